Source: an optimization exercise on an open RTL-to-GDS flow (aim: small area and a short achievable clock period). Production flows keep margins and buffers that such runs may drop.
At most, simulation tests tie the RTL to the original design; equivalence was not proved.
The runs stand in the order in which they began. Some may have run side by side, so a run need not build on the results above it, and the first need not be the original design.
Some runs may be left out. An edit can pass the tests and still lose a function that they never use.
For runs 2 to 4, 11 to 13 and 17, only the layout was checked, not whether the RTL still works.
No activity file was given, so power comes from the tool's default toggle rates.

**flow/design.v**
```verilog
module fitness_eval #(
           parameter NUM_PARTICLE_TYPE        = 3  ,
           parameter DATA_WIDTH               = 4  ,
           parameter PARTICLE_LENGTH          = 2  ,
           parameter LATTICE_LENGTH           = 11 ,
           parameter SELF_FIT_LENGTH          = 10 ,
           parameter SELF_ENERGY_VEC_LENGTH   = NUM_PARTICLE_TYPE,
           parameter INTERACTION_MATRIX_LENGTH = (NUM_PARTICLE_TYPE**2),
           parameter INDIVIDUAL_LENGTH        = LATTICE_LENGTH * PARTICLE_LENGTH,
           parameter POP_SIZE                 = 50,
           parameter IDX_WIDTH                = 8,
           parameter PTR_LENGTH               = 2
       ) (
           input clk_i,
           input rst_n,
           input [DATA_WIDTH   -1 : 0 ]                 self_energy_i,
           input [DATA_WIDTH   -1 : 0]                  interact_energy_i,
           input [INDIVIDUAL_LENGTH   -1 :0]            individual_vec_i,
           input  wrSelfEnergyValid_i,
           input  wrInteractEnergyValid_i,
           input  in_valid_i,
           input [IDX_WIDTH -1 :0]  ind_idx_i,
           output reg out_valid_ff_o,
           output reg done_ff_o,
           output reg[SELF_FIT_LENGTH-1:0] total_energy_ff_o,
           output reg[INDIVIDUAL_LENGTH - 1 :0] individual_vec_ff_o,
           output reg[IDX_WIDTH-1:0] ind_wb_idx_ff_o
       );
localparam SE_DF_ADD1_PIPE_DEPTH = LATTICE_LENGTH;
localparam IE_DF_ADD1_PIPE_DEPTH = LATTICE_LENGTH - 1;
localparam LV1_SE_ADDER_NUM = 6;
localparam LV1_IE_ADDER_NUM = 5;
localparam LV2_SE_ADDER_NUM = 3;
localparam LV2_IE_ADDER_NUM = 3;
localparam LV3_ADDER_NUM = 3;
localparam LV1_ADD_RESULT_WIDTH  = DATA_WIDTH + 2;
localparam LV2_ADD_RESULT_WIDTH  = DATA_WIDTH + 3;
localparam LV3_ADD_RESULT_WIDTH  = DATA_WIDTH + 4;
localparam LV4_ADD_RESULT_WIDTH  = DATA_WIDTH + 5;
localparam LV5_ADD_RESULT_WIDTH  = SELF_FIT_LENGTH;
localparam DF_ADD1_PIPE_WIDTH    = DATA_WIDTH + 1;
localparam PARTIAL_ENERGY_PIPE_WIDTH   = LV3_ADD_RESULT_WIDTH;
localparam CNT_WIDTH = 8;
wire[PTR_LENGTH-1:0] interactMatrix_RowPtr;
wire[PTR_LENGTH-1:0] interactMatrix_ColPtr;
wire[PTR_LENGTH-1:0] selfEnergyPtr;
reg[PARTICLE_LENGTH - 1 :0] individual_buffer[0:LATTICE_LENGTH-1];
reg in_valid_buf;
reg[IDX_WIDTH-1:0] ind_idx_buf;
reg[DATA_WIDTH - 1 :0] self_energy_vec_rf[0:NUM_PARTICLE_TYPE-1];
reg[DATA_WIDTH - 1 :0] interact_matrix_rf[0:NUM_PARTICLE_TYPE-1][0:NUM_PARTICLE_TYPE-1];
reg[DF_ADD1_PIPE_WIDTH - 1: 0] self_energy_DF_ADD1_pipe[0:SE_DF_ADD1_PIPE_DEPTH-1];
reg[DF_ADD1_PIPE_WIDTH - 1: 0] interact_energy_DF_ADD1_pipe[0:IE_DF_ADD1_PIPE_DEPTH-1];
reg in_valid_DF_ADD1_pipe;
reg[IDX_WIDTH -1 :0] ind_idx_DF_ADD1_pipe;
reg[INDIVIDUAL_LENGTH  - 1 :0] individual_vec_DF_ADD1_pipe;
wire[LV1_ADD_RESULT_WIDTH-1:0]      self_energy_add_tree_lv1          [0:LV1_SE_ADDER_NUM -1];
wire[LV2_ADD_RESULT_WIDTH-1:0]      self_energy_add_tree_lv2          [0:LV2_SE_ADDER_NUM -1];
wire[LV1_ADD_RESULT_WIDTH-1:0]      interact_energy_add_tree_lv1      [0:LV1_IE_ADDER_NUM - 1];
wire[LV2_ADD_RESULT_WIDTH-1:0]      interact_energy_add_tree_lv2      [0:LV2_IE_ADDER_NUM - 1];
wire[LV3_ADD_RESULT_WIDTH-1:0]      partial_energy_add_tree_lv3       [0:LV3_ADDER_NUM-1];
reg[PARTIAL_ENERGY_PIPE_WIDTH-1 : 0]     partial_energy_ADD1_ADD2_pipe[0:LV3_ADDER_NUM-1];
reg[INDIVIDUAL_LENGTH        -1 : 0]     individual_vec_ADD1_ADD2_pipe;
reg[IDX_WIDTH-1:0]                       ind_idx_add1_add2_pipe;
reg in_valid_ADD1_ADD2_pipe;
reg[CNT_WIDTH -1:0] individual_cnt;
wire wrInteractMatrix_done_flag ;
wire wrSelfEnergy_done_flag;
wire[LV5_ADD_RESULT_WIDTH-1: 0] total_energy_wr;
wire done_flag;
wire wrInteractRight_bound_reach_flag = interactMatrix_ColPtr == NUM_PARTICLE_TYPE-1;
wire wrInteractLower_bound_reach_flag = interactMatrix_RowPtr == NUM_PARTICLE_TYPE-1;
genvar adder_idx;
integer pipe_idx;
integer i,j;
always @(posedge clk_i or negedge rst_n )
begin : IN_VALID_BUF
    if(~rst_n)
    begin
        in_valid_buf <= 1'b0;
        ind_idx_buf  <= 1'b0;
    end
    else
    begin
        in_valid_buf <= in_valid_i;
        ind_idx_buf  <= ind_idx_i;
    end
end
always @(posedge clk_i or negedge rst_n)
begin: IND_BUF
    if(~rst_n)
    begin
        for(i=0;i<LATTICE_LENGTH;i=i+1)
        begin
            individual_buffer[i] <= 'd0;
        end
    end
    else
    begin
        for(i=0;i<LATTICE_LENGTH;i=i+1)
        begin
            individual_buffer[i] <= in_valid_i ? individual_vec_i[INDIVIDUAL_LENGTH-1 - PARTICLE_LENGTH*i -: PARTICLE_LENGTH] : 'd0;
        end
    end
end
always @(posedge clk_i or negedge rst_n)
begin: SELF_ENERGY_VEC_RF
    if(~rst_n)
    begin
        for(i=0;i<NUM_PARTICLE_TYPE;i=i+1)
        begin
            self_energy_vec_rf[i] <= 'd0;
        end
    end
    else if(wrSelfEnergyValid_i)
    begin
        for(i=0;i<NUM_PARTICLE_TYPE;i=i+1)
        begin
            self_energy_vec_rf[selfEnergyPtr] <= self_energy_i;
        end
    end
    else
    begin
        for(i=0;i<NUM_PARTICLE_TYPE;i=i+1)
        begin
            self_energy_vec_rf[i] <= self_energy_vec_rf[i];
        end
    end
end
always @(posedge clk_i or negedge rst_n)
begin: INTERACT_MATRIX_RF
    if(~rst_n)
    begin
        for(i=0;i<NUM_PARTICLE_TYPE;i=i+1)
        begin
            for(j=0;j<NUM_PARTICLE_TYPE;j=j+1)
            begin
                interact_matrix_rf[i][j] <= 'd0;
            end
        end
    end
    else if(wrInteractEnergyValid_i)
    begin
        interact_matrix_rf[interactMatrix_RowPtr][interactMatrix_ColPtr] <= interact_energy_i;
    end
    else
    begin
        for(i=0;i<NUM_PARTICLE_TYPE;i=i+1)
        begin
            for(j=0;j<NUM_PARTICLE_TYPE;j=j+1)
            begin
                interact_matrix_rf[i][j] <= interact_matrix_rf[i][j];
            end
        end
    end
end
always @(posedge clk_i or negedge rst_n)
begin: SELF_ENERGY_DF_ADD1_PIPE
    if(~rst_n)
    begin
        for(i = 0; i < LATTICE_LENGTH ; i = i + 1)
        begin
            self_energy_DF_ADD1_pipe[i] <= 'd0;
        end
    end
    else
    begin
        for(i = 0; i < LATTICE_LENGTH ; i = i + 1)
        begin
            self_energy_DF_ADD1_pipe[i] <= self_energy_vec_rf[individual_buffer[i]];
        end
    end
end
always @(posedge clk_i or negedge rst_n)
begin: INTERACT_ENERGY_DF_ADD1_PIPE
    if(~rst_n)
    begin
        for(i=0;i<LATTICE_LENGTH-1;i=i+1)
        begin
            interact_energy_DF_ADD1_pipe[i] <= 'd0;
        end
    end
    else
    begin
        for(i=0;i<LATTICE_LENGTH-1;i=i+1)
        begin
            interact_energy_DF_ADD1_pipe[i] <= (interact_matrix_rf[individual_buffer[i]][individual_buffer[i+1]] << 1);
        end
    end
end
always @(posedge clk_i or negedge rst_n)
begin: INDIVIDUAL_VEC_DF_ADD1_PIPE
    if(~rst_n)
    begin
        individual_vec_DF_ADD1_pipe <= 'd0;
    end
    else
    begin
        for(i=0;i<LATTICE_LENGTH;i=i+1)
        begin
            individual_vec_DF_ADD1_pipe[INDIVIDUAL_LENGTH-1 - PARTICLE_LENGTH*i -: PARTICLE_LENGTH] <= individual_buffer[i];
        end
    end
end
always @(posedge clk_i or negedge rst_n )
begin: IN_VALID_DF_ADD1_PIPE
    if(~rst_n)
    begin
        in_valid_DF_ADD1_pipe<= 1'b0;
        ind_idx_DF_ADD1_pipe <= 1'b0;
    end
    else
    begin
        in_valid_DF_ADD1_pipe<= in_valid_buf;
        ind_idx_DF_ADD1_pipe <= ind_idx_buf;
    end
end
generate
    for(adder_idx =0; adder_idx < LV1_SE_ADDER_NUM-1; adder_idx = adder_idx +1)
    begin: LV1_SE_adder_Tree1
        assign self_energy_add_tree_lv1[adder_idx] = (self_energy_DF_ADD1_pipe[adder_idx*2] + self_energy_DF_ADD1_pipe[adder_idx*2+ 1]);
    end
    assign self_energy_add_tree_lv1[LV1_SE_ADDER_NUM-1] = {1'b0,self_energy_DF_ADD1_pipe[LATTICE_LENGTH-1]};
    for(adder_idx =0; adder_idx < LV1_IE_ADDER_NUM; adder_idx = adder_idx +1)
    begin: LV1_IE_adder_Tree1
        assign interact_energy_add_tree_lv1[adder_idx] = (interact_energy_DF_ADD1_pipe[adder_idx*2] + interact_energy_DF_ADD1_pipe[adder_idx*2 + 1]);
    end
endgenerate
generate
    for(adder_idx =0; adder_idx < LV2_SE_ADDER_NUM; adder_idx = adder_idx +1)
    begin: LV2_SE_adder_Tree2
        if(adder_idx == LV2_SE_ADDER_NUM-1)
        begin
            assign self_energy_add_tree_lv2[adder_idx] = (self_energy_add_tree_lv1[adder_idx*2] + {1'b0,self_energy_DF_ADD1_pipe[LATTICE_LENGTH-1]} );
        end
        else
        begin
            assign self_energy_add_tree_lv2[adder_idx] = (self_energy_add_tree_lv1[adder_idx*2] + self_energy_add_tree_lv1[adder_idx*2+1]);
        end
    end
    for(adder_idx =0; adder_idx < LV2_IE_ADDER_NUM; adder_idx = adder_idx +1)
    begin: LV2_IE_adder_Tree2
        if(adder_idx == 0)
        begin
            assign interact_energy_add_tree_lv2[0] = {1'b0,interact_energy_add_tree_lv1[0]} ;
        end
        else
        begin
            assign interact_energy_add_tree_lv2[adder_idx] = interact_energy_add_tree_lv1[adder_idx*2-1] + interact_energy_add_tree_lv1[adder_idx*2];
        end
    end
endgenerate
assign partial_energy_add_tree_lv3[0] = self_energy_add_tree_lv2[0]     + self_energy_add_tree_lv2[1];
assign partial_energy_add_tree_lv3[1] = self_energy_add_tree_lv2[2]     + interact_energy_add_tree_lv2[0];
assign partial_energy_add_tree_lv3[2] = interact_energy_add_tree_lv2[1] + interact_energy_add_tree_lv2[2];
always @(posedge clk_i or negedge rst_n)
begin: ADD1_ADD2_PIPE
    if(~rst_n)
    begin
        for(pipe_idx = 0 ; pipe_idx < LV3_ADDER_NUM ; pipe_idx = pipe_idx + 1)
        begin
            partial_energy_ADD1_ADD2_pipe[pipe_idx] <= 'd0;
        end
    end
    else
    begin
        for(pipe_idx = 0 ; pipe_idx < LV3_ADDER_NUM ; pipe_idx = pipe_idx + 1)
        begin
            partial_energy_ADD1_ADD2_pipe[pipe_idx] <= partial_energy_add_tree_lv3[pipe_idx];
        end
    end
end
always @(posedge clk_i or negedge rst_n)
begin: IN_VALID_ADD1_ADD2_PIPE
    if(~rst_n)
    begin
        in_valid_ADD1_ADD2_pipe<= 1'd0;
        ind_idx_add1_add2_pipe <= 1'd0;
    end
    else
    begin
        in_valid_ADD1_ADD2_pipe <= in_valid_DF_ADD1_pipe;
        ind_idx_add1_add2_pipe  <= ind_idx_DF_ADD1_pipe;
    end
end
always @(posedge clk_i or negedge rst_n)
begin: INDIVIDUAL_ADD1_ADD2_PIPE
    if(~rst_n)
    begin
        individual_vec_ADD1_ADD2_pipe <= 'd0;
    end
    else
    begin
        individual_vec_ADD1_ADD2_pipe <= individual_vec_DF_ADD1_pipe;
    end
end
assign total_energy_wr = (partial_energy_ADD1_ADD2_pipe[0] + partial_energy_ADD1_ADD2_pipe[1]) + {1'b0,partial_energy_ADD1_ADD2_pipe[2]};
always @(posedge clk_i or negedge rst_n)
begin: INDIVIDUAL_CNT
    if(~rst_n)
    begin
        individual_cnt <= 'd0;
    end
    else if(wrInteractEnergyValid_i || wrSelfEnergyValid_i)
    begin
        if(wrInteractMatrix_done_flag)
        begin
            individual_cnt <= 'd0;
        end
        else if(wrInteractRight_bound_reach_flag)
        begin
            individual_cnt[3:2] <= individual_cnt[3:2] + 'd1;
            individual_cnt[1:0] <= 'd0;
        end
        else
        begin
            individual_cnt <= individual_cnt + 'd1;
        end
    end
    else if(done_ff_o)
    begin
        individual_cnt <= 'd0;
    end
    else if(in_valid_ADD1_ADD2_pipe == 1'b1)
    begin
        individual_cnt <= individual_cnt + 'd1;
    end
    else
    begin
        individual_cnt <= individual_cnt;
    end
end
assign interactMatrix_RowPtr = individual_cnt[3:2];
assign interactMatrix_ColPtr = individual_cnt[1:0];
assign selfEnergyPtr         = individual_cnt[1:0];
assign wrInteractMatrix_done_flag       = (wrInteractRight_bound_reach_flag && wrInteractLower_bound_reach_flag);
assign wrSelfEnergy_done_flag           = (individual_cnt == SELF_ENERGY_VEC_LENGTH-1);
assign done_flag                        = (individual_cnt == POP_SIZE-1);
always @(posedge clk_i or negedge rst_n)
begin: TOTAL_ENERGY_O
    if(~rst_n)
    begin
        total_energy_ff_o <= 'd0;
    end
    else
    begin
        total_energy_ff_o <= total_energy_wr;
    end
end
always @(posedge clk_i or negedge rst_n)
begin: INDIVIDUAL_VEC_O
    if(~rst_n)
    begin
        individual_vec_ff_o <= 'd0;
    end
    else
    begin
        individual_vec_ff_o <= individual_vec_ADD1_ADD2_pipe ;
    end
end
always @(posedge clk_i or negedge rst_n)
begin: OUTPUT_INDICATOR_SIGNAL_O
    if(~rst_n)
    begin
        done_ff_o <= 1'b0;
        out_valid_ff_o <= 1'b0;
        ind_wb_idx_ff_o <= 1'b0;
    end
    else
    begin
        done_ff_o <= done_flag;
        out_valid_ff_o <=  in_valid_ADD1_ADD2_pipe;
        ind_wb_idx_ff_o <= ind_idx_add1_add2_pipe;
    end
end
endmodule
```
**flow/run.sh**
```bash
#!/bin/bash
# synth_recipe.tcl (not shown) runs the flow's synth.tcl, then flattens the netlist and writes it again
# the make line also repeats each setting of config.mk as NAME=value (left out here)
make -C /OpenROAD-flow-scripts/flow DESIGN_CONFIG=/design/flow/config.mk WORK_HOME=/design/flow/orfs CLKGATE_MAP_FILE= SYNTH_SCRIPT=/design/flow/synth_recipe.tcl finish
```
**flow/config.mk**
```make
export PLATFORM = sky130hd
export DESIGN_NAME = fitness_eval
export DESIGN_NICKNAME = fitness_eval
export VERILOG_FILES = /design/flow/design.v
export SDC_FILE = /design/flow/constraint.sdc
export NUM_CORES = 4
export LEC_CHECK = 0
export CAP_MARGIN = 20
export CORE_MARGIN = 2
export CORE_UTILIZATION = 40
export SLEW_MARGIN = 20
```
**flow/constraint.sdc**
```tcl
create_clock -name core_clock -period 5.0 [get_ports {clk_i}]
set_input_delay 1.0000 -clock core_clock [delete_from_list [all_inputs] [get_ports {clk_i}]]
set_output_delay 1.0000 -clock core_clock [all_outputs]
set_load 0.01 [all_outputs]
```
==> results of run 1 <==
[area by class of cell]
class | instances | area share
multi-input cells | 919 | 0.435
repair buffers | 87 | 0.0478
inverters | 149 | 0.0300
flip-flops and latches | 295 | 0.396
well taps | 532 | 0.0357
clock buffers | 47 | 0.0486
clock inverters | 9 | 0.00732
[layer usage]
layer,GRT usage,up-vias,wire length (um)
met4,0.0685,0,1680
met5,0,-,0
met3,0.0394,101,3320
met2,0.307,444,19000
li1,-,5100,-
met1,0.285,5547,18800
[cell families (layout without fill, tap and decap cells)]
family / after synthesis / count (layout) / synth area share
muxes: 129 / 129 / 0.100
DFF: 295 / 295 / 0.448
xor gates and xnor gates: 30 / 30 / 0.0159
adders and majority gates: 169 / 169 / 0.164
other: 1 / 1 / 0.000227
and+or+nand+nor: 274 / 274 / 0.0855
AOI/OAI and AO/OA: 316 / 316 / 0.125
buffers and inverters: 252 / 292 / 0.0610
[final timing paths]
path	slack, ns	cells after the start	to	start
setup / recovery	1.45	12	partial_energy_ADD1_ADD2_pipe[2][6]	interact_energy_DF_ADD1_pipe[2][4]
hold / removal	0.34	0	individual_vec_ADD1_ADD2_pipe[0]	individual_vec_DF_ADD1_pipe[0]
setup reg to reg	1.45	12	partial_energy_ADD1_ADD2_pipe[2][6]	interact_energy_DF_ADD1_pipe[2][4]
hold reg to reg	0.34	0	individual_vec_ADD1_ADD2_pipe[0]	individual_vec_DF_ADD1_pipe[0]
max in group asynchronous	3.52	2	individual_buffer[8][0]	rst_n
min in group asynchronous	0.42	1	ind_idx_add1_add2_pipe[1]	rst_n
[sequential cells by signal, summed over array words and instances, names as in the netlist, 9 cells and up]
signal,flops
total_energy_ff_o,9
self_energy_DF_ADD1_pipe,44
interact_energy_DF_ADD1_pipe,40
individual_vec_DF_ADD1_pipe,22
self_energy_vec_rf,12
individual_vec_ADD1_ADD2_pipe,22
interact_matrix_rf,36
individual_vec_ff_o,22
individual_buffer,22
partial_energy_ADD1_ADD2_pipe,21
[critical path, cell delays in order, from the launching register on]
cell,delay (ns)
dfrtp_1,0.32
inv_1,0.05
fa_1,0.53
inv_1,0.06
fa_1,0.50
fa_1,0.54
inv_1,0.05
fa_1,0.61
inv_1,0.06
ha_1,0.28
a21o_1,0.17
a21oi_1,0.16
xnor2_1,0.13
[metrics by stage]
stage / instances / util
floorplan: 1466 / -
global placement: 1982 / 0.432
detailed placement: 1982 / 0.432
CTS: 2038 / 0.458
global route: 2038 / 0.458
finish: 2038 / 0.458
[synth_stat cells, types with 12 or more instances]
cell type  count
and2_1        25
buf_2         21
a22oi_1       53
xnor2_1       20
nor3b_1       14
ha_1          90
o21ai_0       83
mux2i_1       44
nand3b_1      15
dfrtp_1      295
a211oi_1      22
o22ai_1       19
nand3_1       17
nor3_1        13
fa_1          79
nor2b_1       24
clkbuf_1      70
a221oi_1      12
inv_1        149
nand2_1      100
mux4_2        22
a21oi_1       54
mux2_2        62
nor2_1        40
==> impl_results.md, run 1 <==
* Status: complete, no violations
* Mapped Nets at roughly 1.7k
* DR vias at roughly 11k
* Ranking of synthesized cells by area: dfrtp_1, fa_1, ha_1
* I/O pins at between 80 and 90
* Clock Pin Slew Worst Setup and Hold Paths at roughly 0.070 ns
* DR DRC count at 0
* # H-tree levels at 1
* Clock latency at the later pin of the worst-skew pair at roughly 0.57 ns
* Post-synth EDFFs at 0
* Die width at about 210 um
* Initial Utilization at 0.405
* Antenna violations before repair at 0
* Crit Path Max Fanout at 2
* Placed instance area at 17600 um2
* Sequential area share after synthesis at 0.448
* WP data arrival at 4.03 ns
* CP Class: register to register
* Vias in the first global route at around 11k
* Post-synth top area share at 0.448
* Synth Flop Type: dfrtp_1
* Max Freq at about 280 MHz
* Layout area overhead at 13.1%
* Max-slew headroom at 0.369
* Fraction of registers with async set/reset at 1.00
* First-pass GRT wire length at 66900 um
* HPWL Detailed at between 20000 and 30000 um
* Port Buffers at 83
* Vias per std cell at 5.49
* Area occupied by registers at between 7000 and 8000 um2
* Slew Limit Fails at 0
* Setup TNS Final at 0 ns
* Share of cells above drive strength 1 at 0.0956
* Clk root buf: clkbuf_16
* TritonCTS clock tree: built
* Yosys cell types at 66
* Post-Synthesis Cell Area at around 16000 um2
* Antenna cells at 0
* Die Height at between 200 and 250 um
* Actual slew at the worst max-slew pin at between 0.9 and 1 ns
* Mapped Cells at 1466
* GRT overflow at 0
* Pre-CTS setup slack at ~1.4 ns
* Most frequent cells in the layout: dfrtp_1, inv_1, nand2_1
* Core region area at 40700 um2
* Synth Register Bits at 295
* Synth Area per Inst at 11.2 um2
* Antenna viol nets, final at 0
* Postcts setup bufs at 0
* CP startpoint kind: register
* Die area at approximately 43000 um2
* GPL Wtd Cong at around 0.88
* Multi-input gate area at 8100 um2
* Pin count of the biggest net entering global routing at between 90 and 100
* HP Class: register to register
* Routed WL per cell at 21.0 um
* Final worst slack at 1.45 ns
* Initial DRC Count at ~1.1k
* Synth warn at 7
* Final setup viols at 0
* Final hold violations at 0
* Clk sinks at 295
* Clk_skew at a little under 0.02 ns
* Commonest non-fill, non-tap cell in the layout: dfrtp_1
* CP required at around 5.5 ns
* Largest area contributor in the netlist: dfrtp_1
* Clock Path Buffers at 3
* Final hold slack at between 0.3 and 0.4 ns
* Design area at ~19000 um2
* Final net count at 1695
* Post-layout min period at about 3.6 ns
* Post-CTS sizing at 0
* Num rows at 74
* RSZ-0062 raised after global routing: no
* Drt total wl at 42800 um
* Crit path capture type: register
* Max Cap Violations at 0
* Total CTS buffers at 31
* Hold Buf Count CTS at 0
* 1st-pass router iterations at 5
* Filler instances at ~3.7k
* Total track usage at 0.200
* Tcrit/Tclk final at 0.710
Power of run 1 is not shown: the default activity estimate is doubtful for this run.
==> run 2: changes to the inputs <==
==> flow/design.v (replaced) <==
module fitness_eval #(
           parameter NUM_PARTICLE_TYPE        = 3  ,
           parameter DATA_WIDTH               = 4  ,
           parameter PARTICLE_LENGTH          = 2  ,
           parameter LATTICE_LENGTH           = 11 ,
           parameter SELF_FIT_LENGTH          = 10 ,
           parameter SELF_ENERGY_VEC_LENGTH   = NUM_PARTICLE_TYPE,
           parameter INTERACTION_MATRIX_LENGTH = (NUM_PARTICLE_TYPE**2),
           parameter INDIVIDUAL_LENGTH        = LATTICE_LENGTH * PARTICLE_LENGTH,
           parameter POP_SIZE                 = 50,
           parameter IDX_WIDTH                = 8,
           parameter PTR_LENGTH               = 2
       ) (
           input clk_i,
           input rst_n,
           input [DATA_WIDTH   -1 : 0 ]                 self_energy_i,
           input [DATA_WIDTH   -1 : 0]                  interact_energy_i,
           input [INDIVIDUAL_LENGTH   -1 :0]            individual_vec_i,
           input  wrSelfEnergyValid_i,
           input  wrInteractEnergyValid_i,
           input  in_valid_i,
           input [IDX_WIDTH -1 :0]  ind_idx_i,
           output reg out_valid_ff_o,
           output reg done_ff_o,
           output reg[SELF_FIT_LENGTH-1:0] total_energy_ff_o,
           output reg[INDIVIDUAL_LENGTH - 1 :0] individual_vec_ff_o,
           output reg[IDX_WIDTH-1:0] ind_wb_idx_ff_o
       );
integer i;
reg [3:0] s_rf [0:2];
reg [3:0] m_rf [0:8];
always @(posedge clk_i) begin
    if (wrSelfEnergyValid_i) begin
        s_rf[0] <= s_rf[1];
        s_rf[1] <= s_rf[2];
        s_rf[2] <= self_energy_i;
    end
end
always @(posedge clk_i) begin
    if (wrInteractEnergyValid_i) begin
        for (i = 0; i < 8; i = i + 1)
            m_rf[i] <= m_rf[i+1];
        m_rf[8] <= interact_energy_i;
    end
end
reg v1, v2, v3;
always @(posedge clk_i or negedge rst_n) begin
    if (~rst_n) begin
        v1 <= 1'b0; v2 <= 1'b0; v3 <= 1'b0; out_valid_ff_o <= 1'b0;
    end else begin
        v1 <= in_valid_i; v2 <= v1; v3 <= v2; out_valid_ff_o <= v3;
    end
end
reg [21:0] x1, x2, x3;
reg [7:0]  id1, id2, id3;
always @(posedge clk_i) begin
    x1 <= individual_vec_i; x2 <= x1; x3 <= x2; individual_vec_ff_o <= x3;
    id1 <= ind_idx_i; id2 <= id1; id3 <= id2; ind_wb_idx_ff_o <= id3;
end
reg [5:0] cnt;
always @(posedge clk_i or negedge rst_n) begin
    if (~rst_n) begin
        cnt <= 6'd0; done_ff_o <= 1'b0;
    end else begin
        done_ff_o <= (cnt == 6'd49);
        if (wrInteractEnergyValid_i | wrSelfEnergyValid_i | done_ff_o)
            cnt <= 6'd0;
        else if (v3)
            cnt <= cnt + 6'd1;
    end
end
function [3:0] slook;
    input [1:0] a;
    begin
        slook = ({4{~a[1] & ~a[0]}} & s_rf[0]) | ({4{a[0]}} & s_rf[1]) | ({4{a[1]}} & s_rf[2]);
    end
endfunction
function [3:0] mlook;
    input [1:0] a;
    input [1:0] b;
    reg [2:0] ha, hb;
    integer p, q;
    begin
        ha = {a[1], a[0], ~a[1] & ~a[0]};
        hb = {b[1], b[0], ~b[1] & ~b[0]};
        mlook = 4'd0;
        for (p = 0; p < 3; p = p + 1)
            for (q = 0; q < 3; q = q + 1)
                mlook = mlook | ({4{ha[p] & hb[q]}} & m_rf[3*p+q]);
    end
endfunction
function [1:0] site;
    input [21:0] x;
    input integer k;
    begin
        site = x[21-2*k -: 2];
    end
endfunction
reg [5:0] a0, a1, a2, b0, b1;
reg [4:0] b2;
always @(posedge clk_i) begin
    a0 <= slook(site(x1,0)) + slook(site(x1,1)) + slook(site(x1,2)) + slook(site(x1,3));
    a1 <= slook(site(x1,4)) + slook(site(x1,5)) + slook(site(x1,6)) + slook(site(x1,7));
    a2 <= slook(site(x1,8)) + slook(site(x1,9)) + slook(site(x1,10));
    b0 <= mlook(site(x1,0),site(x1,1)) + mlook(site(x1,1),site(x1,2)) + mlook(site(x1,2),site(x1,3)) + mlook(site(x1,3),site(x1,4));
    b1 <= mlook(site(x1,4),site(x1,5)) + mlook(site(x1,5),site(x1,6)) + mlook(site(x1,6),site(x1,7)) + mlook(site(x1,7),site(x1,8));
    b2 <= mlook(site(x1,8),site(x1,9)) + mlook(site(x1,9),site(x1,10));
end
reg [7:0] ss, sm;
always @(posedge clk_i) begin
    ss <= a0 + a1 + a2;
    sm <= b0 + b1 + b2;
end
always @(posedge clk_i) begin
    total_energy_ff_o <= {2'b00, ss} + {1'b0, sm, 1'b0};
end
endmodule
==> run 2 against run 1 <==
Effect of this change:
- first-iteration DRC count is 6.1% lower
- still clean
- register-to-register slack worse by 0.54 ns
- critical endpoint is now b0[5]
- clock skew is 0.010 ns lower
==> impl_results.md, run 2 <==
* Die area at 30300 um2 (was 42900 um2)
* P_leak at about 5.6 nW
* Antenna violations before repair at 0 (unchanged)
* Worst path max stage delay at 0.89 ns (was 0.61 ns)
* Core Util, Final at 0.469 (was 0.458)
* Most Crowded Layer GR: met2 (unchanged)
* Die Height at 174 um (was 207 um)
* Ranking of synthesized cells by area: dfxtp_1, edfxtp_1, a22o_1 (was dfrtp_1, fa_1, ha_1)
* Commonest non-fill, non-tap cell in the layout: dfxtp_1 (was dfrtp_1)
* DR DRC count at 0 (unchanged)
* Die width at 174 um (was 207 um)
* Max-slew headroom at 0.391 (was 0.369)
* DR vias at 8633 (was 11.2k)
* Routed WL per cell at 18.6 um (was 21.0 um)
* Clock Path Buffers at 3 (unchanged)
* Crit path capture type: register (unchanged)
* Core region area at 28500 um2 (was 40700 um2)
* Tcrit/Tclk final at 0.818 (was 0.710)
* TritonCTS clock tree: built (unchanged)
* CP required at 5.47 ns (about the same)
* Drt total wl at 28500 um (was 42800 um)
* Post-CTS sizing at 0 (unchanged)
* Post-synth top area share at 0.313 (was 0.448)
* Layout area overhead at 15.7% (was 13.1%)
* # H-tree levels at 1 (unchanged)
* Most common cell in the netlist: dfxtp_1 (was dfrtp_1)
* HP Class: register to register (unchanged)
* Clock Pin Slew Worst Setup and Hold Paths at 0.06 ns (was 0.07 ns)
* Sequential area share after synthesis at 0.462 (was 0.448)
* Mapped Cells at 1114 (was 1466)
* Clk sinks at 240 (was 295)
* Post-Synthesis Cell Area at 11600 um2 (was 16500 um2)
* Num rows at 62 (was 74)
* Port Buffers at 84 (was 83)
* Post-synth EDFFs at 48 (was 0)
* Synth Flop Type: dfxtp_1 (was dfrtp_1)
* Synth warn at 3 (was 7)
* Synth Register Bits at 240 (was 295)
* Pwr Total at 0.00703 W
* Postcts setup bufs at 0 (unchanged)
* Hold Buf Count CTS at 0 (unchanged)
* Initial Utilization at 0.405 (about the same)
* Yosys cell types at 56 (was 66)
* Worst Path Buf+Inv at 1 (was 4)
* WP data arrival at 4.56 ns (was 4.03 ns)
* Crit Path Max Fanout at 26 (was 2)
* Initial DRC Count at 1025 (was 1092)
* Antenna cells at 0 (unchanged)
* Share of cells above drive strength 1 at 0.0550 (was 0.0956)
* HPWL Detailed at 18800 um (was 29300 um)
* Antenna viol nets, final at 0 (unchanged)
* Slowest CP cell: dfxtp_1 (was fa_1)
* Fraction of registers with async set/reset at 0.0458 (was 1.00)
* GRT overflow at 0 (unchanged)
* Pin count of the biggest net entering global routing at 38 (was 95)
* CP startpoint kind: register (unchanged)
* I/O pins at 85 (unchanged)
* Vias per std cell at 5.64 (was 5.49)
* Slew Limit Fails at 0 (unchanged)
* Crit-path cells: nor2_1 > a221o_1 > a221o_1 > fa_1 > fa_1 > ha_1 > inv_1 > fa_1 > nor2b_1 > o21ai_0 > nand2b_1 (was inv_1 > fa_1 > inv_1 > fa_1 > fa_1 > inv_1 > fa_1 > inv_1 > ha_1 > a21o_1 > a21oi_1 > xnor2_1)
* Status: complete, no violations (unchanged)
* CP most frequent cell: fa_1
* Setup TNS Final at 0 ns (unchanged)
* Delay-heaviest family, CP: adder cells (unchanged)
* 1st-pass router iterations at 6 (was 5)
* Largest Register: m_rf (was self_energy_DF_ADD1_pipe)
* Synth Area per Inst at 10.4 um2 (was 11.2 um2)
* Post-layout min period at 4.09 ns (was 3.55 ns)
* Max reg flops at 36 (was 44)
* Clock latency at the later pin of the worst-skew pair at 0.53 ns (was 0.57 ns)
* GRT met2 Usage at 0.299 (was 0.307)
* Final setup viols at 0 (unchanged)
* First-pass GRT wire length at 45800 um (was 66900 um)
* Final net count at 1271 (was 1695)
* Most frequent cells after synthesis: dfxtp_1, a22o_1, nand2_1 (was dfrtp_1, inv_1, nand2_1)
* Final hold violations at 0 (unchanged)
* Mapped Nets at 1256 (was 1678)
* VDD IR max at 0.235 mV
* Vias in the first global route at 8254 (was 11.5k)
* Total track usage at 0.188 (was 0.200)
* Actual slew at the worst max-slew pin at 0.910 ns (was 0.946 ns)
* Most frequent cells in the layout: dfxtp_1, a22o_1, nand2_1 (was dfrtp_1, inv_1, nand2_1)
* RSZ-0062 raised after global routing: no (unchanged)
* Largest area contributor in the netlist: dfxtp_1 (was dfrtp_1)
* GRT met1 Usage at 0.257 (was 0.285)
* Max Freq at 244 MHz (was 282 MHz)
* Total CTS buffers at 25 (was 31)
* CP Class: register to register (unchanged)
* Clk root buf: clkbuf_16 (unchanged)
* Pwr per Cell Area at approximately 530 nW/um2
* Clk_skew at 0.00927 ns (was 0.0195 ns)
* Max Cap Violations at 0 (unchanged)
* GR Util met3 at 0.0337 (was 0.0394)
* GPL Wtd Cong at 0.879 (was 0.881)
-- run 2: cell count changes in the layout (fill, tap and decap cells not counted), sizes merged, moves of 48 or more --
| cell | delta |
|---|---|
| a22o | +115 |
| dfrtp | -284 |
| dfxtp | +181 |
| edfxtp | +48 |
| inv | -68 |
| mux2 | -63 |
| o21ai | -54 |
-- run 2: layout make-up --
class | count | area (um2)
fillers | 2725 | 15200
multi-input cells | 679 | 5450
flip-flops and latches | 240 | 5340
repair buffers | 102 | 971
clock buffers | 32 | 703
well taps | 384 | 480
inverters | 81 | 304
clock inverters | 12 | 129
-- run 2: worst paths after layout --
kind / from / to / slack [ns] / cells past startpoint
min: x3[5] / individual_vec_ff_o[5] / 0.32 / 0
max in group asynchronous: rst_n / cnt[5] / 3.88 / 1
min reg2reg: x3[5] / individual_vec_ff_o[5] / 0.32 / 0
max reg2reg: x1[17] / b0[5] / 0.91 / 11
max: x1[17] / b0[5] / 0.91 / 11
min in group asynchronous: rst_n / done_ff_o / 0.80 / 1
-- run 2: worst register-to-register path, delay by kind of cell, from the launching register on --
| kind | cells | cell delay (ns) |
|---|---|---|
| AND/OR/NAND/NOR | 3 | 0.65 |
| adder cells (fa/ha/maj) | 4 | 1.59 |
| flip-flops | 1 | 0.89 |
| AO/OA/AOI/OAI | 3 | 0.85 |
| buffers and inverters | 1 | 0.07 |
-- run 2: routing by layer --
layer,part of all wire,wire length [um]
met2,0.45,12900
met3,0.080,2270
met1,0.44,12400
met4,0.031,873
met5,0,0
-- run 2: cell families (layout without fill, tap and decap cells) --
family / after synthesis / in the layout / synth area share
compound gates: 381 / 381 / 0.242
flops: 240 / 240 / 0.462
buf+inv: 195 / 227 / 0.0671
simple gates: 172 / 172 / 0.0678
fa+ha+maj: 99 / 99 / 0.141
xor+xnor: 26 / 26 / 0.0197
mux: 1 / 1 / 0.000866
-- run 2: stage by stage --
step / worst slack (ns) / hold WS [ns] / area, um2 / instances
after floorplan: 1.74 / 0.310 / 11600 / 1114
after global placement: 1.05 / 0.310 / 12500 / 1486
after detailed placement: 0.967 / 0.312 / 12500 / 1486
after CTS: 0.959 / 0.323 / 13400 / 1530
after global routing: 0.714 / 0.329 / 13400 / 1530
final: 0.910 / 0.324 / 13400 / 1530
-- run 2: where the power goes --
group / switching, W / leakage [nW] / internal, W
combinational: 0.00129 / 3.04 / 0.00126
sequential: 0.000261 / 2.14 / 0.00236
clock: 0.000757 / 0.407 / 0.00110
total: 0.00231 / 5.59 / 0.00471
==> run 3: changes to the inputs <==
--- a/flow/design.v
+++ b/flow/design.v
@@ -28,17 +28,15 @@
        );
+reg [3:0] r0, r1, r2;
+reg [4:0] t_rf [0:8];
+wire [3:0] s_cur = wrSelfEnergyValid_i ? self_energy_i : r0;
+wire [4:0] t_in  = {1'b0, interact_energy_i} + {2'b00, s_cur[3:1]};
 integer i;
-reg [3:0] s_rf [0:2];
-reg [3:0] m_rf [0:8];
-always @(posedge clk_i) begin
-    if (wrSelfEnergyValid_i) begin
-        s_rf[0] <= s_rf[1];
-        s_rf[1] <= s_rf[2];
-        s_rf[2] <= self_energy_i;
-    end
-end
 always @(posedge clk_i) begin
     if (wrInteractEnergyValid_i) begin
+        r2 <= s_cur;
+        r1 <= r2;
+        r0 <= r1;
         for (i = 0; i < 8; i = i + 1)
-            m_rf[i] <= m_rf[i+1];
-        m_rf[8] <= interact_energy_i;
+            t_rf[i] <= t_rf[i+1];
+        t_rf[8] <= t_in;
     end
@@ -71,9 +69,17 @@
 end
+function [2:0] onehot;
+    input [1:0] a;
+    begin
+        onehot = {a[1], a[0], ~a[1] & ~a[0]};
+    end
+endfunction
 function [3:0] slook;
     input [1:0] a;
+    reg [2:0] h;
     begin
-        slook = ({4{~a[1] & ~a[0]}} & s_rf[0]) | ({4{a[0]}} & s_rf[1]) | ({4{a[1]}} & s_rf[2]);
+        h = onehot(a);
+        slook = ({4{h[0]}} & r0) | ({4{h[1]}} & r1) | ({4{h[2]}} & r2);
     end
 endfunction
-function [3:0] mlook;
+function [5:0] tlook;
     input [1:0] a;
@@ -81,10 +87,12 @@
     reg [2:0] ha, hb;
+    reg [4:0] hi;
     integer p, q;
     begin
-        ha = {a[1], a[0], ~a[1] & ~a[0]};
-        hb = {b[1], b[0], ~b[1] & ~b[0]};
-        mlook = 4'd0;
+        ha = onehot(a);
+        hb = onehot(b);
+        hi = 5'd0;
         for (p = 0; p < 3; p = p + 1)
             for (q = 0; q < 3; q = q + 1)
-                mlook = mlook | ({4{ha[p] & hb[q]}} & m_rf[3*p+q]);
+                hi = hi | ({5{ha[p] & hb[q]}} & t_rf[3*p+q]);
+        tlook = {hi, (hb[0] & r0[0]) | (hb[1] & r1[0]) | (hb[2] & r2[0])};
     end
@@ -98,19 +106,25 @@
 endfunction
-reg [5:0] a0, a1, a2, b0, b1;
-reg [4:0] b2;
+function [5:0] tk;
+    input [21:0] x;
+    input integer k;
+    begin
+        tk = tlook(site(x,k), site(x,k+1));
+    end
+endfunction
+reg [6:0] p0, p1, p2, p3, p4;
 always @(posedge clk_i) begin
-    a0 <= slook(site(x1,0)) + slook(site(x1,1)) + slook(site(x1,2)) + slook(site(x1,3));
-    a1 <= slook(site(x1,4)) + slook(site(x1,5)) + slook(site(x1,6)) + slook(site(x1,7));
-    a2 <= slook(site(x1,8)) + slook(site(x1,9)) + slook(site(x1,10));
-    b0 <= mlook(site(x1,0),site(x1,1)) + mlook(site(x1,1),site(x1,2)) + mlook(site(x1,2),site(x1,3)) + mlook(site(x1,3),site(x1,4));
-    b1 <= mlook(site(x1,4),site(x1,5)) + mlook(site(x1,5),site(x1,6)) + mlook(site(x1,6),site(x1,7)) + mlook(site(x1,7),site(x1,8));
-    b2 <= mlook(site(x1,8),site(x1,9)) + mlook(site(x1,9),site(x1,10));
+    p0 <= tk(x1,0) + tk(x1,1);
+    p1 <= tk(x1,2) + tk(x1,3);
+    p2 <= tk(x1,4) + tk(x1,5);
+    p3 <= tk(x1,6) + tk(x1,7);
+    p4 <= tk(x1,8) + tk(x1,9);
 end
-reg [7:0] ss, sm;
+reg [8:0] q0;
+reg [7:0] q1;
 always @(posedge clk_i) begin
-    ss <= a0 + a1 + a2;
-    sm <= b0 + b1 + b2;
+    q0 <= p0 + p1 + p2;
+    q1 <= p3 + p4;
 end
 always @(posedge clk_i) begin
-    total_energy_ff_o <= {2'b00, ss} + {1'b0, sm, 1'b0};
+    total_energy_ff_o <= {1'b0, q0 + q1 + slook(site(x3,0))};
 end
--- a/flow/config.mk
+++ b/flow/config.mk
@@ -10,2 +10,3 @@
 export CORE_UTILIZATION = 40
+export SETUP_SLACK_MARGIN = 0
 export SLEW_MARGIN = 20
==> run 3 against run 2 <==
Effect of this change:
- cell count increased by 4.2%
- clock skew increased by 0.0052 ns
- fmax increased by 36%
==> impl_results.md, run 3 <==
* RSZ-0062 raised after global routing: no (unchanged)
* Mapped Nets at 1297 (was 1256)
* Pwr per Cell Area at 512 nW/um2 (was 525 nW/um2)
* Clk root buf: clkbuf_16 (unchanged)
* Actual slew at the worst max-slew pin at 1.01 ns (was 0.910 ns)
* GPL Wtd Cong at 0.936 (was 0.879)
* Max-slew headroom at 0.324 (was 0.391)
* Clock Path Buffers at 3 (unchanged)
* I/O pins at 85 (unchanged)
* Largest area contributor in the netlist: dfxtp_1 (unchanged)
* TritonCTS clock tree: built (unchanged)
* Most frequent cells in the layout: dfxtp_1, a22o_1, nand2_1 (unchanged)
* VDD IR max at 0.285 mV (was 0.235 mV)
* CP required at 5.45 ns (was 5.47 ns)
* Pin count of the biggest net entering global routing at 36 (was 38)
* First-pass GRT wire length at 51900 um (was 45800 um)
* Tcrit/Tclk final at 0.600 (was 0.818)
* Layout area overhead at 14.5% (was 15.7%)
* Switching part of the total at 0.326 (was 0.329)
* Fraction of registers with async set/reset at 0.0442 (was 0.0458)
* HP Class: register to register (unchanged)
* Postcts setup bufs at 0 (unchanged)
* Compound-Gate Fraction of Synth Area at 0.270 (was 0.242)
* Crit Path Max Fanout at 28 (was 26)
* Post-layout min period at 3.00 ns (was 4.09 ns)
* Sequential area share after synthesis at 0.466 (was 0.462)
* Clock latency at the later pin of the worst-skew pair at 0.56 ns (was 0.53 ns)
* # H-tree levels at 1 (unchanged)
* Mapped Cells at 1175 (was 1114)
* Worst path max stage delay at 0.96 ns (was 0.89 ns)
* Max Freq at 333 MHz (was 244 MHz)
* Slew Limit Fails at 0 (unchanged)
* Yosys cell types at 60 (was 56)
* Mux contribution to synthesized area at 0.00613 (was 0.000866)
* Simple-gate share of the synthesized area at 0.0765 (was 0.0678)
* CP Class: register to register (unchanged)
* Final net count at 1307 (was 1271)
* Status: complete, no violations (unchanged)
* Combinational family with the most area after synthesis: compound AO/OA/AOI/OAI gates (unchanged)
* Share of cells above drive strength 1 at 0.0615 (was 0.0550)
* GRT met1 Usage at 0.289 (was 0.257)
* Clock Pin Slew Worst Setup and Hold Paths at 0.06 ns (about the same)
* Port Buffers at 83 (was 84)
* CP startpoint kind: register (unchanged)
* GRT overflow at 0 (unchanged)
* Antenna viol nets, final at 0 (unchanged)
* Die area at 31500 um2 (was 30300 um2)
* Clk sinks at 249 (was 240)
* Psw at 0.00230 W (was 0.00231 W)
* Antenna cells at 0 (unchanged)
* Total track usage at 0.213 (was 0.188)
* Adder-cell share of the synthesized area at 0.0945 (was 0.141)
* Final hold violations at 0 (unchanged)
* Placed instance area at 12900 um2 (was 12500 um2)
* P_leak at 5.58 nW (was 5.59 nW)
* Routed WL per cell at 21.2 um (was 18.6 um)
* Slowest CP cell: dfxtp_1 (unchanged)
* Die width at 178 um (was 174 um)
* Core Util, Final at 0.465 (was 0.469)
* Most frequent cells after synthesis: dfxtp_1, a22o_1, nand2_1 (unchanged)
* GRT met2 Usage at 0.335 (was 0.299)
* Max reg flops at 45 (was 36)
* Final setup viols at 0 (unchanged)
* Vias in the first global route at 8751 (was 8254)
* Hold Buf Count CTS at 0 (unchanged)
* Core region area at 29600 um2 (was 28500 um2)
* Synth Register Bits at 249 (was 240)
* Antenna violations before repair at 2 (was 0)
* HPWL Detailed at 22100 um (was 18800 um)
* Drt total wl at 33800 um (was 28500 um)
* DR vias at 9557 (was 8633)
* Setup TNS Final at 0 ns (unchanged)
* Max Cap Violations at 0 (unchanged)
* Total CTS buffers at 27 (was 25)
* WP data arrival at 3.46 ns (was 4.56 ns)
* Final hold slack at 0.316 ns (was 0.324 ns)
* Num rows at 63 (was 62)
* Largest Register: t_rf (was m_rf)
* Post-CTS sizing at 0 (unchanged)
* Synth warn at 2 (was 3)
* Post-synth top area share at 0.301 (was 0.313)
* Die Height at 178 um (was 174 um)
* Most Crowded Layer GR: met2 (unchanged)
* P_int at 0.00476 W (was 0.00471 W)
* Post-synthesis xor/xnor area fraction at 0.0233 (was 0.0197)
* Most common cell in the netlist: dfxtp_1 (unchanged)
* Clk_skew at 0.0144 ns (was 0.00927 ns)
* Ranking of synthesized cells by area: dfxtp_1, edfxtp_1, a22o_1 (unchanged)
* Design area at 13800 um2 (was 13400 um2)
* Clock power frac at 0.280 (was 0.264)
* Commonest non-fill, non-tap cell in the layout: dfxtp_1 (unchanged)
* Pwr Total at 0.00706 W (was 0.00703 W)
* Crit path capture type: register (unchanged)
* Post-synth EDFFs at 57 (was 48)
* Initial Utilization at 0.406 (was 0.405)
* Seq pwr share at 0.381 (was 0.372)
* Vias per std cell at 6.00 (was 5.64)
* Initial DRC Count at 1316 (was 1025)
* Crit-path cells: nor2_2 > a22oi_1 > o32ai_1 > a221o_1 > ha_1 > nor2b_1 > o31a_1 > o21ai_0 > nand2b_1 (was nor2_1 > a221o_1 > a221o_1 > fa_1 > fa_1 > ha_1 > inv_1 > fa_1 > nor2b_1 > o21ai_0 > nand2b_1)
* DR DRC count at 0 (unchanged)
* GR Util met3 at 0.0394 (was 0.0337)
* Synth Area per Inst at 10.3 um2 (was 10.4 um2)
* Combinational power share at 0.339 (was 0.363)
* 1st-pass router iterations at 9 (was 6)
* Synth Flop Type: dfxtp_1 (unchanged)
* Post-Synthesis Cell Area at 12000 um2 (was 11600 um2)
## run 3: cell types whose count changed after synthesis, sizes merged, moves of 8 or more
cell    before  now
a222oi       6   19
ha          47   59
clkbuf      70   45
a22o       120  105
o31a         1    9
a21oi       83   69
inv         81   51
buf         44   72
fa          52   20
o21ai       31   68
o21bai       0    8
edfxtp      48   57
## run 3: layer usage
metal	up-vias	part of all wire	routed length, um
met3	103	0.10	3380
met1	4528	0.42	14100
met5	-	0.00038	13
li1	4384	-	-
met2	540	0.45	15100
met4	2	0.035	1200
## run 3: logic make-up (layout without fill, tap and decap cells)
family | count (synthesis) | in the layout
flip-flops | 249 | 249
other | 1 | 1
AND/OR/NAND/NOR | 195 | 195
adder cells (fa/ha/maj) | 79 | 79
AO/OA/AOI/OAI | 444 | 444
multiplexers | 7 | 7
XOR/XNOR | 32 | 32
buffers and inverters | 168 | 197
## run 3: path summary, 6_finish.rpt
check                           cells after the start    from  slack (ns)     end
worst max register to register                      9  x1[12]        2.00   p2[6]
worst min register to register                      0   x2[3]        0.32   x3[3]
max in group asynchronous                           1   rst_n        3.91      v2
min in group asynchronous                           1   rst_n        0.77  cnt[2]
worst max-delay path                                9  x1[12]        2.00   p2[6]
worst min-delay path                                0   x2[3]        0.32   x3[3]
## run 3: layout make-up
type,instances,area (um2)
well taps,390,488
inverters,51,191
multi-input cells,758,5680
clock inverters,14,146
clock buffers,34,743
repair buffers,98,938
fillers,2798,15800
flip-flops and latches,249,5610
## run 3: metrics by stage
| step | std cells | setup slack (ns) |
|---|---|---|
| detailed placement | 1546 | 1.96 |
| floorplan | 1175 | 2.55 |
| global route | 1594 | 1.82 |
| global placement | 1546 | 1.98 |
| CTS | 1594 | 2.06 |
| finish | 1594 | 2.00 |
## run 3: power groups by stage
stage                     logic (W)  clock network, W  registers (W)
after floorplan             0.00189                 0        0.00258
after global routing        0.00274           0.00213        0.00272
after detailed placement    0.00238                 0        0.00273
final                       0.00239           0.00198        0.00269
after global placement      0.00235                 0        0.00273
after CTS                   0.00241           0.00203        0.00269
## run 3: worst max-delay path: cells and delay by family, from the launching register on
family	cells	cell delay (ns)
adder cells (fa/ha/maj)	1	0.33
AND/OR/NAND/NOR	3	0.56
AO/OA/AOI/OAI	5	1.04
flip-flops	1	0.96
==> run 4: changes to the inputs <==
--- a/flow/config.mk
+++ b/flow/config.mk
@@ -10,3 +10,3 @@
 export CORE_UTILIZATION = 40
-export SETUP_SLACK_MARGIN = 0
+export SETUP_SLACK_MARGIN = 2.6
 export SLEW_MARGIN = 20
==> run 4 against run 3 <==
Effect of this change:
- fmax up 20%
- critical path depth unchanged
- sequential power down 2%
- die area unchanged
- non-clock buffer count up 101
- cell count up 6.5%
- clock skew up 0.013 ns
- first-iteration DRC count up 4.0%
- sequential share of layout area down 3.1 points
- clock power about the same
- power up 3.5%
==> impl_results.md, run 4 <==
* GPL Wtd Cong at 0.962 (was 0.936)
* Crit Path Max Fanout at 2 (was 28)
* CP required at 5.44 ns (was 5.45 ns)
* Total CTS buffers at 27 (unchanged)
* DR DRC count at 0 (unchanged)
* Max reg flops at 45 (unchanged)
* CP startpoint kind: register (unchanged)
* Slowest CP cell: fa_2 (was dfxtp_1)
* Initial DRC Count at 1369 (was 1316)
* Mapped Nets at 1297 (unchanged)
* Fraction of registers with async set/reset at 0.0442 (unchanged)
* Clk_skew at 0.0278 ns (was 0.0144 ns)
* Delay-heaviest family, CP: adder cells (was compound AO/OA/AOI/OAI gates)
* Largest area contributor in the netlist: dfxtp_1 (unchanged)
* Clock latency at the later pin of the worst-skew pair at 0.56 ns (about the same)
* Most frequent cells after synthesis: dfxtp_1, a22o_1, nand2_1 (unchanged)
* Num rows at 63 (unchanged)
* Pwr per Cell Area at 486 nW/um2 (was 512 nW/um2)
* Die area at 31500 um2 (unchanged)
* Most common cell in the netlist: dfxtp_1 (unchanged)
* # H-tree levels at 1 (unchanged)
* Post-layout min period at 2.51 ns (was 3.00 ns)
* DR vias at 10.1k (was 9557)
* VDD IR max at 0.224 mV (was 0.285 mV)
* Max Freq at 399 MHz (was 333 MHz)
* Clk sinks at 249 (unchanged)
* Port Buffers at 83 (unchanged)
* Total track usage at 0.219 (was 0.213)
* Mapped Cells at 1175 (unchanged)
* Antenna cells at 0 (unchanged)
* Post-Route M1 WL at 14500 um (was 14100 um)
* Antenna violations before repair at 1 (was 2)
* Layout area overhead at 24.9% (was 14.5%)
* Actual slew at the worst max-slew pin at 1.05 ns (was 1.01 ns)
* Routed WL per cell at 21.1 um (was 21.2 um)
* Vias per std cell at 5.97 (was 6.00)
* WL met2 at 15800 um (was 15100 um)
* Worst Path Buf+Inv at 1 (was 0)
* Synth Area per Inst at 10.3 um2 (unchanged)
* Filler instances at 2691 (was 2798)
* Crit-path cells: a22oi_2 > nand2_2 > fa_2 > inv_1 > fa_2 > nor2b_2 > o31a_1 > mux2i_1 > nand2_1 (was nor2_2 > a22oi_1 > o32ai_1 > a221o_1 > ha_1 > nor2b_1 > o31a_1 > o21ai_0 > nand2b_1)
* Post-synth EDFFs at 57 (unchanged)
* First-pass GRT wire length at 53300 um (was 51900 um)
* Worst path max stage delay at 0.60 ns (was 0.96 ns)
* CP most frequent cell: fa_2
* Clock power frac at 0.268 (was 0.280)
* Status: complete, no violations (unchanged)
* I/O pins at 85 (unchanged)
* Die width at 178 um (unchanged)
* Final hold violations at 0 (unchanged)
* Setup TNS Final at 0 ns (unchanged)
* Vias in the first global route at 9306 (was 8751)
* Psw at 0.00242 W (was 0.00230 W)
* Synth warn at 2 (unchanged)
* HPWL Detailed at 22200 um (was 22100 um)
* Initial Utilization at 0.406 (unchanged)
* Combinational power share at 0.373 (was 0.339)
* Drt total wl at 35800 um (was 33800 um)
* Max Cap Violations at 0 (unchanged)
* Seq pwr share at 0.359 (was 0.381)
* Post-synth top area share at 0.301 (unchanged)
* Slew Limit Fails at 0 (unchanged)
* Clk root buf: clkbuf_16 (unchanged)
* Clock Pin Slew Worst Setup and Hold Paths at 0.06 ns (about the same)
* Largest Register: t_rf (unchanged)
* Switching part of the total at 0.331 (was 0.326)
* TritonCTS clock tree: built (unchanged)
* Highest routed layer: met4 (was met5)
* Core region area at 29600 um2 (unchanged)
* Crit path capture type: register (unchanged)
* Final net count at 1408 (was 1307)
* Placed instance area at 12900 um2 (about the same)
* Pin count of the biggest net entering global routing at 45 (was 36)
* Synth Flop Type: dfxtp_1 (unchanged)
* Tcrit/Tclk final at 0.502 (was 0.600)
* Commonest non-fill, non-tap cell in the layout: dfxtp_1 (unchanged)
* HP Class: register to register (unchanged)
* P_leak at 6.27 nW (was 5.58 nW)
* Sequential area share after synthesis at 0.466 (unchanged)
* Die Height at 178 um (unchanged)
* Synth Register Bits at 249 (unchanged)
* Share of cells above drive strength 1 at 0.178 (was 0.0615)
* CP Class: register to register (unchanged)
* Ranking of synthesized cells by area: dfxtp_1, edfxtp_1, a22o_1 (unchanged)
* P_int at 0.00489 W (was 0.00476 W)
* 1st-pass router iterations at 7 (was 9)
* Design area at 15000 um2 (was 13800 um2)
* Most frequent cells in the layout: dfxtp_1, a22o_1, buf_4 (was dfxtp_1, a22o_1, nand2_1)
* Yosys cell types at 60 (unchanged)
* Post-Synthesis Cell Area at 12000 um2 (unchanged)
* WP data arrival at 2.95 ns (was 3.46 ns)
* Clock Path Buffers at 3 (unchanged)
* GRT overflow at 0 (unchanged)
* Met3 routed WL at 3890 um (was 3380 um)
* RSZ-0062 raised after global routing: yes (was no)
* Final setup viols at 0 (unchanged)
* Antenna viol nets, final at 0 (unchanged)
* Max-slew headroom at 0.300 (was 0.324)
run 4: cell counts after synthesis:
No cell type changed its count.
run 4: logic make-up (layout without fill, tap and decap cells):
kind of cell               Yosys count  count (layout)  synth area share
other                                1               1          0.000311
DFF                                249             249             0.466
and+or+nand+nor                    195             195            0.0765
adders and majority gates           79              79            0.0945
muxes                                7               7           0.00613
buffers and inverters              168             300            0.0631
xor gates and xnor gates            32              32            0.0233
AOI/OAI and AO/OA                  444             444             0.270
run 4: power groups by stage:
stage | Clock (W) | Sequential [W] | Combinational (W)
3_5_place_dp | 0 | 0.00273 | 0.00240
3_3_place_gp | 0 | 0.00273 | 0.00235
5_1_grt | 0.00209 | 0.00265 | 0.00306
2_1_floorplan | 0 | 0.00258 | 0.00190
4_1_cts | 0.00200 | 0.00263 | 0.00258
6_report | 0.00196 | 0.00263 | 0.00272
run 4: path summary, 6_finish.rpt:
path | end | startpoint | cells after the start | slack (ns)
max in group asynchronous | cnt[5] | rst_n | 1 | 3.91
worst max-delay path | total_energy_ff_o[7] | r1[2] | 9 | 2.49
worst max register to register | total_energy_ff_o[7] | r1[2] | 9 | 2.49
worst min-delay path | x3[6] | x2[6] | 0 | 0.32
min in group asynchronous | out_valid_ff_o | rst_n | 1 | 0.76
worst min register to register | x3[6] | x2[6] | 0 | 0.32
run 4: what timing repair did:
action	4_1_cts	5_1_grt
hold buffers	0	0
setup buffers	69	31
setup endpoints to repair	67	27
pin swaps	11	53
gates resized for setup	97	75
gates cloned	0	2
run 4: through the flow:
stage / util / worst slack [ns] / hold slack [ns] / instances / power, W
after floorplan: - / 2.63 / 0.310 / 1175 / 0.00448
after global placement: 0.435 / 2.02 / 0.310 / 1545 / 0.00508
after detailed placement: 0.435 / 1.92 / 0.312 / 1545 / 0.00513
after CTS: 0.488 / 2.50 / 0.322 / 1664 / 0.00722
after global routing: 0.508 / 2.36 / 0.329 / 1697 / 0.00781
final: 0.508 / 2.49 / 0.323 / 1697 / 0.00731
run 4: worst reg2reg max path, delay by kind of cell (launching register included):
kind	cells	cell delay, ns
adders and majority gates	2	0.99
DFF	1	0.41
AOI/OAI and AO/OA	2	0.39
and+or+nand+nor	3	0.34
muxes	1	0.19
buffers and inverters	1	0.07
run 4: final cells by class:
cell class / instances / area [um2] / share of cell area
clock buffers: 41 / 781 / 0.0519
clock inverters: 9 / 101 / 0.00674
inverters: 51 / 191 / 0.0127
multi-input cells: 758 / 5950 / 0.396
flip-flops and latches: 249 / 5660 / 0.376
well taps: 390 / 488 / 0.0324
repair buffers: 199 / 1880 / 0.125
run 4: metal layers:
| metal | GRT usage | vias up |
|---|---|---|
| met3 | 0.0450 | 129 |
| met5 | 0 | - |
| met2 | 0.345 | 612 |
| met4 | 0.0844 | 0 |
| met1 | 0.295 | 4797 |
| li1 | - | 4588 |
==> run 5: changes to the inputs <==
--- a/flow/design.v
+++ b/flow/design.v
@@ -113,18 +113,35 @@
 endfunction
-reg [6:0] p0, p1, p2, p3, p4;
+function [11:0] csa;
+    input [5:0] a, b, c;
+    begin
+        csa = {(a & b) | (a & c) | (b & c), a ^ b ^ c};
+    end
+endfunction
+function [17:0] csa9;
+    input [8:0] a, b, c;
+    begin
+        csa9 = {(a & b) | (a & c) | (b & c), a ^ b ^ c};
+    end
+endfunction
+reg [5:0] sa0, ca0, sa1, ca1, sa2, ca2, ta9;
+reg [3:0] sx0;
 always @(posedge clk_i) begin
-    p0 <= tk(x1,0) + tk(x1,1);
-    p1 <= tk(x1,2) + tk(x1,3);
-    p2 <= tk(x1,4) + tk(x1,5);
-    p3 <= tk(x1,6) + tk(x1,7);
-    p4 <= tk(x1,8) + tk(x1,9);
+    {ca0, sa0} <= csa(tk(x1,0), tk(x1,1), tk(x1,2));
+    {ca1, sa1} <= csa(tk(x1,3), tk(x1,4), tk(x1,5));
+    {ca2, sa2} <= csa(tk(x1,6), tk(x1,7), tk(x1,8));
+    ta9 <= tk(x1,9);
+    sx0 <= slook(site(x1,0));
 end
-reg [8:0] q0;
-reg [7:0] q1;
+reg [7:0] u0, u2;
+reg [8:0] u1;
+wire [17:0] k0 = csa9({3'b0, sa0}, {2'b0, ca0, 1'b0}, {3'b0, sa1});
+wire [17:0] k1 = csa9({2'b0, ca1, 1'b0}, {3'b0, sa2}, {2'b0, ca2, 1'b0});
 always @(posedge clk_i) begin
-    q0 <= p0 + p1 + p2;
-    q1 <= p3 + p4;
+    u0 <= k0[7:0] + {k0[15:9], 1'b0};
+    u1 <= k1[8:0] + {k1[16:9], 1'b0};
+    u2 <= ta9 + sx0;
 end
+wire [17:0] kc = csa9({1'b0, u0}, u1, {1'b0, u2});
 always @(posedge clk_i) begin
-    total_energy_ff_o <= {1'b0, q0 + q1 + slook(site(x3,0))};
+    total_energy_ff_o <= {1'b0, kc[8:0] + {kc[16:9], 1'b0}};
 end
--- a/flow/config.mk
+++ b/flow/config.mk
@@ -9,4 +9,4 @@
 export CORE_MARGIN = 2
-export CORE_UTILIZATION = 40
-export SETUP_SLACK_MARGIN = 2.6
+export CORE_UTILIZATION = 65
+export SETUP_SLACK_MARGIN = 3.0
 export SLEW_MARGIN = 20
==> run 5 against run 4 <==
Effect of this change:
- register-to-register slack improved by 0.39 ns
- sequential cell count up 18
- combinational power down 5%
- via count fell by 7.3%
- synthesized area shrank 3.2%
- setup slack better by 0.39 ns
- first-iteration DRC count is 14% higher
- fmax rose by 18%
- clock skew fell by 0.012 ns
- hold slack barely moved
- critical endpoint unchanged
==> impl_results.md, run 5 <==
* Status: complete, no violations (unchanged)
* CP Class: register to register (unchanged)
* P_leak at 6.08 nW (was 6.27 nW)
* Setup TNS Final at 0 ns (unchanged)
* Commonest non-fill, non-tap cell in the layout: dfxtp_1 (unchanged)
* Mapped Cells at 1052 (was 1175)
* Most frequent cells after synthesis: dfxtp_1, a22o_1, nand2_1 (unchanged)
* Final hold violations at 0 (unchanged)
* Max Cap Violations at 0 (unchanged)
* Final setup viols at 0 (unchanged)
* Clock Pin Slew Worst Setup and Hold Paths at 0.06 ns (about the same)
* GPL Wtd Cong at 0.919 (was 0.962)
* Synth Register Bits at 267 (was 249)
* Largest Register: t_rf (unchanged)
* HPWL Detailed at 18000 um (was 22200 um)
* Fraction of registers with async set/reset at 0.0412 (was 0.0442)
* First-pass GRT wire length at 45100 um (was 53300 um)
* DR vias at 9387 (was 10.1k)
* Most common cell in the netlist: dfxtp_1 (unchanged)
* Post-synth top area share at 0.342 (was 0.301)
* Vias per std cell at 6.61 (was 5.97)
* Tcrit/Tclk final at 0.424 (was 0.502)
* Sequential area share after synthesis at 0.512 (was 0.466)
* 1st-pass router iterations at 9 (was 7)
* Die area at 19000 um2 (was 31500 um2)
* R2R depth at 8 (was 9)
* Post-Synthesis Cell Area at 11700 um2 (was 12000 um2)
* # H-tree levels at 1 (unchanged)
* Pwr per Cell Area at 508 nW/um2 (was 486 nW/um2)
* Antenna cells at 0 (unchanged)
* Slew Limit Fails at 0 (unchanged)
* Total CTS buffers at 27 (unchanged)
* Crit path capture type: register (unchanged)
* Antenna violations before repair at 0 (was 1)
* Final non-filler cell total at 1421 (was 1697)
* Mapped Nets at 1165 (was 1297)
* Clk root buf: clkbuf_16 (unchanged)
* Core region area at 17400 um2 (was 29600 um2)
* Num rows at 48 (was 63)
* Clock Path Buffers at 3 (unchanged)
* Worst hold stages at 0 (unchanged)
* I/O pins at 85 (unchanged)
* Clk sinks at 267 (was 249)
* DR DRC count at 0 (unchanged)
* Clk_skew at 0.0160 ns (was 0.0278 ns)
* VDD IR max at 0.759 mV (was 0.224 mV)
* Synth Area per Inst at 11.1 um2 (was 10.3 um2)
* WP data arrival at 2.59 ns (was 2.95 ns)
* Filler instances at 1020 (was 2691)
* CP required at 5.48 ns (was 5.44 ns)
* Die width at 138 um (was 178 um)
* Initial Utilization at 0.670 (was 0.406)
* Ranking of synthesized cells by area: dfxtp_1, edfxtp_1, a22o_1 (unchanged)
* Synth warn at 2 (unchanged)
* Layout area overhead at 23.7% (was 24.9%)
* Synth Flop Type: dfxtp_1 (unchanged)
* Final net count at 1288 (was 1408)
* Crit Path Max Fanout at 3 (was 2)
* Pin count of the biggest net entering global routing at 34 (was 45)
* Actual slew at the worst max-slew pin at 0.732 ns (was 1.05 ns)
* Die Height at 138 um (was 178 um)
* Max reg flops at 45 (unchanged)
* Most frequent cells in the layout: dfxtp_1, a22o_1, buf_4 (unchanged)
* Post-synth EDFFs at 57 (unchanged)
* TritonCTS clock tree: built (unchanged)
* RSZ-0062 raised after global routing: yes (unchanged)
* CP startpoint kind: register (unchanged)
* Placed cells at 1259 (was 1545)
* HP Class: register to register (unchanged)
* Drt total wl at 31400 um (was 35800 um)
* GRT overflow at 0 (unchanged)
* Post-layout min period at 2.12 ns (was 2.51 ns)
* Clock latency at the later pin of the worst-skew pair at 0.54 ns (was 0.56 ns)
* Share of cells above drive strength 1 at 0.249 (was 0.178)
* Antenna viol nets, final at 0 (unchanged)
* Max Freq at 472 MHz (was 399 MHz)
* Port Buffers at 83 (unchanged)
* Yosys cell types at 58 (was 60)
* Total track usage at 0.305 (was 0.219)
* Max-slew headroom at 0.510 (was 0.300)
* Routed WL per cell at 22.1 um (was 21.1 um)
* Largest area contributor in the netlist: dfxtp_1 (unchanged)
* Initial DRC Count at 1554 (was 1369)
* Vias in the first global route at 8298 (was 9306)
-- run 5: power by group --
part | leakage [nW] | switching [W] | internal (W)
Combinational | 3.26 | 0.00133 | 0.00126
Sequential | 2.38 | 0.000215 | 0.00256
Clock | 0.435 | 0.000827 | 0.00114
Total | 6.08 | 0.00237 | 0.00496
-- run 5: logic make-up (layout without fill, tap and decap cells) --
kind of cell	after synthesis	count (layout)	synth area share
compound gates	373	373	0.249
xor+xnor	22	22	0.0165
fa+ha+maj	70	70	0.101
buf+inv	157	300	0.0573
flops	267	267	0.512
mux	4	4	0.00375
other cells	1	1	0.000322
simple gates	158	159	0.0601
-- run 5: metrics by stage --
stage	hold slack [ns]	cell area (um2)	utilization	power, W	worst slack (ns)
6_report	0.323	14400	0.828	0.00733	2.88
5_1_grt	0.329	14400	0.828	0.00771	2.80
4_1_cts	0.326	13500	0.777	0.00708	2.89
3_5_place_dp	0.312	12400	0.713	0.00496	2.04
3_3_place_gp	0.310	12400	0.713	0.00490	2.09
2_1_floorplan	0.310	11700	-	0.00433	2.84
-- run 5: cell type report --
cell class,count,area (um2),share of cell area
repair buffers,210,1830,0.127
inverters,40,150,0.0104
multi-input cells,629,5260,0.365
clock buffers,36,729,0.0506
well taps,225,282,0.0195
clock inverters,14,140,0.00972
flip-flops and latches,267,6030,0.418
-- run 5: final timing paths --
kind | slack (ns) | to | startpoint
setup reg to reg | 2.88 | total_energy_ff_o[7] | u0[1]
min in group asynchronous | 0.79 | cnt[5] | rst_n
setup / recovery | 2.88 | total_energy_ff_o[7] | u0[1]
max in group asynchronous | 3.88 | cnt[3] | rst_n
hold / removal | 0.32 | id2[0] | id1[0]
hold reg to reg | 0.32 | id2[0] | id1[0]
-- run 5: layer usage --
| metal | wire (um) | share of wire | global-route usage | vias up |
|---|---|---|---|---|
| met2 | 14400 | 0.46 | 0.474 | 712 |
| met5 | 0 | 0 | 0 | - |
| met3 | 3780 | 0.12 | 0.0486 | 138 |
| met1 | 11700 | 0.37 | 0.431 | 4383 |
| li1 | - | - | - | 4154 |
| met4 | 1450 | 0.046 | 0.122 | 0 |
-- run 5: timing repair --
action                                  in CTS  in global routing
gates resized for setup                    223                 61
setup buffers                               28                 77
endpoints found under the hold margin        0                  0
endpoints found under the setup margin      86                 51
hold buffers                                 0                  0
gates cloned                                 2                  5
pin swaps                                   17                 17
-- run 5: worst max-delay path: stages (launching register included) --
cell     delay [ns]
dfxtp_2        0.33
fa_1           0.47
ha_2           0.19
inv_2          0.05
fa_2           0.22
nor2b_4        0.05
o31a_1         0.26
or4_1          0.40
nand3_1        0.09
==> run 6: changes to the inputs <==
--- a/flow/config.mk
+++ b/flow/config.mk
@@ -9,3 +9,3 @@
 export CORE_MARGIN = 2
-export CORE_UTILIZATION = 65
+export CORE_UTILIZATION = 40
 export SETUP_SLACK_MARGIN = 3.0
==> run 6 against run 5 <==
Effect of this change:
- critical endpoint unchanged
- power about the same
- cell count increased by 13%
- first-iteration DRC count decreased by 18%
- utilization decreased by 31 points
- setup slack improved by 0.044 ns
- clock skew increased by 0.0066 ns
- clock power increased by 8%
- sequential power decreased by 1%
- combinational power decreased by 4%
==> impl_results.md, run 6 <==
* Port Buffers at 83 (unchanged)
* Post-layout min period at 2.07 ns (was 2.12 ns)
* DR DRC count at 0 (unchanged)
* GR Util met3 at 0.0309 (was 0.0486)
* Commonest non-fill, non-tap cell in the layout: dfxtp_1 (unchanged)
* Post-synth EDFFs at 57 (unchanged)
* Routed WL per cell at 20.3 um (was 22.1 um)
* Final setup viols at 0 (unchanged)
* CP startpoint kind: register (unchanged)
* Tcrit/Tclk final at 0.415 (was 0.424)
* Pin count of the biggest net entering global routing at 34 (unchanged)
* Clk sinks at 267 (unchanged)
* Psw at 0.00225 W (was 0.00237 W)
* WP data arrival at 2.55 ns (was 2.59 ns)
* First-pass GRT wire length at 48300 um (was 45100 um)
* Core region area at 28700 um2 (was 17400 um2)
* Multi-input gate area at 5220 um2 (was 5260 um2)
* Area occupied by registers at 6030 um2 (about the same)
* Clock latency at the later pin of the worst-skew pair at 0.55 ns (was 0.54 ns)
* Final hold violations at 0 (unchanged)
* Synth Flop Type: dfxtp_1 (unchanged)
* Combinational power share at 0.338 (was 0.353)
* Mapped Nets at 1165 (unchanged)
* Post-synth top area share at 0.342 (unchanged)
* P_leak at 6.27 nW (was 6.08 nW)
* GRT met1 Usage at 0.273 (was 0.431)
* Vias per std cell at 5.82 (was 6.61)
* VDD IR max at 0.315 mV (was 0.759 mV)
* Clock Path Buffers at 3 (unchanged)
* GPL Wtd Cong at 0.867 (was 0.919)
* Antenna viol nets, final at 0 (unchanged)
* Die width at 175 um (was 138 um)
* Die area at 30500 um2 (was 19000 um2)
* Status: complete, no violations (unchanged)
* CP required at 5.47 ns (was 5.48 ns)
* HP Class: register to register (unchanged)
* Antenna violations before repair at 0 (unchanged)
* HPWL Detailed at 19000 um (was 18000 um)
* Slew Limit Fails at 0 (unchanged)
* Largest area contributor in the netlist: dfxtp_1 (unchanged)
* Total CTS buffers at 29 (was 27)
* 1st-pass router iterations at 10 (was 9)
* Clock power frac at 0.289 (was 0.268)
* GRT overflow at 0 (unchanged)
* Max reg flops at 45 (unchanged)
* Largest Register: t_rf (unchanged)
* Filler instances at 2548 (was 1020)
* DR vias at 9347 (was 9387)
* Crit Path Max Fanout at 2 (was 3)
* I/O pins at 85 (unchanged)
* Clk_skew at 0.0226 ns (was 0.0160 ns)
* Initial DRC Count at 1281 (was 1554)
* Most frequent cells after synthesis: dfxtp_1, a22o_1, nand2_1 (unchanged)
* TritonCTS clock tree: built (unchanged)
* Mapped Cells at 1052 (unchanged)
* GRT met2 Usage at 0.314 (was 0.474)
* Ranking of synthesized cells by area: dfxtp_1, edfxtp_1, a22o_1 (unchanged)
* P_int at 0.00509 W (was 0.00496 W)
* Yosys cell types at 58 (unchanged)
* Core Util, Final at 0.522 (was 0.828)
* Most common cell in the netlist: dfxtp_1 (unchanged)
* Antenna cells at 0 (unchanged)
* Fraction of registers with async set/reset at 0.0412 (unchanged)
* Clock Pin Slew Worst Setup and Hold Paths at 0.07 ns (was 0.06 ns)
* Synth warn at 2 (unchanged)
* Synth Register Bits at 267 (unchanged)
* Seq pwr share at 0.373 (was 0.379)
* Hold Buf Count CTS at 0 (unchanged)
* Synth Area per Inst at 11.1 um2 (unchanged)
* Num rows at 62 (was 48)
* Total track usage at 0.198 (was 0.305)
* Vias in the first global route at 8511 (was 8298)
* # H-tree levels at 1 (unchanged)
* Max Freq at 482 MHz (was 472 MHz)
* Setup TNS Final at 0 ns (unchanged)
* Actual slew at the worst max-slew pin at 0.768 ns (was 0.732 ns)
* Switching part of the total at 0.307 (was 0.324)
* Initial Utilization at 0.406 (was 0.670)
* Post-Synthesis Cell Area at 11700 um2 (unchanged)
* Max Cap Violations at 0 (unchanged)
* Die Height at 175 um (was 138 um)
* Crit path capture type: register (unchanged)
* Clk root buf: clkbuf_16 (unchanged)
* Final hold slack at 0.323 ns (about the same)
* Final net count at 1315 (was 1288)
* CP Class: register to register (unchanged)
* Pwr per Cell Area at 490 nW/um2 (was 508 nW/um2)
* Most Crowded Layer GR: met2 (unchanged)
* RSZ-0062 raised after global routing: yes (unchanged)
* Share of cells above drive strength 1 at 0.257 (was 0.249)
* Most frequent cells in the layout: dfxtp_1, a22o_1, buf_4 (unchanged)
* Sequential area share after synthesis at 0.512 (unchanged)
* Layout area overhead at 28.5% (was 23.7%)
* Drt total wl at 32600 um (was 31400 um)
* Max-slew headroom at 0.486 (was 0.510)
[run 6: cell counts after synthesis]
Identical to the previous run, type by type.
[run 6: kinds of logic after synthesis]
family / after synthesis / synth area share
multiplexers: 4 / 0.00375
buffers and inverters: 157 / 0.0573
other: 1 / 0.000322
adder cells (fa/ha/maj): 70 / 0.101
XOR/XNOR: 22 / 0.0165
flip-flops: 267 / 0.512
AO/OA/AOI/OAI: 373 / 0.249
AND/OR/NAND/NOR: 158 / 0.0601
[run 6: metrics by stage]
step / setup slack (ns) / power [W] / std cells / instance area [um2]
after floorplan: 2.84 / 0.00433 / 1052 / 11700
after global placement: 2.01 / 0.00492 / 1423 / 12700
after detailed placement: 2.00 / 0.00496 / 1423 / 12700
after CTS: 2.85 / 0.00722 / 1526 / 14000
after global routing: 2.82 / 0.00784 / 1605 / 15000
final: 2.93 / 0.00734 / 1605 / 15000
[run 6: area by class of cell]
type / count / area share
inverter: 40 / 0.0100
clock buffer: 43 / 0.0595
timing repair buffer: 235 / 0.144
multi-input combinational: 629 / 0.348
tap: 384 / 0.0321
sequential: 267 / 0.402
clock inverter: 7 / 0.00467
[run 6: metal layers]
| layer | vias up | part of all wire |
|---|---|---|
| met5 | - | 0 |
| met4 | 0 | 0.041 |
| met3 | 111 | 0.093 |
| met2 | 595 | 0.46 |
| met1 | 4438 | 0.41 |
| li1 | 4203 | - |
[run 6: critical path, cell delays in order (launching register included)]
cell	delay, ns
dfxtp_2	0.32
fa_1	0.48
ha_2	0.20
inv_2	0.05
fa_2	0.22
nor2b_4	0.04
o31a_1	0.25
or4_1	0.39
nand3_1	0.07
[run 6: worst paths after layout]
kind	slack, ns	startpoint	cells past startpoint	endpoint
min reg2reg	0.32	x2[11]	0	x3[11]
min	0.32	x2[11]	0	x3[11]
max reg2reg	2.93	u0[1]	8	total_energy_ff_o[7]
max	2.93	u0[1]	8	total_energy_ff_o[7]
min in group asynchronous	0.79	rst_n	1	cnt[5]
max in group asynchronous	3.87	rst_n	1	v3
[run 6: power groups by stage]
| stage | registers (W) | logic (W) | clock network [W] |
|---|---|---|---|
| 6_report | 0.00274 | 0.00248 | 0.00212 |
| 5_1_grt | 0.00277 | 0.00279 | 0.00228 |
| 4_1_cts | 0.00278 | 0.00227 | 0.00217 |
| 3_5_place_dp | 0.00286 | 0.00211 | 0 |
| 3_3_place_gp | 0.00286 | 0.00207 | 0 |
| 2_1_floorplan | 0.00274 | 0.00159 | 0 |
[run 6: repair_timing]
action,CTS,global route
gates cloned,1,4
setup buffers,52,75
pin swaps,19,31
endpoints found under the setup margin,86,58
gates resized for setup,228,71
==> run 7: changes to the inputs <==
--- a/flow/config.mk
+++ b/flow/config.mk
@@ -10,2 +10,5 @@
 export CORE_UTILIZATION = 40
+export CTS_BUF_LIST = sky130_fd_sc_hd__clkbuf_8 sky130_fd_sc_hd__clkbuf_16
+export CTS_CLUSTER_DIAMETER = 100
+export CTS_CLUSTER_SIZE = 30
 export SETUP_SLACK_MARGIN = 3.0
==> run 7 against run 6 <==
Effect of this change:
- power down 13%
- clock skew up 0.0066 ns
- via count down 1.6%
- final area down 4.2%
- synthesized area unchanged
- wire length down 1.0%
- fmax down 1.6%
- largest cell class unchanged
- cell count down 2.1%
- combinational power about the same
==> impl_results.md, run 7 <==
* Status: complete, no violations (unchanged)
* Max-slew headroom at 0.496 (was 0.486)
* Synth Register Bits at 267 (unchanged)
* Ranking of synthesized cells by area: dfxtp_1, edfxtp_1, a22o_1 (unchanged)
* Most Crowded Layer GR: met2 (unchanged)
* Seq pwr share at 0.429 (was 0.373)
* Mapped Cells at 1052 (unchanged)
* Actual slew at the worst max-slew pin at 0.753 ns (was 0.768 ns)
* CP startpoint kind: register (unchanged)
* GR Util met3 at 0.0281 (was 0.0309)
* Clock latency at the later pin of the worst-skew pair at 0.51 ns (was 0.55 ns)
* Post-synth EDFFs at 57 (unchanged)
* CP required at 5.42 ns (was 5.47 ns)
* Initial Utilization at 0.406 (unchanged)
* Crit path capture type: register (unchanged)
* Slew Limit Fails at 0 (unchanged)
* Tcrit/Tclk final at 0.422 (was 0.415)
* Fraction of registers with async set/reset at 0.0412 (unchanged)
* Num rows at 62 (unchanged)
* Clock Pin Slew Worst Setup and Hold Paths at 0.11 ns (was 0.07 ns)
* HP Class: register to register (unchanged)
* TritonCTS clock tree: built (unchanged)
* GPL Wtd Cong at 0.867 (unchanged)
* Max Cap Violations at 0 (unchanged)
* DR vias at 9193 (was 9347)
* Final non-filler cell total at 1572 (was 1605)
* Vias per std cell at 5.85 (was 5.82)
* 1st-pass router iterations at 9 (was 10)
* Layout area overhead at 23.1% (was 28.5%)
* Most common cell in the netlist: dfxtp_1 (unchanged)
* Synth warn at 2 (unchanged)
* Antenna viol nets, final at 0 (unchanged)
* Core region area at 28700 um2 (unchanged)
* HPWL Detailed at 19000 um (unchanged)
* WP data arrival at 2.53 ns (was 2.55 ns)
* Clk_skew at 0.0293 ns (was 0.0226 ns)
* RSZ-0062 raised after global routing: yes (unchanged)
* Port Buffers at 83 (unchanged)
* Post-Synthesis Cell Area at 11700 um2 (unchanged)
* Antenna cells at 0 (unchanged)
* Commonest non-fill, non-tap cell in the layout: dfxtp_1 (unchanged)
* Clk sinks at 267 (unchanged)
* Vias in the first global route at 8379 (was 8511)
* Sequential area share after synthesis at 0.512 (unchanged)
* Max Freq at 474 MHz (was 482 MHz)
* Routed WL per cell at 20.5 um (was 20.3 um)
* Synth Area per Inst at 11.1 um2 (unchanged)
* Psw at 0.00207 W (was 0.00225 W)
* Clk root buf: clkbuf_16 (unchanged)
* VDD IR max at 0.254 mV (was 0.315 mV)
* First-pass GRT wire length at 47700 um (was 48300 um)
* GRT met2 Usage at 0.317 (was 0.314)
* Post-synth top area share at 0.342 (unchanged)
* P_leak at 5.96 nW (was 6.27 nW)
* Crit Path Max Fanout at 2 (unchanged)
* Antenna violations before repair at 0 (unchanged)
* Final setup viols at 0 (unchanged)
* Filler instances at 2612 (was 2548)
* Largest Register: t_rf (unchanged)
* # H-tree levels at 1 (unchanged)
* Clock Path Buffers at 3 (unchanged)
* Die Height at 175 um (unchanged)
* Pwr per Cell Area at 444 nW/um2 (was 490 nW/um2)
* Hold Buf Count CTS at 0 (unchanged)
* DR DRC count at 0 (unchanged)
* Switching part of the total at 0.325 (was 0.307)
* Largest area contributor in the netlist: dfxtp_1 (unchanged)
* Total CTS buffers at 12 (was 29)
* Yosys cell types at 58 (unchanged)
* Max reg flops at 45 (unchanged)
* Drt total wl at 32300 um (was 32600 um)
* Share of cells above drive strength 1 at 0.241 (was 0.257)
* Post-layout min period at 2.11 ns (was 2.07 ns)
* Placed cells at 1423 (unchanged)
* Synth Flop Type: dfxtp_1 (unchanged)
* Mapped Nets at 1165 (unchanged)
* GRT overflow at 0 (unchanged)
* Most frequent cells after synthesis: dfxtp_1, a22o_1, nand2_1 (unchanged)
* Die width at 175 um (unchanged)
* P_int at 0.00430 W (was 0.00509 W)
* Clock power frac at 0.179 (was 0.289)
* I/O pins at 85 (unchanged)
* Pin count of the biggest net entering global routing at 34 (unchanged)
* Final net count at 1297 (was 1315)
* Total track usage at 0.195 (was 0.198)
* Final hold violations at 0 (unchanged)
* GRT met1 Usage at 0.270 (was 0.273)
* Most frequent cells in the layout: dfxtp_1, a22o_1, buf_4 (unchanged)
* CP Class: register to register (unchanged)
* Setup TNS Final at 0 ns (unchanged)
* Die area at 30500 um2 (unchanged)
* Combinational power share at 0.393 (was 0.338)
* Initial DRC Count at 1398 (was 1281)
## run 7: layer usage
metal	vias up	routed length, um
met4	0	1050
met5	-	0
met2	542	15000
met1	4403	13300
li1	4153	-
met3	95	2950
## run 7: what timing repair did
action,4_1_cts,5_1_grt
gates cloned,2,5
pin swaps,21,25
resized for setup,235,54
setup endpoints to repair,87,44
setup buffers,57,67
## run 7: logic make-up (layout without fill, tap and decap cells)
kind of cell,count (synthesis),after routing,synth area share
buf+inv,157,291,0.0573
mux,4,4,0.00375
xor+xnor,22,22,0.0165
compound gates,373,373,0.249
flops,267,267,0.512
simple gates,158,160,0.0601
fa+ha+maj,70,70,0.101
other cells,1,1,0.000322
## run 7: final timing paths
path | slack (ns) | end | depth (start not counted) | from
worst min-delay path | 0.32 | individual_vec_ff_o[0] | 0 | x3[0]
worst min register to register | 0.32 | individual_vec_ff_o[0] | 0 | x3[0]
worst max register to register | 2.89 | total_energy_ff_o[7] | 8 | u0[1]
max in group asynchronous | 3.82 | cnt[3] | 1 | rst_n
min in group asynchronous | 0.84 | cnt[0] | 1 | rst_n
worst max-delay path | 2.89 | total_energy_ff_o[7] | 8 | u0[1]
## run 7: through the flow
step / instance area [um2] / power [W] / worst slack, ns / hold WS [ns] / utilization
2_1_floorplan: 11700 / 0.00433 / 2.84 / 0.310 / -
3_3_place_gp: 12700 / 0.00492 / 2.01 / 0.310 / 0.441
3_5_place_dp: 12700 / 0.00496 / 2.00 / 0.312 / 0.441
4_1_cts: 13500 / 0.00628 / 2.85 / 0.315 / 0.469
5_1_grt: 14400 / 0.00685 / 2.79 / 0.324 / 0.500
6_report: 14400 / 0.00637 / 2.89 / 0.319 / 0.500
## run 7: power groups by stage
| stage | clock, W | sequential (W) | combinational [W] |
|---|---|---|---|
| after detailed placement | 0 | 0.00286 | 0.00211 |
| after CTS | 0.00119 | 0.00277 | 0.00231 |
| after global routing | 0.00127 | 0.00277 | 0.00281 |
| after global placement | 0 | 0.00286 | 0.00207 |
| after floorplan | 0 | 0.00274 | 0.00159 |
| final | 0.00114 | 0.00273 | 0.00250 |
## run 7: final cells by class
class	instances	area, um2	area share
Clock inverter	4	15.0	0.00105
Inverter	40	150	0.0105
Timing Repair Buffer	233	2100	0.146
Multi-Input combinational cell	630	5250	0.366
Clock buffer	14	339	0.0236
Tap cell	384	480	0.0335
Sequential cell	267	6020	0.419
## run 7: critical path: stages, from the launching register on
cell	delay, ns
dfxtp_2	0.34
fa_1	0.48
ha_2	0.19
inv_2	0.05
fa_2	0.22
nor2b_4	0.04
o31a_1	0.24
or4_1	0.39
nand3_1	0.09
==> run 8: changes to the inputs <==
--- a/flow/config.mk
+++ b/flow/config.mk
@@ -13,3 +13,3 @@
 export CTS_CLUSTER_SIZE = 30
-export SETUP_SLACK_MARGIN = 3.0
+export SETUP_SLACK_MARGIN = 2.7
 export SLEW_MARGIN = 20
==> run 8 against run 7 <==
Effect of this change:
- still clean
- count of clock-buffer cells in the layout decreased by 1
- setup slack got worse by 0.10 ns
- wire length decreased by 11%
- synthesized area unchanged
- clock skew decreased by 0.0083 ns
- global-route usage decreased by 1.1 points
- sequential cell count unchanged
- die area unchanged
- fmax decreased by 4.7%
- hold slack improved by 0.013 ns
- critical path depth decreased by 1
- utilization decreased by 4.8 points
- highest routed layer unchanged
==> impl_results.md, run 8 <==
* # H-tree levels at 1 (unchanged)
* Fraction of registers with async set/reset at 0.0412 (unchanged)
* Mapped Cells at 1052 (unchanged)
* Most frequent cells in the layout: dfxtp_1, a22o_1, nand2_1 (was dfxtp_1, a22o_1, buf_4)
* Routed WL per cell at 19.9 um (was 20.5 um)
* Clk_skew at 0.0209 ns (was 0.0293 ns)
* Post-layout min period at 2.21 ns (was 2.11 ns)
* Num rows at 62 (unchanged)
* Vias per std cell at 5.84 (was 5.85)
* Area occupied by registers at 5980 um2 (was 6020 um2)
* Yosys cell types at 58 (unchanged)
* Share of cells above drive strength 1 at 0.0633 (was 0.241)
* Max Freq at 452 MHz (was 474 MHz)
* Clk root buf: clkbuf_16 (unchanged)
* Multi-input gate area at 5070 um2 (was 5250 um2)
* Most common cell in the netlist: dfxtp_1 (unchanged)
* Max reg flops at 45 (unchanged)
* Die width at 175 um (unchanged)
* Post-synth top area share at 0.342 (unchanged)
* Placed instance area at 12600 um2 (was 12700 um2)
* CP required at 5.26 ns (was 5.42 ns)
* Actual slew at the worst max-slew pin at 0.734 ns (was 0.753 ns)
* Synth Register Bits at 267 (unchanged)
* TritonCTS clock tree: built (unchanged)
* Filler instances at 2694 (was 2612)
* Total CTS buffers at 13 (was 12)
* GRT overflow at 0 (unchanged)
* Core Util, Final at 0.452 (was 0.500)
* Status: complete, no violations (unchanged)
* Total track usage at 0.184 (was 0.195)
* Synth warn at 2 (unchanged)
* Slew Limit Fails at 0 (unchanged)
* Antenna viol nets, final at 0 (unchanged)
* Post-Synthesis Cell Area at 11700 um2 (unchanged)
* Hold Buf Count CTS at 0 (unchanged)
* Pwr per Cell Area at 464 nW/um2 (was 444 nW/um2)
* Commonest non-fill, non-tap cell in the layout: dfxtp_1 (unchanged)
* Final setup viols at 0 (unchanged)
* Crit path capture type: register (unchanged)
* Ranking of synthesized cells by area: dfxtp_1, edfxtp_1, a22o_1 (unchanged)
* Max-slew headroom at 0.509 (was 0.496)
* Final non-filler cell total at 1442 (was 1572)
* Clock Pin Slew Worst Setup and Hold Paths at 0.11 ns (about the same)
* RSZ-0062 raised after global routing: yes (unchanged)
* Worst hold stages at 0 (unchanged)
* DR DRC count at 0 (unchanged)
* WP data arrival at 2.47 ns (was 2.53 ns)
* Placed cells at 1422 (was 1423)
* Crit Path Max Fanout at 5 (was 2)
* GPL Wtd Cong at 0.882 (was 0.867)
* Antenna violations before repair at 1 (was 0)
* VDD IR max at 0.212 mV (was 0.254 mV)
* 1st-pass router iterations at 6 (was 9)
* Core region area at 28700 um2 (unchanged)
* Postcts setup bufs at 0 (was 57)
* Layout area overhead at 11.4% (was 23.1%)
* Drt total wl at 28600 um (was 32300 um)
* Final hold violations at 0 (unchanged)
* Largest area contributor in the netlist: dfxtp_1 (unchanged)
* First-pass GRT wire length at 45000 um (was 47700 um)
* I/O pins at 85 (unchanged)
* Most frequent cells after synthesis: dfxtp_1, a22o_1, nand2_1 (unchanged)
* DR vias at 8417 (was 9193)
* Mapped Nets at 1165 (unchanged)
* Die area at 30500 um2 (unchanged)
* HP Class: register to register (unchanged)
* Pin count of the biggest net entering global routing at 59 (was 34)
* P_leak at 5.23 nW (was 5.96 nW)
* Final worst slack at 2.79 ns (was 2.89 ns)
* Initial Utilization at 0.406 (unchanged)
* Antenna cells at 0 (unchanged)
* Largest Register: t_rf (unchanged)
* Setup TNS Final at 0 ns (unchanged)
* Final net count at 1166 (was 1297)
* Port Buffers at 83 (unchanged)
* CP Class: input pin to register (was register to register)
* Synth Area per Inst at 11.1 um2 (unchanged)
* Synth Flop Type: dfxtp_1 (unchanged)
* HPWL Detailed at 18900 um (was 19000 um)
* Pre-CTS setup slack at 1.95 ns (was 2.00 ns)
* CP startpoint kind: input pin (was register)
* Sequential area share after synthesis at 0.512 (unchanged)
* Clock Path Buffers at 3 (unchanged)
* Post-synth EDFFs at 57 (unchanged)
* Vias in the first global route at 7937 (was 8379)
* Tcrit/Tclk final at 0.442 (was 0.422)
* Die Height at 175 um (unchanged)
* Initial DRC Count at 1017 (was 1398)
* Clk sinks at 267 (unchanged)
* R2R depth at 6 (was 8)
* Design area at 13000 um2 (was 14400 um2)
* Clock latency at the later pin of the worst-skew pair at 0.50 ns (was 0.51 ns)
* Max Cap Violations at 0 (unchanged)
==> run 8: cell count changes in the layout (fill, tap and decap cells not counted), moves of 6 or more <==
| cell | delta |
|---|---|
| buf_12 | -15 |
| buf_4 | -96 |
| dfxtp_2 | -7 |
| inv_2 | -6 |
| dfxtp_1 | +16 |
| fa_1 | +7 |
| dlygate4sd2_1 | +40 |
| dfxtp_4 | -9 |
| buf_6 | -10 |
| fa_2 | -7 |
| buf_2 | -41 |
==> run 8: path summary, 6_finish.rpt <==
kind	from	to	slack, ns
min in group asynchronous	rst_n	cnt[0]	0.82
worst min register to register	x2[7]	x3[7]	0.33
worst max register to register	x1[18]	sa0[5]	2.81
worst min-delay path	x2[7]	x3[7]	0.33
worst max-delay path	wrSelfEnergyValid_i	t_rf[8][3]	2.79
max in group asynchronous	rst_n	cnt[3]	3.85
==> run 8: where the power goes <==
group | internal, W | switching [W]
sequential | 0.00256 | 0.000260
clock | 0.000491 | 0.000673
combinational | 0.00101 | 0.00104
==> run 8: area by class of cell <==
cell class / count / share of cell area
Timing Repair Buffer: 103 / 0.0717
Sequential cell: 267 / 0.460
Inverter: 40 / 0.0116
Tap cell: 384 / 0.0370
Multi-Input combinational cell: 628 / 0.391
Clock buffer: 13 / 0.0250
Clock inverter: 7 / 0.00366
==> run 8: cell families (layout without fill, tap and decap cells) <==
group	after synthesis	after routing	share of synthesized area
compound gates	373	373	0.249
flops	267	267	0.512
simple gates	158	158	0.0601
buf+inv	157	163	0.0573
fa+ha+maj	70	70	0.101
xor+xnor	22	22	0.0165
mux	4	4	0.00375
other cells	1	1	0.000322
==> run 8: what timing repair did <==
action | 4_1_cts | 5_1_grt
resized for setup | 53 | 14
pin swaps | 0 | 2
endpoints found under the setup margin | 74 | 14
==> run 8: routing by layer <==
| metal | up-vias | GRT usage | routed length [um] |
|---|---|---|---|
| li1 | 3887 | - | - |
| met1 | 4067 | 0.253 | 12500 |
| met2 | 393 | 0.295 | 12900 |
| met3 | 70 | 0.0339 | 2250 |
| met4 | 0 | 0.0608 | 977 |
| met5 | - | 0 | 0 |
==> run 8: critical path, stage by stage <==
cell	delay (ns)
dlygate4sd2_1	0.37
mux2i_2	0.31
inv_1	0.09
ha_1	0.28
a21o_1	0.18
a21oi_1	0.17
xnor2_1	0.08
==> run 8: through the flow <==
step	power (W)	hold slack, ns
2_1_floorplan	0.00431	0.310
3_3_place_gp	0.00491	0.310
3_5_place_dp	0.00495	0.312
4_1_cts	0.00610	0.336
5_1_grt	0.00647	0.339
6_report	0.00603	0.332
==> run 9: changes to the inputs <==
--- a/flow/config.mk
+++ b/flow/config.mk
@@ -13,3 +13,3 @@
 export CTS_CLUSTER_SIZE = 30
-export SETUP_SLACK_MARGIN = 2.7
+export SETUP_SLACK_MARGIN = 2.85
 export SLEW_MARGIN = 20
==> run 9 against run 8 <==
Effect of this change:
- synthesized cell count unchanged
- fmax rose by 3.4%
- setup slack better by 0.073 ns
- via count rose by 3.8%
- global-route usage increased by 0.45 points
- combinational power up 5%
- non-clock buffer count is 45 higher
- sequential power about the same
- clock power rose by 6%
- utilization is 1.8 points higher
- clock skew down 0.0063 ns
==> impl_results.md, run 9 <==
* Die Height at 175 um (unchanged)
* Share of cells above drive strength 1 at 0.115 (was 0.0633)
* DR DRC count at 0 (unchanged)
* Synth warn at 2 (unchanged)
* Max reg flops at 45 (unchanged)
* Synth Area per Inst at 11.1 um2 (unchanged)
* P_leak at 5.50 nW (was 5.23 nW)
* Crit path capture type: register (unchanged)
* CP required at 5.43 ns (was 5.26 ns)
* Placed instance area at 12600 um2 (about the same)
* Crit Path Max Fanout at 3 (was 5)
* Drt total wl at 29700 um (was 28600 um)
* Synth Flop Type: dfxtp_1 (unchanged)
* Max Freq at 468 MHz (was 452 MHz)
* Final net count at 1211 (was 1166)
* Tcrit/Tclk final at 0.428 (was 0.442)
* Max-slew headroom at 0.483 (was 0.509)
* Ranking of synthesized cells by area: dfxtp_1, edfxtp_1, a22o_1 (unchanged)
* Final hold violations at 0 (unchanged)
* Setup slack, reg-to-reg at 2.86 ns (was 2.81 ns)
* GPL Wtd Cong at 0.876 (was 0.882)
* Antenna violations before repair at 1 (unchanged)
* TritonCTS clock tree: built (unchanged)
* Die area at 30500 um2 (unchanged)
* Hold Buf Count CTS at 0 (unchanged)
* Core region area at 28700 um2 (unchanged)
* RSZ-0062 raised after global routing: yes (unchanged)
* Pwr per Cell Area at 458 nW/um2 (was 464 nW/um2)
* Post-layout min period at 2.14 ns (was 2.21 ns)
* Clock latency at the later pin of the worst-skew pair at 0.50 ns (about the same)
* Most frequent cells after synthesis: dfxtp_1, a22o_1, nand2_1 (unchanged)
* Final hold slack at 0.330 ns (was 0.332 ns)
* Antenna cells at 0 (unchanged)
* Antenna viol nets, final at 0 (unchanged)
* First-pass GRT wire length at 45700 um (was 45000 um)
* Clk root buf: clkbuf_16 (unchanged)
* Filler instances at 2640 (was 2694)
* WP data arrival at 2.57 ns (was 2.47 ns)
* Largest area contributor in the netlist: dfxtp_1 (unchanged)
* Largest Register: t_rf (unchanged)
* Most frequent cells in the layout: dfxtp_1, a22o_1, nand2_1 (unchanged)
* Layout area overhead at 15.7% (was 11.4%)
* Max Cap Violations at 0 (unchanged)
* GRT overflow at 0 (unchanged)
* Sequential area share after synthesis at 0.512 (unchanged)
* Post-synth top area share at 0.342 (unchanged)
* Actual slew at the worst max-slew pin at 0.773 ns (was 0.734 ns)
* 1st-pass router iterations at 10 (was 6)
* # H-tree levels at 1 (unchanged)
* Mapped Nets at 1165 (unchanged)
* DR vias at 8738 (was 8417)
* Num rows at 62 (unchanged)
* Total CTS buffers at 13 (unchanged)
* Pin count of the biggest net entering global routing at 59 (unchanged)
* Final setup viols at 0 (unchanged)
* Mapped Cells at 1052 (unchanged)
* Yosys cell types at 58 (unchanged)
* Synth Register Bits at 267 (unchanged)
* Fraction of registers with async set/reset at 0.0412 (unchanged)
* Initial Utilization at 0.406 (unchanged)
* Most common cell in the netlist: dfxtp_1 (unchanged)
* Vias per std cell at 5.88 (was 5.84)
* VDD IR max at 0.278 mV (was 0.212 mV)
* Die width at 175 um (unchanged)
* I/O pins at 85 (unchanged)
* Vias in the first global route at 7915 (was 7937)
* Port Buffers at 83 (unchanged)
* Clock Pin Slew Worst Setup and Hold Paths at 0.12 ns (was 0.11 ns)
* Clk sinks at 267 (unchanged)
* Setup TNS Final at 0 ns (unchanged)
* Clk_skew at 0.0147 ns (was 0.0209 ns)
* CP Class: register to register (was input pin to register)
* Total track usage at 0.189 (was 0.184)
* Commonest non-fill, non-tap cell in the layout: dfxtp_1 (unchanged)
* Clock Path Buffers at 3 (unchanged)
* Core Util, Final at 0.470 (was 0.452)
* Slew Limit Fails at 0 (unchanged)
* R2R depth at 8 (was 6)
* Status: complete, no violations (unchanged)
* Routed WL per cell at 20.0 um (was 19.9 um)
* CP startpoint kind: register (was input pin)
* Post-Synthesis Cell Area at 11700 um2 (unchanged)
* Initial DRC Count at 1336 (was 1017)
* HP Class: register to register (unchanged)
* HPWL Detailed at 18800 um (was 18900 um)
* Design area at 13500 um2 (was 13000 um2)
* Worst hold stages at 0 (unchanged)
* Post-synth EDFFs at 57 (unchanged)
[run 9: per-layer routing]
| metal | track usage | part of all wire | vias to the layer above |
|---|---|---|---|
| met5 | 0 | 0 | - |
| met4 | 0.0542 | 0.026 | 0 |
| met3 | 0.0335 | 0.090 | 50 |
| met2 | 0.299 | 0.46 | 451 |
| met1 | 0.265 | 0.43 | 4261 |
| li1 | - | - | 3976 |
[run 9: area by class of cell]
class                           count  area, um2  share of cell area
Sequential cell                   267       6000               0.444
Multi-Input combinational cell    628       5150               0.381
Timing Repair Buffer              148       1320              0.0980
Tap cell                          384        480              0.0356
Clock buffer                       13        325              0.0241
Inverter                           40        150              0.0111
Clock inverter                      7       76.3             0.00565
[run 9: through the flow]
step           power, W  cells  worst slack, ns
3_3_place_gp    0.00491   1420             2.03
6_report        0.00619   1487             2.86
4_1_cts         0.00620   1442             2.80
2_1_floorplan   0.00432   1052             2.84
5_1_grt         0.00665   1487             2.77
3_5_place_dp    0.00495   1420             1.97
[run 9: logic make-up after synthesis]
group           after synthesis  share of synthesized area
buf+inv                     157                     0.0573
xor+xnor                     22                     0.0165
compound gates              373                      0.249
fa+ha+maj                    70                      0.101
other cells                   1                   0.000322
simple gates                158                     0.0601
mux                           4                    0.00375
flops                       267                      0.512
[run 9: worst paths after layout]
| check | start | to |
|---|---|---|
| setup / recovery | u0[1] | total_energy_ff_o[7] |
| hold reg to reg | x2[15] | x3[15] |
| max in group asynchronous | rst_n | cnt[1] |
| setup reg to reg | u0[1] | total_energy_ff_o[7] |
| min in group asynchronous | rst_n | done_ff_o |
| hold / removal | x2[15] | x3[15] |
[run 9: worst max-delay path, stage by stage, from the launching register on]
cell,delay [ns]
dfxtp_2,0.34
fa_1,0.48
ha_2,0.20
inv_2,0.05
fa_2,0.22
nor2b_4,0.04
o31a_1,0.26
or4_1,0.40
nand3_1,0.09
[run 9: where the power goes]
group          internal [W]  switching (W)  leakage, nW  total, W
Sequential          0.00256       0.000240         2.38   0.00280
Clock              0.000546       0.000683        0.211   0.00123
Combinational       0.00108        0.00108         2.91   0.00216
Total               0.00418        0.00201         5.50   0.00619
[run 9: timing repair]
action / CTS / global route
resized for setup: 73 / 27
pin swaps: 4 / 7
setup buffers: 2 / 45
endpoints found under the setup margin: 83 / 33
hold endpoints to repair: 0 / 0
==> run 10: changes to the inputs <==
==> flow/flow/run.sh (new file) <==
#!/bin/bash
# Own layout flow: the standard ORFS flow with two changes.
#  1. Synthesis maps logic with an area-oriented ABC script (flow/abc_area_map.script)
#     instead of the speed script; everything else in synthesis (including the
#     -nofsm -noshare synth calls, flattening and renaming) is synth_recipe.tcl unchanged.
#  2. Port buffers use a small buffer cell (BUFFER_PORTS_ARGS); every port still
#     gets its buffer, and repair may resize it.
# Each tool's output goes to its own log here and under orfs/logs.
set -euo pipefail
HERE=$(pwd)
ABC_SCRIPT="$HERE/flow/abc_area_map.script"
{
  head -n 1 synth_recipe.tcl
  cat <<EOT
proc abc {args} {
  set i [lsearch \$args -script]
  if {\$i >= 0} { lset args [expr {\$i+1}] $ABC_SCRIPT }
  yosys abc {*}\$args
}
EOT
  tail -n +2 synth_recipe.tcl
} > own_synth.tcl
sed "s#SYNTH_SCRIPT=[^ ]*synth_recipe.tcl#SYNTH_SCRIPT=$HERE/own_synth.tcl#" standard.sh > own_standard.sh
grep -q "SYNTH_SCRIPT=$HERE/own_synth.tcl" own_standard.sh
export BUFFER_PORTS_ARGS="${OWN_BUFFER_PORTS_ARGS:--buffer_cell sky130_fd_sc_hd__buf_2}"
bash own_standard.sh > own_standard.log 2>&1
==> flow/flow/abc_area_map.script (new file) <==
strash
dch
map -a
==> flow/standard.sh (new file) <==
#!/bin/bash
# synth_recipe.tcl (not shown) runs the flow's synth.tcl, then flattens the netlist and writes it again
# the make line also repeats each setting of config.mk as NAME=value (left out here)
make -C /OpenROAD-flow-scripts/flow DESIGN_CONFIG=/design/flow/config.mk WORK_HOME=/design/flow/orfs CLKGATE_MAP_FILE= SYNTH_SCRIPT=/design/flow/synth_recipe.tcl "${@:-finish}"
--- a/flow/config.mk
+++ b/flow/config.mk
@@ -13,3 +13,3 @@
 export CTS_CLUSTER_SIZE = 30
-export SETUP_SLACK_MARGIN = 2.85
+export SETUP_SLACK_MARGIN = 2.8
 export SLEW_MARGIN = 20
removed: flow/run.sh
==> run 10 against run 9 <==
Effect of this change:
- synthesized cell count down 1.7%
- critical path type unchanged
- register-to-register slack got worse by 0.14 ns
- still clean on timing, DRC and antenna
- first-iteration DRC count shrank 21%
- largest cell class unchanged
==> impl_results.md, run 10 <==
* Status: complete, no violations (unchanged)
* Final setup viols at 0 (unchanged)
* Pin count of the biggest net entering global routing at 58 (was 59)
* Clk sinks at 267 (unchanged)
* Clock power frac at 0.200 (was 0.199)
* Synth Flop Type: dfxtp_1 (unchanged)
* I/O pins at 85 (unchanged)
* Initial Utilization at 0.406 (about the same)
* Core region area at 26900 um2 (was 28700 um2)
* Slew Limit Fails at 0 (unchanged)
* Routed WL per cell at 23.3 um (was 20.0 um)
* Clock Pin Slew Worst Setup and Hold Paths at 0.11 ns (was 0.12 ns)
* Ranking of synthesized cells by area: dfxtp_1, edfxtp_1, fa_1 (was dfxtp_1, edfxtp_1, a22o_1)
* Placed instance area at 11800 um2 (was 12600 um2)
* Pwr Total at 0.00626 W (was 0.00619 W)
* Hold Buf Count CTS at 0 (unchanged)
* Vias in the first global route at 8704 (was 7915)
* Mapped Cells at 1034 (was 1052)
* Layout area overhead at 20.8% (was 15.7%)
* Most frequent cells after synthesis: dfxtp_1, clkinv_1, nor2_1 (was dfxtp_1, a22o_1, nand2_1)
* Clock latency at the later pin of the worst-skew pair at 0.50 ns (about the same)
* CP Class: register to register (unchanged)
* Design area at 13200 um2 (was 13500 um2)
* Compound-Gate Fraction of Synth Area at 0.194 (was 0.249)
* Max Cap Violations at 0 (unchanged)
* CP required at 5.37 ns (was 5.43 ns)
* CP startpoint kind: register (unchanged)
* Sequential area share after synthesis at 0.547 (was 0.512)
* HP Class: register to register (unchanged)
* Worst hold stages at 0 (unchanged)
* Total track usage at 0.246 (was 0.189)
* Psw at 0.00213 W (was 0.00201 W)
* Crit path capture type: register (unchanged)
* Commonest non-fill, non-tap cell in the layout: dfxtp_1 (unchanged)
* 1st-pass router iterations at 6 (was 10)
* Synth warn at 2 (unchanged)
* DR DRC count at 0 (unchanged)
* Seq pwr share at 0.445 (was 0.452)
* Switching part of the total at 0.340 (was 0.324)
* Yosys cell types at 30 (was 58)
* Die width at 169 um (was 175 um)
* Most common cell in the netlist: dfxtp_1 (unchanged)
* Worst path max stage delay at 0.59 ns (was 0.48 ns)
* P_int at 0.00413 W (was 0.00418 W)
* Post-synth EDFFs at 57 (unchanged)
* Crit Path Max Fanout at 6 (was 3)
* Final net count at 1299 (was 1211)
* Largest area contributor in the netlist: dfxtp_1 (unchanged)
* Vias per std cell at 5.84 (was 5.88)
* WP data arrival at 2.65 ns (was 2.57 ns)
* Clk root buf: clkbuf_16 (unchanged)
* Total CTS buffers at 13 (unchanged)
* Antenna violations before repair at 0 (was 1)
* Num rows at 60 (was 62)
* Crit-path cells: clkinvlp_4 > o22ai_1 > a221oi_1 > o2111ai_2 > fa_1 (was fa_1 > ha_2 > inv_2 > fa_2 > nor2b_4 > o31a_1 > or4_1 > nand3_1)
* Die area at 28600 um2 (was 30500 um2)
* GPL Wtd Cong at 1.04 (was 0.876)
* RSZ-0062 raised after global routing: yes (unchanged)
* Synth Register Bits at 267 (unchanged)
* Drt total wl at 35600 um (was 29700 um)
* Max Freq at 440 MHz (was 468 MHz)
* P_leak at 4.91 nW (was 5.50 nW)
* TritonCTS clock tree: built (unchanged)
* Die Height at 169 um (was 175 um)
* Post-layout min period at 2.27 ns (was 2.14 ns)
* Combinational family with the most area after synthesis: compound AO/OA/AOI/OAI gates (unchanged)
* Clk_skew at 0.0207 ns (was 0.0147 ns)
* Tcrit/Tclk final at 0.455 (was 0.428)
* Final worst slack at 2.73 ns (was 2.86 ns)
* Antenna viol nets, final at 0 (unchanged)
* Most frequent cells in the layout: dfxtp_1, clkinv_1, buf_2 (was dfxtp_1, a22o_1, nand2_1)
* Initial DRC Count at 1055 (was 1336)
* Final hold violations at 0 (unchanged)
* Post-synthesis xor/xnor area fraction at 0.0168 (was 0.0165)
* # H-tree levels at 1 (unchanged)
* Slowest CP cell: edfxtp_1 (was fa_1)
* Post-Synthesis Cell Area at 10900 um2 (was 11700 um2)
* Combinational power share at 0.355 (was 0.349)
* R2R depth at 5 (was 8)
* Max-slew headroom at 0.482 (was 0.483)
* First-pass GRT wire length at 52400 um (was 45700 um)
* Simple-gate share of the synthesized area at 0.0789 (was 0.0601)
* HPWL Detailed at 25900 um (was 18800 um)
* Largest Register: t_rf (unchanged)
* Adder-cell share of the synthesized area at 0.108 (was 0.101)
* Pwr per Cell Area at 474 nW/um2 (was 458 nW/um2)
* Clock Path Buffers at 3 (unchanged)
* Mapped Nets at 1147 (was 1165)
* Antenna cells at 0 (unchanged)
* GRT overflow at 0 (unchanged)
* Share of cells above drive strength 1 at 0.250 (was 0.115)
* VDD IR max at 0.242 mV (was 0.278 mV)
* Pre-CTS setup slack at 2.53 ns (was 1.97 ns)
* Post-synth top area share at 0.365 (was 0.342)
* Port Buffers at 83 (unchanged)
* DR vias at 8940 (was 8738)
* Filler instances at 2512 (was 2640)
* Fraction of registers with async set/reset at 0.0412 (unchanged)
* Synth Area per Inst at 10.6 um2 (was 11.1 um2)
* Actual slew at the worst max-slew pin at 0.777 ns (was 0.773 ns)
* Mux contribution to synthesized area at 0 (was 0.00375)
* Max reg flops at 45 (unchanged)
* Setup TNS Final at 0 ns (unchanged)
run 10: cell count changes after synthesis, sizes merged, moves of 18 or more:
cell,before,now
nand2,95,61
a22o,127,0
a221oi,7,25
o221ai,0,61
inv,40,0
a222oi,21,0
clkbuf,55,0
buf,62,1
nor2,25,115
clkinv,0,159
run 10: power by group through the flow:
stage | sequential, W | combinational [W] | clock (W)
2_1_floorplan | 0.00278 | 0.00137 | 0
3_3_place_gp | 0.00286 | 0.00189 | 0
3_5_place_dp | 0.00285 | 0.00191 | 0
4_1_cts | 0.00279 | 0.00202 | 0.00129
5_1_grt | 0.00282 | 0.00252 | 0.00136
6_report | 0.00279 | 0.00223 | 0.00125
run 10: metal layers:
metal | GRT usage | vias to the layer above | share of wire
met3 | 0.0455 | 123 | 0.10
li1 | - | 4033 | -
met5 | 0 | - | 0
met4 | 0.136 | 0 | 0.062
met1 | 0.315 | 4240 | 0.40
met2 | 0.393 | 544 | 0.44
run 10: cell families after synthesis:
group	count (synthesis)
compound gates	303
flops	267
simple gates	212
buf+inv	160
fa+ha+maj	70
xor+xnor	21
other cells	1
run 10: layout make-up:
class	instances	area, um2	share of cell area
Inverter	159	679	0.0515
Clock buffer	15	353	0.0267
Multi-Input combinational cell	607	4820	0.365
Tap cell	341	427	0.0323
Clock inverter	4	66.3	0.00502
Sequential cell	267	5990	0.454
Timing Repair Buffer	138	866	0.0656
run 10: stage by stage:
step / util / cells / hold WS (ns)
floorplan: - / 1034 / 0.310
global placement: 0.438 / 1458 / 0.310
detailed placement: 0.438 / 1458 / 0.312
CTS: 0.465 / 1501 / 0.326
global route: 0.491 / 1531 / 0.330
finish: 0.491 / 1531 / 0.321
run 10: worst paths after layout:
check,from,end,slack [ns]
worst max-delay path,t_rf[7][1],sa0[2],2.73
worst min-delay path,x2[18],x3[18],0.32
worst max register to register,t_rf[7][1],sa0[2],2.73
worst min register to register,x2[18],x3[18],0.32
max in group asynchronous,rst_n,v3,4.43
min in group asynchronous,rst_n,cnt[2],0.35
run 10: timing repair:
item / 4_1_cts / 5_1_grt
resized for setup: 41 / 124
setup endpoints to repair: 33 / 33
setup buffers: 24 / 30
gates cloned: 0 / 0
pin swaps: 2 / 15
run 10: worst max-delay path, delay by kind of cell (launching register included):
family	cells	cell delay (ns)
flip-flops	1	0.59
adder cells (fa/ha/maj)	1	0.52
buffers and inverters	1	0.27
AO/OA/AOI/OAI	3	0.78
==> run 11: changes to the inputs <==
--- a/flow/design.v
+++ b/flow/design.v
@@ -126,3 +126,2 @@
 reg [5:0] sa0, ca0, sa1, ca1, sa2, ca2, ta9;
-reg [3:0] sx0;
 always @(posedge clk_i) begin
@@ -132,3 +131,2 @@
     ta9 <= tk(x1,9);
-    sx0 <= slook(site(x1,0));
 end
@@ -141,3 +139,3 @@
     u1 <= k1[8:0] + {k1[16:9], 1'b0};
-    u2 <= ta9 + sx0;
+    u2 <= ta9 + slook(site(x2,0));
 end
==> flow/run.sh (new file) <==
#!/bin/bash
# synth_recipe.tcl (not shown) runs the flow's synth.tcl, then flattens the netlist and writes it again
# the make line also repeats each setting of config.mk as NAME=value (left out here)
make -C /OpenROAD-flow-scripts/flow DESIGN_CONFIG=/design/flow/config.mk WORK_HOME=/design/flow/orfs CLKGATE_MAP_FILE= SYNTH_SCRIPT=/design/flow/synth_recipe.tcl finish
removed: flow/flow/run.sh
removed: flow/flow/abc_area_map.script
removed: flow/standard.sh
==> run 11 against run 10 <==
Effect of this change:
- wire length down 16%
- setup slack better by 0.10 ns
- power shrank 3.4%
- count of clock-buffer cells in the layout down 2
- first-iteration DRC count rose by 5.1%
- clock power fell by 6%
- critical path depth is 3 higher
- non-clock buffer count down 20
- hold slack better by 0.0081 ns
- utilization is 3.2 points lower
- final area up 0.15%
- sequential power fell by 1%
==> impl_results.md, run 11 <==
* Status: complete, no violations (unchanged)
* Antenna viol nets, final at 0 (unchanged)
* Tcrit/Tclk final at 0.434 (was 0.455)
* GRT overflow at 0 (unchanged)
* Drt total wl at 29900 um (was 35600 um)
* Clock Path Buffers at 3 (unchanged)
* HP Class: register to register (unchanged)
* Core region area at 28800 um2 (was 26900 um2)
* Die width at 175 um (was 169 um)
* Sequential area share after synthesis at 0.503 (was 0.547)
* Antenna violations before repair at 0 (unchanged)
* Clock Pin Slew Worst Setup and Hold Paths at 0.10 ns (was 0.11 ns)
* Synth Flop Type: dfxtp_1 (unchanged)
* Post-Synthesis Cell Area at 11700 um2 (was 10900 um2)
* Worst path max stage delay at 0.47 ns (was 0.59 ns)
* Yosys cell types at 58 (was 30)
* Largest Register: t_rf (unchanged)
* Max Cap Violations at 0 (unchanged)
* Initial Utilization at 0.407 (was 0.406)
* Max reg flops at 45 (unchanged)
* Vias per std cell at 5.90 (was 5.84)
* 1st-pass router iterations at 8 (was 6)
* Synth Register Bits at 263 (was 267)
* WP data arrival at 2.61 ns (was 2.65 ns)
* CP required at 5.44 ns (was 5.37 ns)
* Mapped Cells at 1057 (was 1034)
* Post-synth top area share at 0.333 (was 0.365)
* Largest area contributor in the netlist: dfxtp_1 (unchanged)
* Crit path capture type: register (unchanged)
* Combinational power share at 0.352 (was 0.355)
* Hold Buf Count CTS at 0 (unchanged)
* Crit-path cells: fa_1 > ha_2 > inv_1 > fa_2 > nor2b_4 > o31a_1 > or4_1 > nand3_1 (was clkinvlp_4 > o22ai_1 > a221oi_1 > o2111ai_2 > fa_1)
* Most common cell in the netlist: dfxtp_1 (unchanged)
* CP Class: register to register (unchanged)
* Die Height at 175 um (was 169 um)
* Slowest CP cell: fa_1 (was edfxtp_1)
* Filler instances at 2662 (was 2512)
* I/O pins at 85 (unchanged)
* Vias in the first global route at 7988 (was 8704)
* Initial DRC Count at 1109 (was 1055)
* RSZ-0062 raised after global routing: yes (unchanged)
* Final setup viols at 0 (unchanged)
* Slew Limit Fails at 0 (unchanged)
* Post-layout min period at 2.17 ns (was 2.27 ns)
* Clock power frac at 0.193 (was 0.200)
* # H-tree levels at 1 (unchanged)
* Actual slew at the worst max-slew pin at 0.760 ns (was 0.777 ns)
* Layout area overhead at 12.8% (was 20.8%)
* Switching part of the total at 0.328 (was 0.340)
* Delay-heaviest family, CP: adder cells (was compound AO/OA/AOI/OAI gates)
* Share of cells above drive strength 1 at 0.0810 (was 0.250)
* Max-slew headroom at 0.493 (was 0.482)
* Psw at 0.00198 W (was 0.00213 W)
* First-pass GRT wire length at 46100 um (was 52400 um)
* Synth warn at 2 (unchanged)
* Final hold violations at 0 (unchanged)
* WL met2 at 13200 um (was 15800 um)
* CP startpoint kind: register (unchanged)
* Fraction of registers with async set/reset at 0.0418 (was 0.0412)
* GPL Wtd Cong at 0.884 (was 1.04)
* Synth Area per Inst at 11.1 um2 (was 10.6 um2)
* DR DRC count at 0 (unchanged)
* Clock latency at the later pin of the worst-skew pair at 0.49 ns (was 0.50 ns)
* Post-Route M1 WL at 13100 um (was 14100 um)
* P_leak at 5.32 nW (was 4.91 nW)
* Clk root buf: clkbuf_16 (unchanged)
* Worst Path Buf+Inv at 1 (unchanged)
* Pwr per Cell Area at 457 nW/um2 (was 474 nW/um2)
* Final hold slack at 0.329 ns (was 0.321 ns)
* Most frequent cells after synthesis: dfxtp_1, a22o_1, nand2_1 (was dfxtp_1, clkinv_1, nor2_1)
* Final worst slack at 2.83 ns (was 2.73 ns)
* TritonCTS clock tree: built (unchanged)
* Num rows at 62 (was 60)
* Pin count of the biggest net entering global routing at 59 (was 58)
* Highest routed layer: met4 (unchanged)
* Post-synth EDFFs at 57 (unchanged)
* Clk_skew at 0.0382 ns (was 0.0207 ns)
* P_int at 0.00406 W (was 0.00413 W)
* Mapped Nets at 1170 (was 1147)
* Commonest non-fill, non-tap cell in the layout: dfxtp_1 (unchanged)
* VDD IR max at 0.261 mV (was 0.242 mV)
* Seq pwr share at 0.455 (was 0.445)
* HPWL Detailed at 18700 um (was 25900 um)
* Final net count at 1181 (was 1299)
* Crit Path Max Fanout at 3 (was 6)
* Met3 routed WL at 2660 um (was 3550 um)
* Routed WL per cell at 20.5 um (was 23.3 um)
* Setup TNS Final at 0 ns (unchanged)
* Die area at 30700 um2 (was 28600 um2)
* DR vias at 8597 (was 8940)
* Max Freq at 460 MHz (was 440 MHz)
* Clk sinks at 263 (was 267)
* Ranking of synthesized cells by area: dfxtp_1, edfxtp_1, a22o_1 (was dfxtp_1, edfxtp_1, fa_1)
* Total track usage at 0.189 (was 0.246)
* Total CTS buffers at 13 (unchanged)
* Pre-CTS setup slack at 1.95 ns (was 2.53 ns)
* Port Buffers at 83 (unchanged)
* Antenna cells at 0 (unchanged)
* Most frequent cells in the layout: dfxtp_1, a22o_1, nand2_1 (was dfxtp_1, clkinv_1, buf_2)
run 11: cell types whose count changed after synthesis, moves of 44 or more:
cell / before / now
clkinv_1: 159 / 0
a22o_1: 0 / 133
nor2_1: 115 / 21
o221ai_1: 61 / 1
clkbuf_1: 0 / 57
buf_2: 0 / 44
run 11: metrics by stage:
stage,std cells,cell area (um2),power [W],utilization
after floorplan,1057,11700,0.00428,-
after global placement,1420,12600,0.00486,0.438
after detailed placement,1420,12600,0.00491,0.438
after CTS,1446,13000,0.00608,0.452
after global routing,1458,13200,0.00650,0.459
final,1458,13200,0.00605,0.459
run 11: worst reg2reg max path, stage by stage, from the launching register on:
cell and delay [ns]:
dfxtp_2 0.34, fa_1 0.47, ha_2 0.19, inv_1 0.08, fa_2 0.24, nor2b_4 0.05
o31a_1 0.27, or4_1 0.41, nand3_1 0.09
run 11: worst paths after layout:
check	startpoint	to	slack [ns]	cells after the start
setup / recovery	u0[1]	total_energy_ff_o[7]	2.83	8
hold reg to reg	id3[4]	ind_wb_idx_ff_o[4]	0.33	0
min in group asynchronous	rst_n	cnt[0]	0.82	1
max in group asynchronous	rst_n	cnt[3]	3.85	1
hold / removal	id3[4]	ind_wb_idx_ff_o[4]	0.33	0
setup reg to reg	u0[1]	total_energy_ff_o[7]	2.83	8
run 11: area by class of cell:
cell class | count | area, um2 | area share
clock buffers | 13 | 325 | 0.0246
clock inverters | 8 | 65.1 | 0.00492
inverters | 40 | 150 | 0.0114
multi-input cells | 632 | 5160 | 0.391
flip-flops and latches | 263 | 5910 | 0.447
well taps | 384 | 480 | 0.0363
repair buffers | 118 | 1130 | 0.0855
run 11: layer usage:
metal	track usage	up-vias
met4	0.0618	0
met2	0.288	440
met1	0.276	4173
met3	0.0265	60
li1	-	3924
met5	0	-
run 11: repair_timing:
item	in CTS	in global routing
resized for setup	58	28
cloned	0	1
buffers inserted	5	11
endpoints found under the setup margin	75	25
pin swaps	2	6
run 11: cells by family after synthesis:
logic type               synth area share
AO/OA/AOI/OAI                       0.248
XOR/XNOR                           0.0164
adder cells (fa/ha/maj)             0.100
buffers and inverters              0.0617
flip-flops                          0.503
multiplexers                      0.00374
other                            0.000320
AND/OR/NAND/NOR                    0.0660
run 11: power by group through the flow:
stage	Combinational (W)	Clock, W	Sequential, W
after floorplan	0.00158	0	0.00270
after global placement	0.00205	0	0.00281
after detailed placement	0.00209	0	0.00281
after CTS	0.00211	0.00122	0.00276
after global routing	0.00241	0.00130	0.00279
final	0.00213	0.00117	0.00275
==> run 12: changes to the inputs <==
==> flow/flow/run.sh (new file) <==
#!/bin/bash
# Own layout flow: the standard ORFS flow (standard.sh, unchanged synthesis and
# steps) with one change: port buffers use sky130_fd_sc_hd__buf_2 (BUFFER_PORTS_ARGS)
# instead of the cell buffer_ports picks by default. Every input and output port still
# gets its buffer, and later repair may resize it.
# make's full output goes to standard.log here; each ORFS step logs under orfs/logs.
set -euo pipefail
export BUFFER_PORTS_ARGS="-buffer_cell sky130_fd_sc_hd__buf_2"
bash standard.sh > standard.log 2>&1
==> flow/standard.sh (new file) <==
#!/bin/bash
# synth_recipe.tcl (not shown) runs the flow's synth.tcl, then flattens the netlist and writes it again
# the make line also repeats each setting of config.mk as NAME=value (left out here)
make -C /OpenROAD-flow-scripts/flow DESIGN_CONFIG=/design/flow/config.mk WORK_HOME=/design/flow/orfs CLKGATE_MAP_FILE= SYNTH_SCRIPT=/design/flow/synth_recipe.tcl "${@:-finish}"
removed: flow/run.sh
==> run 12 against run 11 <==
Effect of this change:
- die area unchanged
- hold slack got worse by 0.0079 ns
- combinational power about the same
- synthesized cell count unchanged
- wire length grew 6.2%
- global-route usage grew 1.1 points
- clock power hardly changed
- sequential power up 2%
- setup slack worse by 0.047 ns
- power increased by 1.4%
- largest power group unchanged
==> impl_results.md, run 12 <==
* Initial DRC Count at 1259 (was 1109)
* Clock latency at the later pin of the worst-skew pair at 0.51 ns (was 0.49 ns)
* Mapped Nets at 1170 (unchanged)
* Synth Area per Inst at 11.1 um2 (unchanged)
* Routed WL per cell at 21.6 um (was 20.5 um)
* Final net count at 1190 (was 1181)
* Final hold violations at 0 (unchanged)
* Die Height at 175 um (unchanged)
* First-pass GRT wire length at 47900 um (was 46100 um)
* Sequential area share after synthesis at 0.503 (unchanged)
* Post-synth EDFFs at 57 (unchanged)
* Synth Flop Type: dfxtp_1 (unchanged)
* Placed instance area at 12100 um2 (was 12600 um2)
* Crit Path Max Fanout at 11 (was 3)
* DR DRC count at 0 (unchanged)
* Post-synth top area share at 0.333 (unchanged)
* TritonCTS clock tree: built (unchanged)
* Design area at 12900 um2 (was 13200 um2)
* Tcrit/Tclk final at 0.444 (was 0.434)
* HP Class: register to register (unchanged)
* 1st-pass router iterations at 9 (was 8)
* Setup TNS Final at 0 ns (unchanged)
* CP required at 5.38 ns (was 5.44 ns)
* Share of cells above drive strength 1 at 0.170 (was 0.0810)
* P_leak at 5.29 nW (was 5.32 nW)
* Synth warn at 2 (unchanged)
* Max-slew headroom at 0.424 (was 0.493)
* Num rows at 62 (unchanged)
* Core region area at 28800 um2 (unchanged)
* Most frequent cells after synthesis: dfxtp_1, a22o_1, nand2_1 (unchanged)
* Actual slew at the worst max-slew pin at 0.863 ns (was 0.760 ns)
* Worst path max stage delay at 0.80 ns (was 0.47 ns)
* Antenna viol nets, final at 0 (unchanged)
* Hold Buf Count CTS at 0 (unchanged)
* Slowest CP cell: edfxtp_1 (was fa_1)
* Ranking of synthesized cells by area: dfxtp_1, edfxtp_1, a22o_1 (unchanged)
* CP startpoint kind: register (unchanged)
* Max reg flops at 45 (unchanged)
* # H-tree levels at 1 (unchanged)
* Most common cell in the netlist: dfxtp_1 (unchanged)
* Die area at 30700 um2 (unchanged)
* Worst Path Buf+Inv at 0 (was 1)
* CP Class: register to register (unchanged)
* Most frequent cells in the layout: dfxtp_1, a22o_1, nand2_1 (unchanged)
* Max Freq at 451 MHz (was 460 MHz)
* Largest Register: t_rf (unchanged)
* Pwr per Cell Area at 476 nW/um2 (was 457 nW/um2)
* Antenna violations before repair at 0 (unchanged)
* Post-Synthesis Cell Area at 11700 um2 (unchanged)
* Mapped Cells at 1057 (unchanged)
* Synth Register Bits at 263 (unchanged)
* I/O pins at 85 (unchanged)
* Worst hold stages at 0 (unchanged)
* Clock Path Buffers at 3 (unchanged)
* Initial Utilization at 0.407 (unchanged)
* GPL Wtd Cong at 0.874 (was 0.884)
* Total CTS buffers at 13 (unchanged)
* Post-layout min period at 2.22 ns (was 2.17 ns)
* Status: complete, no violations (unchanged)
* Drt total wl at 31700 um (was 29900 um)
* Clk sinks at 263 (unchanged)
* Crit path capture type: register (unchanged)
* R2R depth at 3 (was 8)
* HPWL Detailed at 19900 um (was 18700 um)
* Final setup viols at 0 (unchanged)
* Critical path depth in cells at 3 (was 8)
* Total track usage at 0.200 (was 0.189)
* GRT overflow at 0 (unchanged)
* WP data arrival at 2.60 ns (was 2.61 ns)
* VDD IR max at 0.245 mV (was 0.261 mV)
* Commonest non-fill, non-tap cell in the layout: dfxtp_1 (unchanged)
* RSZ-0062 raised after global routing: yes (unchanged)
* Yosys cell types at 58 (unchanged)
* Vias in the first global route at 7763 (was 7988)
* Clk_skew at 0.0326 ns (was 0.0382 ns)
* Pin count of the biggest net entering global routing at 59 (unchanged)
* DR vias at 8609 (was 8597)
* Final hold slack at 0.321 ns (was 0.329 ns)
* Antenna cells at 0 (unchanged)
* Max Cap Violations at 0 (unchanged)
* Crit-path cells: a21oi_1 > o311ai_1 > fa_1 (was fa_1 > ha_2 > inv_1 > fa_2 > nor2b_4 > o31a_1 > or4_1 > nand3_1)
* Vias per std cell at 5.87 (was 5.90)
* Clk root buf: clkbuf_16 (unchanged)
* Clock Pin Slew Worst Setup and Hold Paths at 0.11 ns (was 0.10 ns)
* Largest area contributor in the netlist: dfxtp_1 (unchanged)
* Die width at 175 um (unchanged)
* Port Buffers at 83 (unchanged)
* Slew Limit Fails at 0 (unchanged)
* Layout area overhead at 9.98% (was 12.8%)
* Fraction of registers with async set/reset at 0.0418 (unchanged)
* Delay-heaviest family, CP: flip-flops (was adder cells)
## run 12: cell types whose count changed in the layout (fill, tap and decap cells not counted), moves of 4 or more
cell,before,now
clkdlybuf4s50_1,40,0
buf_4,24,41
dlygate4sd2_1,40,0
dfxtp_4,2,7
buf_6,6,2
buf_2,1,83
## run 12: path summary, 6_finish.rpt
check | from | to | slack, ns
setup / recovery | t_rf[2][3] | sa0[4] | 2.78
hold / removal | x3[2] | individual_vec_ff_o[2] | 0.32
setup reg to reg | t_rf[2][3] | sa0[4] | 2.78
hold reg to reg | x3[2] | individual_vec_ff_o[2] | 0.32
max in group asynchronous | rst_n | v3 | 4.45
min in group asynchronous | rst_n | cnt[0] | 0.35
## run 12: final cells by class
cell class              count  area, um2
clock inverters             8       70.1
flip-flops and latches    263       5920
repair buffers            127        766
fillers                  2677      15900
multi-input cells         632       5170
well taps                 384        480
clock buffers              13        325
inverters                  40        150
## run 12: layer usage
layer	vias up	GRT usage	part of all wire
met5	-	0	0
met4	0	0.0632	0.026
met3	58	0.0389	0.10
met2	526	0.302	0.44
met1	4075	0.289	0.43
li1	3950	-	-
## run 12: worst reg2reg max path, cell delays in order, from the launching register on
cell      delay [ns]
edfxtp_1        0.80
a21oi_1         0.14
o311ai_1        0.62
fa_1            0.54
## run 12: timing repair
item | CTS | global route
gates resized for setup | 21 | 18
setup endpoints to repair | 39 | 21
buffers inserted | 3 | 30
pin swaps | 2 | 7
cloned | 0 | 0
## run 12: power by group
group,internal [W],switching [W]
combinational,0.00106,0.00106
clock,0.000501,0.000692
sequential,0.00252,0.000292
total,0.00409,0.00204
## run 12: kinds of logic after synthesis
family,Yosys count,synth area share
AOI/OAI and AO/OA,372,0.248
xor gates and xnor gates,22,0.0164
adders and majority gates,70,0.100
buffers and inverters,162,0.0617
DFF,263,0.503
muxes,4,0.00374
other,1,0.000320
and+or+nand+nor,163,0.0660
## run 12: through the flow
stage | total power [W] | setup WS [ns] | util | cells
3_5_place_dp | 0.00484 | 2.29 | 0.422 | 1413
4_1_cts | 0.00608 | 2.80 | 0.437 | 1437
6_report | 0.00613 | 2.78 | 0.448 | 1467
5_1_grt | 0.00659 | 2.76 | 0.448 | 1467
2_1_floorplan | 0.00428 | 2.80 | - | 1057
3_3_place_gp | 0.00480 | 2.33 | 0.422 | 1413
==> run 13: changes to the inputs <==
==> flow/run.sh (new file) <==
#!/bin/bash
# synth_recipe.tcl (not shown) runs the flow's synth.tcl, then flattens the netlist and writes it again
# the make line also repeats each setting of config.mk as NAME=value (left out here)
make -C /OpenROAD-flow-scripts/flow DESIGN_CONFIG=/design/flow/config.mk WORK_HOME=/design/flow/orfs CLKGATE_MAP_FILE= SYNTH_SCRIPT=/design/flow/synth_recipe.tcl finish
--- a/flow/config.mk
+++ b/flow/config.mk
@@ -9,3 +9,3 @@
 export CORE_MARGIN = 2
-export CORE_UTILIZATION = 40
+export CORE_UTILIZATION = 60
 export CTS_BUF_LIST = sky130_fd_sc_hd__clkbuf_8 sky130_fd_sc_hd__clkbuf_16
@@ -15 +15,2 @@
 export SLEW_MARGIN = 20
+export TNS_END_PERCENT = 10
removed: flow/flow/run.sh
removed: flow/standard.sh
==> run 13 against run 12 <==
Effect of this change:
- combinational power about the same
- setup slack got worse by 0.15 ns
- synthesized cell count unchanged
- sequential power is essentially flat
- first-iteration DRC count down 9.5%
- clock power is 6% lower
- wire length fell by 10%
- power is 1.9% lower
- critical path depth is 2 lower
- largest power group unchanged
==> impl_results.md, run 13 <==
* Yosys cell types at 58 (unchanged)
* Post-synth EDFFs at 57 (unchanged)
* RSZ-0062 raised after global routing: yes (unchanged)
* CP required at 4.00 ns (was 5.38 ns)
* Worst path max stage delay at 0.55 ns (was 0.80 ns)
* P_leak at 5.16 nW (was 5.29 nW)
* # H-tree levels at 1 (unchanged)
* Clock Pin Slew Worst Setup and Hold Paths at 0.12 ns (was 0.11 ns)
* Clk root buf: clkbuf_16 (unchanged)
* WP data arrival at 1.37 ns (was 2.60 ns)
* Most frequent cells in the layout: dfxtp_1, a22o_1, nand2_1 (unchanged)
* Ranking of synthesized cells by area: dfxtp_1, edfxtp_1, a22o_1 (unchanged)
* Clk sinks at 263 (unchanged)
* Tcrit/Tclk final at 0.474 (was 0.444)
* Crit-path cells: clkdlybuf4s50_1 (was a21oi_1 > o311ai_1 > fa_1)
* Clock latency at the later pin of the worst-skew pair at 0.49 ns (was 0.51 ns)
* Final non-filler cell total at 1320 (was 1467)
* Placed instance area at 12400 um2 (was 12100 um2)
* DR vias at 8590 (was 8609)
* Delay-heaviest family, CP: buffers and inverters (was flip-flops)
* Total CTS buffers at 12 (was 13)
* Core region area at 19300 um2 (was 28800 um2)
* Die Height at 144 um (was 175 um)
* Pwr per Cell Area at 468 nW/um2 (was 476 nW/um2)
* TritonCTS clock tree: built (unchanged)
* Synth Area per Inst at 11.1 um2 (unchanged)
* Max-slew headroom at 0.376 (was 0.424)
* Area occupied by registers at 5900 um2 (was 5920 um2)
* Max Freq at 422 MHz (was 451 MHz)
* 1st-pass router iterations at 9 (unchanged)
* Placed cells at 1298 (was 1413)
* Slew Limit Fails at 0 (unchanged)
* CP Class: register to output pin (was register to register)
* Drt total wl at 28500 um (was 31700 um)
* Largest Register: t_rf (unchanged)
* GPL Wtd Cong at 0.863 (was 0.874)
* Post-layout min period at 2.37 ns (was 2.22 ns)
* Routed WL per cell at 21.6 um (about the same)
* Initial DRC Count at 1139 (was 1259)
* Most common cell in the netlist: dfxtp_1 (unchanged)
* DR DRC count at 0 (unchanged)
* HPWL Detailed at 17800 um (was 19900 um)
* Vias per std cell at 6.51 (was 5.87)
* Crit path capture type: output pin (was register)
* Synth warn at 2 (unchanged)
* Post-synth top area share at 0.333 (unchanged)
* Antenna violations before repair at 0 (unchanged)
* Fraction of registers with async set/reset at 0.0418 (unchanged)
* Final hold violations at 0 (unchanged)
* Post-Synthesis Cell Area at 11700 um2 (unchanged)
* Max Cap Violations at 0 (unchanged)
* VDD IR max at 0.391 mV (was 0.245 mV)
* CP startpoint kind: register (unchanged)
* Actual slew at the worst max-slew pin at 0.934 ns (was 0.863 ns)
* Die width at 144 um (was 175 um)
* Filler instances at 1504 (was 2677)
* Setup TNS Final at 0 ns (unchanged)
* Mapped Cells at 1057 (unchanged)
* Largest area contributor in the netlist: dfxtp_1 (unchanged)
* Final net count at 1162 (was 1190)
* Crit Path Max Fanout at 1 (was 11)
* Layout area overhead at 9.77% (was 9.98%)
* Max reg flops at 45 (unchanged)
* Commonest non-fill, non-tap cell in the layout: dfxtp_1 (unchanged)
* HP Class: register to register (unchanged)
* First-pass GRT wire length at 44300 um (was 47900 um)
* Clk_skew at 0.0267 ns (was 0.0326 ns)
* Status: complete, no violations (unchanged)
* Synth Register Bits at 263 (unchanged)
* Total track usage at 0.276 (was 0.200)
* Final setup viols at 0 (unchanged)
* Share of cells above drive strength 1 at 0.0588 (was 0.170)
* Multi-input gate area at 5160 um2 (was 5170 um2)
* Synth Flop Type: dfxtp_1 (unchanged)
* GRT overflow at 0 (unchanged)
* Pin count of the biggest net entering global routing at 59 (unchanged)
* Die area at 20700 um2 (was 30700 um2)
* Clock Path Buffers at 3 (unchanged)
* Design area at 12900 um2 (about the same)
* Num rows at 51 (was 62)
* Most frequent cells after synthesis: dfxtp_1, a22o_1, nand2_1 (unchanged)
* Antenna cells at 0 (unchanged)
* Slowest CP cell: clkdlybuf4s50_1 (was edfxtp_1)
* Worst Path Buf+Inv at 1 (was 0)
* Vias in the first global route at 7746 (was 7763)
* Mapped Nets at 1170 (unchanged)
* Initial Utilization at 0.606 (was 0.407)
* Antenna viol nets, final at 0 (unchanged)
* Sequential area share after synthesis at 0.503 (unchanged)
* I/O pins at 85 (unchanged)
* Port Buffers at 83 (unchanged)
-- run 13: stage by stage --
stage               power (W)  setup WS [ns]   util  hold WS, ns
global route          0.00646           2.58  0.665        0.321
floorplan             0.00428           2.80      -        0.310
finish                0.00602           2.63  0.665        0.311
detailed placement    0.00492           2.01  0.643        0.312
CTS                   0.00603           2.55  0.662        0.314
global placement      0.00487           2.05  0.643        0.310
-- run 13: area by class of cell --
cell class,count,share of cell area
Clock inverter,7,0.00243
Timing Repair Buffer,99,0.0748
Inverter,40,0.0117
Clock buffer,13,0.0253
Tap cell,265,0.0258
Sequential cell,263,0.459
Multi-Input combinational cell,633,0.401
-- run 13: kinds of logic (layout without fill, tap and decap cells) --
| group | Yosys count | after routing | share of synthesized area |
|---|---|---|---|
| other | 1 | 1 | 0.000320 |
| xor gates and xnor gates | 22 | 22 | 0.0164 |
| adders and majority gates | 70 | 70 | 0.100 |
| AOI/OAI and AO/OA | 372 | 372 | 0.248 |
| muxes | 4 | 4 | 0.00374 |
| and+or+nand+nor | 163 | 164 | 0.0660 |
| DFF | 263 | 263 | 0.503 |
| buffers and inverters | 162 | 159 | 0.0617 |
-- run 13: worst paths after layout --
kind                                          from                      end  slack, ns  cells past startpoint
min                                         x2[18]                   x3[18]       0.31                      0
max reg2reg                                  x1[6]                   sa2[2]       2.72                      5
min reg2reg                                 x2[18]                   x3[18]       0.31                      0
max                        individual_vec_ff_o[10]  individual_vec_ff_o[10]       2.63                      1
min in group asynchronous                    rst_n                   cnt[3]       0.83                      1
max in group asynchronous                    rst_n                       v3       3.85                      1
-- run 13: worst register-to-register path: stages, from the launching register on --
cell	delay (ns)
dfxtp_2	0.51
nor2_2	0.64
and2_1	0.24
a221oi_1	0.05
o31ai_1	0.28
fa_1	0.45
-- run 13: where the power goes --
group          switching [W]  internal, W
Clock               0.000637     0.000480
Combinational        0.00106      0.00105
Sequential          0.000268      0.00252
Total                0.00197      0.00405
-- run 13: what timing repair did --
action / 4_1_cts / 5_1_grt
hold buffers: 0 / 0
pin swaps: 0 / 4
cloned: 0 / 1
setup buffers: 0 / 1
resized for setup: 9 / 17
setup endpoints to repair: 79 / 74
-- run 13: layer usage --
layer | routed length, um | part of all wire | global-route usage | vias up
met5 | 0 | 0 | 0 | -
met4 | 801 | 0.028 | 0.0769 | 0
met3 | 2990 | 0.10 | 0.0470 | 68
met2 | 12500 | 0.44 | 0.416 | 491
met1 | 12200 | 0.43 | 0.413 | 4142
li1 | - | - | - | 3889
==> run 14: changes to the inputs <==
--- a/flow/design.v
+++ b/flow/design.v
@@ -113,33 +113,44 @@
 endfunction
-function [11:0] csa;
-    input [5:0] a, b, c;
+function [17:0] csa;
+    input [8:0] a, b, c;
     begin
-        csa = {(a & b) | (a & c) | (b & c), a ^ b ^ c};
+        csa = {((a & b) | (a & c) | (b & c)) << 1, a ^ b ^ c};
     end
 endfunction
-function [17:0] csa9;
-    input [8:0] a, b, c;
+function [8:0] tw;
+    input [21:0] x;
+    input integer k;
     begin
-        csa9 = {(a & b) | (a & c) | (b & c), a ^ b ^ c};
+        tw = {3'b000, tk(x,k)};
     end
 endfunction
-reg [5:0] sa0, ca0, sa1, ca1, sa2, ca2, ta9;
+reg [8:0] a0, a1, a2, a3, a4, a5, a6;
+function [3:0] slook3;
+    input [1:0] a;
+    input [3:0] s0, s1, s2;
+    begin
+        slook3 = ({4{~a[1] & ~a[0]}} & s0) | ({4{a[0]}} & s1) | ({4{a[1]}} & s2);
+    end
+endfunction
+wire [8:0] a7 = {5'b0, slook3(x2[21:20], r0, r1, r2)};
 always @(posedge clk_i) begin
-    {ca0, sa0} <= csa(tk(x1,0), tk(x1,1), tk(x1,2));
-    {ca1, sa1} <= csa(tk(x1,3), tk(x1,4), tk(x1,5));
-    {ca2, sa2} <= csa(tk(x1,6), tk(x1,7), tk(x1,8));
-    ta9 <= tk(x1,9);
+    {a0, a1} <= csa(tw(x1,0), tw(x1,1), tw(x1,2));
+    {a2, a3} <= csa(tw(x1,3), tw(x1,4), tw(x1,5));
+    {a4, a5} <= csa(tw(x1,6), tw(x1,7), tw(x1,8));
+    a6 <= tw(x1,9);
 end
-reg [7:0] u0, u2;
-reg [8:0] u1;
-wire [17:0] k0 = csa9({3'b0, sa0}, {2'b0, ca0, 1'b0}, {3'b0, sa1});
-wire [17:0] k1 = csa9({2'b0, ca1, 1'b0}, {3'b0, sa2}, {2'b0, ca2, 1'b0});
+wire [8:0] l1a, l1b, l1c, l1d, l2a, l2b, l2c, l2d, l3a, l3b;
+assign {l1a, l1b} = csa(a0, a1, a2);
+assign {l1c, l1d} = csa(a3, a4, a5);
+assign {l2a, l2b} = csa(l1a, l1b, l1c);
+assign {l2c, l2d} = csa(l1d, a6, a7);
+assign {l3a, l3b} = csa(l2a, l2b, l2c);
+reg [8:0] b0, b1, b2;
 always @(posedge clk_i) begin
-    u0 <= k0[7:0] + {k0[15:9], 1'b0};
-    u1 <= k1[8:0] + {k1[16:9], 1'b0};
-    u2 <= ta9 + slook(site(x2,0));
+    b0 <= l3a; b1 <= l3b; b2 <= l2d;
 end
-wire [17:0] kc = csa9({1'b0, u0}, u1, {1'b0, u2});
+wire [8:0] c0, c1;
+assign {c0, c1} = csa(b0, b1, b2);
 always @(posedge clk_i) begin
-    total_energy_ff_o <= {1'b0, kc[8:0] + {kc[16:9], 1'b0}};
+    total_energy_ff_o <= {1'b0, c0 + c1};
 end
--- a/flow/config.mk
+++ b/flow/config.mk
@@ -9,3 +9,3 @@
 export CORE_MARGIN = 2
-export CORE_UTILIZATION = 60
+export CORE_UTILIZATION = 40
 export CTS_BUF_LIST = sky130_fd_sc_hd__clkbuf_8 sky130_fd_sc_hd__clkbuf_16
@@ -15,2 +15 @@
 export SLEW_MARGIN = 20
-export TNS_END_PERCENT = 10
==> run 14 against run 13 <==
Effect of this change:
- still clean
- hold slack improved by 0.0095 ns
- global-route usage shrank 8.5 points
- fmax is 10% higher
- synthesized area fell by 2.6%
- clock skew is 0.0076 ns lower
- count of clock-buffer cells in the layout stayed put
- critical path depth unchanged
- clock power up 11%
- largest cell class unchanged
- largest power group unchanged
- highest routed layer is now met5
==> impl_results.md, run 14 <==
* Status: complete, no violations (unchanged)
* GPL Wtd Cong at 0.872 (was 0.863)
* Clock Path Buffers at 3 (unchanged)
* Initial Utilization at 0.409 (was 0.606)
* Most frequent cells after synthesis: dfxtp_1, a22o_1, nand2_1 (unchanged)
* CP startpoint kind: register (unchanged)
* Max-slew headroom at 0.154 (was 0.376)
* HP Class: register to register (unchanged)
* Placed instance area at 12300 um2 (was 12400 um2)
* Initial DRC Count at 1175 (was 1139)
* Port Buffers at 83 (unchanged)
* HPWL Detailed at 18000 um (was 17800 um)
* Final net count at 1125 (was 1162)
* Crit Path Max Fanout at 2 (was 1)
* Crit path capture type: output pin (unchanged)
* Max Freq at 464 MHz (was 422 MHz)
* Synth Area per Inst at 11.3 um2 (was 11.1 um2)
* Tcrit/Tclk final at 0.431 (was 0.474)
* Clk_skew at 0.0191 ns (was 0.0267 ns)
* Worst Path Buf+Inv at 1 (unchanged)
* Die area at 29900 um2 (was 20700 um2)
* P_leak at 5.27 nW (was 5.16 nW)
* Vias per std cell at 5.95 (was 6.51)
* Clk root buf: clkbuf_16 (unchanged)
* Largest Register: t_rf (unchanged)
* Worst path max stage delay at 0.38 ns (was 0.55 ns)
* Max reg flops at 45 (unchanged)
* Routed WL per cell at 21.5 um (was 21.6 um)
* Commonest non-fill, non-tap cell in the layout: dfxtp_1 (unchanged)
* Core region area at 27900 um2 (was 19300 um2)
* Antenna violations before repair at 1 (was 0)
* Synth warn at 2 (unchanged)
* Clock latency at the later pin of the worst-skew pair at 0.49 ns (about the same)
* DR vias at 8301 (was 8590)
* Pwr per Cell Area at 451 nW/um2 (was 468 nW/um2)
* Sequential area share after synthesis at 0.513 (was 0.503)
* Most common cell in the netlist: dfxtp_1 (unchanged)
* Final setup viols at 0 (unchanged)
* DR DRC count at 0 (unchanged)
* Vias in the first global route at 7812 (was 7746)
* Total CTS buffers at 13 (was 12)
* Mapped Nets at 1120 (was 1170)
* Setup slack, reg-to-reg at 2.85 ns (was 2.72 ns)
* Mapped Cells at 1006 (was 1057)
* Die Height at 173 um (was 144 um)
* Actual slew at the worst max-slew pin at 1.26 ns (was 0.934 ns)
* Post-synth top area share at 0.338 (was 0.333)
* Setup TNS Final at 0 ns (unchanged)
* Crit-path cells: dlygate4sd2_1 (was clkdlybuf4s50_1)
* Pwr Total at 0.00583 W (was 0.00602 W)
* Yosys cell types at 52 (was 58)
* Layout area overhead at 13.1% (was 9.77%)
* Clock Pin Slew Worst Setup and Hold Paths at 0.11 ns (was 0.12 ns)
* VDD IR max at 0.206 mV (was 0.391 mV)
* Max Cap Violations at 0 (unchanged)
* WP data arrival at 1.16 ns (was 1.37 ns)
* Largest area contributor in the netlist: dfxtp_1 (unchanged)
* Num rows at 61 (was 51)
* Synth Flop Type: dfxtp_1 (unchanged)
* TritonCTS clock tree: built (unchanged)
* RSZ-0062 raised after global routing: no (was yes)
* Most frequent cells in the layout: dfxtp_1, a22o_1, nand2_1 (unchanged)
* Drt total wl at 30000 um (was 28500 um)
* First-pass GRT wire length at 45800 um (was 44300 um)
* Slew Limit Fails at 0 (unchanged)
* Post-synth EDFFs at 57 (unchanged)
* Design area at 12900 um2 (about the same)
* Core Util, Final at 0.462 (was 0.665)
* Slowest CP cell: dfrtp_1 (was clkdlybuf4s50_1)
* Final hold violations at 0 (unchanged)
* CP required at 4.00 ns (about the same)
* Post-Synthesis Cell Area at 11400 um2 (was 11700 um2)
* Synth Register Bits at 261 (was 263)
* Ranking of synthesized cells by area: dfxtp_1, edfxtp_1, a22o_1 (unchanged)
* Share of cells above drive strength 1 at 0.0757 (was 0.0588)
* GRT overflow at 0 (unchanged)
* Hold Buf Count CTS at 0 (unchanged)
* Pin count of the biggest net entering global routing at 34 (was 59)
* CP Class: register to output pin (unchanged)
* Post-layout min period at 2.16 ns (was 2.37 ns)
* # H-tree levels at 1 (unchanged)
* Delay-heaviest family, CP: flip-flops (was buffers and inverters)
* Antenna viol nets, final at 0 (unchanged)
* Total track usage at 0.192 (was 0.276)
* Antenna cells at 0 (unchanged)
* Clk sinks at 261 (was 263)
* Fraction of registers with async set/reset at 0.0421 (was 0.0418)
* 1st-pass router iterations at 6 (was 9)
* I/O pins at 85 (unchanged)
* Die width at 173 um (was 144 um)
-- run 14: per-layer routing --
layer | up-vias | track usage | wire [um]
met5 | - | 0 | 13
met4 | 2 | 0.0791 | 1140
met3 | 80 | 0.0330 | 2530
met2 | 444 | 0.304 | 13900
li1 | 3700 | - | -
met1 | 4075 | 0.260 | 12400
-- run 14: path summary, 6_finish.rpt --
path	from	to	depth (start not counted)
max	done_ff_o	done_ff_o	1
min	x2[12]	x3[12]	0
max reg2reg	t_rf[0][3]	a3[4]	5
min reg2reg	x2[12]	x3[12]	0
max in group asynchronous	rst_n	cnt[0]	1
min in group asynchronous	rst_n	done_ff_o	1
-- run 14: power breakdown --
part,internal (W),switching [W]
combinational,0.000872,0.000967
sequential,0.00250,0.000244
clock,0.000548,0.000692
-- run 14: metrics by stage --
stage	hold WS [ns]	setup slack, ns	std cells
after detailed placement	0.312	2.03	1367
after floorplan	0.310	2.80	1006
after global placement	0.310	2.06	1367
after CTS	0.326	2.76	1389
final	0.321	2.84	1395
after global routing	0.331	2.79	1395
-- run 14: final cells by class --
type	instances	area, um2
fill	2624	15000
sequential	261	5880
multi-input combinational	571	4870
timing repair buffer	110	1070
tap	378	473
clock buffer	13	325
inverter	54	203
clock inverter	8	85.1
-- run 14: timing repair --
action / 4_1_cts / 5_1_grt
pin swaps: 0 / 2
gates cloned: 0 / 2
buffers inserted: 1 / 4
resized for setup: 60 / 28
setup endpoints to repair: 71 / 29
-- run 14: cells by family after synthesis --
logic type | after synthesis | share of synthesized area
buffers and inverters | 174 | 0.0666
AND/OR/NAND/NOR | 134 | 0.0532
other | 1 | 0.000329
AO/OA/AOI/OAI | 347 | 0.242
XOR/XNOR | 13 | 0.00997
adder cells (fa/ha/maj) | 71 | 0.110
flip-flops | 261 | 0.513
multiplexers | 5 | 0.00482
==> run 15: changes to the inputs <==
==> flow/flow/run.sh (new file) <==
#!/bin/bash
# Own layout flow: the standard ORFS flow (standard.sh, unchanged synthesis and
# steps) with one change: port buffers use sky130_fd_sc_hd__buf_2 (BUFFER_PORTS_ARGS)
# instead of the cell buffer_ports picks by default. Every input and output port still
# gets its buffer, and later repair may resize it.
# make's full output goes to standard.log here; each ORFS step logs under orfs/logs.
set -euo pipefail
export BUFFER_PORTS_ARGS="-buffer_cell sky130_fd_sc_hd__buf_2"
bash standard.sh > standard.log 2>&1
==> flow/standard.sh (new file) <==
#!/bin/bash
# synth_recipe.tcl (not shown) runs the flow's synth.tcl, then flattens the netlist and writes it again
# the make line also repeats each setting of config.mk as NAME=value (left out here)
make -C /OpenROAD-flow-scripts/flow DESIGN_CONFIG=/design/flow/config.mk WORK_HOME=/design/flow/orfs CLKGATE_MAP_FILE= SYNTH_SCRIPT=/design/flow/synth_recipe.tcl "${@:-finish}"
--- a/flow/config.mk
+++ b/flow/config.mk
@@ -13,3 +13,3 @@
 export CTS_CLUSTER_SIZE = 30
-export SETUP_SLACK_MARGIN = 2.8
+export SETUP_SLACK_MARGIN = 2.95
 export SLEW_MARGIN = 20
removed: flow/run.sh
==> run 15 against run 14 <==
Effect of this change:
- critical path type is now register to register
- synthesized area did not move
- critical path depth increased by 4
- synthesized cell count did not move
- via count rose by 4.0%
- cell count rose by 5.3%
- still clean
- register-to-register slack improved by 0.11 ns
- sequential power barely moved
- utilization rose by 1.2 points
- final area up 2.6%
- setup slack gained 0.11 ns
==> impl_results.md, run 15 <==
* Pwr Total at 0.00585 W (was 0.00583 W)
* VDD IR max at 0.357 mV (was 0.206 mV)
* CP startpoint kind: register (unchanged)
* Final hold slack at 0.330 ns (was 0.321 ns)
* Ranking of synthesized cells by area: dfxtp_1, edfxtp_1, a22o_1 (unchanged)
* Synth Flop Type: dfxtp_1 (unchanged)
* DR DRC count at 0 (unchanged)
* Tcrit/Tclk final at 0.409 (was 0.431)
* WP data arrival at 2.44 ns (was 1.16 ns)
* Port Buffers at 83 (unchanged)
* First-pass GRT wire length at 45900 um (was 45800 um)
* Largest area contributor in the netlist: dfxtp_1 (unchanged)
* 1st-pass router iterations at 8 (was 6)
* RSZ-0062 raised after global routing: yes (was no)
* P_leak at 5.58 nW (was 5.27 nW)
* Commonest non-fill, non-tap cell in the layout: dfxtp_1 (unchanged)
* Initial DRC Count at 1362 (was 1175)
* Actual slew at the worst max-slew pin at 0.842 ns (was 1.26 ns)
* I/O pins at 85 (unchanged)
* Clk root buf: clkbuf_16 (unchanged)
* Most common cell in the netlist: dfxtp_1 (unchanged)
* Max Cap Violations at 0 (unchanged)
* Worst hold stages at 0 (unchanged)
* GPL Wtd Cong at 0.851 (was 0.872)
* Largest Register: t_rf (unchanged)
* Fraction of registers with async set/reset at 0.0421 (unchanged)
* Layout area overhead at 16.1% (was 13.1%)
* Mapped Nets at 1120 (unchanged)
* Clk sinks at 261 (unchanged)
* Status: complete, no violations (unchanged)
* Clock Path Buffers at 3 (unchanged)
* CP required at 5.39 ns (was 4.00 ns)
* Mapped Cells at 1006 (unchanged)
* Slowest CP cell: fa_2 (was dfrtp_1)
* Pin count of the biggest net entering global routing at 36 (was 34)
* GRT overflow at 0 (unchanged)
* TritonCTS clock tree: built (unchanged)
* Crit-path cells: inv_2 > fa_2 > inv_2 > fa_1 > fa_1 (was dlygate4sd2_1)
* Final hold violations at 0 (unchanged)
* Die Height at 173 um (unchanged)
* CP Class: register to register (was register to output pin)
* Post-layout min period at 2.04 ns (was 2.16 ns)
* Final setup viols at 0 (unchanged)
* Pwr per Cell Area at 441 nW/um2 (was 451 nW/um2)
* Die area at 29900 um2 (unchanged)
* HP Class: register to register (unchanged)
* Initial Utilization at 0.409 (unchanged)
* Yosys cell types at 52 (unchanged)
* Setup TNS Final at 0 ns (unchanged)
* Most frequent cells after synthesis: dfxtp_1, a22o_1, nand2_1 (unchanged)
* Max-slew headroom at 0.439 (was 0.154)
* Total track usage at 0.191 (was 0.192)
* Share of cells above drive strength 1 at 0.241 (was 0.0757)
* Die width at 173 um (unchanged)
* R2R depth at 5 (unchanged)
* Routed WL per cell at 20.7 um (was 21.5 um)
* Drt total wl at 30500 um (was 30000 um)
* Slew Limit Fails at 0 (unchanged)
* Clock Pin Slew Worst Setup and Hold Paths at 0.11 ns (about the same)
* Post-synth EDFFs at 57 (unchanged)
* Sequential area share after synthesis at 0.513 (unchanged)
* HPWL Detailed at 18700 um (was 18000 um)
* Final net count at 1198 (was 1125)
* Vias in the first global route at 7900 (was 7812)
* Max Freq at 489 MHz (was 464 MHz)
* DR vias at 8631 (was 8301)
* Antenna viol nets, final at 0 (unchanged)
* Post-synth top area share at 0.338 (unchanged)
* Antenna violations before repair at 0 (was 1)
* Synth warn at 2 (unchanged)
* Max reg flops at 45 (unchanged)
* Most frequent cells in the layout: dfxtp_1, a22o_1, buf_2 (was dfxtp_1, a22o_1, nand2_1)
* Num rows at 61 (unchanged)
* Crit Path Max Fanout at 1 (was 2)
* Core region area at 27900 um2 (unchanged)
* Synth Area per Inst at 11.3 um2 (unchanged)
* # H-tree levels at 1 (unchanged)
* Post-Synthesis Cell Area at 11400 um2 (unchanged)
* Vias per std cell at 5.88 (was 5.95)
* Clock latency at the later pin of the worst-skew pair at 0.51 ns (was 0.49 ns)
* Worst path max stage delay at 0.59 ns (was 0.38 ns)
* Total CTS buffers at 13 (unchanged)
* Crit path capture type: register (was output pin)
* Clk_skew at 0.0250 ns (was 0.0191 ns)
* Synth Register Bits at 261 (unchanged)
-- run 15: where the power goes --
group / internal (W) / total [W] / switching, W / leakage [nW]
Combinational: 0.000915 / 0.00192 / 0.00100 / 3.05
Clock: 0.000501 / 0.00119 / 0.000693 / 0.198
Sequential: 0.00251 / 0.00273 / 0.000226 / 2.33
-- run 15: per-stage QoR --
stage	instance area [um2]	utilization	setup WS, ns	instances
detailed placement	11900	0.426	2.03	1360
finish	13200	0.474	2.96	1469
floorplan	11500	-	2.84	1006
CTS	12500	0.449	2.90	1398
global placement	11900	0.426	2.11	1360
global route	13200	0.474	2.91	1468
-- run 15: worst paths after layout --
check	start	endpoint	slack, ns
setup reg to reg	a0[5]	b1[5]	2.96
hold / removal	x2[5]	x3[5]	0.33
min in group asynchronous	rst_n	cnt[4]	0.34
max in group asynchronous	rst_n	v1	4.45
hold reg to reg	x2[5]	x3[5]	0.33
setup / recovery	a0[5]	b1[5]	2.96
-- run 15: repair_timing --
item,4_1_cts,5_1_grt
hold buffers,0,0
endpoints found under the hold margin,0,0
resized for setup,37,44
endpoints found under the setup margin,41,34
setup buffers,17,69
pin swaps,9,17
cloned,0,1
-- run 15: cell type report --
type,instances,area (um2)
antenna,1,2.50
sequential,261,5910
clock inverter,8,62.6
clock buffer,13,325
inverter,54,203
multi-input combinational,571,4970
fill,2581,14700
timing repair buffer,183,1310
tap,378,473
-- run 15: cell families (layout without fill, tap and decap cells) --
family / after synthesis / count (layout) / share of synthesized area
flops: 261 / 261 / 0.513
xor+xnor: 13 / 13 / 0.00997
other cells: 1 / 2 / 0.000329
mux: 5 / 5 / 0.00482
buf+inv: 174 / 258 / 0.0666
simple gates: 134 / 134 / 0.0532
fa+ha+maj: 71 / 71 / 0.110
compound gates: 347 / 347 / 0.242
-- run 15: per-layer routing --
layer / share of wire / track usage / up-vias
li1: - / - / 3862
met3: 0.097 / 0.0332 / 90
met2: 0.45 / 0.306 / 528
met1: 0.41 / 0.257 / 4151
met5: 0 / 0 / -
met4: 0.042 / 0.0802 / 0
-- run 15: critical path, delay by kind of cell (launching register included) --
| family | cells | cell delay (ns) |
|---|---|---|
| adder cells (fa/ha/maj) | 3 | 1.53 |
| flip-flops | 1 | 0.33 |
| buffers and inverters | 2 | 0.09 |
==> run 16: changes to the inputs <==
--- a/flow/config.mk
+++ b/flow/config.mk
@@ -13,3 +13,3 @@
 export CTS_CLUSTER_SIZE = 30
-export SETUP_SLACK_MARGIN = 2.95
+export SETUP_SLACK_MARGIN = 2.8
 export SLEW_MARGIN = 20
==> run 16 against run 15 <==
Effect of this change:
- via count is 6.9% lower
- wire length is 9.8% lower
- hold slack worse by 0.0037 ns
- combinational power is 11% lower
- first-iteration DRC count is 24% lower
- critical path depth is 1 lower
- die area stayed put
- global-route usage is 1.2 points lower
- power is 3.4% lower
==> impl_results.md, run 16 <==
* Post-Synthesis Cell Area at 11400 um2 (unchanged)
* DR vias at 8039 (was 8631)
* Switching part of the total at 0.326 (was 0.329)
* Worst Path Buf+Inv at 0 (was 2)
* Max Freq at 459 MHz (was 489 MHz)
* Max Cap Violations at 0 (unchanged)
* Largest Register: t_rf (unchanged)
* I/O pins at 85 (unchanged)
* Final worst slack at 2.82 ns (was 2.96 ns)
* Pin count of the biggest net entering global routing at 36 (unchanged)
* Worst r2r src: t_rf[4][4] (was a0[5])
* Yosys cell types at 52 (unchanged)
* Num rows at 61 (unchanged)
* Reg-to-reg endpoint: a0[6] (was b1[5])
* Antenna violations before repair at 0 (unchanged)
* Crit-path cells: and2_1 > a221o_1 > a221o_1 > fa_1 (was inv_2 > fa_2 > inv_2 > fa_1 > fa_1)
* Slew Limit Fails at 0 (unchanged)
* CP startpoint kind: register (unchanged)
* Psw at 0.00184 W (was 0.00192 W)
* CP required at 5.36 ns (was 5.39 ns)
* Clock power frac at 0.208 (was 0.204)
* Synth Register Bits at 261 (unchanged)
* Layout area overhead at 8.34% (was 16.1%)
* Largest area contributor in the netlist: dfxtp_1 (unchanged)
* Sequential area share after synthesis at 0.513 (unchanged)
* Clk root buf: clkbuf_16 (unchanged)
* Post-layout min period at 2.18 ns (was 2.04 ns)
* # H-tree levels at 1 (unchanged)
* Synth warn at 2 (unchanged)
* Setup slack, reg-to-reg at 2.82 ns (was 2.96 ns)
* Crit path capture type: register (unchanged)
* DR DRC count at 0 (unchanged)
* Total track usage at 0.180 (was 0.191)
* Max-slew headroom at 0.491 (was 0.439)
* First-pass GRT wire length at 43200 um (was 45900 um)
* VDD IR max at 0.220 mV (was 0.357 mV)
* Initial Utilization at 0.409 (unchanged)
* Status: complete, no violations (unchanged)
* Vias in the first global route at 7508 (was 7900)
* Ranking of synthesized cells by area: dfxtp_1, edfxtp_1, a22o_1 (unchanged)
* Tcrit/Tclk final at 0.436 (was 0.409)
* Max reg flops at 45 (unchanged)
* Final net count at 1113 (was 1198)
* Final hold slack at 0.326 ns (was 0.330 ns)
* Worst hold stages at 0 (unchanged)
* Design area at 12400 um2 (was 13200 um2)
* Most common cell in the netlist: dfxtp_1 (unchanged)
* Hold Buf Count CTS at 0 (unchanged)
* Min-Delay Endpoint: id3[1] (was x3[5])
* Synth Area per Inst at 11.3 um2 (unchanged)
* Mapped Nets at 1120 (unchanged)
* Final setup viols at 0 (unchanged)
* CP most frequent cell: a221o_1
* Commonest non-fill, non-tap cell in the layout: dfxtp_1 (unchanged)
* Vias per std cell at 5.82 (was 5.88)
* Clk_skew at 0.0137 ns (was 0.0250 ns)
* Final hold violations at 0 (unchanged)
* Share of cells above drive strength 1 at 0.148 (was 0.241)
* Antenna viol nets, final at 0 (unchanged)
* GRT overflow at 0 (unchanged)
* HP Class: register to register (unchanged)
* Routed WL per cell at 19.9 um (was 20.7 um)
* Mapped Cells at 1006 (unchanged)
* Actual slew at the worst max-slew pin at 0.761 ns (was 0.842 ns)
* Combinational power share at 0.301 (was 0.328)
* Pwr per Cell Area at 456 nW/um2 (was 441 nW/um2)
* Drt total wl at 27500 um (was 30500 um)
* TritonCTS clock tree: built (unchanged)
* Port Buffers at 83 (unchanged)
* Synth Flop Type: dfxtp_1 (unchanged)
* Die Height at 173 um (unchanged)
* Clk sinks at 261 (unchanged)
* Area occupied by registers at 5890 um2 (was 5910 um2)
* GPL Wtd Cong at 0.885 (was 0.851)
* 1st-pass router iterations at 6 (was 8)
* P_int at 0.00381 W (was 0.00392 W)
* Multi-input gate area at 4870 um2 (was 4970 um2)
* Antenna cells at 0 (was 1)
* Setup TNS Final at 0 ns (unchanged)
* Die width at 173 um (unchanged)
* RSZ-0062 raised after global routing: no (was yes)
* Pwr Total at 0.00565 W (was 0.00585 W)
* Total CTS buffers at 13 (unchanged)
* Most frequent cells in the layout: dfxtp_1, a22o_1, buf_2 (unchanged)
* R2R depth at 4 (was 5)
* Crit Path Max Fanout at 9 (was 1)
* Slowest CP cell: edfxtp_1 (was fa_2)
* Clock Pin Slew Worst Setup and Hold Paths at 0.11 ns (about the same)
* Worst path max stage delay at 0.64 ns (was 0.59 ns)
* Die area at 29900 um2 (unchanged)
* Clock latency at the later pin of the worst-skew pair at 0.49 ns (was 0.51 ns)
* WP data arrival at 2.54 ns (was 2.44 ns)
* Post-synth EDFFs at 57 (unchanged)
* Fraction of registers with async set/reset at 0.0421 (unchanged)
* HP Start: id2[1] (was x2[5])
* CP Class: register to register (unchanged)
* Seq pwr share at 0.491 (was 0.467)
* Core region area at 27900 um2 (unchanged)
* Initial DRC Count at 1041 (was 1362)
* Clock Path Buffers at 3 (unchanged)
* Placed instance area at 11800 um2 (was 11900 um2)
* Pre-CTS setup slack at 2.05 ns (was 2.03 ns)
* Filler instances at 2640 (was 2581)
* Delay-heaviest family, CP: flip-flops (was adder cells)
* Post-synth top area share at 0.338 (unchanged)
* Most frequent cells after synthesis: dfxtp_1, a22o_1, nand2_1 (unchanged)
* HPWL Detailed at 18400 um (was 18700 um)
* P_leak at 5.11 nW (was 5.58 nW)
-- run 16: cells by family after synthesis --
group           synth area share
flops                      0.513
simple gates              0.0532
other cells             0.000329
mux                      0.00482
xor+xnor                 0.00997
fa+ha+maj                  0.110
compound gates             0.242
buf+inv                   0.0666
-- run 16: worst max path at each step --
| stage | cells after the start | slack, ns | start | to |
|---|---|---|---|---|
| 3_5_place_dp | 5 | 2.05 | x1[15] | a1[4] |
| 2_1_floorplan | 6 | 2.80 | wrSelfEnergyValid_i | t_rf[8][4] |
| 6_report | 4 | 2.82 | t_rf[4][4] | a0[6] |
| 3_3_place_gp | 5 | 2.10 | x1[15] | a1[4] |
| 5_1_grt | 5 | 2.80 | x1[6] | a5[4] |
| 4_1_cts | 5 | 2.81 | x1[5] | a5[4] |
-- run 16: per-stage QoR --
step	utilization	std cells
after floorplan	-	1006
after global placement	0.424	1357
after detailed placement	0.424	1357
after CTS	0.439	1378
after global routing	0.443	1382
final	0.443	1382
-- run 16: power by group through the flow --
stage | Clock (W) | Combinational (W) | Sequential [W]
after floorplan | 0 | 0.00127 | 0.00268
after global placement | 0 | 0.00160 | 0.00282
after detailed placement | 0 | 0.00165 | 0.00282
after CTS | 0.00123 | 0.00166 | 0.00277
after global routing | 0.00130 | 0.00198 | 0.00281
final | 0.00117 | 0.00170 | 0.00277
-- run 16: per-layer routing --
metal	global-route usage	vias to the layer above	part of all wire	wire, um
met3	0.0290	35	0.082	2250
met5	0	-	0	0
met2	0.278	364	0.45	12300
met1	0.266	3958	0.46	12500
met4	0.0374	0	0.014	394
li1	-	3682	-	-
-- run 16: layout make-up --
type / count / area share
Clock buffer: 13 / 0.0263
Clock inverter: 7 / 0.00465
Inverter: 54 / 0.0164
Multi-Input combinational cell: 571 / 0.394
Sequential cell: 261 / 0.476
Tap cell: 378 / 0.0382
Timing Repair Buffer: 98 / 0.0442
-- run 16: what timing repair did --
item | in CTS | in global routing
buffers inserted | 1 | 4
resized for setup | 23 | 14
gates cloned | 0 | 0
pin swaps | 0 | 5
setup endpoints to repair | 34 | 27
==> run 17: changes to the inputs <==
--- a/flow/design.v
+++ b/flow/design.v
@@ -119,2 +119,25 @@
 endfunction
+reg [10:0] z1;
+always @(posedge clk_i) begin
+    for (i = 0; i < 11; i = i + 1)
+        z1[i] <= ~individual_vec_i[21-2*i] & ~individual_vec_i[20-2*i];
+end
+function [5:0] tlookz;
+    input [1:0] a;
+    input       za;
+    input [1:0] b;
+    input       zb;
+    reg [2:0] ha, hb;
+    reg [4:0] hi;
+    integer p, q;
+    begin
+        ha = {a[1], a[0], za};
+        hb = {b[1], b[0], zb};
+        hi = 5'd0;
+        for (p = 0; p < 3; p = p + 1)
+            for (q = 0; q < 3; q = q + 1)
+                hi = hi | ({5{ha[p] & hb[q]}} & t_rf[3*p+q]);
+        tlookz = {hi, (hb[0] & r0[0]) | (hb[1] & r1[0]) | (hb[2] & r2[0])};
+    end
+endfunction
 function [8:0] tw;
@@ -123,3 +146,3 @@
     begin
-        tw = {3'b000, tk(x,k)};
+        tw = {3'b000, tlookz(site(x,k), z1[k], site(x,k+1), z1[k+1])};
     end
==> run 17 against run 16 <==
Effect of this change:
- still clean on timing, DRC and antenna
- sequential share of layout area is 1.8 points higher
- non-clock buffer count rose by 5
- register-to-register slack better by 0.02 ns
- global-route usage up 1.1 points
- synthesized area shrank 0.46%
- sequential power grew 4%
- critical endpoint is now a5[5]
- highest routed layer unchanged
==> impl_results.md, run 17 <==
* Status: complete, no violations (unchanged)
* Port Buffers at 83 (unchanged)
* Most frequent cells after synthesis: dfxtp_1, inv_1, a22o_1 (was dfxtp_1, a22o_1, nand2_1)
* Largest Register: t_rf (unchanged)
* HP Start: x2[14] (was id2[1])
* Max Freq at 463 MHz (was 459 MHz)
* Ranking of synthesized cells by area: dfxtp_1, edfxtp_1, fa_1 (was dfxtp_1, edfxtp_1, a22o_1)
* Worst r2r src: x1[8] (was t_rf[4][4])
* Vias per std cell at 6.08 (was 5.82)
* Mapped Nets at 1087 (was 1120)
* Die area at 29800 um2 (was 29900 um2)
* Die width at 173 um (about the same)
* Pwr Total at 0.00584 W (was 0.00565 W)
* Initial Utilization at 0.408 (was 0.409)
* Placed instance area at 11800 um2 (about the same)
* Num rows at 61 (unchanged)
* DR DRC count at 0 (unchanged)
* Pin count of the biggest net entering global routing at 59 (was 36)
* Slew Limit Fails at 0 (unchanged)
* Clk_skew at 0.0226 ns (was 0.0137 ns)
* Final net count at 1097 (was 1113)
* Sequential area share after synthesis at 0.534 (was 0.513)
* Die Height at 173 um (about the same)
* Filler instances at 2581 (was 2640)
* Vias in the first global route at 7896 (was 7508)
* CP required at 5.39 ns (was 5.36 ns)
* HPWL Detailed at 19300 um (was 18400 um)
* First-pass GRT wire length at 45900 um (was 43200 um)
* Max-slew headroom at 0.460 (was 0.491)
* DR vias at 8316 (was 8039)
* Layout area overhead at 8.34% (about the same)
* Post-synth top area share at 0.359 (was 0.338)
* Max Cap Violations at 0 (unchanged)
* Fraction of registers with async set/reset at 0.0404 (was 0.0421)
* 1st-pass router iterations at 14 (was 6)
* CP startpoint kind: register (unchanged)
* Design area at 12300 um2 (was 12400 um2)
* Commonest non-fill, non-tap cell in the layout: dfxtp_1 (unchanged)
* Actual slew at the worst max-slew pin at 0.809 ns (was 0.761 ns)
* Post-layout min period at 2.16 ns (was 2.18 ns)
* Tcrit/Tclk final at 0.432 (was 0.436)
* Clock Path Buffers at 3 (unchanged)
* Largest area contributor in the netlist: dfxtp_1 (unchanged)
* Setup TNS Final at 0 ns (unchanged)
* Post-synth EDFFs at 57 (unchanged)
* Hold Buf Count CTS at 0 (unchanged)
* Pwr per Cell Area at 474 nW/um2 (was 456 nW/um2)
* Most frequent cells in the layout: dfxtp_1, inv_1, buf_2 (was dfxtp_1, a22o_1, buf_2)
* P_leak at 5.07 nW (was 5.11 nW)
* Final hold slack at 0.316 ns (was 0.326 ns)
* Final hold violations at 0 (unchanged)
* Clock Pin Slew Worst Setup and Hold Paths at 0.12 ns (was 0.11 ns)
* TritonCTS clock tree: built (unchanged)
* Crit Path Max Fanout at 15 (was 9)
* Clk root buf: clkbuf_16 (unchanged)
* Mapped Cells at 973 (was 1006)
* Synth Register Bits at 272 (was 261)
* HP Class: register to register (unchanged)
* Yosys cell types at 40 (was 52)
* Final setup viols at 0 (unchanged)
* Max reg flops at 45 (unchanged)
* GRT overflow at 0 (unchanged)
* Synth Area per Inst at 11.7 um2 (was 11.3 um2)
* Initial DRC Count at 1852 (was 1041)
* I/O pins at 85 (unchanged)
* Most common cell in the netlist: dfxtp_1 (unchanged)
* Core region area at 27900 um2 (about the same)
* Antenna violations before repair at 0 (unchanged)
* First element of the critical path: x1[8] (was t_rf[4][4])
* Post-Synthesis Cell Area at 11400 um2 (about the same)
* CP Class: register to register (unchanged)
* Clock latency at the later pin of the worst-skew pair at 0.51 ns (was 0.49 ns)
* Antenna viol nets, final at 0 (unchanged)
* WP data arrival at 2.55 ns (was 2.54 ns)
* Share of cells above drive strength 1 at 0.148 (about the same)
* Synth warn at 2 (unchanged)
* Total track usage at 0.191 (was 0.180)
* VDD IR max at 0.244 mV (was 0.220 mV)
* Clk sinks at 272 (was 261)
* Synth Flop Type: dfxtp_1 (unchanged)
* Drt total wl at 29100 um (was 27500 um)
* GPL Wtd Cong at 0.911 (was 0.885)
* Routed WL per cell at 21.3 um (was 19.9 um)
* RSZ-0062 raised after global routing: yes (was no)
* Crit path capture type: register (unchanged)
* Total CTS buffers at 13 (unchanged)
* # H-tree levels at 1 (unchanged)
-- run 17: path summary, 6_finish.rpt --
check,end,slack (ns),cells after the start
max,a5[5],2.84,5
min,x3[14],0.32,0
max reg2reg,a5[5],2.84,5
min reg2reg,x3[14],0.32,0
max in group asynchronous,cnt[3],4.46,1
min in group asynchronous,done_ff_o,0.35,1
-- run 17: layout make-up --
class	instances	area [um2]	area share
Clock buffer	13	325	0.0264
Sequential cell	272	6090	0.495
Clock inverter	7	51.3	0.00417
Inverter	90	338	0.0274
Antenna cell	1	2.50	0.000203
Tap cell	378	473	0.0384
Multi-Input combinational cell	503	4460	0.362
Timing Repair Buffer	103	566	0.0459
-- run 17: cell families after synthesis --
logic type / synth area share
compound gates: 0.236
xor+xnor: 0.0100
fa+ha+maj: 0.111
buf+inv: 0.0744
flops: 0.534
mux: 0.00485
other cells: 0.000330
simple gates: 0.0293
-- run 17: report_power, final --
part	internal, W	switching (W)	leakage (nW)
Combinational	0.000821	0.000941	2.45
Clock	0.000492	0.000695	0.196
Sequential	0.00260	0.000290	2.42
Total	0.00391	0.00193	5.07
-- run 17: per-layer routing --
metal  up-vias  GRT usage  routed length [um]
met5         -          0                   0
met4         0     0.0748                1030
met3        92     0.0358                3140
met2       610      0.281               12600
met1      3976      0.278               12400
li1       3638          -                   -
-- run 17: stage by stage --
stage,std cells,worst slack (ns),util
3_3_place_gp,1328,2.53,0.423
6_report,1367,2.84,0.442
4_1_cts,1348,2.80,0.436
3_5_place_dp,1328,2.49,0.423
5_1_grt,1366,2.77,0.442
2_1_floorplan,973,2.80,-
-- run 17: critical path, cell delays in order, from the launching register on --
cell	delay, ns
dfxtp_1	0.76
inv_1	0.35
o22ai_1	0.24
a21oi_1	0.07
o21ai_0	0.16
fa_1	0.46
-- run 17: repair_timing --
action / 4_1_cts / 5_1_grt
buffers inserted: 0 / 18
endpoints found under the hold margin: 0 / 0
resized for setup: 2 / 16
setup endpoints to repair: 2 / 22
pin swaps: 0 / 4
==> run 18: changes to the inputs <==
--- a/flow/design.v
+++ b/flow/design.v
@@ -119,25 +119,2 @@
 endfunction
-reg [10:0] z1;
-always @(posedge clk_i) begin
-    for (i = 0; i < 11; i = i + 1)
-        z1[i] <= ~individual_vec_i[21-2*i] & ~individual_vec_i[20-2*i];
-end
-function [5:0] tlookz;
-    input [1:0] a;
-    input       za;
-    input [1:0] b;
-    input       zb;
-    reg [2:0] ha, hb;
-    reg [4:0] hi;
-    integer p, q;
-    begin
-        ha = {a[1], a[0], za};
-        hb = {b[1], b[0], zb};
-        hi = 5'd0;
-        for (p = 0; p < 3; p = p + 1)
-            for (q = 0; q < 3; q = q + 1)
-                hi = hi | ({5{ha[p] & hb[q]}} & t_rf[3*p+q]);
-        tlookz = {hi, (hb[0] & r0[0]) | (hb[1] & r1[0]) | (hb[2] & r2[0])};
-    end
-endfunction
 function [8:0] tw;
@@ -146,3 +123,3 @@
     begin
-        tw = {3'b000, tlookz(site(x,k), z1[k], site(x,k+1), z1[k+1])};
+        tw = {3'b000, tk(x,k)};
     end
--- a/flow/config.mk
+++ b/flow/config.mk
@@ -13,2 +13,3 @@
 export CTS_CLUSTER_SIZE = 30
+export PLACE_DENSITY = 0.8
 export SETUP_SLACK_MARGIN = 2.8
==> run 18 against run 17 <==
Effect of this change:
- utilization rose by 0.60 points
- via count fell by 0.97%
- synthesized cell count is 3.4% higher
- power fell by 2.4%
- hold slack better by 0.010 ns
- sequential share of layout area down 2.4 points
- critical endpoint is now a3[5]
==> impl_results.md, run 18 <==
* Delay-heaviest family, CP: compound AO/OA/AOI/OAI gates (was flip-flops)
* Placed instance area at 11900 um2 (was 11800 um2)
* Die Height at 173 um (about the same)
* Status: complete, no violations (unchanged)
* Hold Buf Count CTS at 0 (unchanged)
* HP Class: register to register (unchanged)
* DR vias at 8235 (was 8316)
* Initial Utilization at 0.409 (was 0.408)
* Routed WL per cell at 20.1 um (was 21.3 um)
* Die width at 173 um (about the same)
* Final net count at 1123 (was 1097)
* Synth Register Bits at 261 (was 272)
* RSZ-0062 raised after global routing: no (was yes)
* GR Util met3 at 0.0284 (was 0.0358)
* Vias per std cell at 5.91 (was 6.08)
* Commonest non-fill, non-tap cell in the layout: dfxtp_1 (unchanged)
* GRT met1 Usage at 0.253 (was 0.278)
* Most Crowded Layer GR: met2 (unchanged)
* Vias in the first global route at 7899 (was 7896)
* TritonCTS clock tree: built (unchanged)
* Core region area at 27900 um2 (about the same)
* Mapped Cells at 1006 (was 973)
* Synth Flop Type: dfxtp_1 (unchanged)
* Multi-input gate area at 4860 um2 (was 4460 um2)
* Clock Path Buffers at 3 (unchanged)
* Most common cell in the netlist: dfxtp_1 (unchanged)
* Synth Area per Inst at 11.3 um2 (was 11.7 um2)
* Post-Synthesis Cell Area at 11400 um2 (about the same)
* Core Util, Final at 0.448 (was 0.442)
* Pwr per Cell Area at 456 nW/um2 (was 474 nW/um2)
* Worst r2r src: x1[9] (was x1[8])
* Antenna viol nets, final at 0 (unchanged)
* Reg-to-reg endpoint: a3[5] (was a5[5])
* Critical path depth in cells at 7 (was 5)
* Max reg flops at 45 (unchanged)
* Fraction of registers with async set/reset at 0.0421 (was 0.0404)
* Slowest CP cell: fa_1 (was dfxtp_1)
* Max-slew headroom at 0.481 (was 0.460)
* Final hold slack at 0.326 ns (was 0.316 ns)
* Yosys cell types at 52 (was 40)
* VDD IR max at 0.219 mV (was 0.244 mV)
* 1st-pass router iterations at 9 (was 14)
* Die area at 29900 um2 (was 29800 um2)
* Clock latency at the later pin of the worst-skew pair at 0.51 ns (about the same)
* Worst Path Buf+Inv at 2 (was 1)
* HP Start: x2[12] (was x2[14])
* Total track usage at 0.179 (was 0.191)
* First element of the critical path: x1[9] (was x1[8])
* CP Class: register to register (unchanged)
* GRT met2 Usage at 0.280 (was 0.281)
* Setup slack, reg-to-reg at 2.86 ns (was 2.84 ns)
* Antenna cells at 0 (was 1)
* Clock Pin Slew Worst Setup and Hold Paths at 0.11 ns (was 0.12 ns)
* Antenna violations before repair at 0 (unchanged)
* Clk root buf: clkbuf_16 (unchanged)
* DR DRC count at 0 (unchanged)
* # H-tree levels at 1 (unchanged)
* Max Cap Violations at 0 (unchanged)
* Max Freq at 468 MHz (was 463 MHz)
* First-pass GRT wire length at 43600 um (was 45900 um)
* WP data arrival at 2.60 ns (was 2.55 ns)
* Most frequent cells after synthesis: dfxtp_1, a22o_1, nand2_1 (was dfxtp_1, inv_1, a22o_1)
* Actual slew at the worst max-slew pin at 0.776 ns (was 0.809 ns)
* CP required at 5.46 ns (was 5.39 ns)
* Sequential area share after synthesis at 0.513 (was 0.534)
* GRT overflow at 0 (unchanged)
* Total CTS buffers at 13 (unchanged)
* Clk sinks at 261 (was 272)
* Worst path max stage delay at 0.54 ns (was 0.76 ns)
* Most frequent cells in the layout: dfxtp_1, a22o_1, buf_2 (was dfxtp_1, inv_1, buf_2)
* Crit-path cells: buf_12 > nor2_2 > buf_4 > a22o_1 > a222oi_1 > nand2_1 > fa_1 (was inv_1 > o22ai_1 > a21oi_1 > o21ai_0 > fa_1)
* Layout area overhead at 9.59% (was 8.34%)
* Filler instances at 2603 (was 2581)
* CP startpoint kind: register (unchanged)
* Crit Path Max Fanout at 15 (unchanged)
* Pin count of the biggest net entering global routing at 59 (unchanged)
* R2R depth at 7 (was 5)
* HPWL Detailed at 17900 um (was 19300 um)
* P_leak at 5.19 nW (was 5.07 nW)
* Worst Setup EP: a3[5] (was a5[5])
* Area occupied by registers at 5890 um2 (was 6090 um2)
* Post-layout min period at 2.14 ns (was 2.16 ns)
* Post-synth EDFFs at 57 (unchanged)
* Final setup viols at 0 (unchanged)
* Slew Limit Fails at 0 (unchanged)
* Tcrit/Tclk final at 0.427 (was 0.432)
* Port Buffers at 83 (unchanged)
* Ranking of synthesized cells by area: dfxtp_1, edfxtp_1, a22o_1 (was dfxtp_1, edfxtp_1, fa_1)
* Setup TNS Final at 0 ns (unchanged)
* Largest Register: t_rf (unchanged)
* Share of cells above drive strength 1 at 0.155 (was 0.148)
* Final hold violations at 0 (unchanged)
* Synth warn at 2 (unchanged)
* Largest area contributor in the netlist: dfxtp_1 (unchanged)
* I/O pins at 85 (unchanged)
* Final non-filler cell total at 1393 (was 1367)
* Clk_skew at 0.0174 ns (was 0.0226 ns)
* Initial DRC Count at 1242 (was 1852)
* Mapped Nets at 1120 (was 1087)
* Drt total wl at 28000 um (was 29100 um)
* Design area at 12500 um2 (was 12300 um2)
* Crit path capture type: register (unchanged)
* Post-synth top area share at 0.338 (was 0.359)
* GPL Wtd Cong at 0.889 (was 0.911)
* Num rows at 61 (unchanged)
* Placed cells at 1362 (was 1328)
run 18: timing repair:
| action | CTS | global route |
|---|---|---|
| pin swaps | 0 | 4 |
| buffers inserted | 0 | 8 |
| endpoints found under the hold margin | 0 | 0 |
| resized for setup | 22 | 22 |
| gates cloned | 0 | 2 |
| endpoints found under the setup margin | 31 | 23 |
run 18: layout make-up:
type	instances	share of cell area
clock buffers	13	0.0260
clock inverters	8	0.00540
inverters	54	0.0162
multi-input cells	571	0.388
flip-flops and latches	261	0.471
well taps	378	0.0378
repair buffers	108	0.0552
run 18: worst min path at each step:
stage	endpoint	slack (ns)	cells past startpoint
finish	x3[12]	0.33	0
global route	ind_wb_idx_ff_o[4]	0.34	0
CTS	x3[0]	0.33	0
detailed placement	individual_vec_ff_o[17]	0.31	0
global placement	id2[1]	0.31	0
floorplan	b1[0]	0.31	0
run 18: routing by layer:
metal | share of wire | vias to the layer above
met1 | 0.41 | 3932
met4 | 0.030 | 0
li1 | - | 3696
met2 | 0.45 | 528
met3 | 0.11 | 79
met5 | 0 | -
run 18: stage by stage:
step | setup WS [ns] | total power [W]
5_1_grt | 2.78 | 0.00612
3_3_place_gp | 2.13 | 0.00444
4_1_cts | 2.81 | 0.00572
3_5_place_dp | 2.05 | 0.00453
6_report | 2.86 | 0.00570
2_1_floorplan | 2.80 | 0.00395
run 18: logic make-up after synthesis:
logic type | count (synthesis) | synth area share
compound gates | 347 | 0.242
flops | 261 | 0.513
buf+inv | 174 | 0.0666
simple gates | 134 | 0.0532
fa+ha+maj | 71 | 0.110
xor+xnor | 13 | 0.00997
mux | 5 | 0.00482
other cells | 1 | 0.000329
run 18: report_power, final:
part	leakage, nW	total, W	internal (W)	switching (W)
Sequential	2.33	0.00277	0.00250	0.000262
Clock	0.198	0.00120	0.000501	0.000694
Combinational	2.66	0.00174	0.000819	0.000920
==> run 19: changes to the inputs <==
--- a/flow/config.mk
+++ b/flow/config.mk
@@ -7,3 +7,3 @@
 export LEC_CHECK = 0
-export CAP_MARGIN = 20
+export CAP_MARGIN = 0
 export CORE_MARGIN = 2
@@ -15,2 +15,2 @@
 export SETUP_SLACK_MARGIN = 2.8
-export SLEW_MARGIN = 20
+export SLEW_MARGIN = 0
==> run 19 against run 18 <==
Effect of this change:
- still clean
- critical path depth did not move
- sequential cell count unchanged
- sequential power barely moved
- cell count is the same
- hold slack stayed put
- combinational power hardly changed
- highest routed layer unchanged
==> impl_results.md, run 19 <==
* Most frequent cells after synthesis: dfxtp_1, a22o_1, nand2_1 (unchanged)
* Filler instances at 2603 (unchanged)
* Area occupied by registers at 5890 um2 (unchanged)
* Synth Area per Inst at 11.3 um2 (unchanged)
* Post-Synthesis Cell Area at 11400 um2 (unchanged)
* TritonCTS clock tree: built (unchanged)
* Max Freq at 468 MHz (unchanged)
* First element of the critical path: x1[9] (unchanged)
* Tcrit/Tclk final at 0.427 (unchanged)
* GRT met2 Usage at 0.280 (unchanged)
* DR vias at 8235 (unchanged)
* DR DRC count at 0 (unchanged)
* Die Height at 173 um (unchanged)
* Layout area overhead at 9.59% (unchanged)
* Routed WL per cell at 20.1 um (unchanged)
* Vias per std cell at 5.91 (unchanged)
* Clock Path Buffers at 3 (unchanged)
* Most common cell in the netlist: dfxtp_1 (unchanged)
* Setup slack, reg-to-reg at 2.86 ns (about the same)
* Sequential area share after synthesis at 0.513 (unchanged)
* Crit path capture type: register (unchanged)
* Placed instance area at 11900 um2 (unchanged)
* Pwr per Cell Area at 456 nW/um2 (unchanged)
* Initial DRC Count at 1242 (unchanged)
* RSZ-0062 raised after global routing: no (unchanged)
* Actual slew at the worst max-slew pin at 0.776 ns (unchanged)
* First-pass GRT wire length at 43600 um (unchanged)
* Crit Path Max Fanout at 15 (unchanged)
* Antenna violations before repair at 0 (unchanged)
* Most Crowded Layer GR: met2 (unchanged)
* P_leak at 5.19 nW (unchanged)
* Synth warn at 2 (unchanged)
* Setup TNS Final at 0 ns (unchanged)
* Reg-to-reg endpoint: a3[5] (unchanged)
* CP Class: register to register (unchanged)
* HPWL Detailed at 17900 um (unchanged)
* Combinational power share at 0.305 (about the same)
* Final net count at 1123 (unchanged)
* Total track usage at 0.179 (unchanged)
* Post-synth EDFFs at 57 (unchanged)
* Clock latency at the later pin of the worst-skew pair at 0.51 ns (about the same)
* Yosys cell types at 52 (unchanged)
* VDD IR max at 0.219 mV (unchanged)
* Pin count of the biggest net entering global routing at 59 (unchanged)
* Port Buffers at 83 (unchanged)
* I/O pins at 85 (unchanged)
* Clock Pin Slew Worst Setup and Hold Paths at 0.11 ns (about the same)
* Fraction of registers with async set/reset at 0.0421 (unchanged)
* 1st-pass router iterations at 9 (unchanged)
* GR Util met3 at 0.0284 (unchanged)
* HP Class: register to register (unchanged)
* Max-slew headroom at 0.481 (unchanged)
* Final hold violations at 0 (unchanged)
* Slew Limit Fails at 0 (unchanged)
* Worst r2r src: x1[9] (unchanged)
* Final setup viols at 0 (unchanged)
* Most frequent cells in the layout: dfxtp_1, a22o_1, buf_2 (unchanged)
* Post-layout min period at 2.14 ns (unchanged)
* Vias in the first global route at 7899 (unchanged)
* Synth Register Bits at 261 (unchanged)
* GRT met1 Usage at 0.253 (unchanged)
* Switching part of the total at 0.329 (unchanged)
* Die area at 29900 um2 (unchanged)
* CP required at 5.46 ns (about the same)
* GPL Wtd Cong at 0.889 (unchanged)
* Total CTS buffers at 13 (unchanged)
* Psw at 0.00188 W (unchanged)
* P_int at 0.00382 W (unchanged)
* Design area at 12500 um2 (unchanged)
* Mapped Cells at 1006 (unchanged)
* Max reg flops at 45 (unchanged)
* Hold Buf Count CTS at 0 (unchanged)
* Share of cells above drive strength 1 at 0.155 (unchanged)
* Core region area at 27900 um2 (unchanged)
* Antenna cells at 0 (unchanged)
* Initial Utilization at 0.409 (unchanged)
* Largest area contributor in the netlist: dfxtp_1 (unchanged)
* Drt total wl at 28000 um (unchanged)
* CP startpoint kind: register (unchanged)
* Seq pwr share at 0.485 (about the same)
* WP data arrival at 2.60 ns (about the same)
* Antenna viol nets, final at 0 (unchanged)
* Max Cap Violations at 0 (unchanged)
* R2R depth at 7 (unchanged)
* Status: complete, no violations (unchanged)
* Die width at 173 um (unchanged)
* Multi-input gate area at 4860 um2 (unchanged)
* Mapped Nets at 1120 (unchanged)
* Num rows at 61 (unchanged)
* Ranking of synthesized cells by area: dfxtp_1, edfxtp_1, a22o_1 (unchanged)
* GRT overflow at 0 (unchanged)
* # H-tree levels at 1 (unchanged)
* Largest Register: t_rf (unchanged)
* Commonest non-fill, non-tap cell in the layout: dfxtp_1 (unchanged)
* Synth Flop Type: dfxtp_1 (unchanged)
* Post-synth top area share at 0.338 (unchanged)
* Clk sinks at 261 (unchanged)
* Worst Setup EP: a3[5] (unchanged)
* Clk_skew at 0.0174 ns (unchanged)
* Clock power frac at 0.210 (about the same)
* Clk root buf: clkbuf_16 (unchanged)
-- run 19: cell counts in the layout (fill, tap and decap cells not counted) --
Identical to the previous run, type by type.
-- run 19: layout make-up --
| type | instances | share of cell area |
|---|---|---|
| clock inverters | 8 | 0.00540 |
| repair buffers | 108 | 0.0552 |
| inverters | 54 | 0.0162 |
| flip-flops and latches | 261 | 0.471 |
| clock buffers | 13 | 0.0260 |
| multi-input cells | 571 | 0.388 |
| well taps | 378 | 0.0378 |
-- run 19: logic make-up after synthesis --
logic type / after synthesis / share of synthesized area
buf+inv: 174 / 0.0666
other cells: 1 / 0.000329
simple gates: 134 / 0.0532
xor+xnor: 13 / 0.00997
flops: 261 / 0.513
fa+ha+maj: 71 / 0.110
mux: 5 / 0.00482
compound gates: 347 / 0.242
-- run 19: layer usage --
layer	wire length, um	share of wire	up-vias
li1	-	-	3696
met4	846	0.030	0
met1	11500	0.41	3932
met2	12600	0.45	528
met5	0	0	-
met3	3030	0.11	79
-- run 19: per-stage QoR --
| stage | util | std cells | setup WS [ns] | total power (W) | hold slack, ns |
|---|---|---|---|---|---|
| 6_report | 0.448 | 1393 | 2.86 | 0.00570 | 0.326 |
| 3_5_place_dp | 0.425 | 1362 | 2.05 | 0.00453 | 0.312 |
| 5_1_grt | 0.448 | 1393 | 2.78 | 0.00612 | 0.339 |
| 4_1_cts | 0.441 | 1383 | 2.81 | 0.00572 | 0.331 |
| 3_3_place_gp | 0.425 | 1362 | 2.13 | 0.00444 | 0.310 |
| 2_1_floorplan | - | 1006 | 2.80 | 0.00395 | 0.310 |
-- run 19: worst min-delay path by stage --
stage	startpoint	end	slack, ns	cells past startpoint
3_3_place_gp	id1[1]	id2[1]	0.31	0
4_1_cts	x2[0]	x3[0]	0.33	0
2_1_floorplan	a1[0]	b1[0]	0.31	0
5_1_grt	id3[4]	ind_wb_idx_ff_o[4]	0.34	0
6_report	x2[12]	x3[12]	0.33	0
3_5_place_dp	x3[17]	individual_vec_ff_o[17]	0.31	0
-- run 19: worst max-delay path, cell delays in order (launching register included) --
cell and delay (ns):
dfxtp_4 0.41, buf_12 0.15, nor2_2 0.08, buf_4 0.20
a22o_1 0.19, a222oi_1 0.36, nand2_1 0.15, fa_1 0.54
-- run 19: power groups by stage --
| stage | registers [W] | logic (W) | clock network, W |
|---|---|---|---|
| final | 0.00277 | 0.00174 | 0.00120 |
| after global routing | 0.00280 | 0.00202 | 0.00130 |
| after CTS | 0.00276 | 0.00172 | 0.00123 |
| after detailed placement | 0.00281 | 0.00172 | 0 |
| after global placement | 0.00281 | 0.00164 | 0 |
| after floorplan | 0.00268 | 0.00127 | 0 |
-- run 19: what timing repair did --
item | 4_1_cts | 5_1_grt
buffers inserted | 0 | 8
resized for setup | 22 | 22
pin swaps | 0 | 4
cloned | 0 | 2
endpoints found under the setup margin | 31 | 23
==> run 20: changes to the inputs <==
==> flow/config.mk (replaced) <==
export PLATFORM = sky130hd
export DESIGN_NAME = fitness_eval
export DESIGN_NICKNAME = fitness_eval
export VERILOG_FILES = /design/flow/design.v
export SDC_FILE = /design/flow/constraint.sdc
export NUM_CORES = 4
export LEC_CHECK = 0
export CAP_MARGIN = 20
export CORE_MARGIN = 2
export CORE_UTILIZATION = 40
export CTS_BUF_LIST = sky130_fd_sc_hd__clkbuf_8
export CTS_CLUSTER_DIAMETER = 60
export CTS_CLUSTER_SIZE = 12
export PLACE_DENSITY = 0.8
export SETUP_SLACK_MARGIN = 2.8
export SLEW_MARGIN = 20
==> run 20 against run 19 <==
Effect of this change:
- global-route usage rose by 0.32 points
- sequential share of layout area fell by 0.36 points
- sequential power barely moved
- largest power group unchanged
- final area rose by 0.76%
- clock skew rose by 0.0080 ns
- non-clock buffer count did not move
- wire length rose by 1.7%
- clock power rose by 9%
- utilization rose by 0.34 points
==> impl_results.md, run 20 <==
* CP required at 5.54 ns (was 5.46 ns)
* Clock Pin Slew Worst Setup and Hold Paths at 0.09 ns (was 0.11 ns)
* Most frequent cells after synthesis: dfxtp_1, a22o_1, nand2_1 (unchanged)
* Die area at 29900 um2 (unchanged)
* Combinational power share at 0.299 (was 0.305)
* Pwr per Cell Area at 461 nW/um2 (was 456 nW/um2)
* Core region area at 27900 um2 (unchanged)
* GRT overflow at 0 (unchanged)
* Filler instances at 2592 (was 2603)
* Clk sinks at 261 (unchanged)
* Crit-path cells: buf_12 > nor2_2 > buf_4 > a22o_1 > a222oi_1 > nand2_1 > fa_1 (unchanged)
* Synth warn at 2 (unchanged)
* Most common cell in the netlist: dfxtp_1 (unchanged)
* Final setup viols at 0 (unchanged)
* Crit Path Max Fanout at 15 (unchanged)
* Max Cap Violations at 0 (unchanged)
* Initial DRC Count at 1128 (was 1242)
* Psw at 0.00192 W (was 0.00188 W)
* Initial Utilization at 0.409 (unchanged)
* RSZ-0062 raised after global routing: no (unchanged)
* TritonCTS clock tree: built (unchanged)
* Largest Register: t_rf (unchanged)
* Vias in the first global route at 8079 (was 7899)
* CP Class: register to register (unchanged)
* Design area at 12600 um2 (was 12500 um2)
* Largest area contributor in the netlist: dfxtp_1 (unchanged)
* CP startpoint kind: register (unchanged)
* Max reg flops at 45 (unchanged)
* Antenna viol nets, final at 0 (unchanged)
* Max Freq at 471 MHz (was 468 MHz)
* Worst path max stage delay at 0.54 ns (about the same)
* GPL Wtd Cong at 0.889 (unchanged)
* P_leak at 5.29 nW (was 5.19 nW)
* Status: complete, no violations (unchanged)
* Vias per std cell at 5.90 (was 5.91)
* Antenna violations before repair at 0 (unchanged)
* Drt total wl at 28500 um (was 28000 um)
* HP Class: input pin to async pin (was register to register)
* WP data arrival at 2.67 ns (was 2.60 ns)
* Routed WL per cell at 20.1 um (about the same)
* Setup TNS Final at 0 ns (unchanged)
* Post-Synthesis Cell Area at 11400 um2 (unchanged)
* Post-synth top area share at 0.338 (unchanged)
* Post-layout min period at 2.12 ns (was 2.14 ns)
* Clock power frac at 0.225 (was 0.210)
* P_int at 0.00390 W (was 0.00382 W)
* 1st-pass router iterations at 6 (was 9)
* Seq pwr share at 0.476 (was 0.485)
* Clock Path Buffers at 3 (unchanged)
* Actual slew at the worst max-slew pin at 0.798 ns (was 0.776 ns)
* Mapped Nets at 1120 (unchanged)
* Total CTS buffers at 27 (was 13)
* # H-tree levels at 1 (unchanged)
* Mapped Cells at 1006 (unchanged)
* Final hold violations at 0 (unchanged)
* Die width at 173 um (unchanged)
* Die Height at 173 um (unchanged)
* Most frequent cells in the layout: dfxtp_1, a22o_1, buf_2 (unchanged)
* VDD IR max at 0.195 mV (was 0.219 mV)
* Sequential area share after synthesis at 0.513 (unchanged)
* Synth Flop Type: dfxtp_1 (unchanged)
* Clk_skew at 0.0255 ns (was 0.0174 ns)
* I/O pins at 85 (unchanged)
* Clock latency at the later pin of the worst-skew pair at 0.60 ns (was 0.51 ns)
* Synth Area per Inst at 11.3 um2 (unchanged)
* Max-slew headroom at 0.466 (was 0.481)
* Slew Limit Fails at 0 (unchanged)
* Final net count at 1137 (was 1123)
* Port Buffers at 83 (unchanged)
* Tcrit/Tclk final at 0.425 (was 0.427)
* First-pass GRT wire length at 44400 um (was 43600 um)
* Switching part of the total at 0.329 (about the same)
* Multi-input gate area at 4860 um2 (unchanged)
* Area occupied by registers at 5890 um2 (unchanged)
* Slowest CP cell: fa_1 (unchanged)
* Share of cells above drive strength 1 at 0.165 (was 0.155)
* Yosys cell types at 52 (unchanged)
* Total track usage at 0.183 (was 0.179)
* Ranking of synthesized cells by area: dfxtp_1, edfxtp_1, a22o_1 (unchanged)
* Pin count of the biggest net entering global routing at 59 (unchanged)
* HPWL Detailed at 17900 um (unchanged)
* Post-synth EDFFs at 57 (unchanged)
* Antenna cells at 0 (unchanged)
* Synth Register Bits at 261 (unchanged)
* Num rows at 61 (unchanged)
* Placed instance area at 11900 um2 (unchanged)
* Crit path capture type: register (unchanged)
* DR vias at 8350 (was 8235)
* Clk root buf: clkbuf_8 (was clkbuf_16)
* DR DRC count at 0 (unchanged)
* Fraction of registers with async set/reset at 0.0421 (unchanged)
* Layout area overhead at 10.4% (was 9.59%)
* Commonest non-fill, non-tap cell in the layout: dfxtp_1 (unchanged)
-- run 20: per-layer routing --
metal | wire (um) | GRT usage
met5 | 0 | 0
met4 | 983 | 0.0759
met3 | 3150 | 0.0334
met2 | 12800 | 0.283
met1 | 11500 | 0.252
-- run 20: kinds of logic after synthesis --
logic type | share of synthesized area
multiplexers | 0.00482
flip-flops | 0.513
buffers and inverters | 0.0666
adder cells (fa/ha/maj) | 0.110
AO/OA/AOI/OAI | 0.242
other | 0.000329
XOR/XNOR | 0.00997
AND/OR/NAND/NOR | 0.0532
-- run 20: worst max-delay path: cells and delay by family, from the launching register on --
family / cells / cell delay (ns)
AO/OA/AOI/OAI: 2 / 0.55
adder cells (fa/ha/maj): 1 / 0.54
buffers and inverters: 2 / 0.36
flip-flops: 1 / 0.39
AND/OR/NAND/NOR: 2 / 0.22
-- run 20: final cells by class --
cell class,instances,share of cell area
Inverter,54,0.0161
Timing Repair Buffer,108,0.0544
Clock inverter,16,0.00854
Tap cell,378,0.0375
Sequential cell,261,0.468
Multi-Input combinational cell,571,0.385
Clock buffer,28,0.0306
-- run 20: path summary, 6_finish.rpt --
| check | from | to | slack, ns | cells past startpoint |
|---|---|---|---|---|
| setup / recovery | x1[9] | a3[5] | 2.88 | 7 |
| hold / removal | rst_n | cnt[5] | 0.26 | 1 |
| setup reg to reg | x1[9] | a3[5] | 2.88 | 7 |
| hold reg to reg | x3[14] | individual_vec_ff_o[14] | 0.32 | 0 |
| max in group asynchronous | rst_n | cnt[4] | 4.55 | 1 |
| min in group core_clock | x3[14] | individual_vec_ff_o[14] | 0.32 | 0 |
-- run 20: repair_timing --
action | 4_1_cts | 5_1_grt
pin swaps | 0 | 4
hold buffers | 0 | 0
setup buffers | 0 | 8
setup endpoints to repair | 30 | 23
resized for setup | 18 | 25
hold endpoints to repair | 0 | 0
cloned | 0 | 2
-- run 20: power groups by stage --
stage	clock network, W	logic (W)	registers, W
after floorplan	0	0.00127	0.00268
after global placement	0	0.00164	0.00281
after detailed placement	0	0.00172	0.00281
after CTS	0.00136	0.00173	0.00277
after global routing	0.00143	0.00202	0.00280
final	0.00131	0.00174	0.00277
-- run 20: stage by stage --
step / cells / power [W] / hold WS [ns] / worst slack [ns] / util
2_1_floorplan: 1006 / 0.00395 / 0.310 / 2.80 / -
3_3_place_gp: 1362 / 0.00444 / 0.310 / 2.13 / 0.425
3_5_place_dp: 1362 / 0.00453 / 0.312 / 2.05 / 0.425
4_1_cts: 1406 / 0.00585 / 0.233 / 2.80 / 0.444
5_1_grt: 1416 / 0.00625 / 0.254 / 2.79 / 0.451
6_report: 1416 / 0.00582 / 0.262 / 2.88 / 0.451
==> run 21: changes to the inputs <==
--- a/flow/config.mk
+++ b/flow/config.mk
@@ -10,7 +10,7 @@
 export CORE_UTILIZATION = 40
-export CTS_BUF_LIST = sky130_fd_sc_hd__clkbuf_8
-export CTS_CLUSTER_DIAMETER = 60
-export CTS_CLUSTER_SIZE = 12
+export CTS_BUF_LIST = sky130_fd_sc_hd__clkbuf_8 sky130_fd_sc_hd__clkbuf_16
+export CTS_CLUSTER_DIAMETER = 100
+export CTS_CLUSTER_SIZE = 30
 export PLACE_DENSITY = 0.8
-export SETUP_SLACK_MARGIN = 2.8
+export SETUP_SLACK_MARGIN = 2.9
 export SLEW_MARGIN = 20
==> run 21 against run 20 <==
Effect of this change:
- still clean on timing, DRC and antenna
- count of clock-buffer cells in the layout shrank 13
- sequential share of layout area shrank 1.1 points
- power grew 1.1%
- combinational power grew 4%
- die area is the same
- critical path type unchanged
- highest routed layer unchanged
==> impl_results.md, run 21 <==
* Slew Limit Fails at 0 (unchanged)
* R2R depth at 5 (was 7)
* Synth warn at 2 (unchanged)
* CP Class: register to register (unchanged)
* Antenna viol nets, final at 0 (unchanged)
* Antenna violations before repair at 0 (unchanged)
* I/O pins at 85 (unchanged)
* Clock Pin Slew Worst Setup and Hold Paths at 0.11 ns (was 0.09 ns)
* Final net count at 1156 (was 1137)
* Synth Area per Inst at 11.3 um2 (unchanged)
* Pin count of the biggest net entering global routing at 47 (was 59)
* Pwr per Cell Area at 454 nW/um2 (was 461 nW/um2)
* RSZ-0062 raised after global routing: yes (was no)
* Final hold violations at 0 (unchanged)
* Clk_skew at 0.0451 ns (was 0.0255 ns)
* Post-Synthesis Cell Area at 11400 um2 (unchanged)
* Most frequent cells after synthesis: dfxtp_1, a22o_1, nand2_1 (unchanged)
* Die width at 173 um (unchanged)
* Worst Path Buf+Inv at 0 (was 2)
* DR DRC count at 0 (unchanged)
* Clk root buf: clkbuf_16 (was clkbuf_8)
* Port Buffers at 83 (unchanged)
* Routed WL per cell at 20.9 um (was 20.1 um)
* Commonest non-fill, non-tap cell in the layout: dfxtp_1 (unchanged)
* Slowest CP cell: a222oi_1 (was fa_1)
* Initial DRC Count at 1610 (was 1128)
* Mapped Cells at 1006 (unchanged)
* VDD IR max at 0.283 mV (was 0.195 mV)
* Crit path capture type: register (unchanged)
* Crit-path cells: nor3b_1 > a221o_1 > a222oi_1 > o21ai_1 > fa_1 (was buf_12 > nor2_2 > buf_4 > a22o_1 > a222oi_1 > nand2_1 > fa_1)
* Initial Utilization at 0.409 (unchanged)
* CP startpoint kind: register (unchanged)
* Max Freq at 449 MHz (was 471 MHz)
* Actual slew at the worst max-slew pin at 1.07 ns (was 0.798 ns)
* Worst path max stage delay at 0.53 ns (was 0.54 ns)
* Die area at 29900 um2 (unchanged)
* Multi-input gate area at 4920 um2 (was 4860 um2)
* Vias in the first global route at 8069 (was 8079)
* First-pass GRT wire length at 43900 um (was 44400 um)
* Fraction of registers with async set/reset at 0.0421 (unchanged)
* GRT overflow at 0 (unchanged)
* Max Cap Violations at 0 (unchanged)
* TritonCTS clock tree: built (unchanged)
* Critical path depth in cells at 5 (was 7)
* Filler instances at 2553 (was 2592)
* Final setup viols at 0 (unchanged)
* Clock Path Buffers at 3 (unchanged)
* Yosys cell types at 52 (unchanged)
* Design area at 13000 um2 (was 12600 um2)
* HPWL Detailed at 18400 um (was 17900 um)
* Vias per std cell at 6.11 (was 5.90)
* Max reg flops at 45 (unchanged)
* Synth Register Bits at 261 (unchanged)
* DR vias at 8726 (was 8350)
* Most frequent cells in the layout: dfxtp_1, a22o_1, buf_2 (unchanged)
* WP data arrival at 2.60 ns (was 2.67 ns)
* Mapped Nets at 1120 (unchanged)
* Post-synth EDFFs at 57 (unchanged)
* Ranking of synthesized cells by area: dfxtp_1, edfxtp_1, a22o_1 (unchanged)
* Most common cell in the netlist: dfxtp_1 (unchanged)
* Drt total wl at 29800 um (was 28500 um)
* Die Height at 173 um (unchanged)
* Layout area overhead at 13.6% (was 10.4%)
* Clk sinks at 261 (unchanged)
* Worst hold stages at 0
* Status: complete, no violations (unchanged)
* Share of cells above drive strength 1 at 0.198 (was 0.165)
* Sequential area share after synthesis at 0.513 (unchanged)
* Total CTS buffers at 14 (was 27)
* Setup TNS Final at 0 ns (unchanged)
* Tcrit/Tclk final at 0.445 (was 0.425)
* Post-layout min period at 2.23 ns (was 2.12 ns)
* 1st-pass router iterations at 7 (was 6)
* CP required at 5.37 ns (was 5.54 ns)
* GPL Wtd Cong at 0.901 (was 0.889)
* Delay-heaviest family, CP: compound AO/OA/AOI/OAI gates (unchanged)
* Post-synth top area share at 0.338 (unchanged)
* HP Class: register to register (was input pin to async pin)
* Core region area at 27900 um2 (unchanged)
* Hold Buf Count CTS at 0 (unchanged)
* Num rows at 61 (unchanged)
* P_leak at 5.41 nW (was 5.29 nW)
* Antenna cells at 0 (unchanged)
* Placed instance area at 11900 um2 (about the same)
* Synth Flop Type: dfxtp_1 (unchanged)
* Max-slew headroom at 0.285 (was 0.466)
* Setup slack, reg-to-reg at 2.77 ns (was 2.88 ns)
* Crit Path Max Fanout at 2 (was 15)
* Area occupied by registers at 5910 um2 (was 5890 um2)
* # H-tree levels at 1 (unchanged)
* Total track usage at 0.181 (was 0.183)
* Largest Register: t_rf (unchanged)
* Largest area contributor in the netlist: dfxtp_1 (unchanged)
* Clock latency at the later pin of the worst-skew pair at 0.51 ns (was 0.60 ns)
==> run 21: cell counts after synthesis <==
No cell type changed its count.
==> run 21: metrics by stage <==
stage / utilization / hold slack (ns) / std cells / total power, W / setup slack [ns]
2_1_floorplan: - / 0.310 / 1006 / 0.00395 / 2.84
3_3_place_gp: 0.425 / 0.310 / 1356 / 0.00437 / 2.14
3_5_place_dp: 0.425 / 0.312 / 1356 / 0.00446 / 2.06
4_1_cts: 0.448 / 0.331 / 1385 / 0.00584 / 2.85
5_1_grt: 0.464 / 0.328 / 1427 / 0.00626 / 2.75
6_report: 0.464 / 0.335 / 1427 / 0.00588 / 2.77
==> run 21: layout make-up <==
class / count / area share
multi-input cells: 571 / 0.380
flip-flops and latches: 261 / 0.456
inverters: 54 / 0.0156
clock buffers: 15 / 0.0290
well taps: 378 / 0.0365
repair buffers: 140 / 0.0754
clock inverters: 8 / 0.00743
==> run 21: where the power goes <==
| group | total, W | internal (W) | switching, W |
|---|---|---|---|
| clock | 0.00131 | 0.000584 | 0.000729 |
| sequential | 0.00275 | 0.00250 | 0.000249 |
| combinational | 0.00181 | 0.000861 | 0.000953 |
==> run 21: path summary, 6_finish.rpt <==
| check | start | to |
|---|---|---|
| worst max-delay path | t_rf[0][3] | a3[4] |
| worst min-delay path | x3[18] | individual_vec_ff_o[18] |
| worst max register to register | t_rf[0][3] | a3[4] |
| worst min register to register | x3[18] | individual_vec_ff_o[18] |
| max in group asynchronous | rst_n | cnt[3] |
| min in group asynchronous | rst_n | cnt[5] |
==> run 21: logic make-up (layout without fill, tap and decap cells) <==
group / Yosys count / in the layout / synth area share
fa+ha+maj: 71 / 71 / 0.110
xor+xnor: 13 / 13 / 0.00997
other cells: 1 / 1 / 0.000329
compound gates: 347 / 347 / 0.242
simple gates: 134 / 134 / 0.0532
buf+inv: 174 / 217 / 0.0666
mux: 5 / 5 / 0.00482
flops: 261 / 261 / 0.513
==> run 21: routing by layer <==
metal	track usage	part of all wire	routed length, um
met3	0.0372	0.12	3580
met4	0.0727	0.047	1400
met1	0.234	0.38	11200
met2	0.298	0.46	13600
met5	0	0	0
==> run 21: worst register-to-register path, stage by stage (launching register included) <==
cell and delay [ns]:
edfxtp_1 0.46, nor3b_1 0.18, a221o_1 0.30, a222oi_1 0.53, o21ai_1 0.16, fa_1 0.48
==> run 21: timing repair <==
| item | 4_1_cts | 5_1_grt |
|---|---|---|
| endpoints found under the setup margin | 38 | 27 |
| cloned | 1 | 2 |
| setup buffers | 5 | 40 |
| resized for setup | 40 | 27 |
| pin swaps | 6 | 10 |
==> run 22: changes to the inputs <==
--- a/flow/config.mk
+++ b/flow/config.mk
@@ -9,3 +9,3 @@
 export CORE_MARGIN = 2
-export CORE_UTILIZATION = 40
+export CORE_UTILIZATION = 60
 export CTS_BUF_LIST = sky130_fd_sc_hd__clkbuf_8 sky130_fd_sc_hd__clkbuf_16
@@ -13,4 +13,4 @@
 export CTS_CLUSTER_SIZE = 30
-export PLACE_DENSITY = 0.8
-export SETUP_SLACK_MARGIN = 2.9
+export PLACE_DENSITY = 0.85
+export SETUP_SLACK_MARGIN = 2.8
 export SLEW_MARGIN = 20
==> run 22 against run 21 <==
Effect of this change:
- die area shrank 33%
- sequential cell count is the same
- register-to-register slack improved by 0.02 ns
- global-route usage rose by 7.2 points
- critical path type unchanged
- clock skew shrank 0.027 ns
- utilization rose by 18 points
- synthesized cell count did not move
- hold slack got worse by 0.0077 ns
- clock power decreased by 15%
- power shrank 5.1%
- largest power group unchanged
- via count fell by 4.3%
==> impl_results.md, run 22 <==
* Delay-heaviest family, CP: compound AO/OA/AOI/OAI gates (unchanged)
* Die Height at 142 um (was 173 um)
* Clock Pin Slew Worst Setup and Hold Paths at 0.11 ns (about the same)
* Antenna violations before repair at 0 (unchanged)
* Share of cells above drive strength 1 at 0.145 (was 0.198)
* Total CTS buffers at 12 (was 14)
* Clk sinks at 261 (unchanged)
* I/O pins at 85 (unchanged)
* Largest area contributor in the netlist: dfxtp_1 (unchanged)
* Status: complete, no violations (unchanged)
* Most frequent cells in the layout: dfxtp_1, a22o_1, buf_2 (unchanged)
* Final setup viols at 0 (unchanged)
* CP startpoint kind: register (unchanged)
* R2R depth at 5 (unchanged)
* Final hold slack at 0.327 ns (was 0.335 ns)
* Synth warn at 2 (unchanged)
* Synth Register Bits at 261 (unchanged)
* Clock latency at the later pin of the worst-skew pair at 0.49 ns (was 0.51 ns)
* Clock Path Buffers at 3 (unchanged)
* Post-Synthesis Cell Area at 11400 um2 (unchanged)
* Largest Register: t_rf (unchanged)
* HP Start: x2[11] (was x3[18])
* Max reg flops at 45 (unchanged)
* DR vias at 8349 (was 8726)
* Crit Path Max Fanout at 21 (was 2)
* Worst hold stages at 0 (unchanged)
* Die area at 20100 um2 (was 29900 um2)
* Final net count at 1111 (was 1156)
* Pwr per Cell Area at 460 nW/um2 (was 454 nW/um2)
* Fraction of registers with async set/reset at 0.0421 (unchanged)
* Layout area overhead at 6.30% (was 13.6%)
* HPWL Detailed at 17100 um (was 18400 um)
* GRT overflow at 0 (unchanged)
* Synth Area per Inst at 11.3 um2 (unchanged)
* Placed cells at 1210 (was 1356)
* HP Class: register to register (unchanged)
* Pwr Total at 0.00558 W (was 0.00588 W)
* # H-tree levels at 1 (unchanged)
* CP Class: register to register (unchanged)
* CP required at 5.36 ns (was 5.37 ns)
* DR DRC count at 0 (unchanged)
* Setup TNS Final at 0 ns (unchanged)
* Pin count of the biggest net entering global routing at 59 (was 47)
* Final hold violations at 0 (unchanged)
* Die width at 142 um (was 173 um)
* Max-slew headroom at 0.508 (was 0.285)
* Setup slack, reg-to-reg at 2.79 ns (was 2.77 ns)
* Core region area at 18700 um2 (was 27900 um2)
* Max Freq at 453 MHz (was 449 MHz)
* Synth Flop Type: dfxtp_1 (unchanged)
* Routed WL per cell at 21.1 um (was 20.9 um)
* Antenna viol nets, final at 0 (unchanged)
* Worst r2r src: x1[7] (was t_rf[0][3])
* Worst Path Buf+Inv at 0 (unchanged)
* Actual slew at the worst max-slew pin at 0.736 ns (was 1.07 ns)
* 1st-pass router iterations at 6 (was 7)
* Min-Delay Endpoint: x3[11] (was individual_vec_ff_o[18])
* Max Cap Violations at 0 (unchanged)
* Post-synth top area share at 0.338 (unchanged)
* Ranking of synthesized cells by area: dfxtp_1, edfxtp_1, a22o_1 (unchanged)
* Most frequent cells after synthesis: dfxtp_1, a22o_1, nand2_1 (unchanged)
* RSZ-0062 raised after global routing: yes (unchanged)
* Port Buffers at 83 (unchanged)
* Total track usage at 0.253 (was 0.181)
* Hold Buf Count CTS at 0 (unchanged)
* Yosys cell types at 52 (unchanged)
* Slew Limit Fails at 0 (unchanged)
* Sequential area share after synthesis at 0.513 (unchanged)
* Drt total wl at 26100 um (was 29800 um)
* VDD IR max at 0.262 mV (was 0.283 mV)
* Crit-path cells: nor2_1 > a22o_1 > a222oi_1 > o21ai_1 > fa_1 (was nor3b_1 > a221o_1 > a222oi_1 > o21ai_1 > fa_1)
* Vias in the first global route at 7826 (was 8069)
* Initial Utilization at 0.610 (was 0.409)
* Mapped Cells at 1006 (unchanged)
* Clk root buf: clkbuf_16 (unchanged)
* Slowest CP cell: dfxtp_2 (was a222oi_1)
* Mapped Nets at 1120 (unchanged)
* GPL Wtd Cong at 0.924 (was 0.901)
* Vias per std cell at 6.76 (was 6.11)
* First-pass GRT wire length at 40800 um (was 43900 um)
* Initial DRC Count at 1294 (was 1610)
* Post-layout min period at 2.21 ns (was 2.23 ns)
* TritonCTS clock tree: built (unchanged)
* Final non-filler cell total at 1235 (was 1427)
* Crit path capture type: register (unchanged)
* Reg-to-reg endpoint: a4[2] (was a3[4])
* WP data arrival at 2.57 ns (was 2.60 ns)
* Post-synth EDFFs at 57 (unchanged)
* Num rows at 50 (was 61)
* Commonest non-fill, non-tap cell in the layout: dfxtp_1 (unchanged)
* P_leak at 5.10 nW (was 5.41 nW)
* Most common cell in the netlist: dfxtp_1 (unchanged)
* Worst path max stage delay at 0.63 ns (was 0.53 ns)
* Antenna cells at 0 (unchanged)
* Clk_skew at 0.0181 ns (was 0.0451 ns)
* Tcrit/Tclk final at 0.441 (was 0.445)
[run 22: cell counts after synthesis]
No cell type changed its count.
[run 22: metrics by stage]
| stage | setup WS (ns) | util | area, um2 |
|---|---|---|---|
| after floorplan | 2.80 | - | 11400 |
| after global placement | 2.14 | 0.622 | 11600 |
| after detailed placement | 2.07 | 0.622 | 11600 |
| after CTS | 2.81 | 0.643 | 12000 |
| after global routing | 2.74 | 0.649 | 12100 |
| final | 2.79 | 0.649 | 12100 |
[run 22: kinds of logic (layout without fill, tap and decap cells)]
logic type | count (synthesis) | in the layout | synth area share
and+or+nand+nor | 134 | 134 | 0.0532
xor gates and xnor gates | 13 | 13 | 0.00997
buffers and inverters | 174 | 169 | 0.0666
other | 1 | 1 | 0.000329
AOI/OAI and AO/OA | 347 | 347 | 0.242
DFF | 261 | 261 | 0.513
adders and majority gates | 71 | 71 | 0.110
muxes | 5 | 5 | 0.00482
[run 22: area by class of cell]
class | count | area (um2)
timing repair buffer | 97 | 542
inverter | 54 | 203
fill | 1416 | 6570
tap | 234 | 293
clock buffer | 13 | 325
multi-input combinational | 571 | 4850
clock inverter | 5 | 26.3
sequential | 261 | 5900
[run 22: power breakdown]
part | total (W) | switching [W] | internal, W
logic | 0.00167 | 0.000879 | 0.000796
registers | 0.00279 | 0.000290 | 0.00250
clock network | 0.00111 | 0.000634 | 0.000479
[run 22: worst max path at each step]
stage,start,end,cells past startpoint
after floorplan,wrSelfEnergyValid_i,t_rf[8][4],6
after global placement,x1[15],a1[4],5
after detailed placement,x1[15],a1[4],5
after CTS,x1[13],a3[5],5
after global routing,x1[11],a3[3],5
final,x1[7],a4[2],5
[run 22: metal layers]
| layer | vias to the layer above | routed length (um) | GRT usage |
|---|---|---|---|
| met5 | - | 0 | 0 |
| met4 | 0 | 1130 | 0.108 |
| met3 | 110 | 3010 | 0.0498 |
| met2 | 598 | 11800 | 0.393 |
| met1 | 3961 | 10200 | 0.351 |
| li1 | 3680 | - | - |
[run 22: timing repair]
action	4_1_cts	5_1_grt
gates resized for setup	25	12
setup endpoints to repair	33	20
setup buffers	0	7
pin swaps	0	1
==> run 23: changes to the inputs <==
--- a/flow/config.mk
+++ b/flow/config.mk
@@ -9,3 +9,3 @@
 export CORE_MARGIN = 2
-export CORE_UTILIZATION = 60
+export CORE_UTILIZATION = 40
 export CTS_BUF_LIST = sky130_fd_sc_hd__clkbuf_8 sky130_fd_sc_hd__clkbuf_16
@@ -13,4 +13,4 @@
 export CTS_CLUSTER_SIZE = 30
-export PLACE_DENSITY = 0.85
-export SETUP_SLACK_MARGIN = 2.8
+export PLACE_DENSITY = 0.8
+export SETUP_SLACK_MARGIN = 2.85
 export SLEW_MARGIN = 20
==> run 23 against run 22 <==
Effect of this change:
- still clean on timing, DRC and antenna
- setup slack improved by 0.10 ns
- power up 1.4%
- largest cell class unchanged
- sequential cell count stayed put
- largest power group unchanged
- register-to-register slack better by 0.10 ns
- critical endpoint is now a1[1]
==> impl_results.md, run 23 <==
* Clock latency at the later pin of the worst-skew pair at 0.50 ns (was 0.49 ns)
* Final setup viols at 0 (unchanged)
* Vias per std cell at 5.98 (was 6.76)
* Max Cap Violations at 0 (unchanged)
* Seq pwr share at 0.490 (was 0.501)
* Core Util, Final at 0.450 (was 0.649)
* P_int at 0.00382 W (was 0.00378 W)
* Vias in the first global route at 7878 (was 7826)
* Post-synth EDFFs at 57 (unchanged)
* Pwr per Cell Area at 451 nW/um2 (was 460 nW/um2)
* CP startpoint kind: register (unchanged)
* Initial Utilization at 0.409 (was 0.610)
* Antenna violations before repair at 0 (unchanged)
* Slowest CP cell: edfxtp_1 (was dfxtp_2)
* CP Class: register to register (unchanged)
* Delay-heaviest family, CP: compound AO/OA/AOI/OAI gates (unchanged)
* Commonest non-fill, non-tap cell in the layout: dfxtp_1 (unchanged)
* Mapped Nets at 1120 (unchanged)
* Actual slew at the worst max-slew pin at 0.725 ns (was 0.736 ns)
* Clk_skew at 0.0210 ns (was 0.0181 ns)
* Post-synth top area share at 0.338 (unchanged)
* DR vias at 8344 (was 8349)
* Max reg flops at 45 (unchanged)
* Synth warn at 2 (unchanged)
* Worst Path Buf+Inv at 0 (unchanged)
* Switching part of the total at 0.325 (was 0.323)
* Antenna cells at 0 (unchanged)
* Max-slew headroom at 0.516 (was 0.508)
* Post-Synthesis Cell Area at 11400 um2 (unchanged)
* Crit Path Max Fanout at 11 (was 21)
* Pwr Total at 0.00566 W (was 0.00558 W)
* Final non-filler cell total at 1396 (was 1235)
* First-pass GRT wire length at 42900 um (was 40800 um)
* DR DRC count at 0 (unchanged)
* HP Class: register to register (unchanged)
* Clock power frac at 0.214 (was 0.199)
* Final net count at 1125 (was 1111)
* # H-tree levels at 1 (unchanged)
* Die area at 29900 um2 (was 20100 um2)
* Antenna viol nets, final at 0 (unchanged)
* GRT overflow at 0 (unchanged)
* Layout area overhead at 10.0% (was 6.30%)
* Largest Register: t_rf (unchanged)
* Max Freq at 475 MHz (was 453 MHz)
* Port Buffers at 83 (unchanged)
* Worst path max stage delay at 0.63 ns (about the same)
* Die width at 173 um (was 142 um)
* Pin count of the biggest net entering global routing at 40 (was 59)
* GPL Wtd Cong at 0.862 (was 0.924)
* Fraction of registers with async set/reset at 0.0421 (unchanged)
* Filler instances at 2560 (was 1416)
* Total CTS buffers at 13 (was 12)
* Core region area at 27900 um2 (was 18700 um2)
* Crit path capture type: register (unchanged)
* Setup TNS Final at 0 ns (unchanged)
* Total track usage at 0.176 (was 0.253)
* Die Height at 173 um (was 142 um)
* Synth Area per Inst at 11.3 um2 (unchanged)
* P_leak at 5.21 nW (was 5.10 nW)
* I/O pins at 85 (unchanged)
* Status: complete, no violations (unchanged)
* Ranking of synthesized cells by area: dfxtp_1, edfxtp_1, a22o_1 (unchanged)
* Tcrit/Tclk final at 0.421 (was 0.441)
* HPWL Detailed at 18400 um (was 17100 um)
* Most common cell in the netlist: dfxtp_1 (unchanged)
* Sequential area share after synthesis at 0.513 (unchanged)
* TritonCTS clock tree: built (unchanged)
* Num rows at 61 (was 50)
* Most frequent cells in the layout: dfxtp_1, a22o_1, buf_2 (unchanged)
* Final hold violations at 0 (unchanged)
* Synth Flop Type: dfxtp_1 (unchanged)
* Combinational power share at 0.295 (was 0.300)
* WP data arrival at 2.56 ns (was 2.57 ns)
* Share of cells above drive strength 1 at 0.163 (was 0.145)
* Hold Buf Count CTS at 0 (unchanged)
* VDD IR max at 0.202 mV (was 0.262 mV)
* RSZ-0062 raised after global routing: yes (unchanged)
* Mapped Cells at 1006 (unchanged)
* Clk root buf: clkbuf_16 (unchanged)
* Clock Pin Slew Worst Setup and Hold Paths at 0.11 ns (about the same)
* Crit-path cells: a22o_1 > a32o_1 > a221oi_1 > o21ai_1 > fa_1 (was nor2_1 > a22o_1 > a222oi_1 > o21ai_1 > fa_1)
* Drt total wl at 27800 um (was 26100 um)
* Yosys cell types at 52 (unchanged)
* Post-layout min period at 2.10 ns (was 2.21 ns)
* CP required at 5.45 ns (was 5.36 ns)
* Placed cells at 1357 (was 1210)
* Clock Path Buffers at 3 (unchanged)
* Initial DRC Count at 1524 (was 1294)
* Largest area contributor in the netlist: dfxtp_1 (unchanged)
* Slew Limit Fails at 0 (unchanged)
* Clk sinks at 261 (unchanged)
* Psw at 0.00184 W (was 0.00180 W)
* Routed WL per cell at 19.9 um (was 21.1 um)
* Synth Register Bits at 261 (unchanged)
* 1st-pass router iterations at 7 (was 6)
* Most frequent cells after synthesis: dfxtp_1, a22o_1, nand2_1 (unchanged)
run 23: cell count changes in the layout (fill, tap and decap cells not counted), sizes merged:
cell,before,now
clkbuf,14,16
buf,96,108
inv,59,62
run 23: power by group through the flow:
| stage | Sequential [W] | Clock [W] | Combinational [W] |
|---|---|---|---|
| 6_report | 0.00278 | 0.00121 | 0.00167 |
| 5_1_grt | 0.00280 | 0.00132 | 0.00194 |
| 4_1_cts | 0.00278 | 0.00126 | 0.00164 |
| 3_5_place_dp | 0.00283 | 0 | 0.00161 |
| 3_3_place_gp | 0.00283 | 0 | 0.00154 |
| 2_1_floorplan | 0.00268 | 0 | 0.00128 |
run 23: stage by stage:
stage / instance area (um2) / setup WS (ns) / hold WS, ns
2_1_floorplan: 11500 / 2.84 / 0.310
3_3_place_gp: 11900 / 2.20 / 0.310
3_5_place_dp: 11900 / 2.06 / 0.312
4_1_cts: 12300 / 2.80 / 0.331
5_1_grt: 12600 / 2.80 / 0.341
6_report: 12600 / 2.90 / 0.331
run 23: what timing repair did:
action | in CTS | in global routing
resized for setup | 26 | 22
setup endpoints to repair | 37 | 33
endpoints found under the hold margin | 0 | 0
cloned | 0 | 0
pin swaps | 1 | 3
setup buffers | 2 | 15
run 23: logic make-up (layout without fill, tap and decap cells):
logic type | count (synthesis) | after routing | synth area share
AOI/OAI and AO/OA | 347 | 347 | 0.242
DFF | 261 | 261 | 0.513
buffers and inverters | 174 | 186 | 0.0666
and+or+nand+nor | 134 | 134 | 0.0532
adders and majority gates | 71 | 71 | 0.110
xor gates and xnor gates | 13 | 13 | 0.00997
muxes | 5 | 5 | 0.00482
other | 1 | 1 | 0.000329
run 23: metal layers:
metal  vias up  share of wire  global-route usage
met5         -              0                   0
met4         0          0.044              0.0787
met3       116          0.099              0.0288
met2       552           0.46               0.284
met1      3968           0.40               0.233
li1       3708              -                   -
run 23: path summary, 6_finish.rpt:
check                           start                 endpoint  cells after the start  slack, ns
setup / recovery           t_rf[3][0]                    a1[1]                      5       2.90
max in group asynchronous       rst_n                       v1                      1       4.43
setup reg to reg           t_rf[3][0]                    a1[1]                      5       2.90
hold reg to reg                x3[19]  individual_vec_ff_o[19]                      0       0.33
hold / removal                 x3[19]  individual_vec_ff_o[19]                      0       0.33
min in group asynchronous       rst_n                   cnt[4]                      1       0.34
run 23: layout make-up:
type / instances / area, um2 / area share
timing repair buffer: 110 / 684 / 0.0545
multi-input combinational: 571 / 4900 / 0.390
clock buffer: 14 / 339 / 0.0270
sequential: 261 / 5900 / 0.469
inverter: 54 / 203 / 0.0161
clock inverter: 8 / 67.6 / 0.00538
tap: 378 / 473 / 0.0377
==> run 24: changes to the inputs <==
--- a/flow/design.v
+++ b/flow/design.v
@@ -40,3 +40,3 @@
             t_rf[i] <= t_rf[i+1];
-        t_rf[8] <= t_in;
+        t_rf[8] <= ~t_in;
     end
@@ -75,26 +75,2 @@
 endfunction
-function [3:0] slook;
-    input [1:0] a;
-    reg [2:0] h;
-    begin
-        h = onehot(a);
-        slook = ({4{h[0]}} & r0) | ({4{h[1]}} & r1) | ({4{h[2]}} & r2);
-    end
-endfunction
-function [5:0] tlook;
-    input [1:0] a;
-    input [1:0] b;
-    reg [2:0] ha, hb;
-    reg [4:0] hi;
-    integer p, q;
-    begin
-        ha = onehot(a);
-        hb = onehot(b);
-        hi = 5'd0;
-        for (p = 0; p < 3; p = p + 1)
-            for (q = 0; q < 3; q = q + 1)
-                hi = hi | ({5{ha[p] & hb[q]}} & t_rf[3*p+q]);
-        tlook = {hi, (hb[0] & r0[0]) | (hb[1] & r1[0]) | (hb[2] & r2[0])};
-    end
-endfunction
 function [1:0] site;
@@ -106,3 +82,24 @@
 endfunction
-function [5:0] tk;
+function [17:0] csan;
+    input [8:0] a, b, c;
+    begin
+        csan = {((a & b) | (a & c) | (b & c)) << 1 | 9'd1, a ^ b ^ c};
+    end
+endfunction
+function [5:0] tlookn;
+    input [1:0] a;
+    input [1:0] b;
+    reg [2:0] ha, hb;
+    reg [4:0] row [0:2];
+    integer p;
+    begin
+        ha = onehot(a);
+        hb = onehot(b);
+        for (p = 0; p < 3; p = p + 1)
+            row[p] = ~(({5{hb[0]}} & t_rf[3*p]) | ({5{hb[1]}} & t_rf[3*p+1]) | ({5{hb[2]}} & t_rf[3*p+2]));
+        tlookn = {~(({5{ha[0]}} & row[0]) | ({5{ha[1]}} & row[1]) | ({5{ha[2]}} & row[2])),
+                  ~((hb[0] & r0[0]) | (hb[1] & r1[0]) | (hb[2] & r2[0]))};
+    end
+endfunction
+function [8:0] twn;
     input [21:0] x;
@@ -110,16 +107,12 @@
     begin
-        tk = tlook(site(x,k), site(x,k+1));
+        twn = {3'b111, tlookn(site(x,k), site(x,k+1))};
     end
 endfunction
-function [17:0] csa;
-    input [8:0] a, b, c;
+function [3:0] slookn;
+    input [1:0] a;
+    input [3:0] s0, s1, s2;
+    reg [2:0] h;
     begin
-        csa = {((a & b) | (a & c) | (b & c)) << 1, a ^ b ^ c};
-    end
-endfunction
-function [8:0] tw;
-    input [21:0] x;
-    input integer k;
-    begin
-        tw = {3'b000, tk(x,k)};
+        h = onehot(a);
+        slookn = ~(({4{h[0]}} & s0) | ({4{h[1]}} & s1) | ({4{h[2]}} & s2));
     end
@@ -127,22 +120,15 @@
 reg [8:0] a0, a1, a2, a3, a4, a5, a6;
-function [3:0] slook3;
-    input [1:0] a;
-    input [3:0] s0, s1, s2;
-    begin
-        slook3 = ({4{~a[1] & ~a[0]}} & s0) | ({4{a[0]}} & s1) | ({4{a[1]}} & s2);
-    end
-endfunction
-wire [8:0] a7 = {5'b0, slook3(x2[21:20], r0, r1, r2)};
 always @(posedge clk_i) begin
-    {a0, a1} <= csa(tw(x1,0), tw(x1,1), tw(x1,2));
-    {a2, a3} <= csa(tw(x1,3), tw(x1,4), tw(x1,5));
-    {a4, a5} <= csa(tw(x1,6), tw(x1,7), tw(x1,8));
-    a6 <= tw(x1,9);
+    {a0, a1} <= csan(twn(x1,0), twn(x1,1), twn(x1,2));
+    {a2, a3} <= csan(twn(x1,3), twn(x1,4), twn(x1,5));
+    {a4, a5} <= csan(twn(x1,6), twn(x1,7), twn(x1,8));
+    a6 <= twn(x1,9);
 end
+wire [8:0] a7 = {5'b11111, slookn(x2[21:20], r0, r1, r2)};
 wire [8:0] l1a, l1b, l1c, l1d, l2a, l2b, l2c, l2d, l3a, l3b;
-assign {l1a, l1b} = csa(a0, a1, a2);
-assign {l1c, l1d} = csa(a3, a4, a5);
-assign {l2a, l2b} = csa(l1a, l1b, l1c);
-assign {l2c, l2d} = csa(l1d, a6, a7);
-assign {l3a, l3b} = csa(l2a, l2b, l2c);
+assign {l1a, l1b} = csan(a0, a1, a2);
+assign {l1c, l1d} = csan(a3, a4, a5);
+assign {l2a, l2b} = csan(l1a, l1b, l1c);
+assign {l2c, l2d} = csan(l1d, a6, a7);
+assign {l3a, l3b} = csan(l2a, l2b, l2c);
 reg [8:0] b0, b1, b2;
@@ -152,5 +138,5 @@
 wire [8:0] c0, c1;
-assign {c0, c1} = csa(b0, b1, b2);
+assign {c0, c1} = csan(b0, b1, b2);
 always @(posedge clk_i) begin
-    total_energy_ff_o <= {1'b0, c0 + c1};
+    total_energy_ff_o <= {1'b0, ~(c0 + c1 + 9'd1)};
 end
==> run 24 against run 23 <==
Effect of this change:
- non-clock buffer count down 25
- sequential power is essentially flat
- sequential cell count unchanged
- die area is 1.3% lower
- critical path type unchanged
- first-iteration DRC count down 14%
- utilization is 1.1 points lower
- global-route usage is 0.13 points lower
- clock power shrank 3%
- via count up 0.80%
- sequential share of layout area rose by 1.4 points
==> impl_results.md, run 24 <==
* Most common cell in the netlist: dfxtp_1 (unchanged)
* Initial Utilization at 0.405 (was 0.409)
* Fraction of registers with async set/reset at 0.0421 (unchanged)
* Clock Path Buffers at 3 (unchanged)
* TritonCTS clock tree: built (unchanged)
* Core Util, Final at 0.438 (was 0.450)
* Placed cells at 1446 (was 1357)
* Die area at 29500 um2 (was 29900 um2)
* Final non-filler cell total at 1472 (was 1396)
* Layout area overhead at 8.17% (was 10.0%)
* DR vias at 8411 (was 8344)
* Actual slew at the worst max-slew pin at 0.876 ns (was 0.725 ns)
* Post-Synthesis Cell Area at 11300 um2 (was 11400 um2)
* Commonest non-fill, non-tap cell in the layout: dfxtp_1 (unchanged)
* WP data arrival at 2.46 ns (was 2.56 ns)
* Initial DRC Count at 1304 (was 1524)
* Synth Flop Type: dfxtp_1 (unchanged)
* Synth Area per Inst at 10.3 um2 (was 11.3 um2)
* Max Freq at 478 MHz (was 475 MHz)
* Post-layout min period at 2.09 ns (was 2.10 ns)
* Post-synth top area share at 0.343 (was 0.338)
* Vias per std cell at 5.71 (was 5.98)
* P_leak at 5.08 nW (was 5.21 nW)
* Drt total wl at 25900 um (was 27800 um)
* Antenna violations before repair at 1 (was 0)
* GRT overflow at 0 (unchanged)
* Die width at 172 um (was 173 um)
* Post-synth EDFFs at 57 (unchanged)
* Yosys cell types at 44 (was 52)
* Antenna viol nets, final at 0 (unchanged)
* Crit Path Max Fanout at 1 (was 11)
* Share of cells above drive strength 1 at 0.134 (was 0.163)
* Clk sinks at 261 (unchanged)
* Final net count at 1202 (was 1125)
* CP Class: register to register (unchanged)
* I/O pins at 85 (unchanged)
* Status: complete, no violations (unchanged)
* Most frequent cells after synthesis: dfxtp_1, nand2_1, a21oi_1 (was dfxtp_1, a22o_1, nand2_1)
* Final hold slack at 0.322 ns (was 0.331 ns)
* Final setup viols at 0 (unchanged)
* Core region area at 27800 um2 (was 27900 um2)
* CP most frequent cell: fa_1
* Port Buffers at 83 (unchanged)
* GPL Wtd Cong at 0.956 (was 0.862)
* Tcrit/Tclk final at 0.418 (was 0.421)
* RSZ-0062 raised after global routing: no (was yes)
* HPWL Detailed at 17300 um (was 18400 um)
* Largest area contributor in the netlist: dfxtp_1 (unchanged)
* Filler instances at 2636 (was 2560)
* Total track usage at 0.175 (was 0.176)
* Max reg flops at 45 (unchanged)
* Final hold violations at 0 (unchanged)
* Slew Limit Fails at 0 (unchanged)
* Vias in the first global route at 8000 (was 7878)
* CP required at 5.37 ns (was 5.45 ns)
* Die Height at 172 um (was 173 um)
* # H-tree levels at 1 (unchanged)
* Crit-path cells: inv_1 > fa_1 > fa_1 > inv_1 > fa_1 (was a22o_1 > a32o_1 > a221oi_1 > o21ai_1 > fa_1)
* Pwr per Cell Area at 471 nW/um2 (was 451 nW/um2)
* Clock latency at the later pin of the worst-skew pair at 0.50 ns (about the same)
* Worst hold stages at 0 (unchanged)
* DR DRC count at 0 (unchanged)
* Synth Register Bits at 261 (unchanged)
* Crit path capture type: register (unchanged)
* VDD IR max at 0.210 mV (was 0.202 mV)
* Largest Register: t_rf (unchanged)
* Total CTS buffers at 13 (unchanged)
* Worst path max stage delay at 0.54 ns (was 0.63 ns)
* Postcts setup bufs at 0 (was 2)
* Ranking of synthesized cells by area: dfxtp_1, edfxtp_1, fa_1 (was dfxtp_1, edfxtp_1, a22o_1)
* Max Cap Violations at 0 (unchanged)
* Synth warn at 12 (was 2)
* Slowest CP cell: fa_1 (was edfxtp_1)
* Clk root buf: clkbuf_16 (unchanged)
* Most frequent cells in the layout: dfxtp_1, nand2_1, a21oi_1 (was dfxtp_1, a22o_1, buf_2)
* Num rows at 61 (unchanged)
* CP startpoint kind: register (unchanged)
* 1st-pass router iterations at 7 (unchanged)
* Setup TNS Final at 0 ns (unchanged)
* First-pass GRT wire length at 41600 um (was 42900 um)
* Max-slew headroom at 0.415 (was 0.516)
* HP Class: register to register (unchanged)
* R2R depth at 5 (unchanged)
* Sequential area share after synthesis at 0.520 (was 0.513)
* Routed WL per cell at 17.6 um (was 19.9 um)
* Pin count of the biggest net entering global routing at 59 (was 40)
* Mapped Cells at 1090 (was 1006)
* Mapped Nets at 1204 (was 1120)
* Clock Pin Slew Worst Setup and Hold Paths at 0.12 ns (was 0.11 ns)
* Clk_skew at 0.0238 ns (was 0.0210 ns)
## run 24: cell types whose count changed after synthesis, sizes merged, moves of 11 or more
cell    previous run  this run
a21oi             39       136
nand2             75       163
nor3               5        38
a222oi            22         0
clkbuf            60        25
a22o             140        16
inv               54        72
a32oi             11         0
a22oi             51       114
a221oi            10        22
buf               60        82
o21ai             25         3
## run 24: timing repair
action                                  in CTS  in global routing
pin swaps                                    2                  3
endpoints found under the setup margin      34                 21
resized for setup                           23                 13
gates cloned                                 2                  3
hold buffers                                 0                  0
## run 24: report_power, final
group	internal, W	switching, W	leakage, nW
registers	0.00250	0.000272	2.33
clock network	0.000498	0.000675	0.200
logic	0.000816	0.000970	2.55
## run 24: cells by family (layout without fill, tap and decap cells)
family,count (synthesis),count (layout),share of synthesized area
AOI/OAI and AO/OA,328,328,0.196
xor gates and xnor gates,10,10,0.00778
adders and majority gates,71,71,0.112
buffers and inverters,179,177,0.0706
DFF,261,261,0.520
muxes,6,6,0.00589
other,1,2,0.000333
and+or+nand+nor,234,239,0.0880
## run 24: through the flow
step	total power (W)	area (um2)	setup slack, ns
after floorplan	0.00406	11300	2.76
after global placement	0.00449	11700	2.29
after detailed placement	0.00460	11700	2.26
after CTS	0.00578	12100	2.84
after global routing	0.00620	12200	2.85
final	0.00573	12200	2.91
## run 24: metal layers
layer / share of wire / track usage
met1: 0.41 / 0.240
met2: 0.45 / 0.271
met3: 0.11 / 0.0364
met4: 0.030 / 0.0650
met5: 0 / 0
## run 24: final cells by class
cell class	count	area (um2)	area share
Sequential cell	261	5880	0.483
Multi-Input combinational cell	655	4730	0.389
Antenna cell	1	2.50	0.000205
Inverter	72	270	0.0222
Clock inverter	7	60.1	0.00493
Timing Repair Buffer	85	430	0.0353
Tap cell	378	473	0.0388
Clock buffer	13	325	0.0267
## run 24: critical path, delay by kind of cell (launching register included)
family / cells / cell delay [ns]
adder cells (fa/ha/maj): 3 / 1.52
buffers and inverters: 2 / 0.13
flip-flops: 1 / 0.33
## run 24: final timing paths
check | endpoint | start | slack (ns)
min reg2reg | individual_vec_ff_o[10] | x3[10] | 0.32
max in group asynchronous | cnt[3] | rst_n | 4.45
max | b1[4] | a0[4] | 2.91
min in group asynchronous | out_valid_ff_o | rst_n | 0.36
min | individual_vec_ff_o[10] | x3[10] | 0.32
max reg2reg | b1[4] | a0[4] | 2.91
==> run 25: changes to the inputs <==
--- a/flow/config.mk
+++ b/flow/config.mk
@@ -14,3 +14,3 @@
 export PLACE_DENSITY = 0.8
-export SETUP_SLACK_MARGIN = 2.85
+export SETUP_SLACK_MARGIN = 2.95
 export SLEW_MARGIN = 20
==> run 25 against run 24 <==
Effect of this change:
- register-to-register slack improved by 0.04 ns
- fmax rose by 1.9%
- combinational power increased by 4%
- via count increased by 1.3%
- critical path depth stayed put
- hold slack gained 0.013 ns
- clock skew hardly changed
- sequential power hardly changed
- final area increased by 3.0%
- clock power about the same
- sequential share of layout area decreased by 1.2 points
- setup slack gained 0.039 ns
- critical path type unchanged
- highest routed layer is now met5
==> impl_results.md, run 25 <==
* Delay-heaviest family, CP: adder cells (unchanged)
* DR vias at 8522 (was 8411)
* Worst Path Buf+Inv at 2 (unchanged)
* Filler instances at 2642 (was 2636)
* Worst path max stage delay at 0.53 ns (was 0.54 ns)
* I/O pins at 85 (unchanged)
* Post-synth top area share at 0.343 (unchanged)
* Max Cap Violations at 0 (unchanged)
* Final non-filler cell total at 1498 (was 1472)
* Pin count of the biggest net entering global routing at 59 (unchanged)
* HP Class: register to register (unchanged)
* Final setup viols at 0 (unchanged)
* Num rows at 61 (unchanged)
* Design area at 12500 um2 (was 12200 um2)
* Clock latency at the later pin of the worst-skew pair at 0.50 ns (about the same)
* First-pass GRT wire length at 43400 um (was 41600 um)
* Clock Pin Slew Worst Setup and Hold Paths at 0.11 ns (was 0.12 ns)
* Tcrit/Tclk final at 0.410 (was 0.418)
* Synth warn at 12 (unchanged)
* Vias in the first global route at 7778 (was 8000)
* 1st-pass router iterations at 6 (was 7)
* Post-synth EDFFs at 57 (unchanged)
* Vias per std cell at 5.69 (was 5.71)
* Most frequent cells after synthesis: dfxtp_1, nand2_1, a21oi_1 (unchanged)
* Antenna violations before repair at 1 (unchanged)
* Multi-input gate area at 4760 um2 (was 4730 um2)
* Max reg flops at 45 (unchanged)
* Routed WL per cell at 18.8 um (was 17.6 um)
* CP required at 5.38 ns (was 5.37 ns)
* Crit Path Max Fanout at 1 (unchanged)
* CP most frequent cell: fa_1 (unchanged)
* R2R depth at 5 (unchanged)
* Final worst slack at 2.95 ns (was 2.91 ns)
* Area occupied by registers at 5910 um2 (was 5880 um2)
* Post-Synthesis Cell Area at 11300 um2 (unchanged)
* Fraction of registers with async set/reset at 0.0421 (unchanged)
* Mapped Cells at 1090 (unchanged)
* Placed cells at 1450 (was 1446)
* Die Height at 172 um (unchanged)
* Clk sinks at 261 (unchanged)
* DR DRC count at 0 (unchanged)
* Max-slew headroom at 0.467 (was 0.415)
* Largest area contributor in the netlist: dfxtp_1 (unchanged)
* GPL Wtd Cong at 0.965 (was 0.956)
* Total track usage at 0.187 (was 0.175)
* CP Class: register to register (unchanged)
* Clk_skew at 0.0237 ns (was 0.0238 ns)
* Most frequent cells in the layout: dfxtp_1, nand2_1, a21oi_1 (unchanged)
* Core Util, Final at 0.451 (was 0.438)
* Crit-path cells: inv_1 > fa_1 > fa_1 > inv_1 > fa_1 (unchanged)
* Final net count at 1230 (was 1202)
* Mapped Nets at 1204 (unchanged)
* Commonest non-fill, non-tap cell in the layout: dfxtp_1 (unchanged)
* Pre-CTS setup slack at 2.28 ns (was 2.26 ns)
* Critical path depth in cells at 5 (unchanged)
* Max Freq at 487 MHz (was 478 MHz)
* VDD IR max at 0.247 mV (was 0.210 mV)
* Sequential area share after synthesis at 0.520 (unchanged)
* Setup TNS Final at 0 ns (unchanged)
* Synth Area per Inst at 10.3 um2 (unchanged)
* HPWL Detailed at 18400 um (was 17300 um)
* # H-tree levels at 1 (unchanged)
* Clk root buf: clkbuf_16 (unchanged)
* Initial DRC Count at 1132 (was 1304)
* Port Buffers at 83 (unchanged)
* Placed instance area at 11700 um2 (about the same)
* Worst hold stages at 0 (unchanged)
* Core region area at 27800 um2 (unchanged)
* Slowest CP cell: fa_1 (unchanged)
* Synth Flop Type: dfxtp_1 (unchanged)
* Largest Register: t_rf (unchanged)
* Clock Path Buffers at 3 (unchanged)
* Antenna viol nets, final at 0 (unchanged)
* CP startpoint kind: register (unchanged)
* Final hold violations at 0 (unchanged)
* Die width at 172 um (unchanged)
* Die area at 29500 um2 (unchanged)
* Initial Utilization at 0.405 (unchanged)
* Slew Limit Fails at 0 (unchanged)
* Share of cells above drive strength 1 at 0.176 (was 0.134)
* Pwr per Cell Area at 461 nW/um2 (was 471 nW/um2)
* Total CTS buffers at 12 (was 13)
* Most common cell in the netlist: dfxtp_1 (unchanged)
* Crit path capture type: register (unchanged)
* P_leak at 5.26 nW (was 5.08 nW)
* Drt total wl at 28200 um (was 25900 um)
* RSZ-0062 raised after global routing: yes (was no)
* WP data arrival at 2.43 ns (was 2.46 ns)
* TritonCTS clock tree: built (unchanged)
* Post-layout min period at 2.05 ns (was 2.09 ns)
* GRT overflow at 0 (unchanged)
* Antenna cells at 0 (was 1)
* Status: complete, no violations (unchanged)
* Layout area overhead at 11.4% (was 8.17%)
* Yosys cell types at 44 (unchanged)
* Synth Register Bits at 261 (unchanged)
* Actual slew at the worst max-slew pin at 0.799 ns (was 0.876 ns)
* Ranking of synthesized cells by area: dfxtp_1, edfxtp_1, fa_1 (unchanged)
## run 25: per-stage QoR
stage               power (W)  hold WS [ns]
floorplan             0.00406         0.310
global placement      0.00452         0.310
detailed placement    0.00461         0.312
CTS                   0.00577         0.336
global route          0.00620         0.338
finish                0.00578         0.335
## run 25: repair_timing
action / in CTS / in global routing
hold buffers: 0 / 0
buffers inserted: 0 / 28
gates resized for setup: 42 / 27
endpoints found under the hold margin: 0 / 0
gates cloned: 0 / 2
pin swaps: 5 / 15
setup endpoints to repair: 42 / 26
## run 25: cells by family (layout without fill, tap and decap cells)
family          Yosys count  in the layout  share of synthesized area
compound gates          328            328                      0.196
flops                   261            261                      0.520
buf+inv                 179            207                     0.0706
other cells               1              1                   0.000333
xor+xnor                 10             10                    0.00778
mux                       6              6                    0.00589
fa+ha+maj                71             71                      0.112
simple gates            234            236                     0.0880
## run 25: layer usage
metal,global-route usage,part of all wire,vias up,wire (um)
met5,0,0.00025,-,7
met4,0.0756,0.050,2,1400
met3,0.0352,0.10,103,2820
met2,0.289,0.45,547,12600
met1,0.260,0.40,4014,11400
li1,-,-,3856,-
## run 25: path summary, 6_finish.rpt
| kind | end | from | slack, ns |
|---|---|---|---|
| min in group asynchronous | done_ff_o | rst_n | 0.34 |
| worst max-delay path | b1[3] | a1[3] | 2.95 |
| worst min register to register | id3[3] | id2[3] | 0.33 |
| max in group asynchronous | cnt[2] | rst_n | 4.47 |
| worst min-delay path | id3[3] | id2[3] | 0.33 |
| worst max register to register | b1[3] | a1[3] | 2.95 |
## run 25: where the power goes
part / switching [W] / leakage [nW] / total (W) / internal [W]
clock: 0.000632 / 0.190 / 0.00114 / 0.000507
combinational: 0.000997 / 2.74 / 0.00187 / 0.000869
sequential: 0.000272 / 2.33 / 0.00277 / 0.00250
total: 0.00190 / 5.26 / 0.00578 / 0.00388
## run 25: cell type report
| type | count | share of cell area |
|---|---|---|
| sequential | 261 | 0.471 |
| tap | 378 | 0.0377 |
| timing repair buffer | 117 | 0.0607 |
| clock inverter | 3 | 0.00110 |
| inverter | 72 | 0.0215 |
| multi-input combinational | 652 | 0.379 |
| clock buffer | 15 | 0.0281 |
==> run 26: changes to the inputs <==
==> flow/flow/run.sh (replaced) <==
#!/bin/bash
# Own layout flow: the standard ORFS flow (standard.sh) with two changes.
#  1. Synthesis: synth_recipe.tcl unchanged except that its synth calls also get
#     -noabc (they keep -nofsm -noshare), so Yosys's generic pre-mapping ABC pass
#     inside "synth" is skipped before full-adder extraction. Technology mapping
#     with ORFS's ABC script, flattening and renaming are as in synth_recipe.tcl.
#  2. Port buffers use sky130_fd_sc_hd__buf_2 (BUFFER_PORTS_ARGS); every input and
#     output port still gets its buffer, and later repair may resize it.
# make's full output goes to standard.log here; each ORFS step logs under orfs/logs.
set -euo pipefail
HERE=$(pwd)
sed 's/yosys synth -nofsm -noshare {\*}\$args/yosys synth -nofsm -noshare -noabc {*}$args/' synth_recipe.tcl > own_synth.tcl
grep -q -- '-nofsm -noshare -noabc' own_synth.tcl
sed "s#SYNTH_SCRIPT=[^ ]*synth_recipe.tcl#SYNTH_SCRIPT=$HERE/own_synth.tcl#" standard.sh > own_standard.sh
grep -q "SYNTH_SCRIPT=$HERE/own_synth.tcl" own_standard.sh
export BUFFER_PORTS_ARGS="-buffer_cell sky130_fd_sc_hd__buf_2"
bash own_standard.sh > standard.log 2>&1
--- a/flow/config.mk
+++ b/flow/config.mk
@@ -14,3 +14,3 @@
 export PLACE_DENSITY = 0.8
-export SETUP_SLACK_MARGIN = 2.95
+export SETUP_SLACK_MARGIN = 2.85
 export SLEW_MARGIN = 20
==> run 26 against run 25 <==
Effect of this change:
- highest routed layer is now met4
- global-route usage is 0.30 points higher
- critical path depth stayed put
- wire length is 0.14% lower
- first-iteration DRC count is 18% higher
- synthesized area hardly changed
==> impl_results.md, run 26 <==
* Status: complete, no violations (unchanged)
* Initial DRC Count at 1339 (was 1132)
* Largest area contributor in the netlist: dfxtp_1 (unchanged)
* Clk sinks at 261 (unchanged)
* Synth Flop Type: dfxtp_1 (unchanged)
* Filler instances at 2621 (was 2642)
* Crit Path Max Fanout at 1 (unchanged)
* CP required at 5.37 ns (was 5.38 ns)
* Largest Register: t_rf (unchanged)
* Clock Path Buffers at 3 (unchanged)
* I/O pins at 85 (unchanged)
* Mapped Cells at 1139 (was 1090)
* Post-synth top area share at 0.343 (about the same)
* Pwr per Cell Area at 472 nW/um2 (was 461 nW/um2)
* Max-slew headroom at 0.483 (was 0.467)
* Die Height at 172 um (about the same)
* GRT overflow at 0 (unchanged)
* TritonCTS clock tree: built (unchanged)
* Drt total wl at 28200 um (about the same)
* CP startpoint kind: register (unchanged)
* Synth warn at 12 (unchanged)
* Total track usage at 0.190 (was 0.187)
* Vias per std cell at 5.67 (was 5.69)
* Mapped Nets at 1253 (was 1204)
* RSZ-0062 raised after global routing: no (was yes)
* Port Buffers at 83 (unchanged)
* GPL Wtd Cong at 0.954 (was 0.965)
* Total CTS buffers at 13 (was 12)
* HPWL Detailed at 18200 um (was 18400 um)
* Max Freq at 481 MHz (was 487 MHz)
* Most common cell in the netlist: nand2_1 (was dfxtp_1)
* Actual slew at the worst max-slew pin at 0.774 ns (was 0.799 ns)
* 1st-pass router iterations at 7 (was 6)
* DR vias at 8656 (was 8522)
* Clk root buf: clkbuf_16 (unchanged)
* Pin count of the biggest net entering global routing at 59 (unchanged)
* Final net count at 1258 (was 1230)
* Synth Area per Inst at 9.88 um2 (was 10.3 um2)
* Post-Synthesis Cell Area at 11300 um2 (about the same)
* Yosys cell types at 37 (was 44)
* Slew Limit Fails at 0 (unchanged)
* HP Class: register to register (unchanged)
* Post-synth EDFFs at 57 (unchanged)
* Max Cap Violations at 0 (unchanged)
* P_leak at 5.17 nW (was 5.26 nW)
* Synth Register Bits at 261 (unchanged)
* Pwr Total at 0.00579 W (was 0.00578 W)
* CP Class: register to register (unchanged)
* WP data arrival at 2.45 ns (was 2.43 ns)
* Fraction of registers with async set/reset at 0.0421 (unchanged)
* # H-tree levels at 1 (unchanged)
* Core region area at 27800 um2 (unchanged)
* Die width at 172 um (about the same)
* Commonest non-fill, non-tap cell in the layout: nand2_1 (was dfxtp_1)
* Clock Pin Slew Worst Setup and Hold Paths at 0.10 ns (was 0.11 ns)
* Most frequent cells in the layout: nand2_1, dfxtp_1, nand3_1 (was dfxtp_1, nand2_1, a21oi_1)
* Clk_skew at 0.0219 ns (was 0.0237 ns)
* Post-layout min period at 2.08 ns (was 2.05 ns)
* VDD IR max at 0.237 mV (was 0.247 mV)
* Antenna viol nets, final at 0 (unchanged)
* First-pass GRT wire length at 44100 um (was 43400 um)
* Most frequent cells after synthesis: nand2_1, dfxtp_1, nand3_1 (was dfxtp_1, nand2_1, a21oi_1)
* Initial Utilization at 0.405 (about the same)
* Crit path capture type: register (unchanged)
* Vias in the first global route at 8059 (was 7778)
* Die area at 29500 um2 (about the same)
* Setup TNS Final at 0 ns (unchanged)
* Final setup viols at 0 (unchanged)
* Antenna violations before repair at 0 (was 1)
* Routed WL per cell at 18.5 um (was 18.8 um)
* Antenna cells at 0 (unchanged)
* Share of cells above drive strength 1 at 0.133 (was 0.176)
* Layout area overhead at 9.04% (was 11.4%)
* Num rows at 61 (unchanged)
* Tcrit/Tclk final at 0.415 (was 0.410)
* Sequential area share after synthesis at 0.520 (about the same)
* Clock latency at the later pin of the worst-skew pair at 0.50 ns (about the same)
* Ranking of synthesized cells by area: dfxtp_1, edfxtp_1, a22oi_1 (was dfxtp_1, edfxtp_1, fa_1)
* Max reg flops at 45 (unchanged)
* Final hold violations at 0 (unchanged)
* DR DRC count at 0 (unchanged)
run 26: layout make-up:
type | count | area [um2] | share of cell area
Tap cell | 378 | 473 | 0.0385
Inverter | 83 | 312 | 0.0254
Clock buffer | 13 | 325 | 0.0265
Sequential cell | 261 | 5870 | 0.479
Timing Repair Buffer | 94 | 498 | 0.0406
Multi-Input combinational cell | 691 | 4740 | 0.386
Clock inverter | 7 | 55.1 | 0.00449
run 26: routing by layer:
metal | GRT usage | vias up | part of all wire | wire length (um)
li1 | - | 3898 | - | -
met5 | 0 | - | 0 | 0
met2 | 0.291 | 599 | 0.44 | 12400
met4 | 0.0734 | 0 | 0.041 | 1160
met3 | 0.0377 | 99 | 0.10 | 2960
met1 | 0.266 | 4060 | 0.41 | 11600
run 26: repair_timing:
action / CTS / global route
hold buffers: 0 / 0
pin swaps: 5 / 4
cloned: 2 / 3
setup buffers: 0 / 4
gates resized for setup: 23 / 4
endpoints found under the setup margin: 37 / 22
run 26: report_power, final:
group	leakage [nW]	total, W	switching, W	internal [W]
registers	2.33	0.00279	0.000290	0.00250
clock network	0.197	0.00117	0.000674	0.000498
logic	2.65	0.00182	0.00102	0.000803
run 26: logic make-up (layout without fill, tap and decap cells):
kind of cell,after synthesis,after routing,synth area share
and+or+nand+nor,397,402,0.155
muxes,5,5,0.00500
DFF,261,261,0.520
other,1,1,0.000333
buffers and inverters,192,197,0.0698
adders and majority gates,71,71,0.112
AOI/OAI and AO/OA,200,200,0.129
xor gates and xnor gates,12,12,0.00934
run 26: worst paths after layout:
check                           cells past startpoint    from   endpoint  slack (ns)
worst max-delay path                                5   a3[1]      b1[2]        2.92
worst min-delay path                                0  id2[3]     id3[3]        0.33
worst max register to register                      5   a3[1]      b1[2]        2.92
worst min register to register                      0  id2[3]     id3[3]        0.33
max in group asynchronous                           1   rst_n  done_ff_o        4.46
min in group asynchronous                           1   rst_n         v3        0.34
run 26: metrics by stage:
step	instance area (um2)	utilization	hold WS, ns	setup WS (ns)	instances
floorplan	11300	-	0.310	2.76	1139
global placement	11800	0.423	0.310	2.34	1498
detailed placement	11800	0.423	0.312	2.20	1498
CTS	12200	0.440	0.333	2.82	1520
global route	12300	0.442	0.335	2.85	1527
finish	12300	0.442	0.335	2.92	1527
run 26: worst max-delay path: stages, from the launching register on:
cell     delay, ns
dfxtp_1       0.38
fa_1          0.56
inv_1         0.06
fa_1          0.39
inv_1         0.14
fa_1          0.44
==> run 27: changes to the inputs <==
==> flow/flow/run.sh (replaced) <==
#!/bin/bash
# Own layout flow: the standard ORFS flow (standard.sh, unchanged synthesis and
# steps) with one change: port buffers use sky130_fd_sc_hd__buf_2 (BUFFER_PORTS_ARGS)
# instead of the cell buffer_ports picks by default. Every input and output port still
# gets its buffer, and later repair may resize it.
# make's full output goes to standard.log here; each ORFS step logs under orfs/logs.
set -euo pipefail
export BUFFER_PORTS_ARGS="-buffer_cell sky130_fd_sc_hd__buf_2"
bash standard.sh > standard.log 2>&1
--- a/flow/config.mk
+++ b/flow/config.mk
@@ -10,5 +10,2 @@
 export CORE_UTILIZATION = 40
-export CTS_BUF_LIST = sky130_fd_sc_hd__clkbuf_8 sky130_fd_sc_hd__clkbuf_16
-export CTS_CLUSTER_DIAMETER = 100
-export CTS_CLUSTER_SIZE = 30
 export PLACE_DENSITY = 0.8
==> run 27 against run 26 <==
Effect of this change:
- clock power grew 78%
- synthesized area is essentially flat
- register-to-register slack lost 0.03 ns
- sequential share of layout area shrank 1.7 points
- hold slack lost 0.029 ns
- non-clock buffer count shrank 9
- largest power group unchanged
==> impl_results.md, run 27 <==
* Drt total wl at 26400 um (was 28200 um)
* Largest Register: t_rf (unchanged)
* First element of the critical path: a0[4] (was a3[1])
* Vias per std cell at 5.72 (was 5.67)
* Clock Pin Slew Worst Setup and Hold Paths at 0.06 ns (was 0.10 ns)
* Post-synth top area share at 0.343 (about the same)
* Post-Route M1 WL at 10400 um (was 11600 um)
* DR DRC count at 0 (unchanged)
* Fraction of registers with async set/reset at 0.0421 (unchanged)
* Clk_skew at 0.0286 ns (was 0.0219 ns)
* Total track usage at 0.179 (was 0.190)
* Mapped Nets at 1204 (was 1253)
* CP required at 5.41 ns (was 5.37 ns)
* Max reg flops at 45 (unchanged)
* Port Buffers at 83 (unchanged)
* Mapped Cells at 1090 (was 1139)
* Routed WL per cell at 17.6 um (was 18.5 um)
* Actual slew at the worst max-slew pin at 0.868 ns (was 0.774 ns)
* GPL Wtd Cong at 0.956 (was 0.954)
* Max-slew headroom at 0.420 (was 0.483)
* Synth Area per Inst at 10.3 um2 (was 9.88 um2)
* Most frequent cells in the layout: dfxtp_1, nand2_1, a21oi_1 (was nand2_1, dfxtp_1, nand3_1)
* CP startpoint kind: register (unchanged)
* Clk root buf: clkbuf_16 (unchanged)
* HP Class: input pin to async pin (was register to register)
* Slew Limit Fails at 0 (unchanged)
* Final hold slack at 0.306 ns (was 0.335 ns)
* Pin count of the biggest net entering global routing at 59 (unchanged)
* WL met2 at 12000 um (was 12400 um)
* Initial DRC Count at 1194 (was 1339)
* Post-Synthesis Cell Area at 11300 um2 (about the same)
* Antenna violations before repair at 1 (was 0)
* Setup TNS Final at 0 ns (unchanged)
* RSZ-0062 raised after global routing: no (unchanged)
* Vias in the first global route at 8224 (was 8059)
* Final setup viols at 0 (unchanged)
* Core Util, Final at 0.459 (was 0.442)
* Synth Register Bits at 261 (unchanged)
* Max Freq at 474 MHz (was 481 MHz)
* Clock Path Buffers at 3 (unchanged)
* VDD IR max at 0.248 mV (was 0.237 mV)
* Die area at 29500 um2 (about the same)
* TritonCTS clock tree: built (unchanged)
* 1st-pass router iterations at 6 (was 7)
* # H-tree levels at 1 (unchanged)
* Num rows at 61 (unchanged)
* Synth warn at 12 (unchanged)
* HPWL Detailed at 17300 um (was 18200 um)
* I/O pins at 85 (unchanged)
* Core region area at 27800 um2 (unchanged)
* Synth Flop Type: dfxtp_1 (unchanged)
* P_leak at 5.34 nW (was 5.17 nW)
* WP data arrival at 2.52 ns (was 2.45 ns)
* Crit Path Max Fanout at 1 (unchanged)
* CP Class: register to register (unchanged)
* Die Height at 172 um (about the same)
* Layout area overhead at 13.2% (was 9.04%)
* Clock latency at the later pin of the worst-skew pair at 0.56 ns (was 0.50 ns)
* Sequential area share after synthesis at 0.520 (about the same)
* Die width at 172 um (about the same)
* Met3 routed WL at 3060 um (was 2960 um)
* Most frequent cells after synthesis: dfxtp_1, nand2_1, a21oi_1 (was nand2_1, dfxtp_1, nand3_1)
* Post-layout min period at 2.11 ns (was 2.08 ns)
* Largest area contributor in the netlist: dfxtp_1 (unchanged)
* Post-synth EDFFs at 57 (unchanged)
* Final net count at 1217 (was 1258)
* First-pass GRT wire length at 42400 um (was 44100 um)
* Share of cells above drive strength 1 at 0.159 (was 0.133)
* Max Cap Violations at 0 (unchanged)
* DR vias at 8600 (was 8656)
* Final hold violations at 0 (unchanged)
* GRT overflow at 0 (unchanged)
* Total CTS buffers at 28 (was 13)
* Commonest non-fill, non-tap cell in the layout: dfxtp_1 (was nand2_1)
* Crit path capture type: register (unchanged)
* Tcrit/Tclk final at 0.422 (was 0.415)
* Most common cell in the netlist: dfxtp_1 (was nand2_1)
* Antenna viol nets, final at 0 (unchanged)
* Highest routed layer: met4 (unchanged)
* Ranking of synthesized cells by area: dfxtp_1, edfxtp_1, fa_1 (was dfxtp_1, edfxtp_1, a22oi_1)
* Initial Utilization at 0.405 (about the same)
* Final worst slack at 2.89 ns (was 2.92 ns)
* Postcts setup bufs at 0 (unchanged)
* Pwr per Cell Area at 522 nW/um2 (was 472 nW/um2)
* Clk sinks at 261 (unchanged)
* Status: complete, no violations (unchanged)
* Worst r2r src: a0[4] (was a3[1])
* Yosys cell types at 44 (was 37)
* Pre-CTS setup slack at 2.26 ns (was 2.20 ns)
## run 27: changes by cell type after synthesis, sizes merged, moves of 9 or more
cell,change
clkbuf,-37
inv,-11
a22oi,-31
nand4,-9
a21oi,+108
a221oi,+13
buf,+35
a22o,+15
nand2,-46
nor3,+33
nand3,-147
a221o,+13
## run 27: where the power goes
part	switching, W	internal, W	leakage [nW]
combinational	0.000977	0.000815	2.55
sequential	0.000275	0.00251	2.33
clock	0.000872	0.00121	0.464
## run 27: worst paths after layout
path / depth (start not counted) / slack [ns] / endpoint
setup / recovery: 5 / 2.89 / b1[4]
hold / removal: 1 / 0.31 / cnt[4]
setup reg to reg: 5 / 2.89 / b1[4]
hold reg to reg: 0 / 0.33 / individual_vec_ff_o[0]
max in group asynchronous: 1 / 4.49 / v3
min in group core_clock: 0 / 0.33 / individual_vec_ff_o[0]
## run 27: kinds of logic (layout without fill, tap and decap cells)
kind of cell               after synthesis  count (layout)  share of synthesized area
AOI/OAI and AO/OA                      328             328                      0.196
xor gates and xnor gates                10              10                    0.00778
adders and majority gates               71              71                      0.112
buffers and inverters                  179             208                     0.0706
DFF                                    261             261                      0.520
muxes                                    6               6                    0.00589
other                                    1               2                   0.000333
and+or+nand+nor                        234             239                     0.0880
## run 27: worst max-delay path, cell delays in order, from the launching register on
cell	delay, ns
dfxtp_1	0.31
inv_1	0.07
fa_1	0.53
fa_1	0.55
inv_1	0.07
fa_1	0.44
## run 27: final cells by class
cell class / count / area, um2
clock inverters: 20 / 198
diodes: 1 / 2.50
inverters: 72 / 270
flip-flops and latches: 261 / 5880
fillers: 2585 / 15000
repair buffers: 85 / 430
multi-input cells: 655 / 4730
well taps: 378 / 473
clock buffers: 31 / 754
## run 27: per-layer routing
layer | vias up | GRT usage
met1 | 4009 | 0.241
li1 | 3860 | -
met2 | 634 | 0.279
met5 | - | 0
met4 | 0 | 0.0742
met3 | 97 | 0.0389
## run 27: metrics by stage
stage,total power [W],area [um2],cells
after floorplan,0.00406,11300,1090
after global placement,0.00449,11700,1446
after detailed placement,0.00460,11700,1446
after CTS,0.00671,12700,1499
after global routing,0.00713,12700,1502
final,0.00666,12700,1503
## run 27: what timing repair did
action / in CTS / in global routing
pin swaps: 2 / 4
cloned: 2 / 3
setup endpoints to repair: 34 / 20
hold buffers: 0 / 0
gates resized for setup: 24 / 12
==> run 28: changes to the inputs <==
--- a/flow/config.mk
+++ b/flow/config.mk
@@ -10,4 +10,7 @@
 export CORE_UTILIZATION = 40
+export CTS_BUF_LIST = sky130_fd_sc_hd__clkbuf_8 sky130_fd_sc_hd__clkbuf_16
+export CTS_CLUSTER_DIAMETER = 100
+export CTS_CLUSTER_SIZE = 30
 export PLACE_DENSITY = 0.8
-export SETUP_SLACK_MARGIN = 2.85
+export SETUP_SLACK_MARGIN = 2.75
 export SLEW_MARGIN = 20
==> run 28 against run 27 <==
Effect of this change:
- clock skew is 0.0056 ns higher
- synthesized area unchanged
- sequential power about the same
- power shrank 15%
- critical endpoint is now a5[4]
- hold slack better by 0.014 ns
- final area down 5.1%
- die area unchanged
- utilization is 2.3 points lower
- first-iteration DRC count down 13%
- critical path type unchanged
- non-clock buffer count rose by 4
==> impl_results.md, run 28 <==
* Clock Path Buffers at 3 (unchanged)
* Postcts setup bufs at 0 (unchanged)
* Area occupied by registers at 5880 um2 (about the same)
* First-pass GRT wire length at 41300 um (was 42400 um)
* First element of the critical path: x1[9] (was a0[4])
* Port Buffers at 83 (unchanged)
* Post-layout min period at 2.14 ns (was 2.11 ns)
* Synth Register Bits at 261 (unchanged)
* HP Start: x3[17]
* Worst hold stages at 0
* Yosys cell types at 44 (unchanged)
* Total CTS buffers at 12 (was 28)
* Placed instance area at 11700 um2 (about the same)
* Status: complete, no violations (unchanged)
* Antenna cells at 0 (was 1)
* Crit path capture type: register (unchanged)
* Max reg flops at 45 (unchanged)
* R2R depth at 6 (was 5)
* CP Class: register to register (unchanged)
* Num rows at 61 (unchanged)
* Antenna violations before repair at 0 (was 1)
* Die Height at 172 um (unchanged)
* Sequential area share after synthesis at 0.520 (unchanged)
* Worst r2r src: x1[9] (was a0[4])
* Pin count of the biggest net entering global routing at 59 (unchanged)
* Die area at 29500 um2 (unchanged)
* Clk_skew at 0.0343 ns (was 0.0286 ns)
* Setup slack, reg-to-reg at 2.86 ns (was 2.89 ns)
* Synth Flop Type: dfxtp_1 (unchanged)
* Tcrit/Tclk final at 0.428 (was 0.422)
* Synth Area per Inst at 10.3 um2 (unchanged)
* Initial DRC Count at 1039 (was 1194)
* Total track usage at 0.174 (was 0.179)
* Routed WL per cell at 17.4 um (was 17.6 um)
* Multi-input gate area at 4660 um2 (was 4730 um2)
* 1st-pass router iterations at 6 (unchanged)
* Clk sinks at 261 (unchanged)
* Clk root buf: clkbuf_16 (unchanged)
* Ranking of synthesized cells by area: dfxtp_1, edfxtp_1, fa_1 (unchanged)
* Crit Path Max Fanout at 23 (was 1)
* Max-slew headroom at 0.401 (was 0.420)
* Initial Utilization at 0.405 (unchanged)
* CP required at 5.37 ns (was 5.41 ns)
* DR vias at 8265 (was 8600)
* Mapped Nets at 1204 (unchanged)
* Vias per std cell at 5.62 (was 5.72)
* Most frequent cells after synthesis: dfxtp_1, nand2_1, a21oi_1 (unchanged)
* Vias in the first global route at 7846 (was 8224)
* GRT overflow at 0 (unchanged)
* Max Cap Violations at 0 (unchanged)
* Final net count at 1201 (was 1217)
* Final non-filler cell total at 1470 (was 1503)
* Pwr per Cell Area at 466 nW/um2 (was 522 nW/um2)
* Filler instances at 2674 (was 2585)
* Actual slew at the worst max-slew pin at 0.897 ns (was 0.868 ns)
* Largest area contributor in the netlist: dfxtp_1 (unchanged)
* DR DRC count at 0 (unchanged)
* Slew Limit Fails at 0 (unchanged)
* Most common cell in the netlist: dfxtp_1 (unchanged)
* Die width at 172 um (unchanged)
* Fraction of registers with async set/reset at 0.0421 (unchanged)
* Max Freq at 467 MHz (was 474 MHz)
* Drt total wl at 25500 um (was 26400 um)
* Synth warn at 12 (unchanged)
* CP startpoint kind: register (unchanged)
* Post-Synthesis Cell Area at 11300 um2 (unchanged)
* Post-synth top area share at 0.343 (unchanged)
* Setup TNS Final at 0 ns (unchanged)
* Final hold violations at 0 (unchanged)
* Placed cells at 1450 (was 1446)
* RSZ-0062 raised after global routing: yes (was no)
* Core region area at 27800 um2 (unchanged)
* HPWL Detailed at 17400 um (was 17300 um)
* Final setup viols at 0 (unchanged)
* Clock latency at the later pin of the worst-skew pair at 0.51 ns (was 0.56 ns)
* Final hold slack at 0.321 ns (was 0.306 ns)
* Share of cells above drive strength 1 at 0.125 (was 0.159)
* Mapped Cells at 1090 (unchanged)
* Antenna viol nets, final at 0 (unchanged)
* Reg-to-reg endpoint: a5[4] (was b1[4])
* Design area at 12100 um2 (was 12700 um2)
* Layout area overhead at 7.42% (was 13.2%)
* P_leak at 5.07 nW (was 5.34 nW)
* Most frequent cells in the layout: dfxtp_1, nand2_1, a21oi_1 (unchanged)
* Largest Register: t_rf (unchanged)
* Commonest non-fill, non-tap cell in the layout: dfxtp_1 (unchanged)
* GPL Wtd Cong at 0.878 (was 0.956)
* HP Class: register to register (was input pin to async pin)
* Pwr Total at 0.00563 W (was 0.00666 W)
* Clock Pin Slew Worst Setup and Hold Paths at 0.12 ns (was 0.06 ns)
* Post-synth EDFFs at 57 (unchanged)
* Min-Delay Endpoint: individual_vec_ff_o[17]
* TritonCTS clock tree: built (unchanged)
* I/O pins at 85 (unchanged)
* # H-tree levels at 1 (unchanged)
* VDD IR max at 0.215 mV (was 0.248 mV)
* WP data arrival at 2.51 ns (was 2.52 ns)
run 28: cell counts after synthesis:
Identical to the previous run, type by type.
run 28: per-stage QoR:
stage,setup WS (ns),utilization
finish,2.86,0.435
global placement,2.39,0.420
CTS,2.75,0.434
global route,2.72,0.435
detailed placement,2.33,0.420
floorplan,2.73,-
run 28: cells by family after synthesis:
group | count (synthesis) | synth area share
other | 1 | 0.000333
and+or+nand+nor | 234 | 0.0880
AOI/OAI and AO/OA | 328 | 0.196
DFF | 261 | 0.520
xor gates and xnor gates | 10 | 0.00778
buffers and inverters | 179 | 0.0706
adders and majority gates | 71 | 0.112
muxes | 6 | 0.00589
run 28: what timing repair did:
item	CTS	global route
endpoints found under the setup margin	34	19
hold buffers	0	0
pin swaps	0	1
gates resized for setup	20	9
endpoints found under the hold margin	0	0
cloned	0	1
run 28: worst max-delay path by stage:
| stage | endpoint | slack (ns) | depth (start not counted) |
|---|---|---|---|
| 6_report | a5[4] | 2.86 | 6 |
| 5_1_grt | a3[3] | 2.72 | 5 |
| 4_1_cts | a3[2] | 2.75 | 5 |
| 3_5_place_dp | a5[5] | 2.33 | 4 |
| 3_3_place_gp | a5[5] | 2.39 | 4 |
| 2_1_floorplan | t_rf[8][2] | 2.73 | 4 |
run 28: metal layers:
metal | share of wire | wire (um) | track usage | vias to the layer above
li1 | - | - | - | 3802
met1 | 0.42 | 10800 | 0.244 | 3879
met2 | 0.45 | 11600 | 0.277 | 519
met3 | 0.097 | 2490 | 0.0301 | 65
met4 | 0.025 | 641 | 0.0530 | 0
met5 | 0 | 0 | 0 | -
run 28: power by group:
part           internal, W  total [W]  switching, W
combinational     0.000796    0.00174      0.000944
sequential         0.00250    0.00277      0.000264
clock             0.000479    0.00113      0.000648
run 28: area by class of cell:
cell class,instances,area share
clock buffers,13,0.0269
flip-flops and latches,261,0.486
repair buffers,89,0.0381
clock inverters,6,0.00238
multi-input cells,651,0.385
inverters,72,0.0223
well taps,378,0.0391
run 28: critical path, cell delays in order (launching register included):
cell and delay (ns):
dfxtp_2 0.65, nor2_1 0.20, buf_4 0.24, nand2_1 0.07, a21oi_1 0.04, nor3_1 0.33
fa_1 0.47

==> port drivers added, routing unchanged <==
In the flow no input, the clock included, has a driving cell. The finished layouts below were timed again as built, in two steps.
Step 1, drivers: a clkbuf_16 drives clk_i and a buf_2 each remaining input, both assumed.
Step 2, shift: input delay + t, output delay - t, t = (earliest + latest rising clock arrival at the registers) / 2. This alone moves slack from input paths to output paths.
Three values: ideal, step 1, step 2; two values: the first two.
| run | t (ns) | slack for setup (ns) | clock arrival spread, ns |
|---|---|---|---|
| run 1 | 0.606 | 1.448 / 1.448 / 1.448 | 0.020 / 0.020 |
| run 2 | 0.568 | 0.910 / 0.910 / 0.910 | 0.013 / 0.013 |
| run 3 | 0.605 | 1.999 / 1.999 / 1.979 | 0.017 / 0.016 |
| run 4 | 0.595 | 2.491 / 2.491 / 2.278 | 0.031 / 0.030 |
| run 5 | 0.577 | 2.881 / 2.881 / 2.501 | 0.019 / 0.019 |
| run 6 | 0.588 | 2.925 / 2.908 / 2.479 | 0.024 / 0.024 |
| run 7 | 0.544 | 2.892 / 2.892 / 2.478 | 0.033 / 0.033 |
| run 8 | 0.535 | 2.789 / 2.798 / 2.279 | 0.025 / 0.024 |
| run 9 | 0.540 | 2.862 / 2.845 / 2.414 | 0.019 / 0.020 |
| run 10 | 0.538 | 2.727 / 2.727 / 2.553 | 0.021 / 0.021 |
| run 11 | 0.528 | 2.828 / 2.800 / 2.363 | 0.042 / 0.042 |
| run 12 | 0.544 | 2.781 / 2.781 / 2.490 | 0.033 / 0.033 |
| run 13 | 0.526 | 2.628 / 2.582 / 2.299 | 0.027 / 0.027 |
| run 14 | 0.532 | 2.845 / 2.794 / 2.355 | 0.019 / 0.019 |
| run 15 | 0.541 | 2.955 / 2.935 / 2.522 | 0.026 / 0.026 |
| run 16 | 0.532 | 2.822 / 2.822 / 2.475 | 0.020 / 0.019 |
| run 17 | 0.542 | 2.841 / 2.841 / 2.499 | 0.023 / 0.023 |
| run 18 | 0.544 | 2.863 / 2.863 / 2.494 | 0.018 / 0.018 |
| run 19 | 0.544 | 2.863 / 2.863 / 2.494 | 0.018 / 0.018 |
| run 20 | 0.625 | 2.875 / 2.856 / 2.497 | 0.027 / 0.027 |
| run 21 | 0.538 | 2.773 / 2.773 / 2.523 | 0.045 / 0.045 |
| run 22 | 0.532 | 2.794 / 2.794 / 2.507 | 0.020 / 0.019 |
| run 23 | 0.540 | 2.896 / 2.896 / 2.521 | 0.023 / 0.023 |
| run 24 | 0.539 | 2.909 / 2.909 / 2.508 | 0.025 / 0.026 |
| run 25 | 0.532 | 2.948 / 2.925 / 2.533 | 0.025 / 0.025 |
| run 26 | 0.542 | 2.923 / 2.899 / 2.550 | 0.026 / 0.026 |
| run 27 | 0.590 | 2.891 / 2.885 / 2.506 | 0.031 / 0.032 |
| run 28 | 0.542 | 2.860 / 2.860 / 2.469 | 0.037 / 0.037 |
After both steps setup and hold are still met in every run listed. For run 8, which loses most, drivers alone change the setup slack by +0.009 ns; drivers and shift together by -0.510 ns.
